This design comes from an exercise in tuning for small area on the open sky130 flow, not from production work. Where RTL was checked, it was by simulation tests only, not by an equivalence proof against the original. Runs are listed by start time; runs that overlapped did not see each other's results, and the first one shown may already differ from the original design. Some runs may be left out. An edit can pass the tests and still lose a function that they never use. For runs 3 and 4, only the layout was checked, not whether the RTL still works. Power and IR drop assume default switching activity.

==> flow/design.v <==
`timescale 1ns / 1ps
module mux_1 # (
   parameter TDATA_WIDTH = 8,
   parameter TKEEP_WIDTH = TDATA_WIDTH/8
) (
        input wire clk,
        input wire aresetn,
        input wire [TKEEP_WIDTH-1:0] input_keep,
        output logic [7:0] bytes_in_flit
    );
    always_ff @ (posedge clk) begin
        if (!aresetn)
            bytes_in_flit <= 0;
        else begin
            case (input_keep)
                1'b0: bytes_in_flit <= 0;
                1'b1: bytes_in_flit <= 1;
            endcase
        end 
    end
endmodule
`timescale 1ns / 1ps
module mux_2 # (
   parameter TDATA_WIDTH = 16,
   parameter TKEEP_WIDTH = TDATA_WIDTH/8
) (
        input wire clk,
        input wire aresetn,
        input wire [TKEEP_WIDTH-1:0] input_keep,
        output logic [7:0] bytes_in_flit
    );
    always_ff @ (posedge clk) begin
        if (!aresetn)
            bytes_in_flit <= 0;
        else begin
            case (input_keep)
                2'b00: bytes_in_flit <= 0;
                2'b01: bytes_in_flit <= 1;
                2'b11: bytes_in_flit <= 2;
                2'b10: bytes_in_flit <= 1;
            endcase
        end 
    end
endmodule
`timescale 1ns / 1ps
module mux_4 # (
   parameter TDATA_WIDTH = 32,
   parameter TKEEP_WIDTH = TDATA_WIDTH/8
) (
        input wire clk,
        input wire aresetn,
        input wire [TKEEP_WIDTH-1:0] input_keep,
        output logic [7:0] bytes_in_flit
    );
    always_ff @ (posedge clk) begin
        if (!aresetn)
            bytes_in_flit <= 0;
        else begin
            case (input_keep)
                4'h0: bytes_in_flit <= 0;
                4'h1: bytes_in_flit <= 1;
                4'h3: bytes_in_flit <= 2;
                4'h7: bytes_in_flit <= 3;
                4'hF: bytes_in_flit <= 4;
                4'hE: bytes_in_flit <= 3;
                4'hC: bytes_in_flit <= 2;
                4'h8: bytes_in_flit <= 1;
            endcase
        end 
    end
endmodule
`timescale 1ns / 1ps
module mux_8 # (
  parameter TDATA_WIDTH = 64,
  parameter TKEEP_WIDTH = TDATA_WIDTH/8
) (
       input wire clk,
       input wire aresetn,
       input wire [TKEEP_WIDTH-1:0] input_keep,
       output logic [7:0] bytes_in_flit
   );
   always_ff @ (posedge clk) begin
       if (!aresetn)
           bytes_in_flit <= 0;
       else begin
           case (input_keep)
               8'h0: bytes_in_flit <= 0;
               8'h1: bytes_in_flit <= 1;
               8'h3: bytes_in_flit <= 2;
               8'h7: bytes_in_flit <= 3;
               8'hF: bytes_in_flit <= 4;
               8'h1F: bytes_in_flit <= 5;
               8'h3F: bytes_in_flit <= 6;
               8'h7F: bytes_in_flit <= 7;
               8'hFF: bytes_in_flit <= 8;
               8'hFE: bytes_in_flit <= 7;
               8'hFC: bytes_in_flit <= 6;
               8'hF8: bytes_in_flit <= 5;
               8'hF0: bytes_in_flit <= 4;
               8'hE0: bytes_in_flit <= 3;
               8'hC0: bytes_in_flit <= 2;
               8'h80: bytes_in_flit <= 1;
           endcase
       end 
   end
endmodule
`timescale 1ns / 1ps
module mux_16 # (
   parameter TDATA_WIDTH = 128,
   parameter TKEEP_WIDTH = TDATA_WIDTH/8
) (
        input wire clk,
        input wire aresetn,
        input wire [TKEEP_WIDTH-1:0] input_keep,
        output logic [7:0] bytes_in_flit
    );
    always_ff @ (posedge clk) begin
        if (!aresetn)
            bytes_in_flit <= 0;
        else begin
            case (input_keep)
                16'h0: bytes_in_flit <= 0;
                16'h1: bytes_in_flit <= 1;
                16'h3: bytes_in_flit <= 2;
                16'h7: bytes_in_flit <= 3;
                16'hF: bytes_in_flit <= 4;
                16'h1F: bytes_in_flit <= 5;
                16'h3F: bytes_in_flit <= 6;
                16'h7F: bytes_in_flit <= 7;
                16'hFF: bytes_in_flit <= 8;
                16'h1FF: bytes_in_flit <= 9;
                16'h3FF: bytes_in_flit <= 10;
                16'h7FF: bytes_in_flit <= 11;
                16'hFFF: bytes_in_flit <= 12;
                16'h1FFF: bytes_in_flit <= 13;
                16'h3FFF: bytes_in_flit <= 14;
                16'h7FFF: bytes_in_flit <= 15;
                16'hFFFF: bytes_in_flit <= 16;
                16'hFFFE: bytes_in_flit <= 15;
                16'hFFFC: bytes_in_flit <= 14;
                16'hFFF8: bytes_in_flit <= 13;
                16'hFFF0: bytes_in_flit <= 12;
                16'hFFE0: bytes_in_flit <= 11;
                16'hFFC0: bytes_in_flit <= 10;
                16'hFF80: bytes_in_flit <= 9;
                16'hFF00: bytes_in_flit <= 8;
                16'hFE00: bytes_in_flit <= 7;
                16'hFC00: bytes_in_flit <= 6;
                16'hF800: bytes_in_flit <= 5;
                16'hF000: bytes_in_flit <= 4;
                16'hE000: bytes_in_flit <= 3;
                16'hC000: bytes_in_flit <= 2;
                16'h8000: bytes_in_flit <= 1;
            endcase
        end 
    end
endmodule
`timescale 1ns / 1ps
module mux_32 # (
   parameter TDATA_WIDTH = 256,
   parameter TKEEP_WIDTH = TDATA_WIDTH/8
) (
        input wire clk,
        input wire aresetn,
        input wire [TKEEP_WIDTH-1:0] input_keep,
        output logic [7:0] bytes_in_flit
    );
    always_ff @ (posedge clk) begin
        if (!aresetn)
            bytes_in_flit <= 0;
        else begin
            case (input_keep)
                32'h0: bytes_in_flit <= 0;
                32'h1: bytes_in_flit <= 1;
                32'h3: bytes_in_flit <= 2;
                32'h7: bytes_in_flit <= 3;
                32'hF: bytes_in_flit <= 4;
                32'h1F: bytes_in_flit <= 5;
                32'h3F: bytes_in_flit <= 6;
                32'h7F: bytes_in_flit <= 7;
                32'hFF: bytes_in_flit <= 8;
                32'h1FF: bytes_in_flit <= 9;
                32'h3FF: bytes_in_flit <= 10;
                32'h7FF: bytes_in_flit <= 11;
                32'hFFF: bytes_in_flit <= 12;
                32'h1FFF: bytes_in_flit <= 13;
                32'h3FFF: bytes_in_flit <= 14;
                32'h7FFF: bytes_in_flit <= 15;
                32'hFFFF: bytes_in_flit <= 16;
                32'h1FFFF: bytes_in_flit <= 17;
                32'h3FFFF: bytes_in_flit <= 18;
                32'h7FFFF: bytes_in_flit <= 19;
                32'hFFFFF: bytes_in_flit <= 20;
                32'h1FFFFF: bytes_in_flit <= 21;
                32'h3FFFFF: bytes_in_flit <= 22;
                32'h7FFFFF: bytes_in_flit <= 23;
                32'hFFFFFF: bytes_in_flit <= 24;
                32'h1FFFFFF: bytes_in_flit <= 25;
                32'h3FFFFFF: bytes_in_flit <= 26;
                32'h7FFFFFF: bytes_in_flit <= 27;
                32'hFFFFFFF: bytes_in_flit <= 28;
                32'h1FFFFFFF: bytes_in_flit <= 29;
                32'h3FFFFFFF: bytes_in_flit <= 30;
                32'h7FFFFFFF: bytes_in_flit <= 31;
                32'hFFFFFFFF: bytes_in_flit <= 32;
                32'hFFFFFFFE: bytes_in_flit <= 31;
                32'hFFFFFFFC: bytes_in_flit <= 30;
                32'hFFFFFFF8: bytes_in_flit <= 29;
                32'hFFFFFFF0: bytes_in_flit <= 28;
                32'hFFFFFFE0: bytes_in_flit <= 27;
                32'hFFFFFFC0: bytes_in_flit <= 26;
                32'hFFFFFF80: bytes_in_flit <= 25;
                32'hFFFFFF00: bytes_in_flit <= 24;
                32'hFFFFFE00: bytes_in_flit <= 23;
                32'hFFFFFC00: bytes_in_flit <= 22;
                32'hFFFFF800: bytes_in_flit <= 21;
                32'hFFFFF000: bytes_in_flit <= 20;
                32'hFFFFE000: bytes_in_flit <= 19;
                32'hFFFFC000: bytes_in_flit <= 18;
                32'hFFFF8000: bytes_in_flit <= 17;
                32'hFFFF0000: bytes_in_flit <= 16;
                32'hFFFE0000: bytes_in_flit <= 15;
                32'hFFFC0000: bytes_in_flit <= 14;
                32'hFFF80000: bytes_in_flit <= 13;
                32'hFFF00000: bytes_in_flit <= 12;
                32'hFFE00000: bytes_in_flit <= 11;
                32'hFFC00000: bytes_in_flit <= 10;
                32'hFF800000: bytes_in_flit <= 9;
                32'hFF000000: bytes_in_flit <= 8;
                32'hFE000000: bytes_in_flit <= 7;
                32'hFC000000: bytes_in_flit <= 6;
                32'hF8000000: bytes_in_flit <= 5;
                32'hF0000000: bytes_in_flit <= 4;
                32'hE0000000: bytes_in_flit <= 3;
                32'hC0000000: bytes_in_flit <= 2;
                32'h80000000: bytes_in_flit <= 1;
            endcase
        end 
    end
endmodule
`timescale 1ns / 1ps
module mux_64 # (
   parameter TDATA_WIDTH = 512,
   parameter TKEEP_WIDTH = TDATA_WIDTH/8
) (
        input wire clk,
        input wire aresetn,
        input wire [TKEEP_WIDTH-1:0] input_keep,
        output logic [7:0] bytes_in_flit
    );
    always_ff @ (posedge clk) begin
        if (!aresetn)
            bytes_in_flit <= 0;
        else begin
            case (input_keep)
                64'h0: bytes_in_flit <= 0;
                64'h1: bytes_in_flit <= 1;
                64'h3: bytes_in_flit <= 2;
                64'h7: bytes_in_flit <= 3;
                64'hF: bytes_in_flit <= 4;
                64'h1F: bytes_in_flit <= 5;
                64'h3F: bytes_in_flit <= 6;
                64'h7F: bytes_in_flit <= 7;
                64'hFF: bytes_in_flit <= 8;
                64'h1FF: bytes_in_flit <= 9;
                64'h3FF: bytes_in_flit <= 10;
                64'h7FF: bytes_in_flit <= 11;
                64'hFFF: bytes_in_flit <= 12;
                64'h1FFF: bytes_in_flit <= 13;
                64'h3FFF: bytes_in_flit <= 14;
                64'h7FFF: bytes_in_flit <= 15;
                64'hFFFF: bytes_in_flit <= 16;
                64'h1FFFF: bytes_in_flit <= 17;
                64'h3FFFF: bytes_in_flit <= 18;
                64'h7FFFF: bytes_in_flit <= 19;
                64'hFFFFF: bytes_in_flit <= 20;
                64'h1FFFFF: bytes_in_flit <= 21;
                64'h3FFFFF: bytes_in_flit <= 22;
                64'h7FFFFF: bytes_in_flit <= 23;
                64'hFFFFFF: bytes_in_flit <= 24;
                64'h1FFFFFF: bytes_in_flit <= 25;
                64'h3FFFFFF: bytes_in_flit <= 26;
                64'h7FFFFFF: bytes_in_flit <= 27;
                64'hFFFFFFF: bytes_in_flit <= 28;
                64'h1FFFFFFF: bytes_in_flit <= 29;
                64'h3FFFFFFF: bytes_in_flit <= 30;
                64'h7FFFFFFF: bytes_in_flit <= 31;
                64'hFFFFFFFF: bytes_in_flit <= 32;
                64'h1FFFFFFFF: bytes_in_flit <= 33;
                64'h3FFFFFFFF: bytes_in_flit <= 34;
                64'h7FFFFFFFF: bytes_in_flit <= 35;
                64'hFFFFFFFFF: bytes_in_flit <= 36;
                64'h1FFFFFFFFF: bytes_in_flit <= 37;
                64'h3FFFFFFFFF: bytes_in_flit <= 38;
                64'h7FFFFFFFFF: bytes_in_flit <= 39;
                64'hFFFFFFFFFF: bytes_in_flit <= 40;
                64'h1FFFFFFFFFF: bytes_in_flit <= 41;
                64'h3FFFFFFFFFF: bytes_in_flit <= 42;
                64'h7FFFFFFFFFF: bytes_in_flit <= 43;
                64'hFFFFFFFFFFF: bytes_in_flit <= 44;
                64'h1FFFFFFFFFFF: bytes_in_flit <= 45;
                64'h3FFFFFFFFFFF: bytes_in_flit <= 46;
                64'h7FFFFFFFFFFF: bytes_in_flit <= 47;
                64'hFFFFFFFFFFFF: bytes_in_flit <= 48;
                64'h1FFFFFFFFFFFF: bytes_in_flit <= 49;
                64'h3FFFFFFFFFFFF: bytes_in_flit <= 50;
                64'h7FFFFFFFFFFFF: bytes_in_flit <= 51;
                64'hFFFFFFFFFFFFF: bytes_in_flit <= 52;
                64'h1FFFFFFFFFFFFF: bytes_in_flit <= 53;
                64'h3FFFFFFFFFFFFF: bytes_in_flit <= 54;
                64'h7FFFFFFFFFFFFF: bytes_in_flit <= 55;
                64'hFFFFFFFFFFFFFF: bytes_in_flit <= 56;
                64'h1FFFFFFFFFFFFFF: bytes_in_flit <= 57;
                64'h3FFFFFFFFFFFFFF: bytes_in_flit <= 58;
                64'h7FFFFFFFFFFFFFF: bytes_in_flit <= 59;
                64'hFFFFFFFFFFFFFFF: bytes_in_flit <= 60;
                64'h1FFFFFFFFFFFFFFF: bytes_in_flit <= 61;
                64'h3FFFFFFFFFFFFFFF: bytes_in_flit <= 62;
                64'h7FFFFFFFFFFFFFFF: bytes_in_flit <= 63;
                64'hFFFFFFFFFFFFFFFF: bytes_in_flit <= 64;
                64'hFFFFFFFFFFFFFFFE: bytes_in_flit <= 63;
                64'hFFFFFFFFFFFFFFFC: bytes_in_flit <= 62;
                64'hFFFFFFFFFFFFFFF8: bytes_in_flit <= 61;
                64'hFFFFFFFFFFFFFFF0: bytes_in_flit <= 60;
                64'hFFFFFFFFFFFFFFE0: bytes_in_flit <= 59;
                64'hFFFFFFFFFFFFFFC0: bytes_in_flit <= 58;
                64'hFFFFFFFFFFFFFF80: bytes_in_flit <= 57;
                64'hFFFFFFFFFFFFFF00: bytes_in_flit <= 56;
                64'hFFFFFFFFFFFFFE00: bytes_in_flit <= 55;
                64'hFFFFFFFFFFFFFC00: bytes_in_flit <= 54;
                64'hFFFFFFFFFFFFF800: bytes_in_flit <= 53;
                64'hFFFFFFFFFFFFF000: bytes_in_flit <= 52;
                64'hFFFFFFFFFFFFE000: bytes_in_flit <= 51;
                64'hFFFFFFFFFFFFC000: bytes_in_flit <= 50;
                64'hFFFFFFFFFFFF8000: bytes_in_flit <= 49;
                64'hFFFFFFFFFFFF0000: bytes_in_flit <= 48;
                64'hFFFFFFFFFFFE0000: bytes_in_flit <= 47;
                64'hFFFFFFFFFFFC0000: bytes_in_flit <= 46;
                64'hFFFFFFFFFFF80000: bytes_in_flit <= 45;
                64'hFFFFFFFFFFF00000: bytes_in_flit <= 44;
                64'hFFFFFFFFFFE00000: bytes_in_flit <= 43;
                64'hFFFFFFFFFFC00000: bytes_in_flit <= 42;
                64'hFFFFFFFFFF800000: bytes_in_flit <= 41;
                64'hFFFFFFFFFF000000: bytes_in_flit <= 40;
                64'hFFFFFFFFFE000000: bytes_in_flit <= 39;
                64'hFFFFFFFFFC000000: bytes_in_flit <= 38;
                64'hFFFFFFFFF8000000: bytes_in_flit <= 37;
                64'hFFFFFFFFF0000000: bytes_in_flit <= 36;
                64'hFFFFFFFFE0000000: bytes_in_flit <= 35;
                64'hFFFFFFFFC0000000: bytes_in_flit <= 34;
                64'hFFFFFFFF80000000: bytes_in_flit <= 33;
                64'hFFFFFFFF00000000: bytes_in_flit <= 32;
                64'hFFFFFFFE00000000: bytes_in_flit <= 31;
                64'hFFFFFFFC00000000: bytes_in_flit <= 30;
                64'hFFFFFFF800000000: bytes_in_flit <= 29;
                64'hFFFFFFF000000000: bytes_in_flit <= 28;
                64'hFFFFFFE000000000: bytes_in_flit <= 27;
                64'hFFFFFFC000000000: bytes_in_flit <= 26;
                64'hFFFFFF8000000000: bytes_in_flit <= 25;
                64'hFFFFFF0000000000: bytes_in_flit <= 24;
                64'hFFFFFE0000000000: bytes_in_flit <= 23;
                64'hFFFFFC0000000000: bytes_in_flit <= 22;
                64'hFFFFF80000000000: bytes_in_flit <= 21;
                64'hFFFFF00000000000: bytes_in_flit <= 20;
                64'hFFFFE00000000000: bytes_in_flit <= 19;
                64'hFFFFC00000000000: bytes_in_flit <= 18;
                64'hFFFF800000000000: bytes_in_flit <= 17;
                64'hFFFF000000000000: bytes_in_flit <= 16;
                64'hFFFE000000000000: bytes_in_flit <= 15;
                64'hFFFC000000000000: bytes_in_flit <= 14;
                64'hFFF8000000000000: bytes_in_flit <= 13;
                64'hFFF0000000000000: bytes_in_flit <= 12;
                64'hFFE0000000000000: bytes_in_flit <= 11;
                64'hFFC0000000000000: bytes_in_flit <= 10;
                64'hFF80000000000000: bytes_in_flit <= 9;
                64'hFF00000000000000: bytes_in_flit <= 8;
                64'hFE00000000000000: bytes_in_flit <= 7;
                64'hFC00000000000000: bytes_in_flit <= 6;
                64'hF800000000000000: bytes_in_flit <= 5;
                64'hF000000000000000: bytes_in_flit <= 4;
                64'hE000000000000000: bytes_in_flit <= 3;
                64'hC000000000000000: bytes_in_flit <= 2;
                64'h8000000000000000: bytes_in_flit <= 1;
            endcase
        end 
    end
endmodule
`timescale 1ns / 1ps
module packet_snooper # (
   parameter TDATA_WIDTH = 512,
   parameter TKEEP_WIDTH = TDATA_WIDTH/8
) (
   input wire clk,
   input wire aresetn,
   input wire [TDATA_WIDTH-1:0] in_stream_TDATA,
   input wire [TKEEP_WIDTH-1:0] in_stream_TKEEP,
   input wire in_stream_TREADY,
   input wire in_stream_TVALID,
   input wire in_stream_TLAST,
   output logic [63:0] flit_count_TDATA,
   output logic [7:0] flit_count_TKEEP,
   input  logic flit_count_TREADY,
   output logic flit_count_TVALID,
   output logic flit_count_TLAST,
   output logic [63:0] packet_count_TDATA,
   output logic [7:0] packet_count_TKEEP,
   input  logic packet_count_TREADY,
   output logic packet_count_TVALID,
   output logic packet_count_TLAST,
   output logic [63:0] cycle_count_TDATA,
   output logic [7:0] cycle_count_TKEEP,
   input  logic cycle_count_TREADY,
   output logic cycle_count_TVALID,
   output logic cycle_count_TLAST,
   input measure,
   output logic [63:0] packet_size,
   output logic packet_size_valid,
   output logic measure_sync_out
);
   logic read_enable;
   logic fc_write_enable;
   logic pc_write_enable;
   logic cc_write_enable;
   logic [TKEEP_WIDTH-1:0] input_keep;
   logic input_last;
   logic [7:0] bytes_in_flit;
   logic [63:0] byte_sum;
   logic [63:0] flit_counter;  
   logic [63:0] packet_counter;  
   logic [63:0] cycle_counter;  
   assign read_enable = in_stream_TVALID & in_stream_TREADY;
   assign fc_write_enable = flit_count_TREADY;
   assign pc_write_enable = packet_count_TREADY;
   assign cc_write_enable = cycle_count_TREADY;
   assign input_keep = in_stream_TKEEP;
   assign input_last = in_stream_TLAST;
   enum int unsigned {IDLE, MEASURE, DONE} state, next_state;
   always_comb begin
       case (state)
           IDLE: begin
               if (measure)
                   next_state <= MEASURE;
               else
                   next_state <= IDLE;
           end
           MEASURE: begin
               if (!measure)
                   next_state <= DONE;
               else
                   next_state <= MEASURE;
           end
           DONE: begin
               next_state <= IDLE;
           end
           default: next_state <= IDLE;
       endcase
   end
   always_ff @ (posedge clk) begin
       if (!aresetn) begin
           state <= IDLE;
       end
       else begin
           state <= next_state;
       end
   end
   generate
       if (TKEEP_WIDTH == 1) begin
           mux_1 # (.TDATA_WIDTH (TDATA_WIDTH),.TKEEP_WIDTH (TKEEP_WIDTH)) inst1 
                (.clk(clk),
                 .aresetn(aresetn),
                 .input_keep(input_keep),
                 .bytes_in_flit(bytes_in_flit)
                 );
       end
       else if (TKEEP_WIDTH == 2) begin
           mux_2 # (.TDATA_WIDTH (TDATA_WIDTH),.TKEEP_WIDTH (TKEEP_WIDTH)) inst1 
                (.clk(clk),
                 .aresetn(aresetn),
                 .input_keep(input_keep),
                 .bytes_in_flit(bytes_in_flit)
                 );
       end
       else if (TKEEP_WIDTH == 4) begin
           mux_4 # (.TDATA_WIDTH (TDATA_WIDTH),.TKEEP_WIDTH (TKEEP_WIDTH)) inst1 
                (.clk(clk),
                 .aresetn(aresetn),
                 .input_keep(input_keep),
                 .bytes_in_flit(bytes_in_flit)
                 );
       end
       else if (TKEEP_WIDTH == 8) begin
           mux_8 # (.TDATA_WIDTH (TDATA_WIDTH),.TKEEP_WIDTH (TKEEP_WIDTH)) inst1 
                (.clk(clk),
                 .aresetn(aresetn),
                 .input_keep(input_keep),
                 .bytes_in_flit(bytes_in_flit)
                 );
       end
       else if (TKEEP_WIDTH == 16) begin
           mux_16 # (.TDATA_WIDTH (TDATA_WIDTH),.TKEEP_WIDTH (TKEEP_WIDTH)) inst1 
                (.clk(clk),
                 .aresetn(aresetn),
                 .input_keep(input_keep),
                 .bytes_in_flit(bytes_in_flit)
                 );
       end
       else if (TKEEP_WIDTH == 32) begin
           mux_32 # (.TDATA_WIDTH (TDATA_WIDTH),.TKEEP_WIDTH (TKEEP_WIDTH)) inst1 
                (.clk(clk),
                 .aresetn(aresetn),
                 .input_keep(input_keep),
                 .bytes_in_flit(bytes_in_flit)
                 );
       end
       else if (TKEEP_WIDTH == 64) begin
           mux_64 # (.TDATA_WIDTH (TDATA_WIDTH),.TKEEP_WIDTH (TKEEP_WIDTH)) inst1 
                (.clk(clk),
                 .aresetn(aresetn),
                 .input_keep(input_keep),
                 .bytes_in_flit(bytes_in_flit)
                 );
       end
   endgenerate
   always_ff @ (posedge clk) begin
       measure_sync_out <= measure;
       case (state)
           IDLE: begin
               cycle_counter <= 0;
               flit_counter <= 0;
               packet_counter <= 0;
               byte_sum <= 0;
               packet_size_valid <= 0;
           end
           MEASURE: begin
               cycle_counter <= cycle_counter + 1;
               if (read_enable) begin
                   flit_counter <= flit_counter + 1;                                  
                   if (input_last) begin
                       packet_counter = packet_counter + 1;
                       byte_sum = byte_sum + bytes_in_flit;
                       packet_size = byte_sum;
                       packet_size_valid = 1;
                       byte_sum = 0;
                   end
                   else begin
                       byte_sum <= byte_sum + bytes_in_flit;
                       packet_size_valid <= 0;
                   end
               end
           end
           DONE: begin
               if (cc_write_enable) begin
                  cycle_count_TDATA <= cycle_counter;
                  cycle_count_TKEEP <= 8'hFF;
                  cycle_count_TLAST <= 1'b1;
                  cycle_count_TVALID <= 1'b1;
               end
               else begin
                   cycle_count_TVALID <= 1'b0;
               end
               if (pc_write_enable) begin
                  packet_count_TDATA <= packet_counter;
                  packet_count_TKEEP <= 8'hFF;
                  packet_count_TLAST <= 1'b1;
                  packet_count_TVALID <= 1'b1;
               end
               else begin
                   packet_count_TVALID <= 1'b0;
               end
               if (fc_write_enable) begin
                  flit_count_TDATA <= flit_counter;
                  flit_count_TKEEP <= 8'hFF;
                  flit_count_TLAST <= 1'b1;
                  flit_count_TVALID <= 1'b1;
               end
               else begin
                   flit_count_TVALID <= 1'b0;
               end
           end
       endcase
  end
endmodule
==> flow/run.sh <==
#!/bin/bash
# synth_recipe.tcl (not shown) runs the flow's synth.tcl, then flattens the netlist and writes it again
# the make line also repeats each setting of config.mk as NAME=value (left out here)
make -C /OpenROAD-flow-scripts/flow DESIGN_CONFIG=/design/flow/config.mk WORK_HOME=/design/flow/orfs CLKGATE_MAP_FILE= SYNTH_SCRIPT=/design/flow/synth_recipe.tcl finish
==> flow/config.mk <==
export PLATFORM = sky130hd
export DESIGN_NAME = packet_snooper
export DESIGN_NICKNAME = packet_snooper
export VERILOG_FILES = /design/flow/design.v
export SDC_FILE = /design/flow/constraint.sdc
export NUM_CORES = 4
export LEC_CHECK = 0
export CAP_MARGIN = 20
export CORE_MARGIN = 2
export CORE_UTILIZATION = 30
export SLEW_MARGIN = 20
==> flow/constraint.sdc <==
create_clock -name core_clock -period 5.0 [get_ports {clk}]
set_input_delay 1.0000 -clock core_clock [delete_from_list [all_inputs] [get_ports {clk}]]
set_output_delay 1.0000 -clock core_clock [all_outputs]
set_load 0.01 [all_outputs]
==> results.toml, run 1 <==
[global_route]
grt-busiest-layer = "met2"
use_met2_pct = 27.7
gr-usage-all-layers_pct = 16.9
use_met1_pct = 21.5
antenna_found_initial = 3
grt_pass1_vias = 18300
grt_overflow = 0
grt_first_pass_wirelength_um = 113000
gr-usage-met3_pct = 5.08
grt_max_degree = 69

[synthesis]
netlist_area_um2 = 25400
avgSynthCellArea_um2 = 12.1
synthFlopType = "edfxtp_1"
synth_seq_area_share_pct = 61.7
synthArstFlopShare_pct = 0
synth_seq_cells = 526
synthCells = 2105
yosysWarnings = 2
yosysUniqueCellTypes = 78
synth_edf_count = 516

[timing]
whs_ns = 0.479
fin_crit_sh_pct = 85.9
finalClockSkew_ns = 0.0227
maxSlewViolCount = 0
finalHoldViolations = 0
fmax_ghz = 0.233
fin_crit_ns = 4.29
max_slew.worst_pin.slew_ns = 1.07
setup_violations = 0
rsz0062_at_grt = "no"
slew_headroom_pct = 27.9
setup_slack_ns = 0.705

[die]
initial_utilization_pct = 30.3
dieHeight_um = 295
num_rows = 106
dieArea_um2 = 87100
dieWidth_um = 295
ios = 873
core-area_um2 = 83800

[layout]
final_area_um2 = 32100
antenna_cells = 0
area_delta_synth_final_pct = 26.2
fin_util_pct = 38.3
drive_above_1_share_pct = 7.84
nNetsFinal = 3079

[routing]
drtIter0Drc = 1632
drc = 0
vias_per_cell = 5.08
totalWireLength_um = 75600
postRouteAntennaNets = 0
num_vias = 18600
detail_route.wl_per_cell_um = 20.7
first_pass_iters = 5

[clocking]
clkSlewWorstSetupHoldPaths_ns = 0.06
clkLatencyLatePin_ns = 0.59
cts_root_buf = "clkbuf_16"
clock_sinks = 526
htreeDepth = 2
postCtsHoldBufs = 0
cts_made_buffers = 52
cts_setup_buffers = 0
clock_path_buffers = 3
ctsResizeCount = 0
cts_tree = "built"

[critical_path]
rr_startpoint = "flit_counter[2]"
critPathMaxFanout = 9
r2r.worst_path.cells = 8
end_kind = "flop"
cp-start-kind = "input pin"
r2r_setup_slack_ns = 1.29
arrival_ns = 4.75
crit_type = "input pin to flop"
reg2reg_to = "flit_counter[63]"
crit_path_start = "in_stream_TKEEP[0]"
crit_required_ns = 5.45

[power_and_ir_drop]
leakage_uw = 0.0105
totalPowerFinal_uw = 9830
ir_worst_vdd_v = 0.000204
p_per_area_nw_per_um2 = 306

[placement]
numPortBuffers = 333
place_area_um2 = 30300
gp_congestion = 0.886
pre_cts_ws_ns = 0.216
hpwl_um = 56200

[hold_path]
hold_depth = 0
hold_path_startpoint = "flit_counter[63]"
hold_path_end = "flit_count_TDATA[63]"
hold_class = "flop to flop"

[run_status]
status = "timing/DRC/antenna clean"

[run]
drv_cap = 0
[registers in the layout (all words and copies together), names as in the netlist, named ones only]
register             cells
byte_sum                64
cycle_count_TDATA       64
cycle_count_TVALID       1
cycle_counter           64
flit_count_TDATA        64
flit_count_TVALID        1
flit_counter            64
measure_sync_out         1
packet_count_TDATA      64
packet_count_TVALID      1
packet_counter          64
packet_size             64
packet_size_valid        1
state                    2
[synthesized netlist by cell type, types with 27 or more instances]
library cell	n	area share [%]
and4_1	38	1.3
nand3_1	107	2.1
nand4_1	103	2.5
clkbuf_1	53	0.78
xnor2_1	97	3.3
inv_1	45	0.66
o21ai_0	48	0.94
edfxtp_1	516	61
nor3_1	38	0.75
nor2b_1	63	1.6
buf_4	27	0.80
nand2_1	130	1.9
and2_1	33	0.81
nor4_1	59	1.5
or3_1	40	0.98
xor2_1	115	4.0
a21oi_1	54	1.1
nor2_1	227	3.4
and3_1	53	1.3
[cells in the final DEF (no fill, tap or decap), drive strengths merged, types with 9 or more instances in the layout]
cell           count
conb              27
xor2             115
nor3              38
nand4            109
nor2b             63
nand2            131
and3              53
or3               40
and4              41
o21ai             52
nor3b              9
clkdlybuf4s50    333
clkinv            21
a21oi             54
o211ai            12
xnor2             97
nor4              78
o2111ai           10
buf               65
ha                10
inv               48
clkbuf            64
nand3            110
nor2             228
edfxtp           516
and2              34
dfxtp             10
or4               24
nand3b             9
[cells by family after synthesis]
kind of cell | count (synthesis) | synth area share (%)
buffers and inverters | 145 | 2.71
and+or+nand+nor | 1009 | 22.5
AOI/OAI and AO/OA | 201 | 5.17
other | 1 | 0.0148
xor gates and xnor gates | 212 | 7.30
DFF | 526 | 61.7
adders and majority gates | 11 | 0.571
[worst max-delay path: stages]
cell	delay [ns]
clkdlybuf4s50_1	0.60
nor4_1	0.98
nand4_2	0.46
nor3_1	0.59
buf_4	0.21
a32o_1	0.25
a221oi_1	0.14
and3_1	0.24
nand4_2	0.14
o21bai_1	0.12
[stage by stage]
stage | TNS, ns | instances
finish | 0 | 3661
global route | 0 | 3661
CTS | 0 | 3661
detailed placement | 0 | 3563
global placement | -0.381 | 3563
floorplan | 0 | 2131
[metal layers]
metal	wire length [um]	vias to the layer above	part of all wire (%)
met2	35600	702	47
met3	6850	100	9.1
met4	1780	4	2.4
met5	30	-	0.040
met1	31400	9103	41
li1	-	8703	-
[report_power, final]
group,internal [uW],switching [uW],leakage (uW)
Clock,2360,1710,0.000852
Sequential,5040,174,0.00534
Combinational,219,329,0.00428
Total,7620,2210,0.0105
[worst max path at each step]
stage                             end  slack (ns)  depth (start not counted)
floorplan           packet_counter[0]        0.64                          3
detailed placement               flop        0.22                         10
global route                     flop        0.67                         10
global placement                 flop       -0.08                         10
CTS                              flop        0.83                         10
finish                           flop        0.71                         10
[layout make-up]
class                           count  area (um^2)
Sequential cell                   526        15700
Clock buffer                       64         1400
Clock inverter                     34          362
Fill cell                        8096        51700
Multi-Input combinational cell   1460         9210
Timing Repair Buffer              398         3820
Tap cell                         1134         1420
Inverter                           45          169
==> run 2, diff against run 1 <==
==> flow/design.v (replaced) <==
`timescale 1ns / 1ps
module mux_1 # (
   parameter TDATA_WIDTH = 8,
   parameter TKEEP_WIDTH = TDATA_WIDTH/8
) (
        input wire clk,
        input wire aresetn,
        input wire [TKEEP_WIDTH-1:0] input_keep,
        output logic [7:0] bytes_in_flit
    );
    always_ff @ (posedge clk) begin
        if (!aresetn)
            bytes_in_flit <= 0;
        else begin
            case (input_keep)
                1'b0: bytes_in_flit <= 0;
                1'b1: bytes_in_flit <= 1;
            endcase
        end 
    end
endmodule
`timescale 1ns / 1ps
module mux_2 # (
   parameter TDATA_WIDTH = 16,
   parameter TKEEP_WIDTH = TDATA_WIDTH/8
) (
        input wire clk,
        input wire aresetn,
        input wire [TKEEP_WIDTH-1:0] input_keep,
        output logic [7:0] bytes_in_flit
    );
    always_ff @ (posedge clk) begin
        if (!aresetn)
            bytes_in_flit <= 0;
        else begin
            case (input_keep)
                2'b00: bytes_in_flit <= 0;
                2'b01: bytes_in_flit <= 1;
                2'b11: bytes_in_flit <= 2;
                2'b10: bytes_in_flit <= 1;
            endcase
        end 
    end
endmodule
`timescale 1ns / 1ps
module mux_4 # (
   parameter TDATA_WIDTH = 32,
   parameter TKEEP_WIDTH = TDATA_WIDTH/8
) (
        input wire clk,
        input wire aresetn,
        input wire [TKEEP_WIDTH-1:0] input_keep,
        output logic [7:0] bytes_in_flit
    );
    always_ff @ (posedge clk) begin
        if (!aresetn)
            bytes_in_flit <= 0;
        else begin
            case (input_keep)
                4'h0: bytes_in_flit <= 0;
                4'h1: bytes_in_flit <= 1;
                4'h3: bytes_in_flit <= 2;
                4'h7: bytes_in_flit <= 3;
                4'hF: bytes_in_flit <= 4;
                4'hE: bytes_in_flit <= 3;
                4'hC: bytes_in_flit <= 2;
                4'h8: bytes_in_flit <= 1;
            endcase
        end 
    end
endmodule
`timescale 1ns / 1ps
module mux_8 # (
  parameter TDATA_WIDTH = 64,
  parameter TKEEP_WIDTH = TDATA_WIDTH/8
) (
       input wire clk,
       input wire aresetn,
       input wire [TKEEP_WIDTH-1:0] input_keep,
       output logic [7:0] bytes_in_flit
   );
   always_ff @ (posedge clk) begin
       if (!aresetn)
           bytes_in_flit <= 0;
       else begin
           case (input_keep)
               8'h0: bytes_in_flit <= 0;
               8'h1: bytes_in_flit <= 1;
               8'h3: bytes_in_flit <= 2;
               8'h7: bytes_in_flit <= 3;
               8'hF: bytes_in_flit <= 4;
               8'h1F: bytes_in_flit <= 5;
               8'h3F: bytes_in_flit <= 6;
               8'h7F: bytes_in_flit <= 7;
               8'hFF: bytes_in_flit <= 8;
               8'hFE: bytes_in_flit <= 7;
               8'hFC: bytes_in_flit <= 6;
               8'hF8: bytes_in_flit <= 5;
               8'hF0: bytes_in_flit <= 4;
               8'hE0: bytes_in_flit <= 3;
               8'hC0: bytes_in_flit <= 2;
               8'h80: bytes_in_flit <= 1;
           endcase
       end 
   end
endmodule
`timescale 1ns / 1ps
module mux_16 # (
   parameter TDATA_WIDTH = 128,
   parameter TKEEP_WIDTH = TDATA_WIDTH/8
) (
        input wire clk,
        input wire aresetn,
        input wire [TKEEP_WIDTH-1:0] input_keep,
        output logic [7:0] bytes_in_flit
    );
    always_ff @ (posedge clk) begin
        if (!aresetn)
            bytes_in_flit <= 0;
        else begin
            case (input_keep)
                16'h0: bytes_in_flit <= 0;
                16'h1: bytes_in_flit <= 1;
                16'h3: bytes_in_flit <= 2;
                16'h7: bytes_in_flit <= 3;
                16'hF: bytes_in_flit <= 4;
                16'h1F: bytes_in_flit <= 5;
                16'h3F: bytes_in_flit <= 6;
                16'h7F: bytes_in_flit <= 7;
                16'hFF: bytes_in_flit <= 8;
                16'h1FF: bytes_in_flit <= 9;
                16'h3FF: bytes_in_flit <= 10;
                16'h7FF: bytes_in_flit <= 11;
                16'hFFF: bytes_in_flit <= 12;
                16'h1FFF: bytes_in_flit <= 13;
                16'h3FFF: bytes_in_flit <= 14;
                16'h7FFF: bytes_in_flit <= 15;
                16'hFFFF: bytes_in_flit <= 16;
                16'hFFFE: bytes_in_flit <= 15;
                16'hFFFC: bytes_in_flit <= 14;
                16'hFFF8: bytes_in_flit <= 13;
                16'hFFF0: bytes_in_flit <= 12;
                16'hFFE0: bytes_in_flit <= 11;
                16'hFFC0: bytes_in_flit <= 10;
                16'hFF80: bytes_in_flit <= 9;
                16'hFF00: bytes_in_flit <= 8;
                16'hFE00: bytes_in_flit <= 7;
                16'hFC00: bytes_in_flit <= 6;
                16'hF800: bytes_in_flit <= 5;
                16'hF000: bytes_in_flit <= 4;
                16'hE000: bytes_in_flit <= 3;
                16'hC000: bytes_in_flit <= 2;
                16'h8000: bytes_in_flit <= 1;
            endcase
        end 
    end
endmodule
`timescale 1ns / 1ps
module mux_32 # (
   parameter TDATA_WIDTH = 256,
   parameter TKEEP_WIDTH = TDATA_WIDTH/8
) (
        input wire clk,
        input wire aresetn,
        input wire [TKEEP_WIDTH-1:0] input_keep,
        output logic [7:0] bytes_in_flit
    );
    always_ff @ (posedge clk) begin
        if (!aresetn)
            bytes_in_flit <= 0;
        else begin
            case (input_keep)
                32'h0: bytes_in_flit <= 0;
                32'h1: bytes_in_flit <= 1;
                32'h3: bytes_in_flit <= 2;
                32'h7: bytes_in_flit <= 3;
                32'hF: bytes_in_flit <= 4;
                32'h1F: bytes_in_flit <= 5;
                32'h3F: bytes_in_flit <= 6;
                32'h7F: bytes_in_flit <= 7;
                32'hFF: bytes_in_flit <= 8;
                32'h1FF: bytes_in_flit <= 9;
                32'h3FF: bytes_in_flit <= 10;
                32'h7FF: bytes_in_flit <= 11;
                32'hFFF: bytes_in_flit <= 12;
                32'h1FFF: bytes_in_flit <= 13;
                32'h3FFF: bytes_in_flit <= 14;
                32'h7FFF: bytes_in_flit <= 15;
                32'hFFFF: bytes_in_flit <= 16;
                32'h1FFFF: bytes_in_flit <= 17;
                32'h3FFFF: bytes_in_flit <= 18;
                32'h7FFFF: bytes_in_flit <= 19;
                32'hFFFFF: bytes_in_flit <= 20;
                32'h1FFFFF: bytes_in_flit <= 21;
                32'h3FFFFF: bytes_in_flit <= 22;
                32'h7FFFFF: bytes_in_flit <= 23;
                32'hFFFFFF: bytes_in_flit <= 24;
                32'h1FFFFFF: bytes_in_flit <= 25;
                32'h3FFFFFF: bytes_in_flit <= 26;
                32'h7FFFFFF: bytes_in_flit <= 27;
                32'hFFFFFFF: bytes_in_flit <= 28;
                32'h1FFFFFFF: bytes_in_flit <= 29;
                32'h3FFFFFFF: bytes_in_flit <= 30;
                32'h7FFFFFFF: bytes_in_flit <= 31;
                32'hFFFFFFFF: bytes_in_flit <= 32;
                32'hFFFFFFFE: bytes_in_flit <= 31;
                32'hFFFFFFFC: bytes_in_flit <= 30;
                32'hFFFFFFF8: bytes_in_flit <= 29;
                32'hFFFFFFF0: bytes_in_flit <= 28;
                32'hFFFFFFE0: bytes_in_flit <= 27;
                32'hFFFFFFC0: bytes_in_flit <= 26;
                32'hFFFFFF80: bytes_in_flit <= 25;
                32'hFFFFFF00: bytes_in_flit <= 24;
                32'hFFFFFE00: bytes_in_flit <= 23;
                32'hFFFFFC00: bytes_in_flit <= 22;
                32'hFFFFF800: bytes_in_flit <= 21;
                32'hFFFFF000: bytes_in_flit <= 20;
                32'hFFFFE000: bytes_in_flit <= 19;
                32'hFFFFC000: bytes_in_flit <= 18;
                32'hFFFF8000: bytes_in_flit <= 17;
                32'hFFFF0000: bytes_in_flit <= 16;
                32'hFFFE0000: bytes_in_flit <= 15;
                32'hFFFC0000: bytes_in_flit <= 14;
                32'hFFF80000: bytes_in_flit <= 13;
                32'hFFF00000: bytes_in_flit <= 12;
                32'hFFE00000: bytes_in_flit <= 11;
                32'hFFC00000: bytes_in_flit <= 10;
                32'hFF800000: bytes_in_flit <= 9;
                32'hFF000000: bytes_in_flit <= 8;
                32'hFE000000: bytes_in_flit <= 7;
                32'hFC000000: bytes_in_flit <= 6;
                32'hF8000000: bytes_in_flit <= 5;
                32'hF0000000: bytes_in_flit <= 4;
                32'hE0000000: bytes_in_flit <= 3;
                32'hC0000000: bytes_in_flit <= 2;
                32'h80000000: bytes_in_flit <= 1;
            endcase
        end 
    end
endmodule
`timescale 1ns / 1ps
module mux_64 # (
   parameter TDATA_WIDTH = 512,
   parameter TKEEP_WIDTH = TDATA_WIDTH/8
) (
        input wire clk,
        input wire aresetn,
        input wire [TKEEP_WIDTH-1:0] input_keep,
        output logic [6:0] bytes_in_flit
    );
    wire [63:0] u = input_keep[0] ? input_keep : ~input_keep;
    logic bad;
    logic [5:0] m;    
    always_comb begin
        bad = 1'b0;
        m = 6'd0;
        for (int i = 0; i < 63; i++) begin
            bad = bad | (~u[i] & u[i+1]);
            if (u[i] & ~u[i+1]) m = m | 6'(i + 1);
        end
    end
    wire [6:0] n = input_keep[0] ? {input_keep[63], m} : {1'b0, 6'd0 - m};
    always_ff @ (posedge clk) begin
        if (!aresetn)
            bytes_in_flit <= 0;
        else if (!bad)
            bytes_in_flit <= n;
    end
endmodule
`timescale 1ns / 1ps
module packet_snooper # (
   parameter TDATA_WIDTH = 512,
   parameter TKEEP_WIDTH = TDATA_WIDTH/8
) (
   input wire clk,
   input wire aresetn,
   input wire [TDATA_WIDTH-1:0] in_stream_TDATA,
   input wire [TKEEP_WIDTH-1:0] in_stream_TKEEP,
   input wire in_stream_TREADY,
   input wire in_stream_TVALID,
   input wire in_stream_TLAST,
   output logic [63:0] flit_count_TDATA,
   output logic [7:0] flit_count_TKEEP,
   input  logic flit_count_TREADY,
   output logic flit_count_TVALID,
   output logic flit_count_TLAST,
   output logic [63:0] packet_count_TDATA,
   output logic [7:0] packet_count_TKEEP,
   input  logic packet_count_TREADY,
   output logic packet_count_TVALID,
   output logic packet_count_TLAST,
   output logic [63:0] cycle_count_TDATA,
   output logic [7:0] cycle_count_TKEEP,
   input  logic cycle_count_TREADY,
   output logic cycle_count_TVALID,
   output logic cycle_count_TLAST,
   input measure,
   output logic [63:0] packet_size,
   output logic packet_size_valid,
   output logic measure_sync_out
);
   logic active, first, sum_zero;
   logic [6:0] bytes_in_flit;
   logic [63:0] flit_counter, packet_counter, cycle_counter;
   wire st_meas = active & measure_sync_out;
   wire st_done = active & ~measure_sync_out;
   wire hs      = st_meas & in_stream_TVALID & in_stream_TREADY;
   assign flit_count_TKEEP   = 8'hFF;
   assign flit_count_TLAST   = 1'b1;
   assign packet_count_TKEEP = 8'hFF;
   assign packet_count_TLAST = 1'b1;
   assign cycle_count_TKEEP  = 8'hFF;
   assign cycle_count_TLAST  = 1'b1;
   always_ff @ (posedge clk) begin
      measure_sync_out <= measure;
      active <= aresetn & (active ? measure_sync_out : measure);
      first  <= ~active;
   end
   mux_64 # (.TDATA_WIDTH (TDATA_WIDTH),.TKEEP_WIDTH (TKEEP_WIDTH)) inst1
        (.clk(clk),
         .aresetn(aresetn),
         .input_keep(in_stream_TKEEP),
         .bytes_in_flit(bytes_in_flit)
         );
   wire [63:0] cyc_n, flt_n, pkt_n, psz_n;
   wire        pkt_inc = hs & in_stream_TLAST;
   wire        psz_clr = hs & sum_zero;
   wire [6:0]  add_b   = hs ? bytes_in_flit : 7'd0;
   inc64 u_cyc (.q(cycle_counter),  .clr(first), .inc(1'b1),    .n(cyc_n));
   inc64 u_flt (.q(flit_counter),   .clr(first), .inc(hs),      .n(flt_n));
   inc64 u_pkt (.q(packet_counter), .clr(first), .inc(pkt_inc), .n(pkt_n));
   wire [6:0] psz_lm = packet_size[6:0] & {7{~psz_clr}};
   wire [7:0] psz_lo = {1'b0, psz_lm} + {1'b0, add_b};
   wire [63:0] psz_hi;
   inc64 u_psz (.q({7'd0, packet_size[63:7]}), .clr(psz_clr), .inc(psz_lo[7]), .n(psz_hi));
   assign psz_n = {psz_hi[56:0], psz_lo[6:0]};
   always_ff @ (posedge clk) begin
      cycle_counter  <= cyc_n;
      flit_counter   <= flt_n;
      packet_counter <= pkt_n;
   end
   always_ff @ (posedge clk) begin
      packet_size <= psz_n;
      if (~active) begin
         sum_zero <= 1'b1;
         packet_size_valid <= 1'b0;
      end
      else if (hs) begin
         sum_zero <= in_stream_TLAST;
         packet_size_valid <= in_stream_TLAST;
      end
   end
   always_ff @ (posedge clk) begin
      if (st_done) begin
         cycle_count_TVALID  <= cycle_count_TREADY;
         packet_count_TVALID <= packet_count_TREADY;
         flit_count_TVALID   <= flit_count_TREADY;
         if (cycle_count_TREADY)  cycle_count_TDATA  <= cycle_counter;
         if (packet_count_TREADY) packet_count_TDATA <= packet_counter;
         if (flit_count_TREADY)   flit_count_TDATA   <= flit_counter;
      end
   end
endmodule
module inc64 (
   input  wire [63:0] q,
   input  wire        clr,
   input  wire        inc,
   output wire [63:0] n
);
   wire [63:0] l;      
   wire [8:0]  pre;    
   wire [63:0] c;      
   assign pre[0] = 1'b1;
   genvar b, k;
   generate
      for (b = 0; b < 8; b = b + 1) begin : g_blk
         assign pre[b+1] = pre[b] & l[b*8 + 7];
         for (k = 0; k < 8; k = k + 1) begin : g_bit
            if (k == 0) begin : g_first
               assign l[b*8] = q[b*8];
               assign c[b*8] = inc & pre[b];
            end else begin : g_rest
               assign l[b*8 + k] = l[b*8 + k - 1] & q[b*8 + k];
               assign c[b*8 + k] = inc & pre[b] & l[b*8 + k - 1];
            end
            if (b == 0 && k == 0) begin : g_lsb
               assign n[0] = (q[0] & ~clr) ^ inc;
            end else begin : g_up
               assign n[b*8 + k] = ~clr & (q[b*8 + k] ^ c[b*8 + k]);
            end
         end
      end
   endgenerate
endmodule
==> run 2 against run 1 <==
- synthesized cell count shrank 14%
- clock power down 5.4%
- sequential power shrank 24%
- worst setup slack improved by 0.21 ns
- count of clock-buffer cells in the layout increased by 7
- first-iteration DRC count fell by 38%
- non-clock buffer count fell by 46
- critical path depth rose by 3
- critical path type unchanged
==> results.toml, run 2 <==
[run_status]
status = "timing/DRC/antenna clean"

[run]
drv_cap = 0

[clocking]
clkLatencyLatePin_ns = 0.59
clock_sinks = 463
postCtsHoldBufs = 0
clkSlewWorstSetupHoldPaths_ns = 0.06
htreeDepth = 2
cts_tree = "built"
clock_path_buffers = 3
ctsResizeCount = 0
cts_setup_buffers = 0
cts_root_buf = "clkbuf_16"
cts_made_buffers = 51

[timing]
setup_violations = 0
max_slew.worst_pin.slew_ns = 0.921
finalHoldViolations = 0
fin_crit_ns = 4.09
finalClockSkew_ns = 0.0249
rsz0062_at_grt = "no"
fin_crit_sh_pct = 81.8
fmax_ghz = 0.245
slew_headroom_pct = 38.6
fin_tns_setup_ns = 0
maxSlewViolCount = 0

[synthesis]
yosysTopAreaCell = "edfxtp_1"
netlist_top_cells_area = "edfxtp_1 (30%), dfxtp_1 (28%), xor2_1 (5.1%)"
yosysUniqueCellTypes = 66
yosysWarnings = 2
yosysMostFrequentCell = "dfxtp_1"
synthCells = 1803
synth_seq_area_share_pct = 58.1
synthArstFlopShare_pct = 0
synth_edf_count = 195
synth_seq_cells = 463
netlist_area_um2 = 19300
synth_top_area_share_pct = 30.3
avgSynthCellArea_um2 = 10.7
synthFlopType = "dfxtp_1"
synthTopCellsByCount = "dfxtp_1 (268), nor2_1 (261), edfxtp_1 (195), nand2_1 (117), xor2_1 (113)"

[critical_path]
r2r_setup_slack_ns = 0.97
cp_slowest_stage_delay_ns = 0.59
arrival_ns = 4.54
critPathMaxFanout = 11
crit_required_ns = 5.45
cp_top_family = "simple AND/OR/NAND/NOR gates"
slowest_stage = "clkdlybuf4s50_1"
cp-start-kind = "input pin"
crit_type = "input pin to flop"
crit_path_start = "in_stream_TVALID"
crit_buf_inv = 3
rr_startpoint = "cycle_counter[0]"
crit_chain = "clkdlybuf4s50_1, and4_1, nand2_1, buf_4, and2_1, ha_1, inv_1, o21ai_0, nand3_1, or3_1, nor4_1, xnor2_1, nor2_1"
end_kind = "flop"

[layout]
area_delta_synth_final_pct = 31.3
nNetsFinal = 2791
fill_cells = 6154
drive_above_1_share_pct = 5.58
final_common_cell = "clkdlybuf4s50_1"
fin_util_pct = 39.6
most-common-layout-cells = "clkdlybuf4s50_1 (332), dfxtp_1 (267), nor2_1 (261)"

[die]
initial_utilization_pct = 30.2
dieArea_um2 = 66400
core-area_um2 = 64000
dieWidth_um = 258
ios = 873
dieHeight_um = 258
num_rows = 93

[routing]
postRouteAntennaNets = 0
detail_route.wl_per_cell_um = 17.9
totalWireLength_um = 54700
drtIter0Drc = 1016
vias_per_cell = 4.68
num_vias = 14300
drc = 0
first_pass_iters = 5

[placement]
gp_congestion = 0.925
numPortBuffers = 333
hpwl_um = 41700

[power_and_ir_drop]
intPower_uw = 6360
ir_worst_vdd_v = 0.000244
pwr-share-clk_pct = 46.9
switchingPower_uw = 1830
seqPwrFrac_pct = 48.4
p_per_area_nw_per_um2 = 323
switching_share_pct = 22.3
leakage_uw = 0.00918
combPwrFrac_pct = 4.7

[hold_path]
hold_class = "flop to flop"
hold_path_startpoint = "cycle_counter[0]"

[global_route]
grt_first_pass_wirelength_um = 81600
grt_overflow = 0
gr-usage-all-layers_pct = 15.9
antenna_found_initial = 4
grt_pass1_vias = 13800
grt_max_degree = 114
[run 2: changes by cell type after synthesis, sizes merged, moves of 33 or more]
cell | previous run | this run
ha | 10 | 43
nor2 | 228 | 261
dfxtp | 10 | 268
nand4 | 109 | 69
nand2b | 8 | 67
edfxtp | 516 | 195
nor4 | 78 | 21
[run 2: final timing paths]
check | depth (start not counted) | end
worst max register to register | 15 | cycle_counter[63]
worst max-delay path | 13 | packet_size[63]
worst min-delay path | 1 | cycle_counter[0]
worst min register to register | 1 | cycle_counter[0]
[run 2: logic make-up (layout without fill, tap and decap cells)]
family | after synthesis | in the layout | synth area share [%]
buf+inv | 113 | 489 | 2.74
fa+ha+maj | 44 | 44 | 2.89
xor+xnor | 210 | 210 | 9.52
compound gates | 97 | 97 | 3.28
simple gates | 868 | 868 | 23.1
flops | 463 | 463 | 58.1
other cells | 1 | 28 | 0.0194
mux | 7 | 7 | 0.363
[run 2: area by class of cell]
| cell class | instances | area (um^2) | area share (%) |
|---|---|---|---|
| tap | 855 | 1070 | 4.22 |
| clock buffer | 71 | 1460 | 5.76 |
| multi-input combinational | 1253 | 7670 | 30.2 |
| timing repair buffer | 352 | 3500 | 13.8 |
| clock inverter | 25 | 290 | 1.14 |
| inverter | 41 | 154 | 0.607 |
| sequential | 463 | 11200 | 44.3 |
| antenna | 1 | 2.50 | 0.00987 |
[run 2: power by group through the flow]
stage	clock network, uW	logic [uW]	registers, uW
6_report	3840	387	3960
5_1_grt	4120	411	3960
4_1_cts	3970	382	3960
3_5_place_dp	0	381	4050
3_3_place_gp	0	384	4040
2_1_floorplan	0	202	4040
[run 2: through the flow]
stage	hold WS [ns]	worst slack (ns)	power, uW	instance area, um^2	instances
4_1_cts	0.434	0.893	8310	25400	3060
6_report	0.428	0.911	8190	25400	3061
2_1_floorplan	0.385	1.01	4240	19400	1829
3_3_place_gp	0.397	0.291	4430	23600	2964
3_5_place_dp	0.420	0.306	4430	23600	2964
5_1_grt	0.447	0.586	8490	25400	3060
[run 2: worst reg2reg max path, delay by kind of cell (launching register included)]
kind                       cells  cell delay (ns)
and+or+nand+nor                7             2.37
adders and majority gates      7             1.05
DFF                            1             0.36
xor gates and xnor gates       1             0.15
[run 2: routing by layer]
metal  part of all wire [%]  global-route usage, %
met1                     45                   20.4
met3                    9.0                   5.81
met5                  0.071                      0
met2                     44                   24.8
met4                    2.7                   4.82
==> run 3, diff against run 2 <==
--- a/flow/design.v
+++ b/flow/design.v
@@ -248,18 +248,21 @@
         input wire [TKEEP_WIDTH-1:0] input_keep,
         output logic [6:0] bytes_in_flit
     );
-    wire [63:0] u = input_keep[0] ? input_keep : ~input_keep;
-    logic bad;
-    logic [5:0] m;    
-    always_comb begin
-        bad = 1'b0;
-        m = 6'd0;
-        for (int i = 0; i < 63; i++) begin
-            bad = bad | (~u[i] & u[i+1]);
-            if (u[i] & ~u[i+1]) m = m | 6'(i + 1);
+    wire [63:0] u = input_keep ^ {64{~input_keep[0]}};
+    wire bad = |(~u[62:0] & u[63:1]);
+    wire [6:0] m;
+    assign m[6] = u[63];
+    genvar j, r;
+    generate
+        for (j = 0; j < 6; j = j + 1) begin : g_bit
+            wire [(32 >> j) - 1:0] t;
+            for (r = 0; r < (32 >> j); r = r + 1) begin : g_term
+                assign t[r] = u[((2*r+1) << j) - 1] & ~u[((2*r+2) << j) - 1];
+            end
+            assign m[j] = |t;
         end
-    end
-    wire [6:0] n = input_keep[0] ? {input_keep[63], m} : {1'b0, 6'd0 - m};
+    endgenerate
+    wire [6:0] n = input_keep[0] ? m : {1'b0, 6'd0 - m[5:0]};
     always_ff @ (posedge clk) begin
         if (!aresetn)
             bytes_in_flit <= 0;
==> flow/flow/run.sh (new file) <==
#!/bin/bash
# Layout flow: the standard flow (standard synthesis unchanged), with the
# port buffers made from the smallest buffer cell and a clock tree built
# from small clock buffers without dummy loads.
set -euo pipefail
export BUFFER_PORTS_ARGS="-buffer_cell sky130_fd_sc_hd__buf_1"
export CTS_ARGS="-sink_clustering_enable -repair_clock_nets -dont_use_dummy_load -buf_list sky130_fd_sc_hd__clkbuf_4"
bash standard.sh > flow_standard.log 2>&1
==> flow/standard.sh (new file) <==
#!/bin/bash
# synth_recipe.tcl (not shown) runs the flow's synth.tcl, then flattens the netlist and writes it again
# the make line also repeats each setting of config.mk as NAME=value (left out here)
make -C /OpenROAD-flow-scripts/flow DESIGN_CONFIG=/design/flow/config.mk WORK_HOME=/design/flow/orfs CLKGATE_MAP_FILE= SYNTH_SCRIPT=/design/flow/synth_recipe.tcl "${@:-finish}"
removed: flow/run.sh
==> run 3 against run 2 <==
- still clean
- die area fell by 2.6%
- non-clock buffer count is 1 lower
- routed wire length is 6.1% lower
- maximum frequency up 5.0%
- register-to-register slack gained 0.14 ns
==> results.toml, run 3 <==
[synthesis]
synth-compound-area-share_pct = 4.74
synth_fa_ha_area_share_pct = 2.97
synthXorXnorAreaFrac_pct = 9.64
yosysTopAreaCell = "edfxtp_1"
synthArstFlopShare_pct = 0
netlist_area_um2 = 18800
yosysUniqueCellTypes = 65
synth_edf_count = 195
synth_top_area_share_pct = 31.1
synthCells = 1706
yosysMostFrequentCell = "dfxtp_1"
synth_seq_cells = 463
avgSynthCellArea_um2 = 11.0
synth_top_family_by_area = "simple AND/OR/NAND/NOR gates"
synth_seq_area_share_pct = 59.6
muxShareOfSynthArea_pct = 0.446
synthFlopType = "dfxtp_1"
yosysWarnings = 2
synthTopCellsByCount = "dfxtp_1 (268), nor2_1 (246), edfxtp_1 (195), xor2_1 (108), nand2_1 (104)"
netlist_top_cells_area = "edfxtp_1 (31%), dfxtp_1 (29%), xor2_1 (5.0%)"
synthSimpleGateAreaFrac_pct = 19.2

[clocking]
clkSlewWorstSetupHoldPaths_ns = 0.06
postCtsHoldBufs = 0
htreeDepth = 3
cts_made_buffers = 119
clock_sinks = 463
cts_setup_buffers = 0
cts_tree = "built"
clock_path_buffers = 3
ctsResizeCount = 0
cts_root_buf = "clkbuf_4"
clkLatencyLatePin_ns = 0.86

[timing]
fin_crit_ns = 3.89
fin_tns_setup_ns = 0
slew_headroom_pct = 37.5
finalHoldViolations = 0
setup_violations = 0
fin_crit_sh_pct = 77.9
maxSlewViolCount = 0
finalClockSkew_ns = 0.133
whs_ns = 0.322
rsz0062_at_grt = "no"
max_slew.worst_pin.slew_ns = 0.938
fmax_ghz = 0.257

[critical_path]
cp_slowest_stage_delay_ns = 0.68
critPathMaxFanout = 4
slowest_stage = "or4_1"
crit_required_ns = 5.73
r2r_setup_slack_ns = 1.11
crit_path_start = "cycle_counter[0]"
crit_chain = "ha_1, ha_1, ha_1, ha_1, ha_1, ha_1, ha_1, and4_1, nand3_1, or4_1, nor3_1, nand3_1, nor2_1, ha_1, nor2b_1"
cp-start-kind = "flop"
arrival_ns = 4.62
end_kind = "flop"
r2r.worst_path.cells = 15
cpMostUsedCell = "ha_1"
rr_startpoint = "cycle_counter[0]"
reg2reg_to = "cycle_counter[40]"
crit_type = "flop to flop"

[placement]
place_area_um2 = 21000
hpwl_um = 38100
numPortBuffers = 333
gp_congestion = 0.910

[routing]
drc = 0
drtIter0Drc = 986
totalWireLength_um = 51400
vias_per_cell = 4.72
first_pass_iters = 6
num_vias = 14000
postRouteAntennaNets = 0
detail_route.wl_per_cell_um = 17.3

[die]
num_rows = 91
initial_utilization_pct = 30.4
core-area_um2 = 61800
ios = 873
dieArea_um2 = 64700
dieWidth_um = 254
dieHeight_um = 254

[layout]
multiInputGateArea_um2 = 7060
nNetsFinal = 2765
regArea_um2 = 11200
most-common-layout-cells = "buf_1 (333), dfxtp_1 (267), nor2_1 (246)"
final_area_um2 = 21900
drive_above_1_share_pct = 7.59
area_delta_synth_final_pct = 16.5
final_common_cell = "buf_1"
fill_cells = 6284

[hold_path]
hold_depth = 1
hold_path_end = "measure_sync_out"
hold_class = "input pin to flop"
hold_path_startpoint = "measure"

[run]
drv_cap = 0

[global_route]
grt_max_degree = 98
grt_overflow = 0
antenna_found_initial = 3
grt_pass1_vias = 14000
gr-usage-all-layers_pct = 15.6
grt_first_pass_wirelength_um = 78100

[power_and_ir_drop]
ir_worst_vdd_v = 0.000181
leakage_uw = 0.00792
p_per_area_nw_per_um2 = 303

[run_status]
status = "timing/DRC/antenna clean"
run 3: changes by cell type in the layout (fill, tap and decap cells not counted), sizes merged, moves of 20 or more:
cell	delta
clkdlybuf4s50	-332
buf	+331
clkbuf	+48
nor2b	-35
inv	+28
nand3	-27
nand4	-20
run 3: cells by family (layout without fill, tap and decap cells):
kind of cell	after synthesis	after routing
multiplexers	8	8
AO/OA/AOI/OAI	128	128
AND/OR/NAND/NOR	714	714
buffers and inverters	141	543
flip-flops	463	463
XOR/XNOR	207	207
adder cells (fa/ha/maj)	44	44
other	1	29
run 3: worst max path at each step:
stage	to	slack, ns	cells after the start
CTS	cycle_counter[41]	0.97	16
global route	cycle_counter[40]	0.74	15
global placement	packet_size[63]	0.72	14
finish	cycle_counter[40]	1.11	15
detailed placement	packet_size[63]	0.63	14
floorplan	packet_size[55]	1.07	13
run 3: layout make-up:
cell class / count / area share [%]
Antenna cell: 2 / 0.0228
Clock buffer: 119 / 4.08
Inverter: 73 / 1.25
Multi-Input combinational cell: 1128 / 32.2
Sequential cell: 463 / 51.2
Tap cell: 837 / 4.78
Timing Repair Buffer: 351 / 6.41
run 3: metal layers:
layer	track usage [%]	part of all wire, %
met5	0	0.031
met1	18.4	41
met3	7.15	11
met4	6.22	2.5
met2	24.7	46
run 3: through the flow:
stage               setup WS [ns]  cells  total power [uW]  util, %
detailed placement          0.628   2851              4330     33.9
global route                0.736   2973              6940     35.4
CTS                         0.973   2970              6770     35.4
finish                       1.11   2973              6640     35.4
floorplan                    1.07   1732              4220        -
global placement            0.721   2851              4330     33.9
run 3: report_power, final:
group | switching [uW] | internal [uW]
Sequential | 18.1 | 3940
Combinational | 213 | 85.7
Clock | 1310 | 1070
run 3: worst max-delay path: cells and delay by family (launching register included):
kind                     cells  cell delay (ns)
flip-flops                   1             0.36
adder cells (fa/ha/maj)      8             1.37
AND/OR/NAND/NOR              7             2.08
==> run 4, diff against run 3 <==
==> flow/run.sh (new file) <==
#!/bin/bash
# synth_recipe.tcl (not shown) runs the flow's synth.tcl, then flattens the netlist and writes it again
# the make line also repeats each setting of config.mk as NAME=value (left out here)
make -C /OpenROAD-flow-scripts/flow DESIGN_CONFIG=/design/flow/config.mk WORK_HOME=/design/flow/orfs CLKGATE_MAP_FILE= SYNTH_SCRIPT=/design/flow/synth_recipe.tcl finish
--- a/flow/config.mk
+++ b/flow/config.mk
@@ -8,4 +8,5 @@
 export CAP_MARGIN = 20
 export CORE_MARGIN = 2
 export CORE_UTILIZATION = 30
+export CTS_BUF_LIST = sky130_fd_sc_hd__clkbuf_4
 export SLEW_MARGIN = 20
removed: flow/flow/run.sh
removed: flow/standard.sh
==> run 4 against run 3 <==
- still clean on timing, DRC and antenna
- combinational power up 18%
- clock skew down 0.044 ns
- count of clock-buffer cells in the layout up 75
- first-iteration DRC count down 30%
- global-route usage up 0.68 points
- non-clock buffer count up 7
- clock power up 42%
- maximum frequency down 2.8%
- die area unchanged
- hold slack better by 0.096 ns
- highest routed layer unchanged
==> results.toml, run 4 <==
[die]
ios = 873
num_rows = 91
core-area_um2 = 61800
dieHeight_um = 254
dieWidth_um = 254
dieArea_um2 = 64700
initial_utilization_pct = 30.4

[synthesis]
yosysUniqueCellTypes = 65
netlist_area_um2 = 18800
netlist_top_cells_area = "edfxtp_1 (31%), dfxtp_1 (29%), xor2_1 (5.0%)"
synth_edf_count = 195
yosysTopAreaCell = "edfxtp_1"
synth_top_area_share_pct = 31.1
synthCells = 1706
synth_seq_area_share_pct = 59.6
synthArstFlopShare_pct = 0
yosysMostFrequentCell = "dfxtp_1"
avgSynthCellArea_um2 = 11.0
synthTopCellsByCount = "dfxtp_1 (268), nor2_1 (246), edfxtp_1 (195), xor2_1 (108), nand2_1 (104)"
yosysWarnings = 2
synth_seq_cells = 463
synthFlopType = "dfxtp_1"

[routing]
drtIter0Drc = 693
first_pass_iters = 6
num_vias = 14100
detail_route.wl_per_cell_um = 17.3
totalWireLength_um = 53500
postRouteAntennaNets = 0
drc = 0
vias_per_cell = 4.57

[critical_path]
arrival_ns = 4.71
crit_required_ns = 5.71
critPathMaxFanout = 4
end_kind = "flop"
crit_type = "flop to flop"
cp-start-kind = "flop"

[clocking]
ctsResizeCount = 0
clock_sinks = 463
cts_setup_buffers = 0
cts_root_buf = "clkbuf_4"
htreeDepth = 3
clock_path_buffers = 3
cts_made_buffers = 119
clkSlewWorstSetupHoldPaths_ns = 0.07
cts_tree = "built"
clkLatencyLatePin_ns = 0.88
postCtsHoldBufs = 0

[placement]
numPortBuffers = 333
gp_congestion = 0.893
hpwl_um = 39500
pre_cts_ws_ns = 0.256

[timing]
finalClockSkew_ns = 0.0882
fmax_ghz = 0.250
fin_crit_ns = 4.01
finalHoldViolations = 0
rsz0062_at_grt = "no"
fin_crit_sh_pct = 80.1
setup_slack_ns = 0.994
setup_violations = 0
fin_tns_setup_ns = 0
slew_headroom_pct = 38.2
maxSlewViolCount = 0
max_slew.worst_pin.slew_ns = 0.927

[power_and_ir_drop]
p_per_area_nw_per_um2 = 311
leakage_uw = 0.00919
ir_worst_vdd_v = 0.000196

[global_route]
gr-usage-all-layers_pct = 16.3
grt_overflow = 0
grt_pass1_vias = 14200
grt_first_pass_wirelength_um = 80700
grt_max_degree = 77
antenna_found_initial = 4

[layout]
most-common-layout-cells = "clkdlybuf4s50_1 (333), dfxtp_1 (267), nor2_1 (246)"
drive_above_1_share_pct = 11.4
final_common_cell = "clkdlybuf4s50_1"
area_delta_synth_final_pct = 31.6
nNetsFinal = 2772
fin_util_pct = 40.0

[run_status]
status = "timing/DRC/antenna clean"

[run]
drv_cap = 0

[hold_path]
hold_class = "flop to flop"
run 4: cell counts after synthesis:
No cell type changed its count.
run 4: metrics by stage:
stage | instance area, um^2 | power [uW] | instances | hold WS [ns]
global route | 24700 | 8040 | 3083 | 0.423
CTS | 24700 | 7820 | 3081 | 0.416
finish | 24700 | 7690 | 3084 | 0.418
global placement | 23100 | 4400 | 2859 | 0.395
detailed placement | 23100 | 4400 | 2859 | 0.402
floorplan | 18900 | 4220 | 1732 | 0.385
run 4: per-layer routing:
layer | wire length [um] | global-route usage (%)
met1 | 21900 | 19.0
met4 | 1300 | 6.03
met5 | 24 | 0
met3 | 6010 | 8.15
met2 | 24200 | 25.8
run 4: worst paths after layout:
check                                       from                end  slack (ns)  cells after the start
worst max register to register  cycle_counter[0]  cycle_counter[40]        0.99                     15
worst min-delay path            cycle_counter[0]   cycle_counter[0]        0.42                      1
worst min register to register  cycle_counter[0]   cycle_counter[0]        0.42                      1
worst max-delay path            cycle_counter[0]  cycle_counter[40]        0.99                     15
run 4: final cells by class:
type                       count  area [um^2]
fill                        5970        37100
sequential                   463        11200
multi-input combinational   1128         7060
timing repair buffer         358         3520
clock buffer                 194         1460
tap                          837         1050
inverter                      73          274
clock inverter                28          159
antenna                        3         7.51
run 4: logic make-up (layout without fill, tap and decap cells):
group                      count (synthesis)  in the layout  share of synthesized area (%)
AOI/OAI and AO/OA                        128            128                           4.74
xor gates and xnor gates                 207            207                           9.64
adders and majority gates                 44             44                           2.97
buffers and inverters                    141            653                           3.38
DFF                                      463            463                           59.6
muxes                                      8              8                          0.446
other                                      1             30                         0.0199
and+or+nand+nor                          714            714                           19.2
run 4: power by group:
group | switching [uW] | internal [uW] | leakage, uW
logic | 207 | 147 | 0.00398
registers | 24.7 | 3940 | 0.00424
clock network | 1570 | 1810 | 0.000972
total | 1800 | 5890 | 0.00919
run 4: critical path, cell delays in order (launching register included):
cell	delay, ns
dfxtp_1	0.36
ha_1	0.18
ha_1	0.17
ha_1	0.19
ha_1	0.16
ha_1	0.14
ha_1	0.15
ha_1	0.19
and4_1	0.30
nand3_1	0.18
or4_1	0.68
nor3_1	0.39
nand3_1	0.23
nor2_1	0.17
ha_1	0.24
nor2b_1	0.13
==> run 5, diff against run 4 <==
--- a/flow/design.v
+++ b/flow/design.v
@@ -370,27 +370,21 @@
    input  wire        inc,
    output wire [63:0] n
 );
-   wire [63:0] l;      
-   wire [8:0]  pre;    
-   wire [63:0] c;      
-   assign pre[0] = 1'b1;
+   wire [64:0] c;
+   wire [8:0]  bc;
+   assign bc[0] = inc;
    genvar b, k;
    generate
       for (b = 0; b < 8; b = b + 1) begin : g_blk
-         assign pre[b+1] = pre[b] & l[b*8 + 7];
+         assign bc[b+1] = bc[b] & ~clr & (&q[b*8 +: 8]);
          for (k = 0; k < 8; k = k + 1) begin : g_bit
-            if (k == 0) begin : g_first
-               assign l[b*8] = q[b*8];
-               assign c[b*8] = inc & pre[b];
-            end else begin : g_rest
-               assign l[b*8 + k] = l[b*8 + k - 1] & q[b*8 + k];
-               assign c[b*8 + k] = inc & pre[b] & l[b*8 + k - 1];
-            end
+            wire ci = (k == 0) ? bc[b] : c[b*8 + k];
             if (b == 0 && k == 0) begin : g_lsb
-               assign n[0] = (q[0] & ~clr) ^ inc;
+               assign n[0] = (q[0] & ~clr) ^ ci;
             end else begin : g_up
-               assign n[b*8 + k] = ~clr & (q[b*8 + k] ^ c[b*8 + k]);
+               assign n[b*8 + k] = ~clr & (q[b*8 + k] ^ ci);
             end
+            assign c[b*8 + k + 1] = q[b*8 + k] & ci;
          end
       end
    endgenerate
==> flow/flow/run.sh (new file) <==
#!/bin/bash
set -euo pipefail
export BUFFER_PORTS_ARGS="-buffer_cell sky130_fd_sc_hd__buf_1"
export CTS_ARGS="-sink_clustering_enable -repair_clock_nets -dont_use_dummy_load -buf_list sky130_fd_sc_hd__clkbuf_8 -sink_clustering_size 16 -sink_clustering_max_diameter 50"
bash standard.sh > flow_standard.log 2>&1
==> flow/standard.sh (new file) <==
#!/bin/bash
# synth_recipe.tcl (not shown) runs the flow's synth.tcl, then flattens the netlist and writes it again
# the make line also repeats each setting of config.mk as NAME=value (left out here)
make -C /OpenROAD-flow-scripts/flow DESIGN_CONFIG=/design/flow/config.mk WORK_HOME=/design/flow/orfs CLKGATE_MAP_FILE= SYNTH_SCRIPT=/design/flow/synth_recipe.tcl "${@:-finish}"
--- a/flow/config.mk
+++ b/flow/config.mk
@@ -8,5 +8,4 @@
 export CAP_MARGIN = 20
 export CORE_MARGIN = 2
 export CORE_UTILIZATION = 30
-export CTS_BUF_LIST = sky130_fd_sc_hd__clkbuf_4
 export SLEW_MARGIN = 20
removed: flow/run.sh
==> run 5 against run 4 <==
- flip-flop and latch count stayed put
- total power is 19% lower
- routed wire length is 3.2% lower
- design area is 13% lower
==> results.toml, run 5 <==
[hold_path]
hold_path_startpoint = "packet_counter[5]"
hold_class = "flop to flop"
hold_depth = 0
hold_path_end = "packet_count_TDATA[5]"

[clocking]
clkLatencyLatePin_ns = 0.66
clock_path_buffers = 3
cts_tree = "built"
clock_sinks = 463
cts_root_buf = "clkbuf_8"
postCtsHoldBufs = 0
ctsResizeCount = 0
cts_made_buffers = 48
cts_setup_buffers = 0
htreeDepth = 2
clkSlewWorstSetupHoldPaths_ns = 0.10

[synthesis]
synthCells = 1445
synth_edf_count = 195
synth_top_area_share_pct = 31.3
yosysWarnings = 2
synthFlopType = "dfxtp_1"
synth_seq_area_share_pct = 59.9
yosysUniqueCellTypes = 62
netlist_top_cells_area = "edfxtp_1 (31%), dfxtp_1 (29%), ha_1 (15%)"
avgSynthCellArea_um2 = 13.0
netlist_area_um2 = 18700
synth_seq_cells = 463
yosysMostFrequentCell = "dfxtp_1"
yosysTopAreaCell = "edfxtp_1"
synthArstFlopShare_pct = 0
synthTopCellsByCount = "dfxtp_1 (268), ha_1 (222), edfxtp_1 (195), nor2b_1 (185), and2_1 (71)"

[routing]
vias_per_cell = 4.64
first_pass_iters = 6
postRouteAntennaNets = 0
drc = 0
totalWireLength_um = 51800
detail_route.wl_per_cell_um = 19.6
num_vias = 12300
drtIter0Drc = 666

[timing]
setup_violations = 0
finalClockSkew_ns = 0.127
setup_slack_ns = 0.660
fmax_ghz = 0.230
max_slew.worst_pin.slew_ns = 0.959
maxSlewViolCount = 0
finalHoldViolations = 0
slew_headroom_pct = 36.0
rsz0062_at_grt = "no"
whs_ns = 0.370
fin_crit_ns = 4.34
fin_crit_sh_pct = 86.8

[power_and_ir_drop]
intPower_uw = 4850
seqPwrFrac_pct = 63.0
combPwrFrac_pct = 4.2
totalPowerFinal_uw = 6250
switching_share_pct = 22.5
p_per_area_nw_per_um2 = 289
leakage_uw = 0.00920
pwr-share-clk_pct = 32.8
switchingPower_uw = 1410
ir_worst_vdd_v = 0.000171

[critical_path]
cp-start-kind = "input pin"
end_kind = "flop"
slowest_stage = "or4_1"
r2r.worst_path.cells = 18
arrival_ns = 4.88
reg2reg_to = "packet_counter[62]"
rr_startpoint = "measure_sync_out"
crit_chain = "buf_1, nand4_2, nor4_2, nand2_1, or4_1, buf_4, nor3_2, inv_1, nor4_1, buf_4, ha_1, ha_1, ha_1, buf_4, ha_1, ha_1, ha_1, ha_1, nor2b_1"
crit_required_ns = 5.54
cpMostUsedCell = "ha_1"
cp_slowest_stage_delay_ns = 0.55
critPathMaxFanout = 2
crit_type = "input pin to flop"
r2r_setup_slack_ns = 0.71

[layout]
final_common_cell = "buf_1"
antenna_cells = 0
nNetsFinal = 2619
drive_above_1_share_pct = 4.75
fill_cells = 6224
fin_util_pct = 35.0
area_delta_synth_final_pct = 15.4
most-common-layout-cells = "buf_1 (333), dfxtp_1 (267), ha_1 (222)"

[placement]
gp_congestion = 0.984
numPortBuffers = 333
hpwl_um = 40400
pre_cts_ws_ns = -0.0438

[die]
core-area_um2 = 61700
initial_utilization_pct = 30.3
num_rows = 91
dieHeight_um = 254
dieWidth_um = 254
dieArea_um2 = 64400
ios = 873

[run]
drv_cap = 0

[global_route]
grt_overflow = 0
grt_first_pass_wirelength_um = 75700
gr-usage-all-layers_pct = 15.9
grt_pass1_vias = 12500
grt_max_degree = 91
antenna_found_initial = 1

[run_status]
status = "timing/DRC/antenna clean"
## run 5: changes by cell type after synthesis, moves of 21 or more
cell,before,now
nor2_1,246,57
or3_1,23,2
nand2_1,104,18
and2_1,35,71
and3_1,26,1
xnor2_1,99,41
nor2b_1,43,185
nand3_1,70,7
ha_1,43,222
xor2_1,108,1
## run 5: critical path, delay by kind of cell
kind,cells,cell delay (ns)
buffers and inverters,5,0.72
and+or+nand+nor,7,2.00
adders and majority gates,7,1.16
## run 5: logic make-up after synthesis
logic type / synth area share (%)
compound gates: 4.15
simple gates: 15.8
fa+ha+maj: 14.9
buf+inv: 2.97
other cells: 0.0200
flops: 59.9
xor+xnor: 1.96
mux: 0.274
## run 5: cell type report
class | count | area, um^2 | share of cell area, %
Sequential cell | 463 | 11200 | 51.9
Timing Repair Buffer | 353 | 1410 | 6.54
Multi-Input combinational cell | 890 | 7060 | 32.7
Clock buffer | 48 | 661 | 3.06
Inverter | 55 | 206 | 0.955
Tap cell | 837 | 1050 | 4.85
## run 5: worst max-delay path by stage
stage / from / end / slack, ns / cells after the start
detailed placement: in_stream_TREADY / packet_counter[62] / -0.04 / 19
global route: measure_sync_out / packet_counter[63] / 0.40 / 19
CTS: measure_sync_out / packet_counter[62] / 0.67 / 18
global placement: in_stream_TREADY / packet_counter[62] / -0.02 / 19
floorplan: in_stream_TREADY / packet_size[37] / 0.40 / 21
finish: in_stream_TREADY / packet_counter[62] / 0.66 / 19
## run 5: metrics by stage
stage	cells	setup TNS (ns)	cell area, um^2
CTS	2646	0	21600
finish	2646	0	21600
floorplan	1471	0	18800
global route	2646	0	21600
global placement	2598	-0.0160	20900
detailed placement	2598	-0.0659	20900
## run 5: power by group through the flow
stage	sequential, uW	combinational, uW	clock, uW
detailed placement	4020	262	0
CTS	3940	262	2150
global placement	4020	265	0
finish	3940	265	2050
floorplan	4020	159	0
global route	3940	286	2280
## run 5: layer usage
metal / GRT usage, % / routed length, um / part of all wire [%]
met1: 18.4 / 20400 / 39
met2: 25.0 / 22900 / 44
met3: 6.76 / 5720 / 11
met4: 8.13 / 2700 / 5.2
met5: 0 / 17 / 0.033
==> run 6, diff against run 5 <==
==> flow/flow/run.sh (replaced) <==
#!/bin/bash
set -euo pipefail
export BUFFER_PORTS_ARGS="-buffer_cell sky130_fd_sc_hd__buf_1"
export CTS_ARGS="-sink_clustering_enable -repair_clock_nets -dont_use_dummy_load -buf_list sky130_fd_sc_hd__clkbuf_4 -sink_clustering_size 10 -sink_clustering_max_diameter 50"
bash standard.sh > flow_standard.log 2>&1
==> run 6 against run 5 <==
- hold slack worse by 0.064 ns
- synthesized cell count did not move
- global-route usage hardly changed
- count of clock-buffer cells in the layout up 11
- utilization down 0.34 points
- critical endpoint unchanged
- die area unchanged
- first-iteration DRC count down 2.9%
- area after synthesis stayed put
- critical path type is now flop to flop
- flip-flop and latch count is the same
- clock skew is 0.028 ns higher
==> results.toml, run 6 <==
[die]
core-area_um2 = 61700
initial_utilization_pct = 30.3
ios = 873
num_rows = 91
dieHeight_um = 254
dieArea_um2 = 64400
dieWidth_um = 254

[synthesis]
synthCells = 1445
yosysUniqueCellTypes = 62
synth_seq_cells = 463
netlist_top_cells_area = "edfxtp_1 (31%), dfxtp_1 (29%), ha_1 (15%)"
synth_fa_ha_area_share_pct = 14.9
yosysMostFrequentCell = "dfxtp_1"
muxShareOfSynthArea_pct = 0.274
synth_seq_area_share_pct = 59.9
synthFlopType = "dfxtp_1"
yosysWarnings = 2
synth_top_family_by_area = "simple AND/OR/NAND/NOR gates"
synthSimpleGateAreaFrac_pct = 15.8
synth-compound-area-share_pct = 4.15
synth_top_area_share_pct = 31.3
yosysTopAreaCell = "edfxtp_1"
synthXorXnorAreaFrac_pct = 1.96
avgSynthCellArea_um2 = 13.0
synth_edf_count = 195
netlist_area_um2 = 18700
synthTopCellsByCount = "dfxtp_1 (268), ha_1 (222), edfxtp_1 (195), nor2b_1 (185), and2_1 (71)"
synthArstFlopShare_pct = 0

[layout]
fill_cells = 6272
most-common-layout-cells = "buf_1 (333), dfxtp_1 (267), ha_1 (222)"
final_common_cell = "buf_1"
drive_above_1_share_pct = 5.33
final_area_um2 = 21400
nNetsFinal = 2630
multiInputGateArea_um2 = 7060
area_delta_synth_final_pct = 14.3
fin_cells = 2660
regArea_um2 = 11200

[clocking]
cts_root_buf = "clkbuf_4"
postCtsHoldBufs = 0
cts_made_buffers = 59
clkSlewWorstSetupHoldPaths_ns = 0.11
clock_sinks = 463
ctsResizeCount = 0
htreeDepth = 2
cts_tree = "built"
clock_path_buffers = 3
clkLatencyLatePin_ns = 0.81
cts_setup_buffers = 0

[timing]
fin_crit_ns = 4.31
whs_ns = 0.306
finalHoldViolations = 0
finalClockSkew_ns = 0.155
max_slew.worst_pin.slew_ns = 0.957
fmax_ghz = 0.232
rsz0062_at_grt = "no"
fin_crit_sh_pct = 86.3
slew_headroom_pct = 36.2
setup_violations = 0
fin_tns_setup_ns = 0
maxSlewViolCount = 0

[routing]
detail_route.wl_per_cell_um = 19.4
vias_per_cell = 4.65
totalWireLength_um = 51700
first_pass_iters = 5
num_vias = 12400
drtIter0Drc = 647
drc = 0
postRouteAntennaNets = 0

[hold_path]
hold_class = "input pin to flop"
hold_depth = 1

[global_route]
antenna_found_initial = 3
grt_pass1_vias = 12600
grt_overflow = 0
gr-usage-all-layers_pct = 15.9
grt_max_degree = 91
grt_first_pass_wirelength_um = 76500

[placement]
place_inst = 2598
hpwl_um = 40400
numPortBuffers = 333
place_area_um2 = 20900
gp_congestion = 0.984

[critical_path]
crit_type = "flop to flop"
arrival_ns = 5.00
critPathMaxFanout = 5
crit_required_ns = 5.69
end_kind = "flop"
r2r.worst_path.cells = 18
cp-start-kind = "flop"

[power_and_ir_drop]
switching_share_pct = 23.4
intPower_uw = 4530
p_per_area_nw_per_um2 = 276
seqPwrFrac_pct = 66.5
combPwrFrac_pct = 4.5
switchingPower_uw = 1380
leakage_uw = 0.00912
pwr-share-clk_pct = 29.0
totalPowerFinal_uw = 5920
ir_worst_vdd_v = 0.000137

[run]
drv_cap = 0

[run_status]
status = "timing/DRC/antenna clean"
-- run 6: cell counts after synthesis --
No cell type changed its count.
-- run 6: cells by family after synthesis --
kind of cell             count (synthesis)
buffers and inverters                  118
XOR/XNOR                                42
AND/OR/NAND/NOR                        491
AO/OA/AOI/OAI                          102
other                                    1
multiplexers                             5
adder cells (fa/ha/maj)                223
flip-flops                             463
-- run 6: power by group through the flow --
stage,Sequential [uW],Clock (uW),Combinational [uW]
6_report,3940,1710,265
5_1_grt,3940,1960,286
4_1_cts,3940,1810,262
3_5_place_dp,4020,0,262
3_3_place_gp,4020,0,265
2_1_floorplan,4020,0,159
-- run 6: critical path, cell delays in order (launching register included) --
cell and delay (ns):
dfxtp_1 0.42, nand4_2 0.20, nor4_2 0.41, nand2_1 0.11
or4_1 0.55, buf_4 0.19, nor3_2 0.26, inv_1 0.09
nor4_1 0.34, buf_4 0.19, ha_1 0.14, ha_1 0.15
ha_1 0.15, buf_4 0.14, ha_1 0.16, ha_1 0.16
ha_1 0.17, ha_1 0.23, nor2b_1 0.13
-- run 6: final timing paths --
| path | startpoint | to | slack [ns] |
|---|---|---|---|
| worst max-delay path | measure_sync_out | packet_counter[62] | 0.69 |
| worst min-delay path | measure | measure_sync_out | 0.31 |
| worst max register to register | measure_sync_out | packet_counter[62] | 0.69 |
| worst min register to register | cycle_counter[4] | cycle_count_TDATA[4] | 0.35 |
-- run 6: per-layer routing --
metal | share of wire, % | wire [um] | vias up | GRT usage [%]
met3 | 12 | 6080 | 108 | 7.18
met2 | 45 | 23400 | 491 | 25.9
met1 | 39 | 20100 | 5912 | 18.3
met5 | 0.039 | 20 | - | 0
met4 | 4.1 | 2110 | 2 | 6.18
li1 | - | - | 5864 | -
-- run 6: per-stage QoR --
stage               util (%)  worst slack (ns)
floorplan                  -             0.405
global placement        33.9           -0.0160
detailed placement      33.9           -0.0438
CTS                     34.7             0.628
global route            34.7             0.350
finish                  34.7             0.687
-- run 6: area by class of cell --
class                   instances  share of cell area [%]
repair buffers                353                    6.60
well taps                     837                    4.89
clock buffers                  59                    2.07
diodes                          3                  0.0351
flip-flops and latches        463                    52.5
multi-input cells             890                    33.0
inverters                      55                   0.965
==> run 7, diff against run 6 <==
==> flow/flow/run.sh (replaced) <==
#!/bin/bash
set -euo pipefail
export BUFFER_PORTS_ARGS="-buffer_cell sky130_fd_sc_hd__buf_1"
export CTS_ARGS="-sink_clustering_enable -repair_clock_nets -dont_use_dummy_load -buf_list sky130_fd_sc_hd__clkbuf_4 -sink_clustering_size 14 -sink_clustering_max_diameter 50"
bash standard.sh > flow_standard.log 2>&1
--- a/flow/config.mk
+++ b/flow/config.mk
@@ -7,5 +7,5 @@
 export LEC_CHECK = 0
 export CAP_MARGIN = 20
 export CORE_MARGIN = 2
-export CORE_UTILIZATION = 30
+export CORE_UTILIZATION = 55
 export SLEW_MARGIN = 20
==> run 7 against run 6 <==
- area after synthesis did not move
- the flow now stops in I/O pin placement (3_2_place_iop)
- synthesized cell count unchanged
==> results.toml, run 7 <==
[synthesis]
netlist_area_um2 = 18700
netlist_top_cells_area = "edfxtp_1 (31%), dfxtp_1 (29%), ha_1 (15%)"
synthFlopType = "dfxtp_1"
synth_top_family_by_area = "simple AND/OR/NAND/NOR gates"
synth_seq_cells = 463
yosysTopAreaCell = "edfxtp_1"
avgSynthCellArea_um2 = 13.0
yosysWarnings = 2
synthSimpleGateAreaFrac_pct = 15.8
synthTopCellsByCount = "dfxtp_1 (268), ha_1 (222), edfxtp_1 (195), nor2b_1 (185), and2_1 (71)"
synth_seq_area_share_pct = 59.9
synthXorXnorAreaFrac_pct = 1.96
synthArstFlopShare_pct = 0
yosysUniqueCellTypes = 62
synthCells = 1445
synth_fa_ha_area_share_pct = 14.9
synth-compound-area-share_pct = 4.15
synth_edf_count = 195
muxShareOfSynthArea_pct = 0.274
yosysMostFrequentCell = "dfxtp_1"
synth_top_area_share_pct = 31.3

[run_status]
status = "did not finish"
first-error = "[ERROR PPL-0024] Number of IO pins (873) exceeds maximum number of available positions (676). Increase the die perimeter from 754.14um to 1187.28um."
lastStage = "I/O pin placement (3_2_place_iop)"

[die]
num_rows = 67
dieWidth_um = 189
initial_utilization_pct = 55.9
dieHeight_um = 189
-- run 7: cell counts after synthesis --
No cell type changed its count.
-- run 7: kinds of logic after synthesis --
group | count (synthesis)
buffers and inverters | 118
adders and majority gates | 223
other | 1
xor gates and xnor gates | 42
AOI/OAI and AO/OA | 102
muxes | 5
DFF | 463
and+or+nand+nor | 491
==> run 8, diff against run 7 <==
==> flow/flow/run.sh (replaced) <==
#!/bin/bash
set -euo pipefail
export BUFFER_PORTS_ARGS="-buffer_cell sky130_fd_sc_hd__buf_1"
export CTS_ARGS="-sink_clustering_enable -repair_clock_nets -dont_use_dummy_load -buf_list sky130_fd_sc_hd__clkbuf_4 -sink_clustering_size 10 -sink_clustering_max_diameter 50"
bash standard.sh > flow_standard.log 2>&1
==> run 8 against run 7 <==
- the flow again stops in I/O pin placement (3_2_place_iop)
- synthesized cell count unchanged
- area after synthesis stayed put
==> results.toml, run 8 <==
[synthesis]
synth_top_family_by_area = "simple AND/OR/NAND/NOR gates"
synthCells = 1445
synthXorXnorAreaFrac_pct = 1.96
yosysUniqueCellTypes = 62
yosysTopAreaCell = "edfxtp_1"
synth_top_area_share_pct = 31.3
avgSynthCellArea_um2 = 13.0
synth_edf_count = 195
synth_fa_ha_area_share_pct = 14.9
synth_seq_cells = 463
synth-compound-area-share_pct = 4.15
synthFlopType = "dfxtp_1"
muxShareOfSynthArea_pct = 0.274
netlist_top_cells_area = "edfxtp_1 (31%), dfxtp_1 (29%), ha_1 (15%)"
synthTopCellsByCount = "dfxtp_1 (268), ha_1 (222), edfxtp_1 (195), nor2b_1 (185), and2_1 (71)"
synthArstFlopShare_pct = 0
yosysWarnings = 2
synthSimpleGateAreaFrac_pct = 15.8
yosysMostFrequentCell = "dfxtp_1"
netlist_area_um2 = 18700
synth_seq_area_share_pct = 59.9

[die]
num_rows = 67
dieHeight_um = 189
dieWidth_um = 189
initial_utilization_pct = 55.9

[run_status]
status = "did not finish"
lastStage = "I/O pin placement (3_2_place_iop)"
first-error = "[ERROR PPL-0024] Number of IO pins (873) exceeds maximum number of available positions (676). Increase the die perimeter from 754.14um to 1187.28um."
==> run 8: cell counts after synthesis <==
Identical to the previous run, type by type.
==> run 8: cells by family after synthesis <==
kind of cell	Yosys count
other	1
XOR/XNOR	42
flip-flops	463
AO/OA/AOI/OAI	102
adder cells (fa/ha/maj)	223
buffers and inverters	118
multiplexers	5
AND/OR/NAND/NOR	491
==> run 9, diff against run 8 <==
--- a/flow/design.v
+++ b/flow/design.v
@@ -327,16 +327,13 @@
          );
    wire [63:0] cyc_n, flt_n, pkt_n, psz_n;
    wire        pkt_inc = hs & in_stream_TLAST;
-   wire        psz_clr = hs & sum_zero;
-   wire [6:0]  add_b   = hs ? bytes_in_flit : 7'd0;
-   inc64 u_cyc (.q(cycle_counter),  .clr(first), .inc(1'b1),    .n(cyc_n));
-   inc64 u_flt (.q(flit_counter),   .clr(first), .inc(hs),      .n(flt_n));
-   inc64 u_pkt (.q(packet_counter), .clr(first), .inc(pkt_inc), .n(pkt_n));
-   wire [6:0] psz_lm = packet_size[6:0] & {7{~psz_clr}};
-   wire [7:0] psz_lo = {1'b0, psz_lm} + {1'b0, add_b};
-   wire [63:0] psz_hi;
-   inc64 u_psz (.q({7'd0, packet_size[63:7]}), .clr(psz_clr), .inc(psz_lo[7]), .n(psz_hi));
-   assign psz_n = {psz_hi[56:0], psz_lo[6:0]};
+   inc_n #(.W(64), .B(16)) u_cyc (.q(cycle_counter),  .clr(first), .inc(1'b1),    .n(cyc_n));
+   inc_n #(.W(64), .B(8)) u_flt (.q(flit_counter),   .clr(first), .inc(hs),      .n(flt_n));
+   inc_n #(.W(64), .B(8)) u_pkt (.q(packet_counter), .clr(first), .inc(pkt_inc), .n(pkt_n));
+   wire       psz_clr = hs & sum_zero;
+   wire [7:0] psz_lo  = {1'b0, packet_size[6:0] & {7{~sum_zero}}} + {1'b0, bytes_in_flit};
+   inc_n #(.W(57), .B(8)) u_psz (.q(packet_size[63:7]), .clr(psz_clr), .inc(hs & psz_lo[7]), .n(psz_n[63:7]));
+   assign psz_n[6:0] = hs ? psz_lo[6:0] : packet_size[6:0];
    always_ff @ (posedge clk) begin
       cycle_counter  <= cyc_n;
       flit_counter   <= flt_n;
@@ -364,27 +361,37 @@
       end
    end
 endmodule
-module inc64 (
-   input  wire [63:0] q,
-   input  wire        clr,
-   input  wire        inc,
-   output wire [63:0] n
+module inc_n #(
+   parameter W = 64,
+   parameter B = 8
+) (
+   input  wire [W-1:0] q,
+   input  wire         clr,
+   input  wire         inc,
+   output wire [W-1:0] n
 );
-   wire [64:0] c;
-   wire [8:0]  bc;
-   assign bc[0] = inc;
+   localparam NB = (W + B - 1) / B;
+   wire [W:0]  c;
+   wire [NB:0] pre;    
+   assign pre[0] = 1'b1;
    genvar b, k;
    generate
-      for (b = 0; b < 8; b = b + 1) begin : g_blk
-         assign bc[b+1] = bc[b] & ~clr & (&q[b*8 +: 8]);
-         for (k = 0; k < 8; k = k + 1) begin : g_bit
-            wire ci = (k == 0) ? bc[b] : c[b*8 + k];
-            if (b == 0 && k == 0) begin : g_lsb
+      for (b = 0; b < NB; b = b + 1) begin : g_blk
+         localparam LO = b * B;
+         localparam HI = (LO + B < W) ? LO + B : W;
+         if (b == 0) begin : g_p0
+            assign pre[1] = ~clr & (&q[HI-1:LO]);
+         end else begin : g_pn
+            assign pre[b+1] = pre[b] & (&q[HI-1:LO]);
+         end
+         for (k = LO; k < HI; k = k + 1) begin : g_bit
+            wire ci = (k == LO) ? (inc & pre[b]) : c[k];
+            if (k == 0) begin : g_lsb
                assign n[0] = (q[0] & ~clr) ^ ci;
             end else begin : g_up
-               assign n[b*8 + k] = ~clr & (q[b*8 + k] ^ ci);
+               assign n[k] = ~clr & (q[k] ^ ci);
             end
-            assign c[b*8 + k + 1] = q[b*8 + k] & ci;
+            assign c[k+1] = q[k] & ci;
          end
       end
    endgenerate
--- a/flow/config.mk
+++ b/flow/config.mk
@@ -7,5 +7,5 @@
 export LEC_CHECK = 0
 export CAP_MARGIN = 20
 export CORE_MARGIN = 2
-export CORE_UTILIZATION = 55
+export CORE_UTILIZATION = 30
 export SLEW_MARGIN = 20
==> run 9 against run 8 <==
- now clean on timing, DRC and antenna
- area after synthesis fell by 1.0%
- synthesized cell count fell by 3.0%
==> results.toml, run 9 <==
[global_route]
gr-usage-met3_pct = 4.86
use_met2_pct = 22.8
antenna_found_initial = 4
grt_max_degree = 71
grt_first_pass_wirelength_um = 70200
grt-busiest-layer = "met2"
gr-usage-all-layers_pct = 14.2
grt_pass1_vias = 12200
use_met1_pct = 17.9
grt_overflow = 0

[clocking]
postCtsHoldBufs = 0
clock_path_buffers = 3
clock_sinks = 463
clkSlewWorstSetupHoldPaths_ns = 0.10
cts_made_buffers = 58
clkLatencyLatePin_ns = 0.83
cts_root_buf = "clkbuf_4"
ctsResizeCount = 0
cts_tree = "built"
htreeDepth = 2
cts_setup_buffers = 0

[run_status]
status = "timing/DRC/antenna clean"

[critical_path]
cp-start-kind = "flop"
slowest_stage = "dfxtp_1"
cp_top_family = "simple AND/OR/NAND/NOR gates"
end_kind = "flop"
arrival_ns = 4.97
critPathMaxFanout = 5
crit_chain = "nand4_4, buf_4, nor4_2, buf_4, nand2_1, or3_1, or3_4, nor3_4, nand2_2, nor3_2, ha_1, ha_1, ha_1, ha_1, ha_1, ha_1, ha_1, nor2b_1"
cpMostUsedCell = "ha_1"
crit_type = "flop to flop"
crit_buf_inv = 2
crit_required_ns = 5.65
cp_slowest_stage_delay_ns = 0.47

[timing]
fin_crit_sh_pct = 86.5
whs_ns = 0.285
fin_crit_ns = 4.33
max_slew.worst_pin.slew_ns = 0.951
fmax_ghz = 0.231
finalHoldViolations = 0
finalClockSkew_ns = 0.169
setup_violations = 0
rsz0062_at_grt = "no"
maxSlewViolCount = 0
setup_slack_ns = 0.674
slew_headroom_pct = 36.6

[layout]
area_delta_synth_final_pct = 14.1
most-common-layout-cells = "buf_1 (333), dfxtp_1 (260), ha_1 (226)"
final_common_cell = "buf_1"
final_area_um2 = 21100
fin_cells = 2574
drive_above_1_share_pct = 5.45
fin_util_pct = 34.5
nNetsFinal = 2594

[synthesis]
synth_edf_count = 202
synth_seq_cells = 463
synthTopCellsByCount = "dfxtp_1 (261), ha_1 (226), edfxtp_1 (202), nor2b_1 (190), inv_1 (59)"
yosysMostFrequentCell = "dfxtp_1"
yosysTopAreaCell = "edfxtp_1"
netlist_area_um2 = 18500
yosysWarnings = 2
synth_seq_area_share_pct = 60.9
synthCells = 1402
synthFlopType = "dfxtp_1"
netlist_top_cells_area = "edfxtp_1 (33%), dfxtp_1 (28%), ha_1 (15%)"
avgSynthCellArea_um2 = 13.2
yosysUniqueCellTypes = 55
synthArstFlopShare_pct = 0
synth_top_area_share_pct = 32.7

[die]
dieHeight_um = 253
num_rows = 91
initial_utilization_pct = 30.2
core-area_um2 = 61400
dieWidth_um = 253
dieArea_um2 = 63800
ios = 873

[placement]
gp_congestion = 0.951
place_area_um2 = 20700
pre_cts_ws_ns = -0.0537
place_inst = 2512
numPortBuffers = 333
hpwl_um = 34900

[power_and_ir_drop]
seqPwrFrac_pct = 66.7
pwr-share-clk_pct = 28.9
leakage_uw = 0.00914
switchingPower_uw = 1380
intPower_uw = 4530
ir_worst_vdd_v = 0.000165
p_per_area_nw_per_um2 = 279
switching_share_pct = 23.3
combPwrFrac_pct = 4.4

[routing]
num_vias = 12000
vias_per_cell = 4.66
detail_route.wl_per_cell_um = 18.0
postRouteAntennaNets = 0
drc = 0
first_pass_iters = 5
totalWireLength_um = 46200
drtIter0Drc = 662

[run]
drv_cap = 0

[hold_path]
hold_class = "input pin to flop"
run 9: cell count changes after synthesis, moves of 5 or more:
cell       previous run  this run
nand2b_1             43        14
and2_1               71        54
o22ai_1              19        36
a221oi_1              3        10
dfxtp_1             268       261
edfxtp_1            195       202
o2111ai_1            12         5
xnor2_1              41        34
nor2_1               57        51
inv_1                54        59
nand4_1              59        54
nor2b_1             185       190
run 9: worst reg2reg max path, cell delays in order, from the launching register on:
cell     delay (ns)
dfxtp_1        0.47
nand4_4        0.18
buf_4          0.20
nor4_2         0.31
buf_4          0.18
nand2_1        0.06
or3_1          0.43
or3_4          0.44
nor3_4         0.23
nand2_2        0.09
nor3_2         0.21
ha_1           0.18
ha_1           0.18
ha_1           0.17
ha_1           0.17
ha_1           0.15
ha_1           0.15
ha_1           0.23
nor2b_1        0.13
run 9: final timing paths:
| kind | start | end | slack, ns | depth (start not counted) |
|---|---|---|---|---|
| max | measure_sync_out | packet_counter[62] | 0.67 | 18 |
| min | measure | measure_sync_out | 0.29 | 1 |
| max reg2reg | measure_sync_out | packet_counter[62] | 0.67 | 18 |
| min reg2reg | flit_counter[36] | flit_count_TDATA[36] | 0.36 | 0 |
run 9: final cells by class:
class                   count  area, um^2
clock buffers              58         435
well taps                 790         988
flip-flops and latches    463       11300
multi-input cells         844        6790
inverters                  63         236
diodes                      4        10.0
fillers                  6121       40200
repair buffers            352        1390
run 9: metrics by stage:
step | total power, uW | setup TNS (ns)
6_report | 5910 | 0
5_1_grt | 6150 | 0
4_1_cts | 6010 | 0
3_5_place_dp | 4290 | -0.0845
3_3_place_gp | 4290 | 0
2_1_floorplan | 4180 | 0
run 9: cell families after synthesis:
family	count (synthesis)	synth area share [%]
buffers and inverters	121	3.02
xor gates and xnor gates	39	1.84
muxes	6	0.324
adders and majority gates	227	15.4
and+or+nand+nor	429	14.0
DFF	463	60.9
AOI/OAI and AO/OA	116	4.56
other	1	0.0202
run 9: metal layers:
layer | vias up | routed length, um
met2 | 434 | 20900
met4 | 4 | 1100
li1 | 5745 | -
met3 | 89 | 4180
met1 | 5734 | 20000
met5 | - | 27
run 9: power groups by stage:
stage / clock [uW] / sequential, uW / combinational [uW]
3_5_place_dp: 0 / 4030 / 259
2_1_floorplan: 0 / 4030 / 153
6_report: 1710 / 3940 / 261
3_3_place_gp: 0 / 4030 / 263
5_1_grt: 1930 / 3940 / 283
4_1_cts: 1810 / 3940 / 260
==> run 10, diff against run 9 <==
==> flow/flow/run.sh (replaced) <==
#!/bin/bash
set -euo pipefail
export BUFFER_PORTS_ARGS="-buffer_cell sky130_fd_sc_hd__buf_1"
export CTS_ARGS="-sink_clustering_enable -repair_clock_nets -dont_use_dummy_load -buf_list sky130_fd_sc_hd__clkbuf_4 -sink_clustering_size 12 -sink_clustering_max_diameter 40"
bash standard.sh > flow_standard.log 2>&1
==> run 10 against run 9 <==
- still clean on timing, DRC and antenna
- maximum frequency is 0.75% lower
- sequential share of layout area shrank 0.18 points
- register-to-register slack got worse by 0.03 ns
- clock power is 6% higher
- critical path depth is 3 higher
- first-iteration DRC count shrank 7.9%
- largest cell class unchanged
==> results.toml, run 10 <==
[clocking]
cts_tree = "built"
htreeDepth = 3
cts_made_buffers = 68
cts_root_buf = "clkbuf_4"
ctsResizeCount = 0
clock_path_buffers = 3
clkLatencyLatePin_ns = 0.80
clock_sinks = 463
cts_setup_buffers = 0
postCtsHoldBufs = 0
clkSlewWorstSetupHoldPaths_ns = 0.09

[run_status]
status = "timing/DRC/antenna clean"

[synthesis]
netlist_area_um2 = 18500
synth_top_area_share_pct = 32.7
yosysUniqueCellTypes = 55
yosysWarnings = 2
synthCells = 1402
synthTopCellsByCount = "dfxtp_1 (261), ha_1 (226), edfxtp_1 (202), nor2b_1 (190), inv_1 (59)"
synthFlopType = "dfxtp_1"
yosysMostFrequentCell = "dfxtp_1"
synthArstFlopShare_pct = 0
synth_seq_area_share_pct = 60.9
netlist_top_cells_area = "edfxtp_1 (33%), dfxtp_1 (28%), ha_1 (15%)"
yosysTopAreaCell = "edfxtp_1"
synth_edf_count = 202
synth_seq_cells = 463
avgSynthCellArea_um2 = 13.2

[timing]
fin_crit_ns = 4.36
finalClockSkew_ns = 0.129
fmax_ghz = 0.229
setup_violations = 0
fin_crit_sh_pct = 87.2
max_slew.worst_pin.slew_ns = 0.953
rsz0062_at_grt = "no"
maxSlewViolCount = 0
finalHoldViolations = 0
slew_headroom_pct = 36.5

[global_route]
grt_first_pass_wirelength_um = 70100
grt_pass1_vias = 12200
gr-usage-met3_pct = 5.09
grt_max_degree = 71
antenna_found_initial = 4
use_met1_pct = 17.9
grt-busiest-layer = "met2"
grt_overflow = 0
gr-usage-all-layers_pct = 14.3
use_met2_pct = 22.7

[power_and_ir_drop]
totalPowerFinal_uw = 6010
p_per_area_nw_per_um2 = 283
ir_worst_vdd_v = 0.000161
leakage_uw = 0.00918

[critical_path]
crit_chain = "ha_1, nand4_1, nor4_1, buf_4, and2_1, ha_1, ha_1, ha_1, ha_1, ha_1, ha_1, ha_1, ha_1, ha_1, ha_1, ha_1, ha_1, ha_1, ha_1, ha_1, nor2b_1"
cpMostUsedCell = "ha_1"
slowest_stage = "dfxtp_1"
end_kind = "flop"
arrival_ns = 4.97
crit_required_ns = 5.61
cp-start-kind = "flop"
cp_slowest_stage_delay_ns = 0.32
r2r.worst_path.cells = 21
critPathMaxFanout = 2
crit_type = "flop to flop"

[routing]
first_pass_iters = 5
postRouteAntennaNets = 0
drc = 0
drtIter0Drc = 610
detail_route.wl_per_cell_um = 17.9
totalWireLength_um = 46200
num_vias = 12100
vias_per_cell = 4.67

[die]
dieWidth_um = 253
ios = 873
core-area_um2 = 61400
dieArea_um2 = 63800
initial_utilization_pct = 30.2
dieHeight_um = 253
num_rows = 91

[layout]
final_common_cell = "buf_1"
drive_above_1_share_pct = 5.98
nNetsFinal = 2604
final_area_um2 = 21200
area_delta_synth_final_pct = 14.5
fin_cells = 2583
most-common-layout-cells = "buf_1 (333), dfxtp_1 (260), ha_1 (226)"
fill_cells = 6115

[hold_path]
hold_class = "input pin to flop"
hold_depth = 1

[placement]
place_area_um2 = 20700
numPortBuffers = 333
gp_congestion = 0.951
hpwl_um = 34900
place_inst = 2512

[run]
drv_cap = 0
## run 10: cell counts after synthesis
No cell type changed its count.
## run 10: worst max-delay path: cells and delay by family, from the launching register on
family                     cells  cell delay, ns
adders and majority gates     16            3.29
and+or+nand+nor                4            0.45
buffers and inverters          1            0.15
DFF                            1            0.32
## run 10: final cells by class
class | instances | area, um^2 | share of cell area (%)
inverter | 63 | 236 | 1.11
multi-input combinational | 844 | 6790 | 32.0
timing repair buffer | 352 | 1390 | 6.56
antenna | 3 | 7.51 | 0.0354
clock buffer | 68 | 510 | 2.41
tap | 790 | 988 | 4.66
sequential | 463 | 11300 | 53.2
## run 10: final timing paths
| path | from | to | slack [ns] |
|---|---|---|---|
| max reg2reg | cycle_counter[1] | cycle_counter[46] | 0.64 |
| min reg2reg | flit_counter[48] | flit_count_TDATA[48] | 0.38 |
| max | cycle_counter[1] | cycle_counter[46] | 0.64 |
| min | measure | measure_sync_out | 0.34 |
## run 10: power breakdown
part / switching (uW) / leakage [uW] / internal [uW]
combinational: 193 / 0.00452 / 68.5
sequential: 6.67 / 0.00435 / 3930
clock: 1190 / 0.000313 / 625
total: 1380 / 0.00918 / 4630
## run 10: cells by family (layout without fill, tap and decap cells)
group / Yosys count / in the layout / synth area share [%]
adder cells (fa/ha/maj): 227 / 227 / 15.4
XOR/XNOR: 39 / 39 / 1.84
buffers and inverters: 121 / 483 / 3.02
AO/OA/AOI/OAI: 116 / 116 / 4.56
other: 1 / 30 / 0.0202
multiplexers: 6 / 6 / 0.324
flip-flops: 463 / 463 / 60.9
AND/OR/NAND/NOR: 429 / 429 / 14.0
## run 10: layer usage
metal  part of all wire [%]  routed length (um)  vias up
li1                       -                   -     5765
met1                     43               20000     5719
met2                     45               20700      478
met3                    9.2                4240       99
met4                    2.7                1230        4
met5                  0.069                  32        -
## run 10: stage by stage
stage          util, %  hold slack, ns  setup TNS [ns]  setup slack [ns]
2_1_floorplan        -           0.384               0             0.884
3_3_place_gp      33.7           0.396               0           0.00614
3_5_place_dp      33.7           0.400         -0.0845           -0.0537
4_1_cts           34.6           0.225               0             0.536
5_1_grt           34.6           0.253               0             0.374
6_report          34.6           0.342               0             0.641
==> run 11, diff against run 10 <==
==> flow/flow/run.sh (replaced) <==
#!/bin/bash
set -euo pipefail
export BUFFER_PORTS_ARGS="-buffer_cell sky130_fd_sc_hd__buf_1"
export SKIP_REPAIR_TIE_FANOUT=1
export CTS_ARGS="-sink_clustering_enable -repair_clock_nets -dont_use_dummy_load -buf_list sky130_fd_sc_hd__clkbuf_4 -sink_clustering_size 10 -sink_clustering_max_diameter 50"
bash standard.sh > flow_standard.log 2>&1
==> run 11 against run 10 <==
- critical path depth unchanged
- utilization decreased by 0.24 points
- largest cell class unchanged
- clock skew increased by 0.027 ns
- critical endpoint is now cycle_counter[63]
- via count decreased by 0.91%
- flip-flop and latch count unchanged
- die area unchanged
- design area decreased by 0.71%
- non-clock buffer count increased by 2
- area after synthesis unchanged
- count of clock-buffer cells in the layout decreased by 9
==> results.toml, run 11 <==
[run_status]
status = "timing/DRC/antenna clean"

[synthesis]
synth_top_area_share_pct = 32.7
yosysUniqueCellTypes = 55
synth_edf_count = 202
yosysMostFrequentCell = "dfxtp_1"
synthFlopType = "dfxtp_1"
netlist_area_um2 = 18500
synthCells = 1402
synth_seq_cells = 463
avgSynthCellArea_um2 = 13.2
synthTopCellsByCount = "dfxtp_1 (261), ha_1 (226), edfxtp_1 (202), nor2b_1 (190), inv_1 (59)"
synth_seq_area_share_pct = 60.9
yosysWarnings = 2
yosysTopAreaCell = "edfxtp_1"
netlist_top_cells_area = "edfxtp_1 (33%), dfxtp_1 (28%), ha_1 (15%)"
synthArstFlopShare_pct = 0

[layout]
most-common-layout-cells = "buf_1 (333), dfxtp_1 (260), ha_1 (226)"
fin_util_pct = 34.3
fill_cells = 6124
drive_above_1_share_pct = 5.69
final_common_cell = "buf_1"
nNetsFinal = 2571
fin_cells = 2550
area_delta_synth_final_pct = 13.7

[global_route]
gr-usage-all-layers_pct = 14.2
grt_first_pass_wirelength_um = 69900
grt_pass1_vias = 12300
antenna_found_initial = 2
grt_overflow = 0
grt_max_degree = 79

[power_and_ir_drop]
ir_worst_vdd_v = 0.000199
p_per_area_nw_per_um2 = 280
leakage_uw = 0.00907

[clocking]
clock_path_buffers = 3
htreeDepth = 2
cts_setup_buffers = 0
ctsResizeCount = 0
postCtsHoldBufs = 0
clkLatencyLatePin_ns = 0.83
cts_made_buffers = 59
clkSlewWorstSetupHoldPaths_ns = 0.11
clock_sinks = 463
cts_tree = "built"
cts_root_buf = "clkbuf_4"

[die]
ios = 873
dieHeight_um = 253
dieWidth_um = 253
core-area_um2 = 61400
dieArea_um2 = 63800
num_rows = 91
initial_utilization_pct = 30.2

[timing]
rsz0062_at_grt = "no"
finalHoldViolations = 0
fin_tns_setup_ns = 0
max_slew.worst_pin.slew_ns = 0.997
finalClockSkew_ns = 0.156
fin_crit_ns = 4.29
maxSlewViolCount = 0
setup_slack_ns = 0.711
fmax_ghz = 0.233
fin_crit_sh_pct = 85.8
slew_headroom_pct = 33.5
setup_violations = 0

[hold_path]
hold_class = "input pin to flop"
hold_path_startpoint = "measure"

[placement]
gp_congestion = 0.912
hpwl_um = 35000
place_inst = 2488
pre_cts_ws_ns = 0.0513
numPortBuffers = 333

[routing]
totalWireLength_um = 46200
wl_met2_um = 21300
drc = 0
drtIter0Drc = 635
dr_wl_met3_um = 4180
first_pass_iters = 5
detail_route.wl_per_cell_um = 18.1
wl_met1_um = 19300
top_layer_used = "met4"
num_vias = 12000
vias_per_cell = 4.69
postRouteAntennaNets = 0

[run]
drv_cap = 0

[critical_path]
cp-start-kind = "flop"
rr_startpoint = "first"
slowest_stage = "dfxtp_4"
crit_path_start = "first"
cp_top_family = "adder cells"
crit_buf_inv = 1
arrival_ns = 4.95
crit_chain = "nand4b_1, nor4_1, buf_4, and3_1, ha_1, ha_1, ha_1, ha_1, ha_1, ha_1, ha_1, ha_1, ha_1, ha_1, ha_1, ha_1, ha_1, ha_1, ha_1, xnor2_1, nor2_1"
end_kind = "flop"
crit_required_ns = 5.66
cp_slowest_stage_delay_ns = 0.42
critPathMaxFanout = 5
crit_type = "flop to flop"
cpMostUsedCell = "ha_1"
## run 11: stage by stage
| step | hold WS, ns | area, um^2 | total power [uW] |
|---|---|---|---|
| 3_5_place_dp | 0.403 | 20600 | 4280 |
| 6_report | 0.318 | 21100 | 5900 |
| 3_3_place_gp | 0.396 | 20600 | 4290 |
| 4_1_cts | 0.204 | 21100 | 6010 |
| 2_1_floorplan | 0.384 | 18500 | 4180 |
| 5_1_grt | 0.217 | 21100 | 6150 |
## run 11: area by class of cell
class                   instances  area, um^2  share of cell area (%)
multi-input cells             818        6690                    31.8
flip-flops and latches        463       11300                    53.6
repair buffers                354        1410                    6.68
well taps                     790         988                    4.69
clock buffers                  59         443                    2.10
inverters                      63         236                    1.12
diodes                          3        7.51                  0.0356
## run 11: final timing paths
check                                               to  slack (ns)  cells after the start
worst max-delay path                 cycle_counter[63]        0.71                     21
worst max register to register       cycle_counter[63]        0.71                     21
worst min register to register  packet_count_TDATA[55]        0.37                      0
worst min-delay path                  measure_sync_out        0.32                      1
## run 11: cell families after synthesis
kind of cell	Yosys count	share of synthesized area [%]
flip-flops	463	60.9
AND/OR/NAND/NOR	429	14.0
adder cells (fa/ha/maj)	227	15.4
buffers and inverters	121	3.02
AO/OA/AOI/OAI	116	4.56
XOR/XNOR	39	1.84
multiplexers	6	0.324
other	1	0.0202
## run 11: layer usage
layer	global-route usage [%]	up-vias
li1	-	5708
met1	17.2	5706
met2	23.3	438
met3	4.82	103
met4	5.00	0
met5	0	-
## run 11: power breakdown
| part | leakage (uW) | total, uW | switching (uW) | internal, uW |
|---|---|---|---|---|
| registers | 0.00435 | 3940 | 6.91 | 3930 |
| logic | 0.00444 | 261 | 192 | 68.8 |
| clock network | 0.000271 | 1700 | 1160 | 537 |
| total | 0.00907 | 5900 | 1360 | 4540 |
==> run 12, diff against run 11 <==
--- a/flow/flow/run.sh
+++ b/flow/flow/run.sh
@@ -1,4 +1,10 @@
 #!/bin/bash
+# Layout flow: the standard flow (standard synthesis unchanged), with
+#  - the port buffers made from the smallest buffer cell,
+#  - one tie cell for the constant outputs (no tie fanout repair),
+#  - a clock tree of small clock buffers, clustered, without dummy loads.
+# ORFS writes each step's full log under orfs/logs; make's own output goes
+# to flow_standard.log.
 set -euo pipefail
 export BUFFER_PORTS_ARGS="-buffer_cell sky130_fd_sc_hd__buf_1"
 export SKIP_REPAIR_TIE_FANOUT=1
==> run 12 against run 11 <==
- still clean
- global-route usage stayed put
- sequential power is essentially flat
- critical path depth unchanged
- utilization did not move
- clock skew unchanged
- design area is the same
- first-iteration DRC count is the same
==> results.toml, run 12 <==
[layout]
final_area_um2 = 21100
nNetsFinal = 2571
final_common_cell = "buf_1"
area_delta_synth_final_pct = 13.7
most-common-layout-cells = "buf_1 (333), dfxtp_1 (260), ha_1 (226)"
drive_above_1_share_pct = 5.69

[critical_path]
crit_required_ns = 5.66
arrival_ns = 4.95
crit_type = "flop to flop"
crit_buf_inv = 1
cp_top_family = "adder cells"
slowest_stage = "dfxtp_4"
crit_chain = "nand4b_1, nor4_1, buf_4, and3_1, ha_1, ha_1, ha_1, ha_1, ha_1, ha_1, ha_1, ha_1, ha_1, ha_1, ha_1, ha_1, ha_1, ha_1, ha_1, xnor2_1, nor2_1"
end_kind = "flop"
critPathMaxFanout = 5
cp-start-kind = "flop"
r2r_setup_slack_ns = 0.71
cp_slowest_stage_delay_ns = 0.42
cpMostUsedCell = "ha_1"

[clocking]
clkLatencyLatePin_ns = 0.83
cts_tree = "built"
cts_setup_buffers = 0
postCtsHoldBufs = 0
ctsResizeCount = 0
clock_sinks = 463
clock_path_buffers = 3
clkSlewWorstSetupHoldPaths_ns = 0.11
cts_made_buffers = 59
cts_root_buf = "clkbuf_4"
htreeDepth = 2

[synthesis]
netlist_area_um2 = 18500
synthTopCellsByCount = "dfxtp_1 (261), ha_1 (226), edfxtp_1 (202), nor2b_1 (190), inv_1 (59)"
netlist_top_cells_area = "edfxtp_1 (33%), dfxtp_1 (28%), ha_1 (15%)"
yosysMostFrequentCell = "dfxtp_1"
synth_seq_cells = 463
synthArstFlopShare_pct = 0
yosysTopAreaCell = "edfxtp_1"
avgSynthCellArea_um2 = 13.2
synth_top_area_share_pct = 32.7
synthCells = 1402
synth_seq_area_share_pct = 60.9
synthFlopType = "dfxtp_1"
yosysUniqueCellTypes = 55
synth_edf_count = 202
yosysWarnings = 2

[die]
ios = 873
core-area_um2 = 61400
dieHeight_um = 253
initial_utilization_pct = 30.2
dieArea_um2 = 63800
dieWidth_um = 253
num_rows = 91

[timing]
maxSlewViolCount = 0
finalClockSkew_ns = 0.156
max_slew.worst_pin.slew_ns = 0.997
rsz0062_at_grt = "no"
fmax_ghz = 0.233
finalHoldViolations = 0
fin_crit_ns = 4.29
setup_violations = 0
fin_crit_sh_pct = 85.8
fin_tns_setup_ns = 0
slew_headroom_pct = 33.5

[routing]
postRouteAntennaNets = 0
num_vias = 12000
wl_met1_um = 19300
drc = 0
wl_met2_um = 21300
detail_route.wl_per_cell_um = 18.1
first_pass_iters = 5
dr_wl_met3_um = 4180
drtIter0Drc = 635
vias_per_cell = 4.69
top_layer_used = "met4"
totalWireLength_um = 46200

[global_route]
grt_pass1_vias = 12300
gr-usage-all-layers_pct = 14.2
antenna_found_initial = 2
grt_overflow = 0
grt_first_pass_wirelength_um = 69900
grt_max_degree = 79

[power_and_ir_drop]
ir_worst_vdd_v = 0.000199
leakage_uw = 0.00907
p_per_area_nw_per_um2 = 280

[placement]
hpwl_um = 35000
place_area_um2 = 20600
numPortBuffers = 333
gp_congestion = 0.912

[run_status]
status = "timing/DRC/antenna clean"

[run]
drv_cap = 0

[hold_path]
hold_class = "input pin to flop"
[run 12: cell counts after synthesis]
No cell type changed its count.
[run 12: kinds of logic (layout without fill, tap and decap cells)]
logic type | count (synthesis) | count (layout) | share of synthesized area, %
AO/OA/AOI/OAI | 116 | 116 | 4.56
XOR/XNOR | 39 | 39 | 1.84
adder cells (fa/ha/maj) | 227 | 227 | 15.4
buffers and inverters | 121 | 476 | 3.02
flip-flops | 463 | 463 | 60.9
multiplexers | 6 | 6 | 0.324
other | 1 | 4 | 0.0202
AND/OR/NAND/NOR | 429 | 429 | 14.0
[run 12: final timing paths]
kind / from / to / depth (start not counted)
min reg2reg: packet_counter[55] / packet_count_TDATA[55] / 0
max: first / cycle_counter[63] / 21
min: measure / measure_sync_out / 1
max reg2reg: first / cycle_counter[63] / 21
[run 12: worst reg2reg max path, cell delays in order, from the launching register on]
cell,delay [ns]
dfxtp_4,0.42
nand4b_1,0.13
nor4_1,0.06
buf_4,0.14
and3_1,0.14
ha_1,0.21
ha_1,0.21
ha_1,0.20
ha_1,0.20
ha_1,0.20
ha_1,0.20
ha_1,0.21
ha_1,0.20
ha_1,0.20
ha_1,0.20
ha_1,0.19
ha_1,0.20
ha_1,0.21
ha_1,0.20
ha_1,0.21
xnor2_1,0.14
nor2_1,0.06
[run 12: where the power goes]
part,leakage [uW],switching (uW),internal [uW]
Clock,0.000271,1160,537
Combinational,0.00444,192,68.8
Sequential,0.00435,6.91,3930
Total,0.00907,1360,4540
[run 12: cell type report]
type                    count  area, um^2
flip-flops and latches    463       11300
repair buffers            354        1410
well taps                 790         988
clock buffers              59         443
fillers                  6124       40300
inverters                  63         236
multi-input cells         818        6690
diodes                      3        7.51
[run 12: per-stage QoR]
step / worst slack [ns] / hold WS, ns / power, uW / utilization, % / cells
after floorplan: 0.884 / 0.384 / 4180 / - / 1402
after global placement: 0.0556 / 0.396 / 4290 / 33.6 / 2488
after detailed placement: 0.0513 / 0.403 / 4280 / 33.6 / 2488
after CTS: 0.603 / 0.204 / 6010 / 34.3 / 2547
after global routing: 0.389 / 0.217 / 6150 / 34.3 / 2550
final: 0.711 / 0.318 / 5900 / 34.3 / 2550
[run 12: layer usage]
layer / up-vias / GRT usage [%]
li1: 5708 / -
met1: 5706 / 17.2
met2: 438 / 23.3
met3: 103 / 4.82
met4: 0 / 5.00
met5: - / 0
==> run 13, diff against run 12 <==
--- a/flow/config.mk
+++ b/flow/config.mk
@@ -8,4 +8,5 @@
 export CAP_MARGIN = 20
 export CORE_MARGIN = 2
 export CORE_UTILIZATION = 30
+export PLACE_DENSITY = 0.9
 export SLEW_MARGIN = 20
==> run 13 against run 12 <==
- register-to-register slack got worse by 0.19 ns
- design area decreased by 0.27%
- global-route usage is 0.38 points lower
- combinational power is 3% lower
- sequential power barely moved
- hold slack improved by 0.063 ns
- flip-flop and latch count unchanged
- via count is 1.4% higher
- clock skew fell by 0.044 ns
- total power is 0.91% lower
- largest power group unchanged
- first-iteration DRC count is 13% lower
- clock power decreased by 3%
==> results.toml, run 13 <==
[synthesis]
netlist_top_cells_area = "edfxtp_1 (33%), dfxtp_1 (28%), ha_1 (15%)"
synth_seq_area_share_pct = 60.9
yosysTopAreaCell = "edfxtp_1"
synthTopCellsByCount = "dfxtp_1 (261), ha_1 (226), edfxtp_1 (202), nor2b_1 (190), inv_1 (59)"
synthCells = 1402
netlist_area_um2 = 18500
yosysMostFrequentCell = "dfxtp_1"
yosysWarnings = 2
avgSynthCellArea_um2 = 13.2
synth_seq_cells = 463
synth_edf_count = 202
yosysUniqueCellTypes = 55
synthFlopType = "dfxtp_1"
synth_top_area_share_pct = 32.7
synthArstFlopShare_pct = 0

[clocking]
cts_root_buf = "clkbuf_4"
postCtsHoldBufs = 0
clock_path_buffers = 3
cts_setup_buffers = 0
ctsResizeCount = 0
cts_made_buffers = 56
htreeDepth = 2
clock_sinks = 463
cts_tree = "built"
clkSlewWorstSetupHoldPaths_ns = 0.10
clkLatencyLatePin_ns = 0.78

[power_and_ir_drop]
intPower_uw = 4510
seqPwrFrac_pct = 67.5
ir_worst_vdd_v = 0.000216
switching_share_pct = 22.8
switchingPower_uw = 1330
totalPowerFinal_uw = 5840
combPwrFrac_pct = 4.4
p_per_area_nw_per_um2 = 278
pwr-share-clk_pct = 28.2
leakage_uw = 0.00903

[layout]
most-common-layout-cells = "buf_1 (333), dfxtp_1 (260), ha_1 (226)"
fin_cells = 2541
nNetsFinal = 2564
final_common_cell = "buf_1"
drive_above_1_share_pct = 5.31
area_delta_synth_final_pct = 13.3
fin_util_pct = 34.2
final_area_um2 = 21000

[critical_path]
crit_chain = "buf_1, nand4_4, buf_4, nor4_2, buf_4, nand2_1, or3_1, or3_4, nor3_4, nand2_2, nor3_2, ha_1, ha_1, ha_1, ha_1, ha_1, ha_1, ha_1, xnor2_1, nor2_1"
crit_required_ns = 5.62
cp_slowest_stage_delay_ns = 0.45
crit_type = "input pin to flop"
cp-start-kind = "input pin"
rr_startpoint = "measure_sync_out"
slowest_stage = "or3_4"
cpMostUsedCell = "ha_1"
critPathMaxFanout = 5
crit_path_start = "in_stream_TREADY"
arrival_ns = 5.21
end_kind = "flop"

[placement]
gp_congestion = 0.975
numPortBuffers = 333
place_area_um2 = 20600
hpwl_um = 34300
place_inst = 2484

[global_route]
gr-usage-all-layers_pct = 13.8
grt_overflow = 0
grt_pass1_vias = 12200
antenna_found_initial = 1
grt_first_pass_wirelength_um = 68300
grt_max_degree = 96

[routing]
drtIter0Drc = 551
totalWireLength_um = 45100
postRouteAntennaNets = 0
num_vias = 12100
drc = 0
detail_route.wl_per_cell_um = 17.7
first_pass_iters = 7
vias_per_cell = 4.77

[timing]
fmax_ghz = 0.218
maxSlewViolCount = 0
max_slew.worst_pin.slew_ns = 1.09
slew_headroom_pct = 27.0
rsz0062_at_grt = "no"
fin_crit_sh_pct = 91.7
finalHoldViolations = 0
finalClockSkew_ns = 0.112
fin_crit_ns = 4.58
setup_violations = 0
fin_tns_setup_ns = 0

[die]
dieArea_um2 = 63800
ios = 873
num_rows = 91
dieHeight_um = 253
core-area_um2 = 61400
dieWidth_um = 253
initial_utilization_pct = 30.2

[run]
drv_cap = 0

[run_status]
status = "timing/DRC/antenna clean"

[hold_path]
hold_path_startpoint = "flit_counter[61]"
hold_class = "flop to flop"
[run 13: cell counts after synthesis]
Identical to the previous run, type by type.
[run 13: power by group through the flow]
stage / Combinational, uW / Sequential [uW] / Clock, uW
finish: 254 / 3940 / 1650
global route: 275 / 3940 / 1850
CTS: 250 / 3940 / 1730
detailed placement: 250 / 4030 / 0
global placement: 254 / 4030 / 0
floorplan: 153 / 4030 / 0
[run 13: final timing paths]
| check | to | slack, ns | cells after the start |
|---|---|---|---|
| worst max-delay path | packet_counter[63] | 0.42 | 20 |
| worst min-delay path | flit_count_TDATA[61] | 0.38 | 0 |
| worst max register to register | packet_counter[63] | 0.52 | 19 |
| worst min register to register | flit_count_TDATA[61] | 0.38 | 0 |
[run 13: per-layer routing]
layer,vias to the layer above,global-route usage (%),part of all wire [%]
li1,5708,-,-
met1,5766,16.1,40
met2,535,23.5,47
met3,112,4.18,8.6
met4,0,5.75,3.9
met5,-,0,0
[run 13: layout make-up]
cell class,count,area [um^2]
diodes,1,2.50
inverters,63,236
fillers,5913,40400
multi-input cells,818,6690
repair buffers,350,1380
flip-flops and latches,463,11300
clock buffers,56,420
well taps,790,988
[run 13: stage by stage]
stage,setup WS (ns),hold slack [ns]
finish,0.417,0.381
global route,0.141,0.364
CTS,0.385,0.334
detailed placement,-0.374,0.419
global placement,-0.261,0.414
floorplan,0.884,0.384
[run 13: logic make-up (layout without fill, tap and decap cells)]
family | count (synthesis) | count (layout) | share of synthesized area [%]
compound gates | 116 | 116 | 4.56
xor+xnor | 39 | 39 | 1.84
fa+ha+maj | 227 | 227 | 15.4
buf+inv | 121 | 469 | 3.02
flops | 463 | 463 | 60.9
mux | 6 | 6 | 0.324
other cells | 1 | 2 | 0.0202
simple gates | 429 | 429 | 14.0
[run 13: worst max-delay path: cells and delay by family]
kind,cells,cell delay [ns]
simple gates,9,2.08
fa+ha+maj,7,1.32
buf+inv,3,0.64
xor+xnor,1,0.14
==> run 14, diff against run 13 <==
--- a/flow/config.mk
+++ b/flow/config.mk
@@ -5,8 +5,7 @@
 export SDC_FILE = /design/flow/constraint.sdc
 export NUM_CORES = 4
 export LEC_CHECK = 0
-export CAP_MARGIN = 20
+export CAP_MARGIN = 0
 export CORE_MARGIN = 2
 export CORE_UTILIZATION = 30
-export PLACE_DENSITY = 0.9
-export SLEW_MARGIN = 20
+export SLEW_MARGIN = 0
==> run 14 against run 13 <==
- total power rose by 0.92%
- die area is the same
- area after synthesis stayed put
- routed wire length rose by 2.5%
- utilization rose by 0.094 points
- register-to-register slack improved by 0.19 ns
- critical endpoint is now cycle_counter[63]
- highest routed layer unchanged
==> results.toml, run 14 <==
[clocking]
clkLatencyLatePin_ns = 0.83
clkSlewWorstSetupHoldPaths_ns = 0.11
clock_path_buffers = 3
clock_sinks = 463
postCtsHoldBufs = 0
cts_root_buf = "clkbuf_4"
cts_tree = "built"
cts_made_buffers = 59
cts_setup_buffers = 0
ctsResizeCount = 0
htreeDepth = 2

[layout]
fin_util_pct = 34.3
nNetsFinal = 2571
final_common_cell = "buf_1"
most-common-layout-cells = "buf_1 (333), dfxtp_1 (260), ha_1 (226)"
area_delta_synth_final_pct = 13.7
drive_above_1_share_pct = 5.69
fin_cells = 2550
fill_cells = 6124

[synthesis]
synth_seq_area_share_pct = 60.9
yosysUniqueCellTypes = 55
synthArstFlopShare_pct = 0
synthCells = 1402
netlist_area_um2 = 18500
yosysWarnings = 2
synthTopCellsByCount = "dfxtp_1 (261), ha_1 (226), edfxtp_1 (202), nor2b_1 (190), inv_1 (59)"
synthSimpleGateAreaFrac_pct = 14.0
muxShareOfSynthArea_pct = 0.324
yosysTopAreaCell = "edfxtp_1"
avgSynthCellArea_um2 = 13.2
synth-compound-area-share_pct = 4.56
synth_seq_cells = 463
synth_top_area_share_pct = 32.7
synth_top_family_by_area = "adder cells"
netlist_top_cells_area = "edfxtp_1 (33%), dfxtp_1 (28%), ha_1 (15%)"
synthXorXnorAreaFrac_pct = 1.84
synthFlopType = "dfxtp_1"
synth_edf_count = 202
synth_fa_ha_area_share_pct = 15.4
yosysMostFrequentCell = "dfxtp_1"

[global_route]
grt_overflow = 0
antenna_found_initial = 2
grt_pass1_vias = 12300
grt_max_degree = 79
gr-usage-all-layers_pct = 14.2
grt_first_pass_wirelength_um = 69900

[critical_path]
crit_type = "flop to flop"
r2r_setup_slack_ns = 0.71
r2r.worst_path.cells = 21
arrival_ns = 4.95
critPathMaxFanout = 5
cp-start-kind = "flop"
crit_path_start = "first"
end_kind = "flop"
rr_startpoint = "first"
crit_required_ns = 5.66
reg2reg_to = "cycle_counter[63]"

[routing]
first_pass_iters = 5
postRouteAntennaNets = 0
drc = 0
detail_route.wl_per_cell_um = 18.1
totalWireLength_um = 46200
vias_per_cell = 4.69
drtIter0Drc = 635
num_vias = 12000

[timing]
fin_crit_sh_pct = 85.8
fmax_ghz = 0.233
maxSlewViolCount = 0
setup_violations = 0
max_slew.worst_pin.slew_ns = 0.997
finalHoldViolations = 0
fin_crit_ns = 4.29
rsz0062_at_grt = "no"
fin_tns_setup_ns = 0
slew_headroom_pct = 33.5
finalClockSkew_ns = 0.156

[hold_path]
hold_path_end = "measure_sync_out"
hold_class = "input pin to flop"
hold_depth = 1
hold_path_startpoint = "measure"

[die]
initial_utilization_pct = 30.2
core-area_um2 = 61400
dieWidth_um = 253
ios = 873
dieHeight_um = 253
num_rows = 91
dieArea_um2 = 63800

[placement]
place_inst = 2488
hpwl_um = 35000
gp_congestion = 0.912
numPortBuffers = 333

[power_and_ir_drop]
totalPowerFinal_uw = 5900
leakage_uw = 0.00907
ir_worst_vdd_v = 0.000199
p_per_area_nw_per_um2 = 280

[run]
drv_cap = 0

[run_status]
status = "timing/DRC/antenna clean"
[run 14: worst max-delay path by stage]
stage                    endpoint  slack [ns]  cells past startpoint
6_report        cycle_counter[63]        0.71                     21
5_1_grt        packet_counter[63]        0.39                     19
4_1_cts        packet_counter[63]        0.60                     19
3_5_place_dp     flit_counter[62]        0.05                     17
3_3_place_gp     flit_counter[62]        0.06                     17
2_1_floorplan    flit_counter[62]        0.88                     16
[run 14: cells by family (layout without fill, tap and decap cells)]
logic type / after synthesis / count (layout)
AOI/OAI and AO/OA: 116 / 116
xor gates and xnor gates: 39 / 39
adders and majority gates: 227 / 227
buffers and inverters: 121 / 476
DFF: 463 / 463
muxes: 6 / 6
other: 1 / 4
and+or+nand+nor: 429 / 429
[run 14: layout make-up]
class	instances	area [um^2]	share of cell area (%)
Antenna cell	3	7.51	0.0356
Clock buffer	59	443	2.10
Inverter	63	236	1.12
Multi-Input combinational cell	818	6690	31.8
Sequential cell	463	11300	53.6
Tap cell	790	988	4.69
Timing Repair Buffer	354	1410	6.68
[run 14: critical path, stage by stage, from the launching register on]
cell and delay [ns]:
dfxtp_4 0.42, nand4b_1 0.13, nor4_1 0.06, buf_4 0.14, and3_1 0.14, ha_1 0.21, ha_1 0.21, ha_1 0.20
ha_1 0.19, ha_1 0.20, ha_1 0.20, ha_1 0.21, ha_1 0.20, ha_1 0.20, ha_1 0.20, ha_1 0.19
ha_1 0.20, ha_1 0.21, ha_1 0.20, ha_1 0.21, xnor2_1 0.14, nor2_1 0.06
[run 14: stage by stage]
stage / instance area [um^2] / worst slack, ns / hold WS (ns)
3_5_place_dp: 20600 / 0.0513 / 0.403
3_3_place_gp: 20600 / 0.0556 / 0.396
6_report: 21100 / 0.711 / 0.318
5_1_grt: 21100 / 0.389 / 0.217
4_1_cts: 21100 / 0.603 / 0.204
2_1_floorplan: 18500 / 0.884 / 0.384
[run 14: power by group]
group	internal (uW)	leakage [uW]	switching, uW
clock network	537	0.000271	1160
registers	3930	0.00435	6.91
logic	68.8	0.00444	192
total	4540	0.00907	1360
[run 14: per-layer routing]
layer / share of wire [%] / wire (um) / global-route usage [%] / vias up
li1: - / - / - / 5708
met1: 42 / 19300 / 17.2 / 5706
met2: 46 / 21300 / 23.3 / 438
met3: 9.0 / 4180 / 4.82 / 103
met4: 2.9 / 1350 / 5.00 / 0
met5: 0 / 0 / 0 / -
==> run 15, diff against run 14 <==
--- a/flow/config.mk
+++ b/flow/config.mk
@@ -8,4 +8,5 @@
 export CAP_MARGIN = 0
 export CORE_MARGIN = 2
 export CORE_UTILIZATION = 30
+export PLACE_DENSITY = 0.9
 export SLEW_MARGIN = 0
==> run 15 against run 14 <==
- non-clock buffer count decreased by 4
- critical path type is now input pin to flop
- clock power is 3% lower
- clock skew fell by 0.044 ns
- die area did not move
- largest cell class unchanged
- hold slack better by 0.063 ns
==> results.toml, run 15 <==
[clocking]
ctsResizeCount = 0
clock_sinks = 463
cts_setup_buffers = 0
cts_root_buf = "clkbuf_4"
htreeDepth = 2
cts_tree = "built"
clkSlewWorstSetupHoldPaths_ns = 0.10
clkLatencyLatePin_ns = 0.78
postCtsHoldBufs = 0
clock_path_buffers = 3
cts_made_buffers = 56

[die]
initial_utilization_pct = 30.2
dieWidth_um = 253
core-area_um2 = 61400
num_rows = 91
dieHeight_um = 253
ios = 873
dieArea_um2 = 63800

[global_route]
gr-usage-all-layers_pct = 13.8
grt_overflow = 0
grt_first_pass_wirelength_um = 68300
grt_pass1_vias = 12200
grt_max_degree = 96
antenna_found_initial = 1

[routing]
detail_route.wl_per_cell_um = 17.7
drc = 0
totalWireLength_um = 45100
first_pass_iters = 7
vias_per_cell = 4.77
drtIter0Drc = 551
num_vias = 12100
postRouteAntennaNets = 0

[hold_path]
hold_path_end = "flit_count_TDATA[61]"
hold_class = "flop to flop"
hold_depth = 0
hold_path_startpoint = "flit_counter[61]"

[power_and_ir_drop]
p_per_area_nw_per_um2 = 278
intPower_uw = 4510
ir_worst_vdd_v = 0.000216
combPwrFrac_pct = 4.4
switching_share_pct = 22.8
switchingPower_uw = 1330
pwr-share-clk_pct = 28.2
leakage_uw = 0.00903
seqPwrFrac_pct = 67.5

[critical_path]
crit_chain = "buf_1, nand4_4, buf_4, nor4_2, buf_4, nand2_1, or3_1, or3_4, nor3_4, nand2_2, nor3_2, ha_1, ha_1, ha_1, ha_1, ha_1, ha_1, ha_1, xnor2_1, nor2_1"
arrival_ns = 5.21
critPathMaxFanout = 5
slowest_stage = "or3_4"
crit_type = "input pin to flop"
end_kind = "flop"
cpMostUsedCell = "ha_1"
crit_buf_inv = 3
reg2reg_to = "packet_counter[63]"
cp_top_family = "simple AND/OR/NAND/NOR gates"
rr_startpoint = "measure_sync_out"
r2r.worst_path.cells = 19
path_depth = 20
cp_slowest_stage_delay_ns = 0.45
cp-start-kind = "input pin"
crit_required_ns = 5.62
r2r_setup_slack_ns = 0.52

[timing]
fin_crit_ns = 4.58
max_slew.worst_pin.slew_ns = 1.09
setup_slack_ns = 0.417
finalClockSkew_ns = 0.112
finalHoldViolations = 0
maxSlewViolCount = 0
slew_headroom_pct = 27.0
whs_ns = 0.381
fin_crit_sh_pct = 91.7
setup_violations = 0
rsz0062_at_grt = "no"
fmax_ghz = 0.218

[synthesis]
synthTopCellsByCount = "dfxtp_1 (261), ha_1 (226), edfxtp_1 (202), nor2b_1 (190), inv_1 (59)"
yosysWarnings = 2
synth_seq_cells = 463
yosysMostFrequentCell = "dfxtp_1"
yosysUniqueCellTypes = 55
yosysTopAreaCell = "edfxtp_1"
synthArstFlopShare_pct = 0
synthCells = 1402
netlist_top_cells_area = "edfxtp_1 (33%), dfxtp_1 (28%), ha_1 (15%)"
synthFlopType = "dfxtp_1"
netlist_area_um2 = 18500
synth_top_area_share_pct = 32.7
avgSynthCellArea_um2 = 13.2
synth_seq_area_share_pct = 60.9
synth_edf_count = 202

[placement]
pre_cts_ws_ns = -0.374
hpwl_um = 34300
place_area_um2 = 20600
numPortBuffers = 333
gp_congestion = 0.975

[layout]
final_area_um2 = 21000
area_delta_synth_final_pct = 13.3
nNetsFinal = 2564
most-common-layout-cells = "buf_1 (333), dfxtp_1 (260), ha_1 (226)"
fill_cells = 5913
drive_above_1_share_pct = 5.31
final_common_cell = "buf_1"
fin_util_pct = 34.2

[run_status]
status = "timing/DRC/antenna clean"

[run]
drv_cap = 0
run 15: cell types whose count changed in the layout (fill, tap and decap cells not counted):
cell,previous run,this run
clkbuf_4,59,56
diode_2,3,1
buf_4,21,17
run 15: worst max path at each step:
stage                           from                 end  slack [ns]
floorplan           in_stream_TREADY    flit_counter[62]        0.88
global placement    in_stream_TREADY  packet_counter[62]       -0.26
detailed placement  in_stream_TREADY  packet_counter[63]       -0.37
CTS                 measure_sync_out  packet_counter[63]        0.39
global route        measure_sync_out  packet_counter[63]        0.14
finish              in_stream_TREADY  packet_counter[63]        0.42
run 15: logic make-up (layout without fill, tap and decap cells):
| logic type | count (synthesis) | after routing | share of synthesized area, % |
|---|---|---|---|
| AOI/OAI and AO/OA | 116 | 116 | 4.56 |
| xor gates and xnor gates | 39 | 39 | 1.84 |
| adders and majority gates | 227 | 227 | 15.4 |
| buffers and inverters | 121 | 469 | 3.02 |
| DFF | 463 | 463 | 60.9 |
| muxes | 6 | 6 | 0.324 |
| other | 1 | 2 | 0.0202 |
| and+or+nand+nor | 429 | 429 | 14.0 |
run 15: per-layer routing:
layer	wire (um)	vias up	share of wire [%]	track usage, %
met2	21400	535	47	23.5
li1	-	5708	-	-
met4	1740	0	3.9	5.75
met3	3890	112	8.6	4.18
met1	18100	5766	40	16.1
met5	0	-	0	0
run 15: cell type report:
class	instances	area [um^2]	area share (%)
antenna	1	2.50	0.0119
clock buffer	56	420	2.00
inverter	63	236	1.13
multi-input combinational	818	6690	31.9
sequential	463	11300	53.7
tap	790	988	4.70
timing repair buffer	350	1380	6.56
run 15: per-stage QoR:
stage | setup TNS [ns] | cells | power, uW
4_1_cts | 0 | 2540 | 5920
3_3_place_gp | -0.976 | 2484 | 4280
5_1_grt | 0 | 2541 | 6070
2_1_floorplan | 0 | 1402 | 4180
6_report | 0 | 2541 | 5840
3_5_place_dp | -1.40 | 2484 | 4280
run 15: power groups by stage:
stage / Combinational, uW / Sequential (uW) / Clock [uW]
CTS: 250 / 3940 / 1730
floorplan: 153 / 4030 / 0
global placement: 254 / 4030 / 0
global route: 275 / 3940 / 1850
detailed placement: 250 / 4030 / 0
finish: 254 / 3940 / 1650
==> run 16, diff against run 15 <==
--- a/flow/config.mk
+++ b/flow/config.mk
@@ -5,8 +5,9 @@
 export SDC_FILE = /design/flow/constraint.sdc
 export NUM_CORES = 4
 export LEC_CHECK = 0
-export CAP_MARGIN = 0
+export CAP_MARGIN = 20
 export CORE_MARGIN = 2
 export CORE_UTILIZATION = 30
+export GPL_TIMING_DRIVEN = 0
 export PLACE_DENSITY = 0.9
-export SLEW_MARGIN = 0
+export SLEW_MARGIN = 20
==> run 16 against run 15 <==
- hold slack worse by 0.051 ns
- clock skew up 0.047 ns
- area after synthesis unchanged
- final cell count up 1.8%
- via count up 1.2%
- die area unchanged
- non-clock buffer count up 41
- maximum frequency up 2.7%
- largest cell class unchanged
==> results.toml, run 16 <==
[synthesis]
yosysUniqueCellTypes = 55
synthSimpleGateAreaFrac_pct = 14.0
synthArstFlopShare_pct = 0
synthXorXnorAreaFrac_pct = 1.84
synth_seq_area_share_pct = 60.9
netlist_area_um2 = 18500
netlist_top_cells_area = "edfxtp_1 (33%), dfxtp_1 (28%), ha_1 (15%)"
synth-compound-area-share_pct = 4.56
muxShareOfSynthArea_pct = 0.324
synth_top_area_share_pct = 32.7
synthTopCellsByCount = "dfxtp_1 (261), ha_1 (226), edfxtp_1 (202), nor2b_1 (190), inv_1 (59)"
synthCells = 1402
yosysMostFrequentCell = "dfxtp_1"
synthFlopType = "dfxtp_1"
synth_seq_cells = 463
synth_fa_ha_area_share_pct = 15.4
synth_edf_count = 202
yosysWarnings = 2
yosysTopAreaCell = "edfxtp_1"
avgSynthCellArea_um2 = 13.2
synth_top_family_by_area = "adder cells"

[global_route]
grt_pass1_vias = 12200
grt_overflow = 0
gr-usage-all-layers_pct = 14.2
grt_max_degree = 65
antenna_found_initial = 4
grt_first_pass_wirelength_um = 69600

[layout]
nNetsFinal = 2607
fin_util_pct = 34.7
most-common-layout-cells = "buf_1 (331), dfxtp_1 (261), ha_1 (226)"
final_area_um2 = 21300
area_delta_synth_final_pct = 14.8
final_common_cell = "buf_1"
drive_above_1_share_pct = 6.08

[clocking]
postCtsHoldBufs = 0
cts_setup_buffers = 0
clock_path_buffers = 3
cts_tree = "built"
clkLatencyLatePin_ns = 0.78
ctsResizeCount = 0
htreeDepth = 2
cts_root_buf = "clkbuf_4"
clkSlewWorstSetupHoldPaths_ns = 0.11
clock_sinks = 463
cts_made_buffers = 58

[power_and_ir_drop]
p_per_area_nw_per_um2 = 276
intPower_uw = 4540
pwr-share-clk_pct = 28.0
switching_share_pct = 22.6
seqPwrFrac_pct = 67.1
switchingPower_uw = 1330
ir_worst_vdd_v = 0.000280
combPwrFrac_pct = 4.9
leakage_uw = 0.00914

[die]
dieArea_um2 = 63800
core-area_um2 = 61400
ios = 873
dieWidth_um = 253
initial_utilization_pct = 30.2
num_rows = 91
dieHeight_um = 253

[timing]
fmax_ghz = 0.224
finalHoldViolations = 0
maxSlewViolCount = 0
finalClockSkew_ns = 0.159
fin_crit_ns = 4.46
max_slew.worst_pin.slew_ns = 1.03
whs_ns = 0.330
setup_slack_ns = 0.536
setup_violations = 0
slew_headroom_pct = 30.9
fin_tns_setup_ns = 0
fin_crit_sh_pct = 89.3
rsz0062_at_grt = "no"

[routing]
vias_per_cell = 4.74
drtIter0Drc = 608
drc = 0
first_pass_iters = 5
totalWireLength_um = 46300
num_vias = 12300
postRouteAntennaNets = 0
detail_route.wl_per_cell_um = 17.9

[critical_path]
arrival_ns = 5.10
end_kind = "flop"
crit_type = "input pin to flop"
cp-start-kind = "input pin"
crit_required_ns = 5.63
r2r.worst_path.cells = 21
critPathMaxFanout = 6

[hold_path]
hold_class = "input pin to flop"
hold_depth = 1

[run_status]
status = "timing/DRC/antenna clean"

[placement]
gp_congestion = 0.971
hpwl_um = 36000
pre_cts_ws_ns = -0.360
numPortBuffers = 331
place_area_um2 = 20800

[run]
drv_cap = 0
## run 16: path summary, 6_finish.rpt
kind / from / end / slack, ns
setup / recovery: in_stream_TREADY / flit_counter[62] / 0.54
hold / removal: measure / measure_sync_out / 0.33
setup reg to reg: cycle_counter[0] / cycle_counter[63] / 0.56
hold reg to reg: cycle_counter[24] / cycle_count_TDATA[24] / 0.39
## run 16: final cells by class
class,count,area [um^2]
diodes,5,12.5
plain buffers,58,325
clock buffers,58,435
fillers,5906,40100
inverters,63,236
multi-input cells,818,6700
flip-flops and latches,463,11300
well taps,790,988
repair buffers,333,1290
## run 16: critical path, stage by stage
cell,delay [ns]
buf_1,0.22
nand4_4,0.29
or4_4,0.67
or3_4,0.43
nor3_4,0.23
nand2_2,0.11
nor3_4,0.33
nand2_2,0.15
nor3_2,0.22
ha_1,0.17
ha_1,0.23
ha_1,0.22
ha_1,0.16
ha_1,0.15
ha_1,0.15
ha_1,0.22
nor2b_1,0.13
## run 16: cell families after synthesis
logic type / Yosys count
buffers and inverters: 121
AND/OR/NAND/NOR: 429
AO/OA/AOI/OAI: 116
other: 1
adder cells (fa/ha/maj): 227
flip-flops: 463
XOR/XNOR: 39
multiplexers: 6
## run 16: metal layers
| layer | vias to the layer above | wire [um] | part of all wire, % | track usage (%) |
|---|---|---|---|---|
| li1 | 5795 | - | - | - |
| met2 | 568 | 21100 | 46 | 23.2 |
| met1 | 5757 | 18700 | 40 | 17.0 |
| met5 | - | 13 | 0.028 | 0 |
| met3 | 145 | 4370 | 9.4 | 4.54 |
| met4 | 2 | 2010 | 4.3 | 6.36 |
## run 16: metrics by stage
step | power, uW | std cells
floorplan | 4180 | 1402
global placement | 4310 | 2523
detailed placement | 4310 | 2525
CTS | 5950 | 2583
global route | 6100 | 2587
finish | 5870 | 2588
## run 16: power by group through the flow
stage	clock network (uW)	registers [uW]	logic (uW)
2_1_floorplan	0	4030	153
3_3_place_gp	0	4030	285
3_5_place_dp	0	4030	282
4_1_cts	1730	3940	283
5_1_grt	1850	3940	309
6_report	1650	3940	285

-- afterwards: timing with drivers on the ports --
No port has a modelled driver above. Below, the same layouts with a new extraction and two added sets of constraints. Step 1: set_driving_cell puts a clkbuf_16 on clk and a buf_2 on each other input, an assumption about the parent block. Step 2 times the ports against the registers' clock, not the clock port: input delays grow and output delays shrink by t, the midpoint of the rising clock arrivals with the driver on. a / b / c = ideal ports / drivers / drivers and shift; a / b = the first two.
run | t (ns) | setup WS [ns] | hold WS [ns] | latest minus earliest clock arrival (ns)
run 1 | 0.645 | 0.705 / 0.743 / 0.098 | 0.479 / 0.479 / 0.479 | 0.029 / 0.028
run 2 | 0.639 | 0.911 / 0.937 / 0.298 | 0.428 / 0.428 / 0.428 | 0.029 / 0.029
run 3 | 0.841 | 1.106 / 1.106 / 0.515 | 0.322 / 0.308 / 0.363 | 0.141 / 0.141
run 4 | 0.895 | 0.994 / 0.994 / 0.148 | 0.418 / 0.418 / 0.418 | 0.098 / 0.098
run 5 | 0.647 | 0.660 / 0.685 / 0.038 | 0.370 / 0.370 / 0.370 | 0.129 / 0.128
run 6 | 0.783 | 0.687 / 0.687 / 0.057 | 0.306 / 0.281 / 0.346 | 0.163 / 0.163
run 9 | 0.797 | 0.674 / 0.674 / 0.065 | 0.285 / 0.257 / 0.361 | 0.177 / 0.177
run 10 | 0.799 | 0.641 / 0.641 / -0.003 | 0.342 / 0.314 / 0.384 | 0.141 / 0.141
run 11 | 0.806 | 0.711 / 0.711 / 0.135 | 0.318 / 0.299 / 0.369 | 0.157 / 0.157
run 12 | 0.806 | 0.711 / 0.711 / 0.135 | 0.318 / 0.299 / 0.369 | 0.157 / 0.157
run 13 | 0.772 | 0.417 / 0.444 / -0.328 | 0.381 / 0.381 / 0.381 | 0.112 / 0.112
run 14 | 0.806 | 0.711 / 0.711 / 0.135 | 0.318 / 0.299 / 0.369 | 0.157 / 0.157
run 15 | 0.772 | 0.417 / 0.444 / -0.328 | 0.381 / 0.381 / 0.381 | 0.112 / 0.112
run 16 | 0.750 | 0.536 / 0.557 / -0.186 | 0.330 / 0.352 / 0.385 | 0.161 / 0.162
With both steps, setup timing fails in run 10, run 13, run 15 and run 16, where it was met with ideal ports. The setup slack of run 4, which loses most, moves by 0.000 ns with the drivers and by -0.846 ns with both steps.
